From an optimization exercise on the open Yosys and OpenROAD flow, aimed at small area and few clock cycles; shortcuts taken in it are not production practice.
Where RTL was checked, it was by simulation tests only, not by an equivalence proof against the original.
The runs stand in the order in which they began. Some may have run side by side, so a run need not build on the results above it, and the first need not be the original design.
The series may have gaps, and a smaller design here may also do less where the tests do not look.
No functional check of the RTL was part of run 3.
Power figures rest on the tool's default switching activity, not on a simulated workload.

[design/flow/run.sh]
#!/bin/bash
# synth_recipe.tcl (not shown) runs the flow's synth.tcl, then flattens the netlist and writes it again
# the make line also repeats each setting of config.mk as NAME=value (left out here)
make -C /OpenROAD-flow-scripts/flow DESIGN_CONFIG=/design/flow/config.mk WORK_HOME=/design/flow/orfs CLKGATE_MAP_FILE= SYNTH_SCRIPT=/design/flow/synth_recipe.tcl finish
[design/flow/config.mk]
export PLATFORM = sky130hd
export DESIGN_NAME = convolution_top_module
export DESIGN_NICKNAME = convolution_top_module
export VERILOG_FILES = /design/flow/design.v
export SDC_FILE = /design/flow/constraint.sdc
export NUM_CORES = 4
export LEC_CHECK = 0
export CAP_MARGIN = 20
export CORE_MARGIN = 2
export CORE_UTILIZATION = 40
export SLEW_MARGIN = 20
[design/flow/constraint.sdc]
create_clock -name core_clock -period 6.0 [get_ports {iCLK}]
set_input_delay 1.2000 -clock core_clock [delete_from_list [all_inputs] [get_ports {iCLK}]]
set_output_delay 1.2000 -clock core_clock [all_outputs]
set_load 0.01 [all_outputs]
[design/flow/design.v]
module adder
#(parameter I_X0=1, I_X1=1, O_Y0=1)
(
input signed [I_X0-1:0] i_x0,
input signed [I_X1-1:0] i_x1,
output reg signed [O_Y0-1:0] o_y0);
always @(*) begin
	o_y0=i_x0+i_x1;
	end
endmodule
module multiply
#(parameter I_X0=1, I_X1=1, O_Y0=1)
(
input signed [I_X0-1:0] i_x0,
input signed [I_X1-1:0] i_x1,
output reg signed [O_Y0-1:0] o_y0);
always @(*) begin
	o_y0= i_x0*i_x1;
	end
endmodule
module d_ff
#(parameter D=1)(
input i_clk,
input i_rst_n,
input [D-1:0] i_data,
output reg [D-1:0] o_data);
always @(posedge i_clk, negedge i_rst_n) begin
  	if(!i_rst_n)
    	o_data<=0;
    else
    	o_data<=i_data;
  	end
endmodule
module generate_d_ff
#(parameter D=16, N=27)(
input i_clk, i_rst_n,
input 		[D-1:0] i_data,
output 		[D-1:0] o_data);
wire [D-1:0] temp[0:N]; 
assign temp[0]=i_data;
genvar i;
	generate for(i=0; i<N; i=i+1)
	begin: gen_d_ff
		d_ff #(D) 
			d_ff_n(
				.i_clk(i_clk),
				.i_rst_n(i_rst_n),
				.i_data(temp[i]),
				.o_data(temp[i+1]));
		end
	endgenerate
assign o_data=temp[N];
endmodule
module processing_element
#(parameter I_X=8, I_W=8, I_PSUM=16, O_PSUM=19, O_MULTIPLY=16, O_ADDER=19, D=19)
(
input i_clk, i_rst_n,
input signed [I_X-1:0] i_x,
input signed [I_W-1:0] i_w,
input signed [I_PSUM-1:0] i_psum,
output signed [O_PSUM-1:0] o_psum);
wire signed [O_MULTIPLY-1:0] r_multiply;
wire signed [O_ADDER-1:0] r_adder;
multiply #(.I_X0(I_X), .I_X1(I_W), .O_Y0(O_MULTIPLY)) 
	mul0(
		.i_x0(i_x),
		.i_x1(i_w),
		.o_y0(r_multiply));
adder #(.I_X0(I_PSUM), .I_X1(O_MULTIPLY), .O_Y0(O_ADDER)) 
	add0 (
		.i_x0(i_psum),
		.i_x1(r_multiply),
		.o_y0(r_adder));
d_ff #(.D(O_PSUM)) 
	dff0 (
		.i_clk(i_clk),
		.i_rst_n(i_rst_n),
		.i_data(r_adder),
		.o_data(o_psum));
endmodule
module store_weight
(
	input i_clk, i_rst_n,
	input signed [7:0] i_w,
	input [4:0] i_addr,
	input i_wr_en,
	input i_valid,
	output reg signed[7:0] o_w0,
	output reg signed[7:0] o_w1,
	output reg signed[7:0] o_w2,
	output reg signed[7:0] o_w3,
	output reg signed[7:0] o_w4,
	output reg signed[7:0] o_w5,
	output reg signed[7:0] o_w6,
	output reg signed[7:0] o_w7,
	output reg signed[7:0] o_w8,
	output reg signed[7:0] o_w9,
	output reg signed[7:0] o_w10,
	output reg signed[7:0] o_w11,
	output reg signed[7:0] o_w12,
	output reg signed[7:0] o_w13,
	output reg signed[7:0] o_w14,
	output reg signed[7:0] o_w15,
	output reg signed[7:0] o_w16,
	output reg signed[7:0] o_w17,
	output reg signed[7:0] o_w18,
	output reg signed[7:0] o_w19,
	output reg signed[7:0] o_w20,
	output reg signed[7:0] o_w21,
	output reg signed[7:0] o_w22,
	output reg signed[7:0] o_w23,
	output reg signed[7:0] o_w24
);
always @(posedge i_clk, negedge i_rst_n) begin
	if(!i_rst_n) begin
		o_w0<=0;
		o_w1<=0;
		o_w2<=0;
		o_w3<=0;
		o_w4<=0;
		o_w5<=0;
		o_w6<=0;
		o_w7<=0;
		o_w8<=0;
		o_w9<=0;
		o_w10<=0;
		o_w11<=0;
		o_w12<=0;
		o_w13<=0;
		o_w14<=0;
		o_w15<=0;
		o_w16<=0;
		o_w17<=0;
		o_w18<=0;
		o_w19<=0;
		o_w20<=0;
		o_w21<=0;
		o_w22<=0;
		o_w23<=0;
		o_w24<=0;
		end
	else if(i_valid==1) begin
		if(i_wr_en==1 && i_addr==5'd0) o_w0<=i_w;
		else if(i_wr_en==1 && i_addr==5'd1) o_w1<=i_w;
		else if(i_wr_en==1 && i_addr==5'd2) o_w2<=i_w;
		else if(i_wr_en==1 && i_addr==5'd3) o_w3<=i_w;
		else if(i_wr_en==1 && i_addr==5'd4) o_w4<=i_w;
		else if(i_wr_en==1 && i_addr==5'd5) o_w5<=i_w;
		else if(i_wr_en==1 && i_addr==5'd6) o_w6<=i_w;
		else if(i_wr_en==1 && i_addr==5'd7) o_w7<=i_w;
		else if(i_wr_en==1 && i_addr==5'd8) o_w8<=i_w;
		else if(i_wr_en==1 && i_addr==5'd9) o_w9<=i_w;
		else if(i_wr_en==1 && i_addr==5'd10) o_w10<=i_w;
		else if(i_wr_en==1 && i_addr==5'd11) o_w11<=i_w;
		else if(i_wr_en==1 && i_addr==5'd12) o_w12<=i_w;
		else if(i_wr_en==1 && i_addr==5'd13) o_w13<=i_w;
		else if(i_wr_en==1 && i_addr==5'd14) o_w14<=i_w;
		else if(i_wr_en==1 && i_addr==5'd15) o_w15<=i_w;
		else if(i_wr_en==1 && i_addr==5'd16) o_w16<=i_w;
		else if(i_wr_en==1 && i_addr==5'd17) o_w17<=i_w;
		else if(i_wr_en==1 && i_addr==5'd18) o_w18<=i_w;
		else if(i_wr_en==1 && i_addr==5'd19) o_w19<=i_w;
		else if(i_wr_en==1 && i_addr==5'd20) o_w20<=i_w;
		else if(i_wr_en==1 && i_addr==5'd21) o_w21<=i_w;
		else if(i_wr_en==1 && i_addr==5'd22) o_w22<=i_w;
		else if(i_wr_en==1 && i_addr==5'd23) o_w23<=i_w;
		else if(i_wr_en==1 && i_addr==5'd24) o_w24<=i_w;
		end
	else begin
		o_w0<=0;
		o_w1<=0;
		o_w2<=0;
		o_w3<=0;
		o_w4<=0;
		o_w5<=0;
		o_w6<=0;
		o_w7<=0;
		o_w8<=0;
		o_w9<=0;
		o_w10<=0;
		o_w11<=0;
		o_w12<=0;
		o_w13<=0;
		o_w14<=0;
		o_w15<=0;
		o_w16<=0;
		o_w17<=0;
		o_w18<=0;
		o_w19<=0;
		o_w20<=0;
		o_w21<=0;
		o_w22<=0;
		o_w23<=0;
		o_w24<=0;
		end
	end
endmodule
module control
(
	input i_clk, i_rst_n,
	input i_valid,
	output reg o_valid
	);
reg [4:0] row;
reg [4:0] column;
always @(posedge i_clk, negedge i_rst_n) begin 
if(!i_rst_n) begin   
	row<=0;
	column<=0;
 	end
else begin
	if(i_valid==1) begin
		row<=row+1;
		if(row>=31) begin
			row<=0;
			column<=column+1;
			end
		end
  	end
end
always @(*) begin
	o_valid=0;
	if(i_valid==1) begin
		if(row<28) begin
			if(column<28) begin
				o_valid=1;
				end
			end
		end
	end
endmodule			
module saturation
#(parameter I=19, O=16)(
input signed [I-1:0] i_data,
output reg signed [O-1:0] o_data); 
localparam signed [O-1:0] max = {1'b0,{(O-1){1'b1}}}; 
localparam signed [O-1:0] min = {1'b1,{(O-1){1'b0}}};  
always @(*) begin  
	if(max<=i_data) begin
		o_data=max;
		end
	else if(i_data<=min) begin
		o_data=min;
		end
	else begin
		o_data={i_data[I-1],i_data[O-2:0]};
		end
	end
endmodule
module convolution_top_module
#(parameter I_X=8, I_W=8, I_PSUM=16, O_SAT=16) 
(
input iCLK, iRSTn,
input signed [7:0] iW, iX,
input [4:0] iADDR,
input iWren, iValid,
output signed [15:0] oY,
output oValid);
wire r_valid0;
wire r_valid1;
wire [7:0] r_x0;
wire [7:0] r_w0;
wire [7:0] r_w1;
wire [7:0] r_w2;
wire [7:0] r_w3;
wire [7:0] r_w4;
wire [7:0] r_w5;
wire [7:0] r_w6;
wire [7:0] r_w7;
wire [7:0] r_w8;
wire [7:0] r_w9;
wire [7:0] r_w10;
wire [7:0] r_w11;
wire [7:0] r_w12;
wire [7:0] r_w13;
wire [7:0] r_w14;
wire [7:0] r_w15;
wire [7:0] r_w16;
wire [7:0] r_w17;
wire [7:0] r_w18;
wire [7:0] r_w19;
wire [7:0] r_w20;
wire [7:0] r_w21;
wire [7:0] r_w22;
wire [7:0] r_w23;
wire [7:0] r_w24;
wire [15:0] r_psum1;
wire [16:0] r_psum2;
wire [16:0] r_psum3;
wire [17:0] r_psum4;
wire [18:0] r_psum5;
wire [15:0] r_psum6;
wire [16:0] r_psum7;
wire [16:0] r_psum8;
wire [17:0] r_psum9;
wire [18:0] r_psum10;
wire [15:0] r_psum11;
wire [16:0] r_psum12;
wire [16:0] r_psum13;
wire [17:0] r_psum14;
wire [18:0] r_psum15;
wire [15:0] r_psum16;
wire [16:0] r_psum17;
wire [16:0] r_psum18;
wire [17:0] r_psum19;
wire [18:0] r_psum20;
wire [15:0] r_psum21;
wire [16:0] r_psum22;
wire [16:0] r_psum23;
wire [17:0] r_psum24;
wire [18:0] r_psum25;
wire [15:0] r_sat0;
wire [15:0] r_sat1;
wire [15:0] r_sat2;
wire [15:0] r_sat3;
wire [15:0] r_gen0;
wire [15:0] r_gen1;
wire [15:0] r_gen2;
wire [15:0] r_gen3;
store_weight
	sw0(
		.i_clk(iCLK),
		.i_rst_n(iRSTn),
		.i_w(iW),
		.i_addr(iADDR),
		.i_wr_en(iWren),
		.i_valid(iValid),
		.o_w0(r_w0),
		.o_w1(r_w1),
		.o_w2(r_w2),
		.o_w3(r_w3),
		.o_w4(r_w4),
		.o_w5(r_w5),
		.o_w6(r_w6),
		.o_w7(r_w7),
		.o_w8(r_w8),
		.o_w9(r_w9),
		.o_w10(r_w10),
		.o_w11(r_w11),
		.o_w12(r_w12),
		.o_w13(r_w13),
		.o_w14(r_w14),
		.o_w15(r_w15),
		.o_w16(r_w16),
		.o_w17(r_w17),
		.o_w18(r_w18),
		.o_w19(r_w19),
		.o_w20(r_w20),
		.o_w21(r_w21),
		.o_w22(r_w22),
		.o_w23(r_w23),
		.o_w24(r_w24)
		);
generate_d_ff #(.D(16), .N(1))
	dff0(
		.i_clk(iCLK),
		.i_rst_n(iRSTn),
		.i_data(iX),
		.o_data(r_x0)
		);
generate_d_ff #(.D(16), .N(1))
	dff1(
		.i_clk(iCLK),
		.i_rst_n(iRSTn),
		.i_data(iValid),
		.o_data(r_valid0)
		);
control
		ct0(
			.i_clk(iCLK),
			.i_rst_n(iRSTn),
			.i_valid(r_valid0),
			.o_valid(r_valid1)
			);
generate_d_ff #(.D(16), .N(133))
	gdf_ct0(
		.i_clk(iCLK),
		.i_rst_n(iRSTn),
		.i_data(r_valid1),
		.o_data(oValid) );
processing_element 	#(	.I_X(8), .I_W(8), .I_PSUM(16), 
						.O_MULTIPLY(16), .O_ADDER(16), .O_PSUM(16), 
						.D(16)
						)
					pe0(
						.i_clk(iCLK),
						.i_rst_n(iRSTn),
						.i_x(r_x0),
						.i_w(r_w0),
						.i_psum(0),
						.o_psum(r_psum1)
						);
processing_element 	#(	.I_X(8), .I_W(8), .I_PSUM(16), 
						.O_MULTIPLY(16), .O_ADDER(17), .O_PSUM(17), 
						.D(17)
						)
					pe1(
						.i_clk(iCLK),
						.i_rst_n(iRSTn),
						.i_x(r_x0),
						.i_w(r_w1),
						.i_psum(r_psum1),
						.o_psum(r_psum2)
						);
processing_element 	#(	.I_X(8), .I_W(8), .I_PSUM(17), 
						.O_MULTIPLY(16), .O_ADDER(17), .O_PSUM(17), 
						.D(17)
						)
					pe2(
						.i_clk(iCLK),
						.i_rst_n(iRSTn),
						.i_x(r_x0),
						.i_w(r_w2),
						.i_psum(r_psum2),
						.o_psum(r_psum3)
						);
processing_element 	#(	.I_X(8), .I_W(8), .I_PSUM(17), 
						.O_MULTIPLY(16), .O_ADDER(18), .O_PSUM(18), 
						.D(18)
						)
					pe3(
						.i_clk(iCLK),
						.i_rst_n(iRSTn),
						.i_x(r_x0),
						.i_w(r_w3),
						.i_psum(r_psum3),
						.o_psum(r_psum4)
						);
processing_element 	#(	.I_X(8), .I_W(8), .I_PSUM(18), 
						.O_MULTIPLY(16), .O_ADDER(19), .O_PSUM(19), 
						.D(19)
						)
					pe4(
						.i_clk(iCLK),
						.i_rst_n(iRSTn),
						.i_x(r_x0),
						.i_w(r_w4),
						.i_psum(r_psum4),
						.o_psum(r_psum5)
						);
saturation #(.I(19), .O(16))
			sat0(
				.i_data(r_psum5),
				.o_data(r_sat0)
				);
generate_d_ff #(.D(16), .N(27))
	gdf0(
		.i_clk(iCLK),
		.i_rst_n(iRSTn),
		.i_data(r_sat0),
		.o_data(r_gen0) );  
processing_element 	#(	.I_X(8), .I_W(8), .I_PSUM(16), 
						.O_MULTIPLY(16), .O_ADDER(16), .O_PSUM(16), 
						.D(16)
						)
					pe5(
						.i_clk(iCLK),
						.i_rst_n(iRSTn),
						.i_x(r_x0),
						.i_w(r_w5),
						.i_psum(r_gen0),
						.o_psum(r_psum6)
						);
processing_element 	#(	.I_X(8), .I_W(8), .I_PSUM(16), 
						.O_MULTIPLY(16), .O_ADDER(17), .O_PSUM(17), 
						.D(17)
						)
					pe6(
						.i_clk(iCLK),
						.i_rst_n(iRSTn),
						.i_x(r_x0),
						.i_w(r_w6),
						.i_psum(r_psum6),
						.o_psum(r_psum7)
						);
processing_element 	#(	.I_X(8), .I_W(8), .I_PSUM(17), 
						.O_MULTIPLY(16), .O_ADDER(17), .O_PSUM(17), 
						.D(17)
						)
					pe7(
						.i_clk(iCLK),
						.i_rst_n(iRSTn),
						.i_x(r_x0),
						.i_w(r_w7),
						.i_psum(r_psum7),
						.o_psum(r_psum8)
						);
processing_element 	#(	.I_X(8), .I_W(8), .I_PSUM(17), 
						.O_MULTIPLY(16), .O_ADDER(18), .O_PSUM(18), 
						.D(18)
						)
					pe8(
						.i_clk(iCLK),
						.i_rst_n(iRSTn),
						.i_x(r_x0),
						.i_w(r_w8),
						.i_psum(r_psum8),
						.o_psum(r_psum9)
						);
processing_element 	#(	.I_X(8), .I_W(8), .I_PSUM(18), 
						.O_MULTIPLY(16), .O_ADDER(19), .O_PSUM(19), 
						.D(19)
						)
					pe9(
						.i_clk(iCLK),
						.i_rst_n(iRSTn),
						.i_x(r_x0),
						.i_w(r_w9),
						.i_psum(r_psum9),
						.o_psum(r_psum10)
						);
saturation #(.I(19), .O(16))
			sat1(
				.i_data(r_psum10),
				.o_data(r_sat1)
				);
generate_d_ff #(.D(16), .N(27))
	gdf1(
		.i_clk(iCLK),
		.i_rst_n(iRSTn),
		.i_data(r_sat1),
		.o_data(r_gen1) );  
processing_element 	#(	.I_X(8), .I_W(8), .I_PSUM(16), 
						.O_MULTIPLY(16), .O_ADDER(16), .O_PSUM(16), 
						.D(16)
						)
					pe10(
						.i_clk(iCLK),
						.i_rst_n(iRSTn),
						.i_x(r_x0),
						.i_w(r_w10),
						.i_psum(r_gen1),
						.o_psum(r_psum11)
						);
processing_element 	#(	.I_X(8), .I_W(8), .I_PSUM(16), 
						.O_MULTIPLY(16), .O_ADDER(17), .O_PSUM(17), 
						.D(17)
						)
					pe11(
						.i_clk(iCLK),
						.i_rst_n(iRSTn),
						.i_x(r_x0),
						.i_w(r_w11),
						.i_psum(r_psum11),
						.o_psum(r_psum12)
						);
processing_element 	#(	.I_X(8), .I_W(8), .I_PSUM(17), 
						.O_MULTIPLY(16), .O_ADDER(17), .O_PSUM(17), 
						.D(17)
						)
					pe12(
						.i_clk(iCLK),
						.i_rst_n(iRSTn),
						.i_x(r_x0),
						.i_w(r_w12),
						.i_psum(r_psum12),
						.o_psum(r_psum13)
						);
processing_element 	#(	.I_X(8), .I_W(8), .I_PSUM(17), 
						.O_MULTIPLY(16), .O_ADDER(18), .O_PSUM(18), 
						.D(18)
						)
					pe13(
						.i_clk(iCLK),
						.i_rst_n(iRSTn),
						.i_x(r_x0),
						.i_w(r_w13),
						.i_psum(r_psum13),
						.o_psum(r_psum14)
						);
processing_element 	#(	.I_X(8), .I_W(8), .I_PSUM(18), 
						.O_MULTIPLY(16), .O_ADDER(19), .O_PSUM(19), 
						.D(19)
						)
					pe14(
						.i_clk(iCLK),
						.i_rst_n(iRSTn),
						.i_x(r_x0),
						.i_w(r_w14),
						.i_psum(r_psum14),
						.o_psum(r_psum15)
						);
saturation #(.I(19), .O(16))
			sat2(
				.i_data(r_psum15),
				.o_data(r_sat2)
				);
generate_d_ff #(.D(16), .N(27))
	gdf2(
		.i_clk(iCLK),
		.i_rst_n(iRSTn),
		.i_data(r_sat2),
		.o_data(r_gen2) );  
processing_element 	#(	.I_X(8), .I_W(8), .I_PSUM(16), 
						.O_MULTIPLY(16), .O_ADDER(16), .O_PSUM(16), 
						.D(16)
						)
					pe15(
						.i_clk(iCLK),
						.i_rst_n(iRSTn),
						.i_x(r_x0),
						.i_w(r_w15),
						.i_psum(r_gen2),
						.o_psum(r_psum16)
						);
processing_element 	#(	.I_X(8), .I_W(8), .I_PSUM(16), 
						.O_MULTIPLY(16), .O_ADDER(17), .O_PSUM(17), 
						.D(17)
						)
					pe16(
						.i_clk(iCLK),
						.i_rst_n(iRSTn),
						.i_x(r_x0),
						.i_w(r_w16),
						.i_psum(r_psum16),
						.o_psum(r_psum17)
						);
processing_element 	#(	.I_X(8), .I_W(8), .I_PSUM(17), 
						.O_MULTIPLY(16), .O_ADDER(17), .O_PSUM(17), 
						.D(17)
						)
					pe17(
						.i_clk(iCLK),
						.i_rst_n(iRSTn),
						.i_x(r_x0),
						.i_w(r_w17),
						.i_psum(r_psum17),
						.o_psum(r_psum18)
						);
processing_element 	#(	.I_X(8), .I_W(8), .I_PSUM(17), 
						.O_MULTIPLY(16), .O_ADDER(18), .O_PSUM(18), 
						.D(18)
						)
					pe18(
						.i_clk(iCLK),
						.i_rst_n(iRSTn),
						.i_x(r_x0),
						.i_w(r_w18),
						.i_psum(r_psum18),
						.o_psum(r_psum19)
						);
processing_element 	#(	.I_X(8), .I_W(8), .I_PSUM(18), 
						.O_MULTIPLY(16), .O_ADDER(19), .O_PSUM(19), 
						.D(19)
						)
					pe19(
						.i_clk(iCLK),
						.i_rst_n(iRSTn),
						.i_x(r_x0),
						.i_w(r_w19),
						.i_psum(r_psum19),
						.o_psum(r_psum20)
						);
saturation #(.I(19), .O(16))
			sat3(
				.i_data(r_psum20),
				.o_data(r_sat3)
				);
generate_d_ff #(.D(16), .N(27))
	gdf3(
		.i_clk(iCLK),
		.i_rst_n(iRSTn),
		.i_data(r_sat3),
		.o_data(r_gen3) );  
processing_element 	#(	.I_X(8), .I_W(8), .I_PSUM(16), 
						.O_MULTIPLY(16), .O_ADDER(16), .O_PSUM(16), 
						.D(16)
						)
					pe20(
						.i_clk(iCLK),
						.i_rst_n(iRSTn),
						.i_x(r_x0),
						.i_w(r_w20),
						.i_psum(r_gen3),
						.o_psum(r_psum21)
						);
processing_element 	#(	.I_X(8), .I_W(8), .I_PSUM(16), 
						.O_MULTIPLY(16), .O_ADDER(17), .O_PSUM(17), 
						.D(17)
						)
					pe21(
						.i_clk(iCLK),
						.i_rst_n(iRSTn),
						.i_x(r_x0),
						.i_w(r_w21),
						.i_psum(r_psum21),
						.o_psum(r_psum22)
						);
processing_element 	#(	.I_X(8), .I_W(8), .I_PSUM(17), 
						.O_MULTIPLY(16), .O_ADDER(17), .O_PSUM(17), 
						.D(17)
						)
					pe22(
						.i_clk(iCLK),
						.i_rst_n(iRSTn),
						.i_x(r_x0),
						.i_w(r_w22),
						.i_psum(r_psum22),
						.o_psum(r_psum23)
						);
processing_element 	#(	.I_X(8), .I_W(8), .I_PSUM(17), 
						.O_MULTIPLY(16), .O_ADDER(18), .O_PSUM(18), 
						.D(18)
						)
					pe23(
						.i_clk(iCLK),
						.i_rst_n(iRSTn),
						.i_x(r_x0),
						.i_w(r_w23),
						.i_psum(r_psum23),
						.o_psum(r_psum24)
						);
processing_element 	#(	.I_X(8), .I_W(8), .I_PSUM(18), 
						.O_MULTIPLY(16), .O_ADDER(19), .O_PSUM(19), 
						.D(19)
						)
					pe24(
						.i_clk(iCLK),
						.i_rst_n(iRSTn),
						.i_x(r_x0),
						.i_w(r_w24),
						.i_psum(r_psum24),
						.o_psum(r_psum25)
						);
saturation #(.I(19), .O(16))
			sat4(
				.i_data(r_psum25),
				.o_data(oY)
				);  
endmodule
==> metrics.md, run 1 <==
| Metric | Value |
|---|---|
| Status | `finished clean` |
| Sink Count | `between 2000 and 3000` |
| Average cell area after synthesis | `12.6 µm²` |
| Synth warn | `23` |
| First-pass GRT wire length | `477000 µm` |
| Cell Area, Synth | `approximately 140000 µm²` |
| Post-synthesis compound-gate area fraction | `between 2 and 3%` |
| Cts bufs inserted | `roughly 270` |
| H-tree levels | `5` |
| Synth Area in Adders | `35.2%` |
| Tmin final | `5.67 ns` |
| Routed wire length | `286000 µm` |
| DP HPWL | `about 210000 µm` |
| Initial antenna violation count | `14` |
| CP required | `~6.8 ns` |
| Synth unique cells | `81` |
| Starting density of the core | `40.2%` |
| Via Count | `76800` |
| Area growth syn-to-layout | `11.5%` |
| GRT Util Overall | `16.5%` |
| Tcrit/Tclk final | `94.5%` |
| Post-Synth Simple-Gate Area | `8.06%` |
| Setup CP Type | `flop to flop` |
| Core Rows | `220` |
| Final ANT Viol Nets | `0` |
| Global route overflow | `0` |
| Vias per cell | `4.60` |
| Slew margin rel. | `a little over a quarter` |
| Clock buffer depth | `4` |
| Crit-path max FO | `38` |
| Filler cells | `32400` |
| Final number of max-transition violations | `0` |
| Die Area | `~370000 µm²` |
| Placer Congestion | `0.847` |
| Top-Level Pins | `between 40 and 50` |
| Core box area | `approximately 360000 µm²` |
| Crit path capture type | `flop` |
| Clock Tree Root | `clkbuf_16` |
| Largest family of logic cells by synthesized area | `adder cells` |
| Die width | `606 µm` |
| Post-place setup slack | `0.348 ns` |
| EDFF count, synth | `0` |
| Starting DRT DRC Count | `between 4000 and 5000` |
| Post-synth ARST share | `100%` |
| Crit path arrival time | `6.46 ns` |
| Seq/Total Area, Yosys | `~43%` |
| CTS tree | `yes` |
| Mapped Cells | `11500` |
| Port Buffers | `41` |
| Top FF cell, synth | `dfrtp_1` |
| Final setup viols | `0` |
| Worst Slack Setup Final | `roughly 0.33 ns` |
| Hold Violations, Final | `0` |
| Drt wl/cell | `17.1 µm` |
| Total negative slack | `0 ns` |
| Layout cells sized above 1 | `7.31%` |
| Max Clock Freq | `176 MHz` |
| Mux cell area share after synthesis | `1.35%` |
| Largest net degree at the start of global routing | `180` |
| RSZ-0062 raised after global routing | `no` |
| Register bit total from synthesis | `about 2500` |
| NumNets Final | `approximately 15000` |
| Worst skew pair latency | `0.92 ns` |
| CP Launch Type | `flop` |
| # DRC | `0` |
| Worst hold path type | `input port to asynchronous set/reset pin` |
| MaxCap Viol Count | `0` |
| Clock skew | `0.0740 ns` |
| 1st-pass router iterations | `6` |
| Clock transition at the registers of the reported paths | `0.06 ns` |
| DIE HEIGHT | `between 600 and 700 µm` |
| Actual slew at the worst max-slew pin | `1.10 ns` |
| Xor-xnor portion of the synthesized cell area | `2.63%` |
| Number of global-route vias before repair | `approximately 84000` |
## cells in the mapped netlist, drive strengths merged, types with 36 or more instances
| master | n | area share, % |
|---|---|---|
| o21a | 70 | 0.36 |
| nand2b | 69 | 0.30 |
| a21oi | 170 | 0.59 |
| nand3 | 45 | 0.16 |
| xnor2 | 365 | 2.2 |
| fa | 1919 | 27 |
| inv | 2152 | 5.6 |
| xor2 | 70 | 0.42 |
| nor2b | 64 | 0.28 |
| mux2 | 164 | 1.3 |
| o21ai | 146 | 0.55 |
| o21bai | 36 | 0.19 |
| ha | 1000 | 8.6 |
| nor2 | 446 | 1.2 |
| nor3 | 50 | 0.17 |
| and2 | 818 | 3.5 |
| dfrtp | 2515 | 43 |
| clkbuf | 256 | 0.67 |
| nand2 | 719 | 1.9 |
## final cells by class
type / instances / area (µm²) / area share, %
Multi-Input combinational cell: 6495 / 72600 / 45.0
Sequential cell: 2515 / 63000 / 39.0
Inverter: 2172 / 8150 / 5.05
Clock buffer: 369 / 7640 / 4.74
Tap cell: 4773 / 5970 / 3.70
Timing Repair Buffer: 232 / 2390 / 1.48
Clock inverter: 122 / 1570 / 0.973
Antenna cell: 12 / 30.0 / 0.0186
## through the flow
| stage | instances | instance area (µm²) | hold WS (ns) | util, % |
|---|---|---|---|---|
| 6_report | 16700 | 161000 | 0.264 | 44.8 |
| 5_1_grt | 16700 | 161000 | 0.264 | 44.8 |
| 4_1_cts | 16700 | 161000 | 0.227 | 44.8 |
| 3_5_place_dp | 16200 | 152000 | 0.335 | 42.3 |
| 3_3_place_gp | 16200 | 152000 | 0.331 | 42.3 |
| 2_1_floorplan | 11500 | 145000 | 0.331 | - |
## state kept, by name, indices dropped and copies added (netlist names), 19 cells and up
register and count:
gdf2.gen_d_ff.d_ff_n.o_data 432, gdf0.gen_d_ff.d_ff_n.o_data 432, pe9.dff0.o_data 19, gdf3.gen_d_ff.d_ff_n.o_data 432
pe19.dff0.o_data 19, pe24.dff0.o_data 19, gdf_ct0.gen_d_ff.d_ff_n.o_data 133, pe4.dff0.o_data 19
pe14.dff0.o_data 19, gdf1.gen_d_ff.d_ff_n.o_data 432
## routing by layer
metal	vias up	wire length [µm]	global-route usage (%)
li1	35200	-	-
met1	40000	132000	23.8
met2	1250	133000	25.9
met3	434	12500	2.67
met4	0	8780	4.83
met5	-	0	0
## logic make-up after synthesis
group | count (synthesis)
muxes | 175
adders and majority gates | 2919
buffers and inverters | 2462
xor gates and xnor gates | 435
and+or+nand+nor | 2343
AOI/OAI and AO/OA | 623
DFF | 2515
## worst max-delay path: stages (launching register included)
cell     delay [ns]
dfrtp_4        0.78
buf_12         0.29
buf_4          0.29
nand2_1        0.10
fa_1           0.51
inv_1          0.05
fa_1           0.48
fa_1           0.56
fa_1           0.43
fa_1           0.44
ha_1           0.33
o21a_1         0.21
o31a_1         0.11
nor2_1         0.21
o21ai_0        0.16
a41oi_1        0.27
nor2b_1        0.19
xnor2_1        0.13
## final timing paths
kind / startpoint / end / slack, ns / depth (start not counted)
setup / recovery: dff0.gen_d_ff[0].d_ff_n.o_data[6] / pe13.dff0.o_data[14] / 0.33 / 17
hold / removal: iRSTn / pe3.dff0.o_data[16] / 0.26 / 1
setup reg to reg: dff0.gen_d_ff[0].d_ff_n.o_data[6] / pe13.dff0.o_data[14] / 0.33 / 17
hold reg to reg: gdf1.gen_d_ff[10].d_ff_n.o_data[6] / gdf1.gen_d_ff[11].d_ff_n.o_data[6] / 0.31 / 0
max in group asynchronous: iRSTn / gdf2.gen_d_ff[12].d_ff_n.o_data[8] / 4.23 / 2
min in group core_clock: gdf1.gen_d_ff[10].d_ff_n.o_data[6] / gdf1.gen_d_ff[11].d_ff_n.o_data[6] / 0.31 / 0
## placed cells by master (no fill, tap or decap), types with 121 or more instances in the layout
master,instances
a21oi_1,170
and2_1,810
buf_4,149
clkbuf_16,274
dfrtp_1,2507
fa_1,1919
ha_1,1000
inv_1,2152
mux2_2,164
nand2_1,719
nor2_1,446
o21ai_0,121
xnor2_1,365
## timing repair
item,4_1_cts,5_1_grt
endpoints found under the setup margin,0,1
endpoints found under the hold margin,0,0
hold buffers,0,0
gates resized for setup,0,0
setup buffers,0,1
Testbench counts, summed over its fixed seeds: cycles 49,168.
Power of run 1 is not shown: the default activity estimate is doubtful for this run.
--- run 2: outline of the changes from run 1 ---
design/flow/design.v: 730 -> 3324 lines; modules unchanged: 0
  fa: new, 4 lines
  ha: new, 4 lines
  convolution_top_module: edited, 481 -> 3316 lines, shown in part
  removed: adder, multiply, d_ff, generate_d_ff, processing_element, store_weight, control, saturation
==> module fa as of run 2 <==
module fa (input a, input b, input c, output s, output co);
	assign s = a ^ b ^ c;
	assign co = (a & b) | (c & (a ^ b));
endmodule
==> module ha as of run 2 <==
module ha (input a, input b, output s, output co);
	assign s = a ^ b;
	assign co = a & b;
endmodule
==> module convolution_top_module as of run 2, first 50 of 3316 lines <==
module convolution_top_module
(
input iCLK, iRSTn,
input signed [7:0] iW, iX,
input [4:0] iADDR,
input iWren, iValid,
output signed [15:0] oY,
output oValid);
reg [7:0] w0, w1, w2, w3, w4, w5, w6, w7, w8, w9, w10, w11, w12,
          w13, w14, w15, w16, w17, w18, w19, w20, w21, w22, w23, w24;
always @(posedge iCLK)
	if (iValid && iWren)
		case (iADDR)
		5'd0: w0 <= iW;   5'd1: w1 <= iW;   5'd2: w2 <= iW;   5'd3: w3 <= iW;
		5'd4: w4 <= iW;   5'd5: w5 <= iW;   5'd6: w6 <= iW;   5'd7: w7 <= iW;
		5'd8: w8 <= iW;   5'd9: w9 <= iW;   5'd10: w10 <= iW; 5'd11: w11 <= iW;
		5'd12: w12 <= iW; 5'd13: w13 <= iW; 5'd14: w14 <= iW; 5'd15: w15 <= iW;
		5'd16: w16 <= iW; 5'd17: w17 <= iW; 5'd18: w18 <= iW; 5'd19: w19 <= iW;
		5'd20: w20 <= iW; 5'd21: w21 <= iW; 5'd22: w22 <= iW; 5'd23: w23 <= iW;
		5'd24: w24 <= iW;
		default: ;
		endcase
reg [1031:0] line;
always @(posedge iCLK) line <= {line[1023:0], iX};
function [15:0] sat18(input [17:0] v);
	if (!v[17] && v[16:15] != 2'b00) sat18 = 16'h7fff;
	else if (v[17] && v[16:15] != 2'b11) sat18 = 16'h8000;
	else sat18 = v[15:0];
endfunction
reg [15:0] T0, T1, T2, T3, T4;
reg [17:0] Q0, Q1, Q2, Q3, Q4;
wire [7:0] xq01 = line[1023:1016];
wire [7:0] xq02 = line[1015:1008];
wire [7:0] xq03 = line[1007:1000];
wire [7:0] xq04 = line[999:992];
wire q0_p1 = (w1[0] & xq01[0]);
wire q0_p2 = (w2[0] & xq02[0]);
wire q0_p3 = (w3[0] & xq03[0]);
wire q0_p4 = (w4[0] & xq04[0]);
wire q0_p5 = (w1[0] & xq01[1]);
wire q0_p6 = (w1[1] & xq01[0]);
wire q0_p7 = (w2[0] & xq02[1]);
wire q0_p8 = (w2[1] & xq02[0]);
wire q0_p9 = (w3[0] & xq03[1]);
wire q0_p10 = (w3[1] & xq03[0]);
wire q0_p11 = (w4[0] & xq04[1]);
wire q0_p12 = (w4[1] & xq04[0]);
wire q0_p13 = (w1[0] & xq01[2]);
wire q0_p14 = (w1[1] & xq01[1]);
wire q0_p15 = (w1[2] & xq01[0]);
--- a/design/flow/config.mk
+++ b/design/flow/config.mk
@@ -11 +11,2 @@
 export SLEW_MARGIN = 20
+export SYNTH_HIERARCHICAL = 1
==> metrics.md, run 2 <==
| Metric | Value |
|---|---|
| Tmin final | `5.91 ns (+0.238 ns)` |
| Synth Area in Adders | `39.6% (+4.4 points)` |
| Final ANT Viol Nets | `0 (unchanged)` |
| Tcrit/Tclk final | `98.4% (+4.0 points)` |
| Worst Slack Setup Final | `0.0949 ns (-0.238 ns)` |
| Register bit total from synthesis | `1414 (-44%)` |
| Finished Core Util | `46.7% (+1.8 points)` |
| Crit path capture type | `flop` |
| First-pass GRT wire length | `304000 µm (-36%)` |
| Average cell area after synthesis | `12.9 µm² (+2.1%)` |
| Post-place setup slack | `-0.0213 ns (-0.370 ns)` |
| Die Area | `203000 µm² (-45%)` |
| Global route overflow | `0 (unchanged)` |
| Synth unique cells | `71 (-12%)` |
| Number of flip-flops in the largest register | `1032` |
| Critical-path top delay cell | `fa_2` |
| Port Buffers | `41 (unchanged)` |
| CP required | `6.74 ns (-0.06 ns)` |
| Filler cells | `17800 (-45%)` |
| Reg with most FFs | `line` |
| Commonest non-fill, non-tap cell in the layout | `fa_1` |
| WP buf/inv | `0 (-3)` |
| Post-synth ARST share | `0.849% (-99 points)` |
| Synth warn | `7 (-70%)` |
| Mapped Cells | `6184 (-46%)` |
| Starting DRT DRC Count | `2888 (-31%)` |
| Hold Violations, Final | `0 (unchanged)` |
| MaxCap Viol Count | `0 (unchanged)` |
| Drt wl/cell | `20.7 µm (+21%)` |
| DIE HEIGHT | `450 µm (-26%)` |
| Clock Tree Root | `clkbuf_16` |
| # DRC | `0 (unchanged)` |
| Clock transition at the registers of the reported paths | `0.06 ns (about the same)` |
| Max rail drop VDD | `1.17 mV` |
| CTS tree | `yes` |
| Post-synthesis compound-gate area fraction | `5.13% (+2.2 points)` |
| RSZ-0062 raised after global routing | `yes` |
| DP HPWL | `156000 µm (-25%)` |
| Placed cells | `9131 (-44%)` |
| 1st-pass router iterations | `7 (+1)` |
| Routed wire length | `197000 µm (-31%)` |
| Post-Synth Simple-Gate Area | `13.9% (+5.8 points)` |
| Cell Area, Synth | `79700 µm² (-45%)` |
| Delay-heaviest family, CP | `adder cells` |
| Layout cells sized above 1 | `12.1% (+4.7 points)` |
| Top FF cell, synth | `dfxtp_1` |
| Status | `finished clean` |
| CP cell instances | `and2_4, fa_1, fa_2, fa_2, fa_1, fa_2, fa_1, fa_1, ha_4, a21o_1, a21o_1, o31ai_2, a31oi_2, a41o_1, a21oi_2, xnor2_1` |
| Synth area leader | `fa_1` |
| Vias per cell | `4.93 (+7.2%)` |
| Synth top cells by count | `fa_1 (1356), and2_1 (1230), dfxtp_1 (1202), nand2_1 (467), ha_1 (354)` |
| Largest net degree at the start of global routing | `26 (-86%)` |
| Largest family of logic cells by synthesized area | `adder cells` |
| Number of global-route vias before repair | `51200 (-39%)` |
| Xor-xnor portion of the synthesized cell area | `2.37% (-0.26 points)` |
| Max Clock Freq | `169 MHz (-4.0%)` |
| Worst skew pair latency | `0.82 ns (-0.10 ns)` |
| Starting density of the core | `40.3% (+0.093 points)` |
| LEAKAGE | `about 0.04 µW` |
| Crit-path max FO | `6 (-84%)` |
| Initial antenna violation count | `9 (-5)` |
| Crit path arrival time | `6.64 ns (+0.18 ns)` |
| Die width | `450 µm (-26%)` |
| Placer Congestion | `0.913 (+7.9%)` |
| Sink Count | `1414 (-44%)` |
| Final setup viols | `0 (unchanged)` |
| Slew margin rel. | `21.7% (-4.8 points)` |
| Core box area | `198000 µm² (-45%)` |
| Actual slew at the worst max-slew pin | `1.17 ns (+0.0681 ns)` |
| CP Launch Type | `flop` |
| Core Rows | `163 (-26%)` |
| Mux cell area share after synthesis | `0.0534% (-1.3 points)` |
| Final hold slack | `0.281 ns (+0.0174 ns)` |
| Setup CP Type | `flop to flop` |
| Clock buffer depth | `3 (-1)` |
| EDFF count, synth | `200 (+200)` |
| Cell with the most instances after synthesis | `fa_1` |
| Via Count | `46900 (-39%)` |
| Cts bufs inserted | `149 (-46%)` |
| Largest cells by area after synthesis | `fa_1 (34%), dfxtp_1 (30%), and2_1 (9.7%)` |
| NumNets Final | `8471 (-42%)` |
| Layout Cells excl Fill | `9506 (-43%)` |
| Top-Level Pins | `42 (unchanged)` |
| H-tree levels | `4 (-1)` |
| Pwr/cell area | `463 nW/µm²` |
| Worst hold path type | `flop to flop` |
| Seq/Total Area, Yosys | `38.1% (-5.4 points)` |
| Top-area cell type share of the netlist area | `34.1% (-9.4 points)` |
| Area growth syn-to-layout | `15.7%` |
| GRT Util Overall | `19.8% (+3.3 points)` |
| CP peak stage delay | `0.59 ns (-0.19 ns)` |
| Clock skew | `0.0605 ns (-0.0135 ns)` |
| Final number of max-transition violations | `0 (unchanged)` |
| Most frequent cells in the layout | `fa_1 (1329), and2_1 (1219), dfxtp_1 (1183)` |
| Hold buffer count at CTS | `0 (unchanged)` |
| Worst path most repeated cell | `fa_1` |
[run 2: cell count changes after synthesis, moves of 162 or more]
| cell | delta |
|---|---|
| mux2_2 | -162 |
| ha_1 | -646 |
| inv_1 | -2047 |
| dfxtp_1 | +1202 |
| and2_1 | +412 |
| fa_1 | -563 |
| clkbuf_1 | -186 |
| edfxtp_1 | +200 |
| nand2_1 | -252 |
| xnor2_1 | -211 |
| dfrtp_1 | -2503 |
| nor2_1 | -287 |
[run 2: cell type report]
class | count | area, µm² | share of cell area (%)
multi-input combinational | 4598 | 49200 | 53.3
sequential | 1414 | 30400 | 33.0
clock buffer | 199 | 4250 | 4.61
timing repair buffer | 468 | 3640 | 3.95
tap | 2640 | 3300 | 3.58
clock inverter | 77 | 1050 | 1.14
inverter | 105 | 394 | 0.427
antenna | 5 | 12.5 | 0.0136
[run 2: where the power goes]
| group | internal [µW] | total [µW] | leakage (µW) | switching [µW] |
|---|---|---|---|---|
| combinational | 10600 | 22400 | 0.0256 | 11800 |
| clock | 5540 | 9630 | 0.00257 | 4090 |
| sequential | 10400 | 10600 | 0.0118 | 246 |
| total | 26600 | 42700 | 0.0400 | 16100 |
[run 2: worst register-to-register path: stages, from the launching register on]
cell and delay [ns]:
edfxtp_1 0.48, and2_4 0.21, fa_1 0.56, fa_2 0.48, fa_2 0.59, fa_1 0.44
fa_2 0.56, fa_1 0.43, fa_1 0.54, ha_4 0.23, a21o_1 0.16, a21o_1 0.22
o31ai_2 0.26, a31oi_2 0.10, a41o_1 0.28, a21oi_2 0.14, xnor2_1 0.14
[run 2: repair_timing]
action                     4_1_cts  5_1_grt
resized for setup                3      115
pin swaps                        0       69
buffers inserted                24       70
setup endpoints to repair        9       30
[run 2: kinds of logic after synthesis]
kind of cell | count (synthesis)
buffers and inverters | 179
other | 1
flip-flops | 1414
AND/OR/NAND/NOR | 2021
XOR/XNOR | 215
adder cells (fa/ha/maj) | 1710
multiplexers | 4
AO/OA/AOI/OAI | 640
[run 2: worst paths after layout]
check | from | to | slack (ns) | cells past startpoint
min in group asynchronous | iRSTn | ov[1] | 0.79 | 1
worst min register to register | line[356] | line[364] | 0.28 | 0
max in group asynchronous | iRSTn | cnt[0] | 4.82 | 1
worst min-delay path | line[356] | line[364] | 0.28 | 0
worst max-delay path | w3[6] | Q0[16] | 0.09 | 16
worst max register to register | w3[6] | Q0[16] | 0.09 | 16
[run 2: metal layers]
metal	vias up	GRT usage (%)	share of wire (%)
met5	-	0	0.014
met4	4	6.59	3.2
met3	306	4.05	6.0
met2	1210	31.9	48
met1	24200	26.8	43
li1	21200	-	-
[run 2: per-stage QoR]
stage	total power (µW)	cell area (µm²)	setup TNS (ns)
after floorplan	25000	79700	0
after global routing	45900	92200	-0.375
final	42700	92200	0
after global placement	31700	85700	-0.0556
after detailed placement	31700	85700	-0.0409
after CTS	41900	91200	0
[run 2: modules after synthesis (local to each module, per instance)]
| module | flip-flops and latches | cell area (µm²) |
|---|---|---|
| fa | 0 | 20.0 |
| convolution_top_module | 1414 | 51600 |
| ha | 0 | 12.5 |
Testbench counts for the RTL of run 2, summed over its fixed seeds: cycles 49,168.
## Run 3: large edit since run 2, in outline
design/flow/design.v: 3324 -> 3749 lines; modules unchanged: 2
  pgc: new, 4 lines
  gc: new, 3 lines
  convolution_top_module: edited, 3316 -> 3734 lines, shown in part
==> module pgc as of run 3 <==
module pgc (input gh, input ph, input gl, input pl, output g, output p);
	assign g = gh | (ph & gl);
	assign p = ph & pl;
endmodule
==> module gc as of run 3 <==
module gc (input gh, input ph, input gl, output g);
	assign g = gh | (ph & gl);
endmodule
==> module convolution_top_module, changes in run 3, first 41 of 4474 lines <==
@@ -10,2 +10,3 @@
           w13, w14, w15, w16, w17, w18, w19, w20, w21, w22, w23, w24;
+wire [7:0] nW = ~iW;
 always @(posedge iCLK)
@@ -13,9 +14,9 @@
 		case (iADDR)
-		5'd0: w0 <= iW;   5'd1: w1 <= iW;   5'd2: w2 <= iW;   5'd3: w3 <= iW;
-		5'd4: w4 <= iW;   5'd5: w5 <= iW;   5'd6: w6 <= iW;   5'd7: w7 <= iW;
-		5'd8: w8 <= iW;   5'd9: w9 <= iW;   5'd10: w10 <= iW; 5'd11: w11 <= iW;
-		5'd12: w12 <= iW; 5'd13: w13 <= iW; 5'd14: w14 <= iW; 5'd15: w15 <= iW;
-		5'd16: w16 <= iW; 5'd17: w17 <= iW; 5'd18: w18 <= iW; 5'd19: w19 <= iW;
-		5'd20: w20 <= iW; 5'd21: w21 <= iW; 5'd22: w22 <= iW; 5'd23: w23 <= iW;
-		5'd24: w24 <= iW;
+		5'd0: w0 <= nW;   5'd1: w1 <= nW;   5'd2: w2 <= nW;   5'd3: w3 <= nW;
+		5'd4: w4 <= nW;   5'd5: w5 <= nW;   5'd6: w6 <= nW;   5'd7: w7 <= nW;
+		5'd8: w8 <= nW;   5'd9: w9 <= nW;   5'd10: w10 <= nW; 5'd11: w11 <= nW;
+		5'd12: w12 <= nW; 5'd13: w13 <= nW; 5'd14: w14 <= nW; 5'd15: w15 <= nW;
+		5'd16: w16 <= nW; 5'd17: w17 <= nW; 5'd18: w18 <= nW; 5'd19: w19 <= nW;
+		5'd20: w20 <= nW; 5'd21: w21 <= nW; 5'd22: w22 <= nW; 5'd23: w23 <= nW;
+		5'd24: w24 <= nW;
 		default: ;
@@ -23,3 +24,3 @@
 reg [1031:0] line;
-always @(posedge iCLK) line <= {line[1023:0], iX};
+always @(posedge iCLK) line <= {line[1023:0], ~iX};
 function [15:0] sat18(input [17:0] v);
@@ -35,258 +36,258 @@
 wire [7:0] xq04 = line[999:992];
-wire q0_p1 = (w1[0] & xq01[0]);
-wire q0_p2 = (w2[0] & xq02[0]);
-wire q0_p3 = (w3[0] & xq03[0]);
-wire q0_p4 = (w4[0] & xq04[0]);
-wire q0_p5 = (w1[0] & xq01[1]);
-wire q0_p6 = (w1[1] & xq01[0]);
-wire q0_p7 = (w2[0] & xq02[1]);
-wire q0_p8 = (w2[1] & xq02[0]);
-wire q0_p9 = (w3[0] & xq03[1]);
-wire q0_p10 = (w3[1] & xq03[0]);
-wire q0_p11 = (w4[0] & xq04[1]);
-wire q0_p12 = (w4[1] & xq04[0]);
-wire q0_p13 = (w1[0] & xq01[2]);
--- a/design/flow/config.mk
+++ b/design/flow/config.mk
@@ -9,3 +9,6 @@
 export CORE_MARGIN = 2
-export CORE_UTILIZATION = 40
+export CORE_UTILIZATION = 55
+export CTS_CLUSTER_DIAMETER = 150
+export CTS_CLUSTER_SIZE = 24
+export GPL_TIMING_DRIVEN = 0
 export SLEW_MARGIN = 20
==> metrics.md, run 3 <==
| Metric | Value |
|---|---|
| Global route overflow | `0 (unchanged)` |
| Register bit total from synthesis | `1414 (unchanged)` |
| EDFF count, synth | `200 (unchanged)` |
| 1st-pass router iterations | `7 (unchanged)` |
| Top-area cell type share of the netlist area | `34.7% (+0.69 points)` |
| Hold Violations, Final | `0 (unchanged)` |
| Max Clock Freq | `165 MHz (-2.7%)` |
| Synth warn | `7 (unchanged)` |
| Xor-xnor portion of the synthesized cell area | `2.58% (+0.21 points)` |
| Worst Slack Setup Final | `-0.0688 ns (-0.164 ns)` |
| Largest family of logic cells by synthesized area | `adder cells` |
| Setup CP Type | `flop to flop` |
| MaxCap Viol Count | `0 (unchanged)` |
| Area growth syn-to-layout | `9.23%` |
| Number of flip-flops in the largest register | `1032 (unchanged)` |
| DP HPWL | `142000 µm (-9.0%)` |
| Worst hold path type | `flop to flop` |
| Starting density of the core | `55.5% (+15 points)` |
| Final setup viols | `4 (+4)` |
| Clock transition at the registers of the reported paths | `0.11 ns (+0.05 ns)` |
| Mux cell area share after synthesis | `0.0129% (-0.040 points)` |
| Clock skew | `0.0368 ns (-0.0237 ns)` |
| Via Count | `45400 (-3.3%)` |
| # DRC | `0 (unchanged)` |
| CTS tree | `yes` |
| Top FF cell, synth | `dfxtp_1` |
| Clock buffer depth | `3 (unchanged)` |
| NumNets Final | `8106 (-4.3%)` |
| Post-synth ARST share | `0.849% (unchanged)` |
| Tmin final | `6.07 ns (+0.164 ns)` |
| Actual slew at the worst max-slew pin | `1.19 ns (+0.0166 ns)` |
| Tcrit/Tclk final | `101% (+2.7 points)` |
| Final number of max-transition violations | `0 (unchanged)` |
| Routed wire length | `187000 µm (-5.2%)` |
| Cts bufs inserted | `70 (-53%)` |
| Drt wl/cell | `22.5 µm (+8.7%)` |
| Most frequent cells in the layout | `fa_1 (1292), nor2_1 (1291), dfxtp_1 (1178)` |
| DIE HEIGHT | `380 µm (-16%)` |
| Synth Area in Adders | `40.6% (+0.99 points)` |
| Layout cells sized above 1 | `14.7% (+2.6 points)` |
| Core box area | `140000 µm² (-29%)` |
| Largest net degree at the start of global routing | `26 (unchanged)` |
| CP Launch Type | `flop` |
| Initial antenna violation count | `10 (+1)` |
| Crit-path max FO | `5 (-1)` |
| Worst skew pair latency | `0.72 ns (-0.10 ns)` |
| Commonest non-fill, non-tap cell in the layout | `fa_1` |
| Min-delay src | `line[464]` |
| Synth unique cells | `57 (-20%)` |
| Die width | `380 µm (-16%)` |
| Total negative slack | `-0.155 ns (-0.155 ns)` |
| Core Rows | `137 (-16%)` |
| RSZ-0062 raised after global routing | `yes` |
| Crit path arrival time | `6.69 ns (+0.05 ns)` |
| Synth top cells by count | `fa_1 (1347), nor2_1 (1306), dfxtp_1 (1202), or2_2 (370), ha_1 (363)` |
| Crit path capture type | `flop` |
| Sink Count | `1414 (unchanged)` |
| Synth area leader | `fa_1` |
| Post-synthesis compound-gate area fraction | `4.80% (-0.33 points)` |
| Final ANT Viol Nets | `0 (unchanged)` |
| Reg2reg start | `w13[7]` |
| Seq/Total Area, Yosys | `39.1% (+1.0 points)` |
| Final hold slack | `0.306 ns (+0.0249 ns)` |
| Largest cells by area after synthesis | `fa_1 (35%), dfxtp_1 (31%), edfxtp_1 (7.7%)` |
| GRT Util Overall | `26.8% (+7.0 points)` |
| Average cell area after synthesis | `12.5 µm² (-3.1%)` |
| Vias per cell | `5.47 (+11%)` |
| Port Buffers | `38 (-7.3%)` |
| Number of global-route vias before repair | `49600 (-3.2%)` |
| Cell with the most instances after synthesis | `fa_1` |
| CP required | `6.62 ns (-0.12 ns)` |
| CP Launch Point | `w13[7]` |
| Top-Level Pins | `42 (unchanged)` |
| Post-Synth Simple-Gate Area | `10.9% (-3.0 points)` |
| Die Area | `144000 µm² (-29%)` |
| Violated checks | `setup timing` |
| Placer Congestion | `0.938 (+2.7%)` |
| Cell Area, Synth | `77600 µm² (-2.6%)` |
| Slew margin rel. | `20.6% (-1.1 points)` |
| Hold buffer count at CTS | `0 (unchanged)` |
| H-tree levels | `3 (-1)` |
| Reg with most FFs | `line` |
| Starting DRT DRC Count | `3109 (+7.7%)` |
| Mapped Cells | `6212 (+0.45%)` |
| First-pass GRT wire length | `293000 µm (-3.8%)` |
| Clock Tree Root | `clkbuf_16` |
| Status | `complete, but fails checks` |
[run 3: changes by cell type after synthesis, moves of 155 or more]
cell,previous run,this run
and2_1,1230,89
clkbuf_1,68,328
a21o_1,106,261
nand2_1,467,41
nor2_1,159,1306
or2_2,9,370
[run 3: layer usage]
layer | part of all wire (%) | track usage (%) | vias to the layer above
met1 | 42 | 37.3 | 23400
met4 | 3.8 | 9.05 | 8
li1 | - | - | 20000
met2 | 47 | 42.6 | 1578
met5 | 0.034 | 0 | -
met3 | 6.8 | 5.13 | 384
[run 3: area by class of cell]
class                   instances  area, µm²
inverters                      80        300
clock buffers                  96       1880
fillers                     11300      54900
diodes                          7       17.5
multi-input cells            4397      46700
clock inverters                10        153
repair buffers                233       2040
well taps                    1876       2350
plain buffers                 175        886
flip-flops and latches       1414      30400
[run 3: worst paths after layout]
path,to,slack [ns],cells past startpoint
max,Q2[15],-0.07,15
max in group asynchronous,ov[0],4.82,1
min reg2reg,line[472],0.31,0
min in group asynchronous,cnt[4],0.84,1
max reg2reg,Q2[15],-0.07,15
min,line[472],0.31,0
[run 3: per-stage QoR]
| stage | utilization (%) | worst slack [ns] | area, µm² | std cells |
|---|---|---|---|---|
| finish | 60.7 | -0.0688 | 84800 | 8288 |
| global placement | 57.5 | -0.992 | 80400 | 8133 |
| CTS | 60.1 | -0.0277 | 83900 | 8247 |
| detailed placement | 57.7 | -0.952 | 80600 | 8143 |
| floorplan | - | 0.0201 | 77600 | 6219 |
| global route | 60.7 | -0.154 | 84700 | 8281 |
[run 3: per-module statistics from Yosys, one instance, submodules excluded]
module / area [µm²] / cells / copies in the design / flops+latches
convolution_top_module: 45400 / 4309 / 1 / 1414
fa: 20.0 / 1 / 1341 / 0
pgc: 13.8 / 2 / 87 / 0
ha: 12.5 / 1 / 252 / 0
gc: 7.51 / 1 / 136 / 0
[run 3: cells by family (layout without fill, tap and decap cells)]
logic type | count (synthesis) | after routing
AND/OR/NAND/NOR | 1893 | 1893
adder cells (fa/ha/maj) | 1710 | 1710
AO/OA/AOI/OAI | 556 | 556
other | 1 | 15
multiplexers | 1 | 1
buffers and inverters | 408 | 594
XOR/XNOR | 229 | 229
flip-flops | 1414 | 1414
[run 3: repair_timing]
item	4_1_cts	5_1_grt
setup endpoints to repair	39	32
buffers inserted	142	42
resized for setup	251	166
pin swaps	90	98
[run 3: worst max-delay path, cell delays in order (launching register included)]
cell and delay, ns:
edfxtp_1 0.46, buf_6 0.16, or2_2 0.28, fa_2 0.56, fa_1 0.46, fa_1 0.54, fa_1 0.45, fa_1 0.60
fa_1 0.44, fa_2 0.60, ha_4 0.24, a21oi_4 0.15, nor2_1 0.07, a2111o_1 0.39, or4b_1 0.47, o211ai_1 0.10
Power of run 3 is not shown: the default activity estimate is doubtful for this run.
## Run 4: large edit since run 3, in outline
design/flow/design.v: 3749 -> 3954 lines; modules unchanged: 4
  convolution_top_module: edited, 3734 -> 3939 lines, shown in part
==> module convolution_top_module, changes in run 4, first 26 of 2394 lines <==
@@ -31,3 +31,3 @@
 reg [15:0] T0, T1, T2, T3, T4;
-reg [17:0] Q0, Q1, Q2, Q3, Q4;
+reg [17:0] Q0a, Q1a, Q2a, Q3a, Q4a, Q0b, Q1b, Q2b, Q3b, Q4b;
 wire [7:0] xq01 = line[1023:1016];
@@ -530,3 +530,3 @@
 wire [17:0] q0_B728 = {1'b0, q0_c726, q0_c724, q0_c722, q0_c720, q0_c718, q0_c716, q0_c714, q0_c712, q0_c710, q0_c708, q0_c706, q0_c704, q0_c702, q0_c700, q0_c698, q0_c696, q0_s695};
-always @(posedge iCLK) Q0 <= q0_A727 + q0_B728;
+always @(posedge iCLK) begin Q0a <= q0_A727; Q0b <= q0_B728; end
 wire [7:0] xq11 = line[775:768];
@@ -1029,3 +1029,3 @@
 wire [17:0] q1_B1456 = {1'b0, q1_c1454, q1_c1452, q1_c1450, q1_c1448, q1_c1446, q1_c1444, q1_c1442, q1_c1440, q1_c1438, q1_c1436, q1_c1434, q1_c1432, q1_c1430, q1_c1428, q1_c1426, q1_c1424, q1_s1423};
-always @(posedge iCLK) Q1 <= q1_A1455 + q1_B1456;
+always @(posedge iCLK) begin Q1a <= q1_A1455; Q1b <= q1_B1456; end
 wire [7:0] xq21 = line[527:520];
@@ -1528,3 +1528,3 @@
 wire [17:0] q2_B2184 = {1'b0, q2_c2182, q2_c2180, q2_c2178, q2_c2176, q2_c2174, q2_c2172, q2_c2170, q2_c2168, q2_c2166, q2_c2164, q2_c2162, q2_c2160, q2_c2158, q2_c2156, q2_c2154, q2_c2152, q2_s2151};
-always @(posedge iCLK) Q2 <= q2_A2183 + q2_B2184;
+always @(posedge iCLK) begin Q2a <= q2_A2183; Q2b <= q2_B2184; end
 wire [7:0] xq31 = line[279:272];
@@ -2027,3 +2027,3 @@
 wire [17:0] q3_B2912 = {1'b0, q3_c2910, q3_c2908, q3_c2906, q3_c2904, q3_c2902, q3_c2900, q3_c2898, q3_c2896, q3_c2894, q3_c2892, q3_c2890, q3_c2888, q3_c2886, q3_c2884, q3_c2882, q3_c2880, q3_s2879};
-always @(posedge iCLK) Q3 <= q3_A2911 + q3_B2912;
+always @(posedge iCLK) begin Q3a <= q3_A2911; Q3b <= q3_B2912; end
 wire [7:0] xq41 = line[31:24];
@@ -2526,3 +2526,3 @@
==> metrics.md, run 4 <==
| Metric | Value |
|---|---|
| DIE HEIGHT | `379 µm (-0.25%)` |
| Placer Congestion | `0.920 (-2.0%)` |
| Reg2reg start | `T2[1]` |
| Post-synth ARST share | `0.803% (-0.045 points)` |
| DP HPWL | `139000 µm (-2.4%)` |
| Max Clock Freq | `172 MHz (+4.4%)` |
| Worst skew pair latency | `0.73 ns (about the same)` |
| Starting DRT DRC Count | `3061 (-1.5%)` |
| Status | `finished clean` |
| MaxCap Viol Count | `0 (unchanged)` |
| Critical-path top delay cell | `clkdlybuf4s50_1` |
| Die width | `379 µm (-0.25%)` |
| Global route overflow | `0 (unchanged)` |
| Initial antenna violation count | `10 (unchanged)` |
| Hold buffer count at CTS | `0 (unchanged)` |
| Largest net degree at the start of global routing | `26 (unchanged)` |
| First-pass GRT wire length | `274000 µm (-6.5%)` |
| # DRC | `0 (unchanged)` |
| Via Count | `42100 (-7.2%)` |
| Register bit total from synthesis | `1494 (+5.7%)` |
| Top FF cell, synth | `dfxtp_1` |
| Clock Tree Root | `clkbuf_16` |
| Synth top cells by count | `fa_1 (1412), dfxtp_1 (1282), nor2_1 (1258), or2_2 (370), clkbuf_1 (322)` |
| WP buf/inv | `3 (+2)` |
| Drt wl/cell | `21.9 µm (-2.7%)` |
| Clock transition at the registers of the reported paths | `0.09 ns (-0.02 ns)` |
| Cell Area, Synth | `77200 µm² (-0.51%)` |
| Largest cells by area after synthesis | `fa_1 (37%), dfxtp_1 (33%), edfxtp_1 (7.8%)` |
| CP cell instances | `ha_1, inv_1, ha_1, ha_1, and2_1, and2_1, and2_1, a21o_1, a21o_1, xnor2_2, o21ai_1, clkbuf_2, o21ai_1, clkdlybuf4s50_1` |
| RSZ-0062 raised after global routing | `no` |
| H-tree levels | `3 (unchanged)` |
| Mapped Cells | `5887 (-5.2%)` |
| Clock skew | `0.0413 ns (+0.00451 ns)` |
| Top-area cell type share of the netlist area | `36.6% (+1.9 points)` |
| CP peak stage delay | `0.58 ns (-0.02 ns)` |
| Port Buffers | `38 (unchanged)` |
| Die Area | `143000 µm² (-0.51%)` |
| Sink Count | `1494 (+5.7%)` |
| Tcrit/Tclk final | `96.9% (-4.3 points)` |
| Crit path arrival time | `4.61 ns (-2.08 ns)` |
| 1st-pass router iterations | `8 (+1)` |
| Average cell area after synthesis | `13.1 µm² (+5.0%)` |
| Number of global-route vias before repair | `46400 (-6.4%)` |
| Crit path capture type | `primary output` |
| Starting density of the core | `55.4% (-0.15 points)` |
| Reg with most FFs | `line` |
| Min-delay src | `line[726]` |
| Layout cells sized above 1 | `8.59% (-6.1 points)` |
| Core Rows | `137 (unchanged)` |
| Cts bufs inserted | `73 (+4.3%)` |
| Most frequent cells in the layout | `fa_1 (1412), dfxtp_1 (1281), nor2_1 (1254)` |
| Seq/Total Area, Yosys | `41.4% (+2.3 points)` |
| Hold Violations, Final | `0 (unchanged)` |
| Total negative slack | `0 ns (+0.155 ns)` |
| Synth area leader | `fa_1` |
| Clock buffer depth | `3 (unchanged)` |
| Delay-heaviest family, CP | `adder cells` |
| Core box area | `139000 µm² (-0.25%)` |
| CP Launch Type | `flop` |
| Crit-path max FO | `10 (+5)` |
| Commonest non-fill, non-tap cell in the layout | `fa_1` |
| NumNets Final | `7772 (-4.1%)` |
| Number of flip-flops in the largest register | `1032 (unchanged)` |
| Setup CP Type | `flop to primary output` |
| Slew margin rel. | `32.9% (+12 points)` |
| Final setup viols | `0 (-4)` |
| Worst hold path type | `flop to flop` |
| Cell with the most instances after synthesis | `fa_1` |
| GRT Util Overall | `25.7% (-1.1 points)` |
| CTS tree | `yes` |
| Top-Level Pins | `42 (unchanged)` |
| Vias per cell | `5.30 (-3.2%)` |
| CP required | `4.80 ns (-1.82 ns)` |
| Routed wire length | `174000 µm (-6.7%)` |
| CP Launch Point | `T4[15]` |
| Area growth syn-to-layout | `7.01%` |
| Actual slew at the worst max-slew pin | `1.00 ns (-0.183 ns)` |
| Final ANT Viol Nets | `0 (unchanged)` |
| Synth warn | `7 (unchanged)` |
| Final number of max-transition violations | `0 (unchanged)` |
| EDFF count, synth | `200 (unchanged)` |
| Synth unique cells | `37 (-35%)` |
| Tmin final | `5.81 ns (-0.256 ns)` |
## run 4: kinds of logic after synthesis
| logic type | count (synthesis) | share of synthesized area [%] |
|---|---|---|
| DFF | 1494 | 41.4 |
| other | 1 | 0.00486 |
| adders and majority gates | 1720 | 41.6 |
| AOI/OAI and AO/OA | 334 | 2.97 |
| buffers and inverters | 407 | 1.98 |
| xor gates and xnor gates | 165 | 1.87 |
| and+or+nand+nor | 1766 | 10.2 |
## run 4: per-layer routing
layer | global-route usage (%) | vias up | share of wire [%]
met2 | 39.3 | 1347 | 45
met5 | 0 | - | 0.013
li1 | - | 18500 | -
met3 | 4.97 | 237 | 7.2
met4 | 6.83 | 4 | 2.5
met1 | 37.8 | 22000 | 45
## run 4: worst paths after layout
check / slack (ns) / cells after the start / to
worst max-delay path: 0.19 / 14 / oY[13]
worst min-delay path: 0.31 / 0 / line[734]
worst max register to register: 0.27 / 21 / T3[15]
worst min register to register: 0.31 / 0 / line[734]
max in group asynchronous: 4.85 / 1 / cnt[6]
min in group asynchronous: 0.81 / 1 / ov[0]
## run 4: timing repair
action / CTS / global route
gates resized for setup: 18 / 39
endpoints found under the setup margin: 27 / 19
pin swaps: 0 / 5
setup buffers: 0 / 2
## run 4: final cells by class
cell class                      instances  area (µm²)
Timing Repair Buffer                   53         614
Clock buffer                          106        1990
Antenna cell                            3        7.51
Tap cell                             1876        2350
Sequential cell                      1494       32000
Fill cell                           11400       56700
Buffer                                323        1230
Inverter                               84         315
Multi-Input combinational cell       3998       43900
Clock inverter                         10         215
## run 4: modules after synthesis, one instance, submodules excluded
module	area (µm²)	copies in the design
convolution_top_module	43300	1
fa	20.0	1411
gc	7.51	136
ha	12.5	272
pgc	13.8	87
## run 4: through the flow
step | cell area [µm²] | utilization [%] | cells | hold WS (ns) | setup WS, ns
6_report | 82600 | 59.3 | 7947 | 0.307 | 0.187
5_1_grt | 82600 | 59.3 | 7946 | 0.313 | 0.00543
4_1_cts | 82500 | 59.2 | 7942 | 0.313 | -0.0113
3_5_place_dp | 80200 | 57.6 | 7826 | 0.312 | -0.531
3_3_place_gp | 80000 | 57.4 | 7813 | 0.309 | -0.460
2_1_floorplan | 77200 | - | 5899 | 0.310 | 0.871
Testbench counts for the RTL of run 4, summed over its fixed seeds: cycles 49,168.
Power of run 4 is not shown: the default activity estimate is doubtful for this run.
==> run 5: too many edits to list; what changed since run 4 <==
design/flow/design.v: 3954 -> 3986 lines; modules unchanged: 4
  convolution_top_module: edited, 3939 -> 3971 lines, shown in part
==> module convolution_top_module, changes in run 5, first 26 of 6799 lines <==
@@ -31,3 +31,5 @@
 reg [15:0] T0, T1, T2, T3, T4;
-reg [17:0] Q0a, Q1a, Q2a, Q3a, Q4a, Q0b, Q1b, Q2b, Q3b, Q4b;
+reg [8:0] Q0a, Q1a, Q2a, Q3a, Q4a, Q0b, Q1b, Q2b, Q3b, Q4b;
+reg [8:0] Q0l, Q1l, Q2l, Q3l, Q4l;
+reg       Q0c, Q1c, Q2c, Q3c, Q4c;
 wire [7:0] xq01 = line[1023:1016];
@@ -530,3 +532,12 @@
 wire [17:0] q0_B728 = {1'b0, q0_c726, q0_c724, q0_c722, q0_c720, q0_c718, q0_c716, q0_c714, q0_c712, q0_c710, q0_c708, q0_c706, q0_c704, q0_c702, q0_c700, q0_c698, q0_c696, q0_s695};
-always @(posedge iCLK) begin Q0a <= q0_A727; Q0b <= q0_B728; end
+wire rq0_s729, rq0_c730; ha urq0_s729 (q0_A727[0], q0_B728[0], rq0_s729, rq0_c730);
+wire rq0_s731, rq0_c732; fa urq0_s731 (q0_A727[1], q0_B728[1], rq0_c730, rq0_s731, rq0_c732);
+wire rq0_s733, rq0_c734; fa urq0_s733 (q0_A727[2], q0_B728[2], rq0_c732, rq0_s733, rq0_c734);
+wire rq0_s735, rq0_c736; fa urq0_s735 (q0_A727[3], q0_B728[3], rq0_c734, rq0_s735, rq0_c736);
+wire rq0_s737, rq0_c738; fa urq0_s737 (q0_A727[4], q0_B728[4], rq0_c736, rq0_s737, rq0_c738);
+wire rq0_s739, rq0_c740; fa urq0_s739 (q0_A727[5], q0_B728[5], rq0_c738, rq0_s739, rq0_c740);
+wire rq0_s741, rq0_c742; fa urq0_s741 (q0_A727[6], q0_B728[6], rq0_c740, rq0_s741, rq0_c742);
+wire rq0_s743, rq0_c744; fa urq0_s743 (q0_A727[7], q0_B728[7], rq0_c742, rq0_s743, rq0_c744);
+wire rq0_s745, rq0_c746; fa urq0_s745 (q0_A727[8], q0_B728[8], rq0_c744, rq0_s745, rq0_c746);
+always @(posedge iCLK) begin Q0l <= {rq0_s745, rq0_s743, rq0_s741, rq0_s739, rq0_s737, rq0_s735, rq0_s733, rq0_s731, rq0_s729}; Q0c <= rq0_c746; Q0a <= q0_A727[17:9]; Q0b <= q0_B728[17:9]; end
 wire [7:0] xq11 = line[775:768];
@@ -535,497 +546,506 @@
 wire [7:0] xq14 = line[751:744];
-wire q1_p729 = ~(w6[0] | xq11[0]);
-wire q1_p730 = ~(w7[0] | xq12[0]);
-wire q1_p731 = ~(w8[0] | xq13[0]);
==> metrics.md, run 5 <==
| Metric | Value |
|---|---|
| DP HPWL | `138000 µm (-0.55%)` |
| Initial antenna violation count | `12 (+2)` |
| Number of global-route vias before repair | `46900 (+1.0%)` |
| Crit path arrival time | `6.50 ns (+1.89 ns)` |
| Status | `finished clean` |
| Synth unique cells | `37 (unchanged)` |
| Vias per cell | `5.29 (about the same)` |
| Mapped Cells | `5877 (-0.17%)` |
| Setup CP Type | `flop to flop` |
| H-tree levels | `3 (unchanged)` |
| Final number of max-transition violations | `0 (unchanged)` |
| Reg2reg start | `line[1011]` |
| Reg with most FFs | `line` |
| CP Launch Type | `flop` |
| Critical-path top delay cell | `fa_1` |
| Finished Core Util | `58.9% (-0.38 points)` |
| Global route overflow | `0 (unchanged)` |
| EDFF count, synth | `200 (unchanged)` |
| MaxCap Viol Count | `0 (unchanged)` |
| 1st-pass router iterations | `6 (-2)` |
| GRT Util Overall | `25.9% (+0.22 points)` |
| Average cell area after synthesis | `13.1 µm² (-0.38%)` |
| Worst skew pair latency | `0.74 ns (about the same)` |
| Drt wl/cell | `22.1 µm (+0.57%)` |
| # DRC | `0 (unchanged)` |
| Area growth syn-to-layout | `6.65%` |
| Die width | `378 µm (-0.27%)` |
| Largest cells by area after synthesis | `fa_1 (37%), dfxtp_1 (32%), edfxtp_1 (7.8%)` |
| Largest net degree at the start of global routing | `26 (unchanged)` |
| Actual slew at the worst max-slew pin | `1.08 ns (+0.0736 ns)` |
| Post-synth ARST share | `0.825% (+0.022 points)` |
| CTS tree | `yes` |
| Starting DRT DRC Count | `2969 (-3.0%)` |
| CP cell instances | `clkbuf_1, nor2_1, fa_1, fa_1, fa_1, fa_1, fa_1, fa_1, fa_1, fa_1, fa_1, fa_1` |
| Synth top cells by count | `fa_1 (1412), nor2_1 (1258), dfxtp_1 (1242), or2_2 (370), ha_1 (338)` |
| Cts bufs inserted | `71 (-2.7%)` |
| Port Buffers | `38 (unchanged)` |
| CP Launch Point | `line[1011]` |
| Register bit total from synthesis | `1454 (-2.7%)` |
| Commonest non-fill, non-tap cell in the layout | `fa_1` |
| Slew margin rel. | `27.9% (-4.9 points)` |
| DIE HEIGHT | `378 µm (-0.27%)` |
| Delay-heaviest family, CP | `adder cells` |
| First-pass GRT wire length | `276000 µm (+0.62%)` |
| Routed wire length | `174000 µm (about the same)` |
| Clock skew | `0.0487 ns (+0.00742 ns)` |
| Hold Violations, Final | `0 (unchanged)` |
| Top-area cell type share of the netlist area | `36.8% (+0.20 points)` |
| Top FF cell, synth | `dfxtp_1` |
| Sink Count | `1454 (-2.7%)` |
| Post-CTS Setup Bufs | `0 (unchanged)` |
| Die Area | `143000 µm² (-0.55%)` |
| Max Clock Freq | `170 MHz (-1.4%)` |
| Cell with the most instances after synthesis | `fa_1` |
| Number of flip-flops in the largest register | `1032 (unchanged)` |
| WP buf/inv | `1 (-2)` |
| Clock transition at the registers of the reported paths | `0.10 ns (about the same)` |
| Starting density of the core | `55.2% (-0.17 points)` |
| Crit path capture type | `flop` |
| RSZ-0062 raised after global routing | `no` |
| Core Rows | `137 (unchanged)` |
| Clock buffer depth | `3 (unchanged)` |
| Tmin final | `5.90 ns (+0.0841 ns)` |
| CP peak stage delay | `0.60 ns (+0.02 ns)` |
| Clock Tree Root | `clkbuf_16` |
| Synth area leader | `fa_1` |
| Worst hold path type | `flop to flop` |
| CP required | `6.60 ns (+1.80 ns)` |
| Most frequent cells in the layout | `fa_1 (1412), nor2_1 (1256), dfxtp_1 (1242)` |
| Placer Congestion | `0.906 (-1.5%)` |
| Layout cells sized above 1 | `8.75% (+0.16 points)` |
| Final ANT Viol Nets | `0 (unchanged)` |
| Tcrit/Tclk final | `98.3% (+1.4 points)` |
| Crit-path max FO | `8 (-2)` |
| Core box area | `139000 µm² (-0.25%)` |
| Top-Level Pins | `42 (unchanged)` |
| Worst path most repeated cell | `fa_1` |
| Synth warn | `7 (unchanged)` |
| Min-delay src | `line[228]` |
| Cell Area, Synth | `76800 µm² (-0.55%)` |
| Via Count | `41800 (-0.62%)` |
| Final setup viols | `0 (unchanged)` |
| NumNets Final | `7762 (-0.13%)` |
| Seq/Total Area, Yosys | `40.6% (-0.81 points)` |
-- run 5: changes by cell type after synthesis, sizes merged --
cell,previous run,this run
dfxtp,1282,1242
ha,308,338
-- run 5: kinds of logic after synthesis --
| kind of cell | Yosys count | synth area share (%) |
|---|---|---|
| AND/OR/NAND/NOR | 1766 | 10.2 |
| XOR/XNOR | 165 | 1.88 |
| flip-flops | 1454 | 40.6 |
| other | 1 | 0.00488 |
| AO/OA/AOI/OAI | 334 | 2.98 |
| adder cells (fa/ha/maj) | 1750 | 42.3 |
| buffers and inverters | 407 | 1.99 |
-- run 5: worst paths after layout --
path                                  end  slack [ns]  cells after the start
max in group asynchronous          cnt[5]        4.79                      1
worst max-delay path               Q0l[8]        0.10                     12
worst min-delay path            line[236]        0.30                      0
worst min register to register  line[236]        0.30                      0
min in group asynchronous           ov[1]        0.83                      1
worst max register to register     Q0l[8]        0.10                     12
-- run 5: area by class of cell --
cell class,count,area [µm²]
fillers,11300,57100
flip-flops and latches,1454,31200
repair buffers,49,568
clock inverters,10,208
plain buffers,299,1160
inverters,84,325
well taps,1876,2350
diodes,2,5.00
clock buffers,102,1890
multi-input cells,4028,44200
-- run 5: routing by layer --
metal	track usage (%)	up-vias	routed length [µm]
li1	-	18500	-
met1	35.8	21900	74400
met2	42.5	1176	84500
met3	4.32	274	9960
met4	7.36	4	5470
met5	0	-	19
-- run 5: metrics by stage --
step	setup TNS (ns)	area (µm²)	cells	worst slack (ns)	hold slack [ns]
after CTS	0	81900	7926	0.000355	0.303
after global placement	-0.143	79500	7803	-0.143	0.310
after detailed placement	-0.243	79800	7814	-0.143	0.312
final	0	81900	7904	0.103	0.298
after floorplan	0	76800	5889	0.695	0.310
after global routing	0	81900	7902	0.00139	0.316
-- run 5: worst reg2reg max path, delay by kind of cell (launching register included) --
kind,cells,cell delay (ns)
fa+ha+maj,10,4.78
buf+inv,1,0.46
flops,1,0.42
simple gates,1,0.14
-- run 5: modules after synthesis (local to each module, per instance) --
| module | cells | cell area [µm²] | copies in the design | flops+latches |
|---|---|---|---|---|
| ha | 1 | 12.5 | 302 | 0 |
| fa | 1 | 20.0 | 1411 | 0 |
| gc | 1 | 7.51 | 136 | 0 |
| pgc | 2 | 13.8 | 87 | 0 |
| convolution_top_module | 3854 | 42500 | 1 | 1454 |
-- run 5: what timing repair did --
action                     4_1_cts  5_1_grt
hold buffers                     0        0
gates resized for setup         12       55
setup endpoints to repair        4       27
Testbench counts for the RTL of run 5, summed over its fixed seeds: cycles 49,168.
Power of run 5 is not shown: the default activity estimate is doubtful for this run.
## Run 6: large edit since run 5, in outline
design/flow/design.v: 3986 -> 5592 lines; modules unchanged: 4
  ppa: new, 3 lines
  ppn: new, 3 lines
  convolution_top_module: edited, 3971 -> 5571 lines, shown in part
==> module ppa as of run 6 <==
module ppa (input an, input bn, output y);
	assign y = ~(an | bn);
endmodule
==> module ppn as of run 6 <==
module ppn (input an, input bn, output y);
	assign y = an | bn;
endmodule
==> module convolution_top_module, changes in run 6, first 35 of 9419 lines <==
@@ -35,3924 +35,5524 @@
 wire [7:0] xq01 = line[1023:1016];
+wire q0_g1; ppa uq0_g1 (w1[0], xq01[0], q0_g1);
+wire q0_g2; ppa uq0_g2 (w1[0], xq01[1], q0_g2);
+wire q0_g3; ppa uq0_g3 (w1[0], xq01[2], q0_g3);
+wire q0_g4; ppa uq0_g4 (w1[0], xq01[3], q0_g4);
+wire q0_g5; ppa uq0_g5 (w1[0], xq01[4], q0_g5);
+wire q0_g6; ppa uq0_g6 (w1[0], xq01[5], q0_g6);
+wire q0_g7; ppa uq0_g7 (w1[0], xq01[6], q0_g7);
+wire q0_g8; ppa uq0_g8 (w1[1], xq01[0], q0_g8);
+wire q0_g9; ppa uq0_g9 (w1[1], xq01[1], q0_g9);
+wire q0_g10; ppa uq0_g10 (w1[1], xq01[2], q0_g10);
+wire q0_g11; ppa uq0_g11 (w1[1], xq01[3], q0_g11);
+wire q0_g12; ppa uq0_g12 (w1[1], xq01[4], q0_g12);
+wire q0_g13; ppa uq0_g13 (w1[1], xq01[5], q0_g13);
+wire q0_g14; ppa uq0_g14 (w1[1], xq01[6], q0_g14);
+wire q0_g15; ppa uq0_g15 (w1[2], xq01[0], q0_g15);
+wire q0_g16; ppa uq0_g16 (w1[2], xq01[1], q0_g16);
+wire q0_g17; ppa uq0_g17 (w1[2], xq01[2], q0_g17);
+wire q0_g18; ppa uq0_g18 (w1[2], xq01[3], q0_g18);
+wire q0_g19; ppa uq0_g19 (w1[2], xq01[4], q0_g19);
+wire q0_g20; ppa uq0_g20 (w1[2], xq01[5], q0_g20);
+wire q0_g21; ppa uq0_g21 (w1[2], xq01[6], q0_g21);
+wire q0_g22; ppa uq0_g22 (w1[3], xq01[0], q0_g22);
+wire q0_g23; ppa uq0_g23 (w1[3], xq01[1], q0_g23);
+wire q0_g24; ppa uq0_g24 (w1[3], xq01[2], q0_g24);
+wire q0_g25; ppa uq0_g25 (w1[3], xq01[3], q0_g25);
+wire q0_g26; ppa uq0_g26 (w1[3], xq01[4], q0_g26);
+wire q0_g27; ppa uq0_g27 (w1[3], xq01[5], q0_g27);
+wire q0_g28; ppa uq0_g28 (w1[3], xq01[6], q0_g28);
+wire q0_g29; ppa uq0_g29 (w1[4], xq01[0], q0_g29);
+wire q0_g30; ppa uq0_g30 (w1[4], xq01[1], q0_g30);
+wire q0_g31; ppa uq0_g31 (w1[4], xq01[2], q0_g31);
+wire q0_g32; ppa uq0_g32 (w1[4], xq01[3], q0_g32);
+wire q0_g33; ppa uq0_g33 (w1[4], xq01[4], q0_g33);
==> metrics.md, run 6 <==
| Metric | Value |
|---|---|
| Status | `finished clean` |
| Placed instance area | `78500 µm² (-1.6%)` |
| CTS tree | `yes` |
| Synth Area in Adders | `43.0% (+0.66 points)` |
| CP required | `6.57 ns (-0.03 ns)` |
| Seq/Total Area, Yosys | `41.2% (+0.63 points)` |
| Setup CP Type | `flop to flop` |
| Routed wire length | `177000 µm (+1.2%)` |
| Actual slew at the worst max-slew pin | `1.08 ns (+0.00747 ns)` |
| Post-synth ARST share | `0.825% (unchanged)` |
| Commonest non-fill, non-tap cell in the layout | `fa_1` |
| Top-Level Pins | `42 (unchanged)` |
| Sink Count | `1454 (unchanged)` |
| Global route overflow | `0 (unchanged)` |
| WP buf/inv | `0 (-1)` |
| Synth area leader | `fa_1` |
| Cell Area, Synth | `75600 µm² (-1.5%)` |
| Port Buffers | `38 (unchanged)` |
| Area growth syn-to-layout | `6.65% (about the same)` |
| Slew margin rel. | `27.4% (-0.50 points)` |
| Mapped Cells | `5576 (-5.1%)` |
| GRT Util Overall | `26.3% (+0.40 points)` |
| Synth warn | `7 (unchanged)` |
| Placer Congestion | `0.908 (+0.22%)` |
| Cts bufs inserted | `71 (unchanged)` |
| Die Area | `140000 µm² (-1.5%)` |
| Tcrit/Tclk final | `98.1% (-0.18 points)` |
| Most frequent cells in the layout | `fa_1 (1412), nor2_1 (1276), dfxtp_1 (1238)` |
| Average cell area after synthesis | `13.6 µm² (+3.8%)` |
| Final setup viols | `0 (unchanged)` |
| Worst path most repeated cell | `fa_1` |
| Largest family of logic cells by synthesized area | `adder cells` |
| Clock Tree Root | `clkbuf_16` |
| Worst hold path type | `flop to flop` |
| CP cell instances | `nor2_1, fa_1, fa_1, fa_1, fa_1, fa_1, fa_1, fa_1, fa_1, fa_1, fa_1` |
| Post-Synth Simple-Gate Area | `10.3% (+0.077 points)` |
| CP peak stage delay | `0.71 ns (+0.11 ns)` |
| Top-area cell type share of the netlist area | `37.4% (+0.57 points)` |
| Top FF cell, synth | `dfxtp_1` |
| Crit path arrival time | `6.45 ns (-0.05 ns)` |
| RSZ-0062 raised after global routing | `no` |
| Initial antenna violation count | `12 (unchanged)` |
| DIE HEIGHT | `375 µm (-0.76%)` |
| Synth top cells by count | `fa_1 (1412), nor2_1 (1276), dfxtp_1 (1242), or2_1 (350), ha_1 (338)` |
| Largest cells by area after synthesis | `fa_1 (37%), dfxtp_1 (33%), edfxtp_1 (7.9%)` |
| Clock skew | `0.0474 ns (-0.00128 ns)` |
| Delay-heaviest family, CP | `adder cells` |
| Worst skew pair latency | `0.72 ns (-0.02 ns)` |
| Number of flip-flops in the largest register | `1032 (unchanged)` |
| Tmin final | `5.89 ns (-0.0110 ns)` |
| Starting DRT DRC Count | `3045 (+2.6%)` |
| MaxCap Viol Count | `0 (unchanged)` |
| Crit path capture type | `flop` |
| Reg with most FFs | `line` |
| First-pass GRT wire length | `276000 µm (about the same)` |
| Final ANT Viol Nets | `0 (unchanged)` |
| Starting density of the core | `55.2% (about the same)` |
| Via Count | `41400 (-1.1%)` |
| Clock transition at the registers of the reported paths | `0.10 ns (about the same)` |
| Sequential Area | `31200 µm² (about the same)` |
| Crit-path max FO | `9 (+1)` |
| Post-synthesis compound-gate area fraction | `3.01% (+0.030 points)` |
| Largest net degree at the start of global routing | `26 (unchanged)` |
| Hold Violations, Final | `0 (unchanged)` |
| Core box area | `137000 µm² (-1.5%)` |
| EDFF count, synth | `200 (unchanged)` |
| Die width | `375 µm (-0.76%)` |
| Mux cell area share after synthesis | `0% (unchanged)` |
| Clock buffer depth | `3 (unchanged)` |
| Hold buffer count at CTS | `0 (unchanged)` |
| 1st-pass router iterations | `5 (-1)` |
| NumNets Final | `7484 (-3.6%)` |
| Register bit total from synthesis | `1454 (unchanged)` |
| Xor-xnor portion of the synthesized cell area | `1.92% (+0.041 points)` |
| Max Clock Freq | `170 MHz (+0.19%)` |
| Number of global-route vias before repair | `45800 (-2.2%)` |
| # DRC | `0 (unchanged)` |
| Final number of max-transition violations | `0 (unchanged)` |
| H-tree levels | `3 (unchanged)` |
| Filler cells | `11000 (-2.9%)` |
| Synth unique cells | `42 (+14%)` |
| Combined area of the multi-input logic cells | `44200 µm² (about the same)` |
| Critical-path top delay cell | `dfxtp_1` |
| Cell with the most instances after synthesis | `fa_1` |
| Layout cells sized above 1 | `2.39% (-6.4 points)` |
| Final Cell Area | `80600 µm² (-1.5%)` |
| DP HPWL | `136000 µm (-1.4%)` |
| Core Rows | `136 (-0.73%)` |
| Vias per cell | `5.49 (+3.6%)` |
| CP Launch Type | `flop` |
| Drt wl/cell | `23.4 µm (+6.1%)` |
## run 6: final cells by class
| cell class | instances | area share [%] |
|---|---|---|
| clock buffer | 96 | 2.35 |
| inverter | 99 | 0.464 |
| multi-input combinational | 4022 | 54.8 |
| tap | 1794 | 2.78 |
| antenna | 4 | 0.0124 |
| sequential | 1454 | 38.7 |
| timing repair buffer | 48 | 0.714 |
| buffer | 13 | 0.0698 |
| clock inverter | 10 | 0.166 |
## run 6: metal layers
layer	routed length [µm]	share of wire (%)	track usage, %
met4	5130	2.9	8.17
met2	82500	47	40.9
met3	12900	7.3	5.07
met5	0	0	0
met1	76000	43	37.7
## run 6: cell families (layout without fill, tap and decap cells)
group,after synthesis,count (layout)
compound gates,333,333
xor+xnor,166,166
fa+ha+maj,1750,1750
buf+inv,112,266
flops,1454,1454
other cells,1,17
simple gates,1760,1760
## run 6: timing repair
| action | in CTS | in global routing |
|---|---|---|
| gates cloned | 0 | 0 |
| buffers inserted | 0 | 1 |
| gates resized for setup | 11 | 33 |
| pin swaps | 0 | 0 |
| endpoints found under the setup margin | 15 | 23 |
## run 6: worst paths after layout
path                             from   endpoint  slack (ns)  depth (start not counted)
max in group asynchronous       iRSTn     cnt[1]        4.83                          1
max                        line[1011]     Q0l[8]        0.11                         11
max reg2reg                line[1011]     Q0l[8]        0.11                         11
min reg2reg                 line[967]  line[975]        0.30                          0
min                         line[967]  line[975]        0.30                          0
min in group asynchronous       iRSTn      ov[1]        0.83                          1
## run 6: stage by stage
step | hold slack, ns | utilization (%) | cells | worst slack (ns) | TNS [ns]
global route | 0.323 | 58.9 | 7536 | 0.000388 | 0
floorplan | 0.310 | - | 5588 | 0.763 | 0
CTS | 0.298 | 58.8 | 7535 | 0.00377 | 0
global placement | 0.310 | 57.1 | 7420 | -0.186 | -0.208
finish | 0.303 | 58.9 | 7540 | 0.114 | 0
detailed placement | 0.312 | 57.3 | 7429 | -0.251 | -0.369
## run 6: per-module statistics from Yosys, one instance, submodules excluded
module / flops+latches / cells / times used
ppn: 0 / 1 / 350
ha: 0 / 1 / 302
pgc: 0 / 2 / 87
gc: 0 / 1 / 136
ppa: 0 / 1 / 1250
fa: 0 / 1 / 1411
convolution_top_module: 1454 / 1953 / 1
Testbench counts for the RTL of run 6, summed over its fixed seeds: cycles 49,168.
Power of run 6 is not shown: the default activity estimate is doubtful for this run.
--- run 7: outline of the changes from run 6 ---
design/flow/design.v: 5592 -> 5596 lines; modules unchanged: 6
  convolution_top_module: edited, 5571 -> 5575 lines, shown in part
==> module convolution_top_module, changes in run 7, first 38 of 11023 lines <==
@@ -30,4184 +30,4166 @@
 endfunction
-reg [15:0] T0, T1, T2, T3, T4;
-reg [8:0] Q0a, Q1a, Q2a, Q3a, Q4a, Q0b, Q1b, Q2b, Q3b, Q4b;
-reg [8:0] Q0l, Q1l, Q2l, Q3l, Q4l;
+reg [15:0] T1, T2, T3, T4;
+reg [9:0] Q0a, Q1a, Q2a, Q3a, Q4a, Q0b, Q1b, Q2b, Q3b, Q4b;
+reg [7:0] Q0l, Q1l, Q2l, Q3l, Q4l;
 reg       Q0c, Q1c, Q2c, Q3c, Q4c;
+wire [7:0] xq00 = line[1031:1024];
+wire q0_g1; ppa uq0_g1 (w0[0], xq00[0], q0_g1);
+wire q0_g2; ppa uq0_g2 (w0[0], xq00[1], q0_g2);
+wire q0_g3; ppa uq0_g3 (w0[0], xq00[2], q0_g3);
+wire q0_g4; ppa uq0_g4 (w0[0], xq00[3], q0_g4);
+wire q0_g5; ppa uq0_g5 (w0[0], xq00[4], q0_g5);
+wire q0_g6; ppa uq0_g6 (w0[0], xq00[5], q0_g6);
+wire q0_g7; ppa uq0_g7 (w0[0], xq00[6], q0_g7);
+wire q0_g8; ppa uq0_g8 (w0[1], xq00[0], q0_g8);
+wire q0_g9; ppa uq0_g9 (w0[1], xq00[1], q0_g9);
+wire q0_g10; ppa uq0_g10 (w0[1], xq00[2], q0_g10);
+wire q0_g11; ppa uq0_g11 (w0[1], xq00[3], q0_g11);
+wire q0_g12; ppa uq0_g12 (w0[1], xq00[4], q0_g12);
+wire q0_g13; ppa uq0_g13 (w0[1], xq00[5], q0_g13);
+wire q0_g14; ppa uq0_g14 (w0[1], xq00[6], q0_g14);
+wire q0_g15; ppa uq0_g15 (w0[2], xq00[0], q0_g15);
+wire q0_g16; ppa uq0_g16 (w0[2], xq00[1], q0_g16);
+wire q0_g17; ppa uq0_g17 (w0[2], xq00[2], q0_g17);
+wire q0_g18; ppa uq0_g18 (w0[2], xq00[3], q0_g18);
+wire q0_g19; ppa uq0_g19 (w0[2], xq00[4], q0_g19);
+wire q0_g20; ppa uq0_g20 (w0[2], xq00[5], q0_g20);
+wire q0_g21; ppa uq0_g21 (w0[2], xq00[6], q0_g21);
+wire q0_g22; ppa uq0_g22 (w0[3], xq00[0], q0_g22);
+wire q0_g23; ppa uq0_g23 (w0[3], xq00[1], q0_g23);
+wire q0_g24; ppa uq0_g24 (w0[3], xq00[2], q0_g24);
+wire q0_g25; ppa uq0_g25 (w0[3], xq00[3], q0_g25);
+wire q0_g26; ppa uq0_g26 (w0[3], xq00[4], q0_g26);
+wire q0_g27; ppa uq0_g27 (w0[3], xq00[5], q0_g27);
+wire q0_g28; ppa uq0_g28 (w0[3], xq00[6], q0_g28);
==> metrics.md, run 7 <==
| Metric | Value |
|---|---|
| 1st-pass router iterations | `5 (unchanged)` |
| Placer Congestion | `0.918 (+1.1%)` |
| Delay-heaviest family, CP | `compound AO/OA/AOI/OAI gates` |
| Register bit total from synthesis | `1445 (-0.62%)` |
| GRT Util Overall | `26.1% (-0.18 points)` |
| Seq/Total Area, Yosys | `41.0% (-0.24 points)` |
| Crit path capture type | `primary output` |
| Port Buffers | `38 (unchanged)` |
| Post-synth ARST share | `0.830% (+0.0051 points)` |
| Core Rows | `136 (unchanged)` |
| Max Clock Freq | `171 MHz (+0.91%)` |
| Clock skew | `0.0406 ns (-0.00689 ns)` |
| Most frequent cells in the layout | `fa_1 (1431), nor2_1 (1272), dfxtp_1 (1233)` |
| Largest net degree at the start of global routing | `26 (unchanged)` |
| Post-CTS Setup Bufs | `0 (unchanged)` |
| Layout cells sized above 1 | `3.02% (+0.63 points)` |
| Hold buffer count at CTS | `0 (unchanged)` |
| Cell with the most instances after synthesis | `fa_1` |
| Top-Level Pins | `42 (unchanged)` |
| Area growth syn-to-layout | `6.67% (about the same)` |
| Hold Violations, Final | `0 (unchanged)` |
| Crit path arrival time | `4.63 ns (-1.82 ns)` |
| DIE HEIGHT | `375 µm (about the same)` |
| CTS tree | `yes` |
| Clock transition at the registers of the reported paths | `0.11 ns (about the same)` |
| Final setup viols | `0 (unchanged)` |
| Crit-path max FO | `10 (+1)` |
| Commonest non-fill, non-tap cell in the layout | `fa_1` |
| Placed cells | `7386 (-0.58%)` |
| Critical-path top delay cell | `clkdlybuf4s50_1` |
| Setup CP Type | `flop to primary output` |
| Top FF cell, synth | `dfxtp_1` |
| Actual slew at the worst max-slew pin | `0.935 ns (-0.150 ns)` |
| WP buf/inv | `2 (+2)` |
| CP peak stage delay | `0.49 ns (-0.22 ns)` |
| Combined area of the multi-input logic cells | `44300 µm² (+0.21%)` |
| Worst skew pair latency | `0.72 ns (about the same)` |
| Routed wire length | `175000 µm (-0.68%)` |
| Via Count | `40800 (-1.3%)` |
| Worst path most repeated cell | `a21o_1` |
| DP HPWL | `139000 µm (+1.9%)` |
| Clock buffer depth | `3 (unchanged)` |
| Slew margin rel. | `37.5% (+10 points)` |
| Average cell area after synthesis | `13.7 µm² (+0.96%)` |
| EDFF count, synth | `200 (unchanged)` |
| Sink Count | `1445 (-0.62%)` |
| # DRC | `0 (unchanged)` |
| Synth area leader | `fa_1` |
| CP required | `4.80 ns (-1.77 ns)` |
| Final hold slack | `0.309 ns (+0.00594 ns)` |
| NumNets Final | `7450 (-0.45%)` |
| RSZ-0062 raised after global routing | `yes` |
| Tcrit/Tclk final | `97.2% (-0.88 points)` |
| Clock Tree Root | `clkbuf_16` |
| Status | `finished clean` |
| Starting density of the core | `55.2% (about the same)` |
| CP cell instances | `ha_1, fa_1, ha_1, a21o_1, a21o_1, a21o_1, a21o_1, a21o_1, xor2_1, o21ai_2, buf_6, o21ai_0, clkdlybuf4s50_1` |
| Tmin final | `5.83 ns (-0.0528 ns)` |
| Synth warn | `7 (unchanged)` |
| Core box area | `137000 µm² (unchanged)` |
| Final number of max-transition violations | `0 (unchanged)` |
| First-pass GRT wire length | `274000 µm (-0.79%)` |
| Global route overflow | `0 (unchanged)` |
| Number of flip-flops in the largest register | `1032 (unchanged)` |
| CP Launch Type | `flop` |
| Die Area | `140000 µm² (about the same)` |
| Number of global-route vias before repair | `45600 (-0.43%)` |
| Reg with most FFs | `line` |
| Drt wl/cell | `23.4 µm (-0.15%)` |
| Filler cells | `11000 (-0.25%)` |
| Vias per cell | `5.44 (-0.74%)` |
| Layout Cells excl Fill | `7500 (-0.53%)` |
| Mapped Cells | `5524 (-0.93%)` |
| Worst hold path type | `flop to flop` |
| MaxCap Viol Count | `0 (unchanged)` |
| Synth unique cells | `36 (-14%)` |
| Die width | `375 µm (about the same)` |
| Final ANT Viol Nets | `0 (unchanged)` |
| Starting DRT DRC Count | `2859 (-6.1%)` |
| Synth top cells by count | `fa_1 (1431), nor2_1 (1272), dfxtp_1 (1233), or2_1 (350), ha_1 (329)` |
| Top-area cell type share of the netlist area | `37.9% (+0.50 points)` |
| Largest cells by area after synthesis | `fa_1 (38%), dfxtp_1 (33%), edfxtp_1 (7.9%)` |
| Cell Area, Synth | `75600 µm² (about the same)` |
| Sequential Area | `31000 µm² (-0.59%)` |
| Cts bufs inserted | `71 (unchanged)` |
| Initial antenna violation count | `5 (-7)` |
| H-tree levels | `3 (unchanged)` |
-- run 7: per-layer routing --
layer  share of wire, %  global-route usage, %
met1                 41                   34.6
met2                 51                   44.9
met3                4.9                   3.33
met4                3.5                   8.54
met5                  0                      0
-- run 7: worst paths after layout --
kind | end | slack [ns] | from | depth (start not counted)
worst max-delay path | oY[5] | 0.17 | T4[9] | 13
max in group asynchronous | cnt[0] | 4.77 | iRSTn | 1
worst min-delay path | line[430] | 0.31 | line[422] | 0
min in group asynchronous | cnt[8] | 0.85 | iRSTn | 1
worst min register to register | line[430] | 0.31 | line[422] | 0
worst max register to register | T4[15] | 0.37 | T3[9] | 20
-- run 7: final cells by class --
type	count	share of cell area, %
inverters	98	0.456
flip-flops and latches	1445	38.4
repair buffers	49	0.726
plain buffers	13	0.154
diodes	3	0.00931
well taps	1794	2.78
clock buffers	101	2.38
clock inverters	10	0.199
multi-input cells	3987	54.9
-- run 7: modules after synthesis, one instance, submodules excluded --
module,cell area (µm²),cells,flops+latches,times used
fa,20.0,1,0,1431
gc,7.51,1,0,136
convolution_top_module,34000,1876,1445,1
ppa,3.75,1,0,1250
pgc,13.8,2,0,87
ha,12.5,1,0,307
ppn,6.26,1,0,350
-- run 7: cells by family (layout without fill, tap and decap cells) --
| family | after synthesis | in the layout | share of synthesized area, % |
|---|---|---|---|
| buf+inv | 111 | 271 | 0.650 |
| flops | 1445 | 1445 | 41.0 |
| compound gates | 310 | 310 | 3.02 |
| simple gates | 1743 | 1743 | 10.2 |
| other cells | 1 | 23 | 0.00496 |
| fa+ha+maj | 1760 | 1760 | 43.3 |
| xor+xnor | 154 | 154 | 1.82 |
-- run 7: metrics by stage --
stage	util (%)	TNS (ns)	worst slack (ns)	instance area, µm²
6_report	58.9	0	0.167	80700
3_5_place_dp	57.3	0	0.357	78500
4_1_cts	58.9	0	0.0623	80600
2_1_floorplan	-	0	1.01	75700
5_1_grt	58.9	-0.0571	-0.0252	80700
3_3_place_gp	57.2	0	0.339	78300
-- run 7: timing repair --
action / 4_1_cts / 5_1_grt
pin swaps: 0 / 0
hold endpoints to repair: 0 / 0
gates resized for setup: 1 / 2
setup endpoints to repair: 15 / 11
Testbench counts for the RTL of run 7, summed over its fixed seeds: cycles 49,168.
Power of run 7 is not shown: the default activity estimate is doubtful for this run.
==> inputs of run 8 (changes only) <==
--- a/design/flow/config.mk
+++ b/design/flow/config.mk
@@ -9,3 +9,3 @@
 export CORE_MARGIN = 2
-export CORE_UTILIZATION = 55
+export CORE_UTILIZATION = 65
 export CTS_CLUSTER_DIAMETER = 150
==> metrics.md, run 8 <==
| Metric | Value |
|---|---|
| Cts bufs inserted | `70 (-1.4%)` |
| Vias per cell | `5.67 (+4.2%)` |
| Tcrit/Tclk final | `96.9% (-0.36 points)` |
| Seq/Total Area, Yosys | `41.0% (unchanged)` |
| Synth unique cells | `36 (unchanged)` |
| First-pass GRT wire length | `268000 µm (-2.1%)` |
| Top FF cell, synth | `dfxtp_1` |
| Setup CP Type | `flop to primary output` |
| NumNets Final | `7450 (unchanged)` |
| Number of flip-flops in the largest register | `1032 (unchanged)` |
| Placer Congestion | `0.955 (+4.0%)` |
| Worst Slack Setup Final | `0.188 ns (+0.0216 ns)` |
| CP cell instances | `ha_1, fa_1, ha_1, a21o_1, a21o_1, a21o_1, a21o_1, a21o_1, xor2_1, a21oi_4, buf_6, o21ai_1, clkdlybuf4s50_1` |
| DP HPWL | `132000 µm (-4.6%)` |
| Worst skew pair latency | `0.69 ns (-0.03 ns)` |
| Crit-path max FO | `10 (unchanged)` |
| Cell Area, Synth | `75600 µm² (unchanged)` |
| Reg with most FFs | `line` |
| Placed cells | `7117 (-3.6%)` |
| Layout Cells excl Fill | `7232 (-3.6%)` |
| Final setup viols | `0 (unchanged)` |
| Die Area | `119000 µm² (-15%)` |
| Die width | `345 µm (-7.9%)` |
| Synth area leader | `fa_1` |
| Starting DRT DRC Count | `3267 (+14%)` |
| Top-Level Pins | `42 (unchanged)` |
| Synth warn | `7 (unchanged)` |
| Largest cells by area after synthesis | `fa_1 (38%), dfxtp_1 (33%), edfxtp_1 (7.9%)` |
| Layout cells sized above 1 | `2.96% (-0.054 points)` |
| GRT Util Overall | `29.9% (+3.8 points)` |
| CTS tree | `yes` |
| Crit path arrival time | `4.61 ns (-0.02 ns)` |
| Global route overflow | `0 (unchanged)` |
| Commonest non-fill, non-tap cell in the layout | `fa_1` |
| Final number of max-transition violations | `0 (unchanged)` |
| Via Count | `41000 (+0.50%)` |
| Post-place setup slack | `0.386 ns (+0.0299 ns)` |
| Post-synth ARST share | `0.830% (unchanged)` |
| Max Clock Freq | `172 MHz (+0.37%)` |
| Number of global-route vias before repair | `46000 (+0.83%)` |
| Post-CTS Setup Bufs | `0 (unchanged)` |
| Crit path capture type | `primary output` |
| CP required | `4.80 ns (about the same)` |
| Starting density of the core | `65.3% (+10 points)` |
| Critical-path top delay cell | `clkdlybuf4s50_1` |
| Clock skew | `0.0306 ns (-0.00997 ns)` |
| Worst hold path type | `flop to flop` |
| DIE HEIGHT | `345 µm (-7.9%)` |
| Clock buffer depth | `3 (unchanged)` |
| EDFF count, synth | `200 (unchanged)` |
| Core box area | `116000 µm² (-16%)` |
| Slew margin rel. | `39.4% (+1.9 points)` |
| Clock transition at the registers of the reported paths | `0.10 ns (about the same)` |
| Synth top cells by count | `fa_1 (1431), nor2_1 (1272), dfxtp_1 (1233), or2_1 (350), ha_1 (329)` |
| Port Buffers | `38 (unchanged)` |
| CP Launch Type | `flop` |
| Routed wire length | `169000 µm (-3.8%)` |
| Area growth syn-to-layout | `6.19%` |
| Average cell area after synthesis | `13.7 µm² (unchanged)` |
| Top-area cell type share of the netlist area | `37.9% (unchanged)` |
| Cell with the most instances after synthesis | `fa_1` |
| MaxCap Viol Count | `0 (unchanged)` |
| R2R setup slack | `0.36 ns (about the same)` |
| H-tree levels | `3 (unchanged)` |
| Actual slew at the worst max-slew pin | `0.906 ns (-0.0287 ns)` |
| Core Rows | `125 (-8.1%)` |
| Sink Count | `1445 (unchanged)` |
| Drt wl/cell | `23.3 µm (-0.22%)` |
| Largest net degree at the start of global routing | `26 (unchanged)` |
| Worst path most repeated cell | `a21o_1` |
| 1st-pass router iterations | `5 (unchanged)` |
| Status | `finished clean` |
| Most frequent cells in the layout | `fa_1 (1431), nor2_1 (1272), dfxtp_1 (1233)` |
| Final ANT Viol Nets | `0 (unchanged)` |
| Tmin final | `5.81 ns (-0.0216 ns)` |
| Clock Tree Root | `clkbuf_16` |
| CP peak stage delay | `0.55 ns (+0.06 ns)` |
| Register bit total from synthesis | `1445 (unchanged)` |
| Initial antenna violation count | `4 (-1)` |
| Hold Violations, Final | `0 (unchanged)` |
| Mapped Cells | `5524 (unchanged)` |
| # DRC | `0 (unchanged)` |
-- run 8: cell counts after synthesis --
Identical to the previous run, type by type.
-- run 8: logic make-up (layout without fill, tap and decap cells) --
kind of cell               count (synthesis)  in the layout  synth area share (%)
AOI/OAI and AO/OA                        310            310                  3.02
xor gates and xnor gates                 154            154                  1.82
adders and majority gates               1760           1760                  43.3
buffers and inverters                    111            274                 0.650
DFF                                     1445           1445                  41.0
other                                      1             22               0.00496
and+or+nand+nor                         1743           1743                  10.2
-- run 8: Yosys stat by module (local to each module, per instance) --
module                  copies in the design  cells
ppn                                      350      1
pgc                                       87      2
convolution_top_module                     1   1876
ppa                                     1250      1
gc                                       136      1
fa                                      1431      1
ha                                       307      1
-- run 8: timing repair --
action / 4_1_cts / 5_1_grt
setup endpoints to repair: 0 / 11
gates resized for setup: 0 / 3
hold buffers: 0 / 0
-- run 8: final cells by class --
| cell class | count | area, µm² |
|---|---|---|
| fill | 8252 | 35400 |
| clock buffer | 104 | 1880 |
| multi-input combinational | 3987 | 44300 |
| antenna | 2 | 5.00 |
| sequential | 1445 | 31000 |
| clock inverter | 9 | 163 |
| inverter | 98 | 368 |
| timing repair buffer | 50 | 601 |
| buffer | 13 | 124 |
| tap | 1524 | 1910 |
-- run 8: per-layer routing --
layer	global-route usage [%]	vias to the layer above	part of all wire, %
li1	-	17700	-
met5	0	-	0
met2	49.1	1616	49
met3	4.95	348	7.3
met4	11.9	0	4.3
met1	40.5	21400	39
-- run 8: path summary, 6_finish.rpt --
| check | start | cells after the start | end |
|---|---|---|---|
| max | T4[9] | 13 | oY[13] |
| min | line[730] | 0 | line[738] |
| max reg2reg | T3[9] | 21 | T4[15] |
| min reg2reg | line[730] | 0 | line[738] |
| max in group asynchronous | iRSTn | 1 | cnt[0] |
| min in group asynchronous | iRSTn | 1 | cnt[1] |
-- run 8: critical path, delay by kind of cell, from the launching register on --
kind,cells,cell delay (ns)
AOI/OAI and AO/OA,7,1.26
adders and majority gates,3,1.11
buffers and inverters,2,0.76
DFF,1,0.44
xor gates and xnor gates,1,0.37
-- run 8: metrics by stage --
| step | util (%) | hold WS [ns] | cell area [µm²] | setup TNS, ns |
|---|---|---|---|---|
| 5_1_grt | 69.4 | 0.319 | 80300 | -0.0273 |
| 3_3_place_gp | 67.4 | 0.310 | 78000 | 0 |
| 3_5_place_dp | 67.6 | 0.312 | 78200 | 0 |
| 4_1_cts | 69.3 | 0.315 | 80300 | 0 |
| 2_1_floorplan | - | 0.310 | 75700 | 0 |
| 6_report | 69.4 | 0.318 | 80300 | 0 |
Power of run 8 is not shown: the default activity estimate is doubtful for this run.
==> inputs of run 9 (changes only) <==
--- a/design/flow/config.mk
+++ b/design/flow/config.mk
@@ -9,5 +9,6 @@
 export CORE_MARGIN = 2
-export CORE_UTILIZATION = 65
-export CTS_CLUSTER_DIAMETER = 150
-export CTS_CLUSTER_SIZE = 24
+export CORE_UTILIZATION = 55
+export CTS_BUF_LIST = sky130_fd_sc_hd__clkbuf_8
+export CTS_CLUSTER_DIAMETER = 100
+export CTS_CLUSTER_SIZE = 14
 export GPL_TIMING_DRIVEN = 0
==> metrics.md, run 9 <==
| Metric | Value |
|---|---|
| Die Area | `140000 µm² (+18%)` |
| Die width | `375 µm (+8.6%)` |
| Clock Tree Root | `clkbuf_8` |
| Average cell area after synthesis | `13.7 µm² (unchanged)` |
| DIE HEIGHT | `375 µm (+8.6%)` |
| Actual slew at the worst max-slew pin | `0.978 ns (+0.0719 ns)` |
| Starting DRT DRC Count | `2501 (-23%)` |
| EDFF count, synth | `200 (unchanged)` |
| Post-synth ARST share | `0.830% (unchanged)` |
| Mapped Cells | `5524 (unchanged)` |
| Port Buffers | `38 (unchanged)` |
| Crit path arrival time | `4.67 ns (+0.06 ns)` |
| Cts bufs inserted | `116 (+66%)` |
| H-tree levels | `3 (unchanged)` |
| Placer Congestion | `0.918 (-3.9%)` |
| Setup CP Type | `flop to primary output` |
| Largest net degree at the start of global routing | `18 (-31%)` |
| Tmin final | `5.87 ns (+0.0579 ns)` |
| Synth area leader | `fa_1` |
| Status | `finished clean` |
| Crit path capture type | `primary output` |
| DP HPWL | `139000 µm (+4.8%)` |
| Placed cells | `7386 (+3.8%)` |
| Register bit total from synthesis | `1445 (unchanged)` |
| Starting density of the core | `55.2% (-10 points)` |
| Final hold slack | `0.302 ns (-0.0163 ns)` |
| Number of flip-flops in the largest register | `1032 (unchanged)` |
| Synth top cells by count | `fa_1 (1431), nor2_1 (1272), dfxtp_1 (1233), or2_1 (350), ha_1 (329)` |
| Clock skew | `0.0408 ns (+0.0102 ns)` |
| Worst hold path type | `flop to flop` |
| Routed wire length | `177000 µm (+4.7%)` |
| Sink Count | `1445 (unchanged)` |
| Filler cells | `11000 (+33%)` |
| Max Clock Freq | `170 MHz (-0.99%)` |
| Synth unique cells | `36 (unchanged)` |
| Via Count | `41200 (+0.31%)` |
| CP required | `4.80 ns (about the same)` |
| Core Rows | `136 (+8.8%)` |
| Worst skew pair latency | `0.87 ns (+0.18 ns)` |
| Clock transition at the registers of the reported paths | `0.11 ns (about the same)` |
| Most frequent cells in the layout | `fa_1 (1430), nor2_1 (1272), dfxtp_1 (1230)` |
| Area growth syn-to-layout | `6.56%` |
| Number of global-route vias before repair | `46100 (+0.30%)` |
| Core box area | `137000 µm² (+18%)` |
| Vias per cell | `5.44 (-4.1%)` |
| Reg with most FFs | `line` |
| Seq/Total Area, Yosys | `41.0% (unchanged)` |
| Drt wl/cell | `23.3 µm (about the same)` |
| Largest cells by area after synthesis | `fa_1 (38%), dfxtp_1 (33%), edfxtp_1 (7.9%)` |
| MaxCap Viol Count | `0 (unchanged)` |
| Top-area cell type share of the netlist area | `37.9% (unchanged)` |
| Top FF cell, synth | `dfxtp_1` |
| Clock buffer depth | `3 (unchanged)` |
| Tcrit/Tclk final | `97.8% (+0.97 points)` |
| Layout Cells excl Fill | `7567 (+4.6%)` |
| Slew margin rel. | `34.6% (-4.8 points)` |
| Commonest non-fill, non-tap cell in the layout | `fa_1` |
| Synth warn | `7 (unchanged)` |
| Final setup viols | `0 (unchanged)` |
| Crit-path max FO | `10 (unchanged)` |
| Global route overflow | `0 (unchanged)` |
| NumNets Final | `7495 (+0.60%)` |
| Cell Area, Synth | `75600 µm² (unchanged)` |
| First-pass GRT wire length | `275000 µm (+2.8%)` |
| CTS tree | `yes` |
| Cell with the most instances after synthesis | `fa_1` |
| CP Launch Type | `flop` |
| Layout cells sized above 1 | `3.93% (+0.97 points)` |
| Top-Level Pins | `42 (unchanged)` |
| Hold Violations, Final | `0 (unchanged)` |
| Final ANT Viol Nets | `0 (unchanged)` |
| 1st-pass router iterations | `7 (+2)` |
| GRT Util Overall | `26.3% (-3.7 points)` |
| Initial antenna violation count | `6 (+2)` |
| Final number of max-transition violations | `0 (unchanged)` |
| RSZ-0062 raised after global routing | `yes` |
| # DRC | `0 (unchanged)` |
-- run 9: cell counts after synthesis --
No cell type changed its count.
-- run 9: path summary, 6_finish.rpt --
path,startpoint,end,slack (ns),cells after the start
setup reg to reg,T3[9],T4[15],0.40,20
setup / recovery,T4[9],oY[10],0.13,13
hold / removal,line[625],line[633],0.30,0
hold reg to reg,line[625],line[633],0.30,0
min in group asynchronous,iRSTn,cnt[3],0.70,1
max in group asynchronous,iRSTn,cnt[7],4.91,1
-- run 9: worst max-delay path: stages, from the launching register on --
cell	delay, ns
dfxtp_2	0.36
ha_1	0.31
fa_1	0.46
ha_1	0.34
a21o_1	0.20
a21o_1	0.22
a21o_1	0.18
a21o_1	0.22
a21o_1	0.23
xnor2_4	0.28
a21oi_4	0.12
buf_6	0.20
o21ai_2	0.13
clkdlybuf4s50_1	0.55
-- run 9: kinds of logic (layout without fill, tap and decap cells) --
logic type,after synthesis,count (layout),share of synthesized area [%]
adders and majority gates,1760,1760,43.3
and+or+nand+nor,1743,1743,10.2
DFF,1445,1445,41.0
AOI/OAI and AO/OA,310,310,3.02
xor gates and xnor gates,154,154,1.82
buffers and inverters,111,337,0.650
other,1,24,0.00496
-- run 9: cell type report --
type | instances | area, µm² | share of cell area (%)
inverters | 98 | 368 | 0.457
well taps | 1794 | 2240 | 2.79
clock inverters | 60 | 349 | 0.433
repair buffers | 49 | 584 | 0.725
clock buffers | 117 | 1610 | 2.00
flip-flops and latches | 1445 | 31000 | 38.5
plain buffers | 13 | 124 | 0.154
multi-input cells | 3987 | 44300 | 55.0
diodes | 4 | 10.0 | 0.0124
-- run 9: routing by layer --
metal  track usage, %  vias up  share of wire (%)
met2             44.9     1307                 50
met3             3.64      312                5.2
met1             34.7    21800                 41
met4             8.93        0                3.5
met5                0        -                  0
li1                 -    17800                  -
-- run 9: stage by stage --
step	cell area [µm²]	worst slack [ns]	setup TNS, ns	utilization [%]
after floorplan	75700	1.01	0	-
after global placement	78300	0.339	0	57.2
after detailed placement	78500	0.357	0	57.3
after CTS	80600	0.000509	0	58.8
after global routing	80600	-0.0993	-0.622	58.8
final	80600	0.130	0	58.8
-- run 9: per-module statistics from Yosys (local to each module, per instance) --
| module | copies in the design | area (µm²) |
|---|---|---|
| convolution_top_module | 1 | 34000 |
| fa | 1431 | 20.0 |
| pgc | 87 | 13.8 |
| ha | 307 | 12.5 |
| gc | 136 | 7.51 |
| ppn | 350 | 6.26 |
| ppa | 1250 | 3.75 |
-- run 9: what timing repair did --
item | in CTS | in global routing
hold buffers | 0 | 0
resized for setup | 13 | 1
endpoints found under the setup margin | 15 | 9
setup buffers | 0 | 0
pin swaps | 1 | 0
Power of run 9 is not shown: the default activity estimate is doubtful for this run.
==> inputs of run 10 (changes only) <==
--- a/design/flow/config.mk
+++ b/design/flow/config.mk
@@ -10,5 +10,5 @@
 export CORE_UTILIZATION = 55
-export CTS_BUF_LIST = sky130_fd_sc_hd__clkbuf_8
-export CTS_CLUSTER_DIAMETER = 100
-export CTS_CLUSTER_SIZE = 14
+export CTS_BUF_LIST = sky130_fd_sc_hd__clkbuf_4 sky130_fd_sc_hd__clkbuf_8
+export CTS_CLUSTER_DIAMETER = 80
+export CTS_CLUSTER_SIZE = 10
 export GPL_TIMING_DRIVEN = 0
==> metrics.md, run 10 <==
| Metric | Value |
|---|---|
| RSZ-0062 raised after global routing | `yes` |
| CP Launch Type | `flop` |
| Crit path arrival time | `4.58 ns (-0.09 ns)` |
| CP peak stage delay | `0.56 ns (about the same)` |
| Number of global-route vias before repair | `46700 (+1.3%)` |
| Starting DRT DRC Count | `2556 (+2.2%)` |
| Clock skew | `0.0483 ns (+0.00748 ns)` |
| WP buf/inv | `1 (-1)` |
| Register bit total from synthesis | `1445 (unchanged)` |
| Layout cells sized above 1 | `5.84% (+1.9 points)` |
| Worst hold path type | `flop to flop` |
| Worst Slack Setup Final | `0.221 ns (+0.0906 ns)` |
| Hold buffer count at CTS | `0 (unchanged)` |
| Cell with the most instances after synthesis | `fa_1` |
| Die Area | `140000 µm² (unchanged)` |
| Max Clock Freq | `173 MHz (+1.6%)` |
| Crit path capture type | `primary output` |
| Filler cells | `11000 (-0.34%)` |
| Mux cell area share after synthesis | `0% (unchanged)` |
| GRT Util Overall | `26.5% (+0.26 points)` |
| Finished Core Util | `59.6% (+0.79 points)` |
| Port Buffers | `38 (unchanged)` |
| Commonest non-fill, non-tap cell in the layout | `fa_1` |
| Via Count | `41400 (+0.59%)` |
| Worst path most repeated cell | `a21o_1` |
| Largest family of logic cells by synthesized area | `adder cells` |
| Top-Level Pins | `42 (unchanged)` |
| Routed wire length | `177000 µm (+0.50%)` |
| Synth area leader | `fa_1` |
| Final setup viols | `0 (unchanged)` |
| MaxCap Viol Count | `0 (unchanged)` |
| Post-synthesis compound-gate area fraction | `3.02% (unchanged)` |
| Cell Area, Synth | `75600 µm² (unchanged)` |
| H-tree levels | `4 (+1)` |
| Clock buffer depth | `3 (unchanged)` |
| Seq/Total Area, Yosys | `41.0% (unchanged)` |
| Synth unique cells | `36 (unchanged)` |
| Vias per cell | `5.42 (-0.37%)` |
| # DRC | `0 (unchanged)` |
| Global route overflow | `0 (unchanged)` |
| Core Rows | `136 (unchanged)` |
| Synth Area in Adders | `43.3% (unchanged)` |
| Critical-path top delay cell | `clkdlybuf4s50_1` |
| Actual slew at the worst max-slew pin | `0.972 ns (-0.00628 ns)` |
| Worst skew pair latency | `0.91 ns (+0.04 ns)` |
| Cts bufs inserted | `168 (+45%)` |
| Drt wl/cell | `23.2 µm (-0.46%)` |
| Number of flip-flops in the largest register | `1032 (unchanged)` |
| First-pass GRT wire length | `278000 µm (+0.85%)` |
| Final number of max-transition violations | `0 (unchanged)` |
| Clock Tree Root | `clkbuf_8` |
| Most frequent cells in the layout | `fa_1 (1431), nor2_1 (1272), dfxtp_1 (1231)` |
| CTS tree | `yes` |
| Synth top cells by count | `fa_1 (1431), nor2_1 (1272), dfxtp_1 (1233), or2_1 (350), ha_1 (329)` |
| Delay-heaviest family, CP | `compound AO/OA/AOI/OAI gates` |
| Sink Count | `1445 (unchanged)` |
| Slew margin rel. | `35.0% (+0.42 points)` |
| Final ANT Viol Nets | `0 (unchanged)` |
| Die width | `375 µm (unchanged)` |
| Placer Congestion | `0.918 (unchanged)` |
| Tcrit/Tclk final | `96.3% (-1.5 points)` |
| Hold Violations, Final | `0 (unchanged)` |
| DP HPWL | `139000 µm (unchanged)` |
| CP cell instances | `ha_1, fa_1, ha_1, a21o_1, a21o_1, a21o_1, a21o_1, a21o_1, xnor2_4, a21oi_4, o21ai_0, clkdlybuf4s50_1` |
| CP required | `4.80 ns (about the same)` |
| Crit-path max FO | `6 (-4)` |
| Starting density of the core | `55.2% (unchanged)` |
| Final Cell Area | `81700 µm² (+1.3%)` |
| Tmin final | `5.78 ns (-0.0906 ns)` |
| Initial antenna violation count | `6 (unchanged)` |
| EDFF count, synth | `200 (unchanged)` |
| Clock transition at the registers of the reported paths | `0.08 ns (-0.03 ns)` |
| Largest net degree at the start of global routing | `17 (-1)` |
| Post-Synth Simple-Gate Area | `10.2% (unchanged)` |
| Average cell area after synthesis | `13.7 µm² (unchanged)` |
| Placed instance area | `78500 µm² (unchanged)` |
| Top FF cell, synth | `dfxtp_1` |
| Reg with most FFs | `line` |
| Status | `finished clean` |
| Top-area cell type share of the netlist area | `37.9% (unchanged)` |
| Setup CP Type | `flop to primary output` |
| Xor-xnor portion of the synthesized cell area | `1.82% (unchanged)` |
| Post-synth ARST share | `0.830% (unchanged)` |
| DIE HEIGHT | `375 µm (unchanged)` |
| 1st-pass router iterations | `7 (unchanged)` |
| Area growth syn-to-layout | `8.00%` |
| Mapped Cells | `5524 (unchanged)` |
| Core box area | `137000 µm² (unchanged)` |
| Largest cells by area after synthesis | `fa_1 (38%), dfxtp_1 (33%), edfxtp_1 (7.9%)` |
| NumNets Final | `7548 (+0.71%)` |
| Post-place setup slack | `0.357 ns (unchanged)` |
| Synth warn | `7 (unchanged)` |
## run 10: cell count changes in the layout (fill, tap and decap cells not counted), moves of 2 or more
cell / before / now
clkbuf_8: 117 / 174
clkbuf_4: 0 / 50
inv_1: 135 / 90
dlygate4sd2_1: 3 / 13
clkdlybuf4s50_1: 34 / 25
clkinvlp_4: 0 / 6
diode_2: 4 / 6
inv_6: 5 / 3
inv_8: 2 / 4
## run 10: per-module statistics from Yosys (local to each module, per instance)
module                  times used  area (µm²)
ppa                           1250        3.75
pgc                             87        13.8
gc                             136        7.51
ha                             307        12.5
ppn                            350        6.26
fa                            1431        20.0
convolution_top_module           1       34000
## run 10: timing repair
action,CTS,global route
resized for setup,21,0
setup endpoints to repair,15,2
pin swaps,1,0
buffers inserted,1,0
## run 10: area by class of cell
class,instances,area [µm²],area share (%)
Multi-Input combinational cell,3987,44300,54.2
Sequential cell,1445,31000,38.0
Clock buffer,224,2770,3.39
Tap cell,1794,2240,2.75
Timing Repair Buffer,50,577,0.706
Inverter,98,368,0.450
Clock inverter,23,282,0.345
Buffer,13,124,0.152
Antenna cell,6,15.0,0.0184
## run 10: worst paths after layout
check	slack [ns]	end	cells past startpoint	startpoint
min in group asynchronous	0.67	cnt[2]	1	iRSTn
max in group asynchronous	4.95	cnt[3]	1	iRSTn
max	0.22	oY[4]	12	T4[9]
max reg2reg	0.41	T4[15]	20	T3[9]
min reg2reg	0.28	line[487]	0	line[479]
min	0.28	line[487]	0	line[479]
## run 10: kinds of logic (layout without fill, tap and decap cells)
group,count (synthesis),after routing
AOI/OAI and AO/OA,310,310
xor gates and xnor gates,154,154
adders and majority gates,1760,1760
buffers and inverters,111,408
DFF,1445,1445
other,1,26
and+or+nand+nor,1743,1743
## run 10: worst reg2reg max path: cells and delay by family, from the launching register on
family	cells	cell delay, ns
AO/OA/AOI/OAI	12	2.59
adder cells (fa/ha/maj)	5	1.95
XOR/XNOR	2	0.46
flip-flops	1	0.31
AND/OR/NAND/NOR	1	0.17
## run 10: layer usage
metal / GRT usage [%] / up-vias / routed length (µm)
met1: 34.6 / 21900 / 71600
met4: 9.29 / 0 / 6160
met5: 0 / - / 0
li1: - / 17900 / -
met2: 45.1 / 1301 / 89500
met3: 4.51 / 335 / 10200
## run 10: through the flow
step / hold slack [ns] / cells / setup TNS, ns
floorplan: 0.310 / 5543 / 0
global placement: 0.310 / 7375 / 0
detailed placement: 0.312 / 7386 / 0
CTS: 0.288 / 7634 / 0
global route: 0.288 / 7638 / -0.0641
finish: 0.279 / 7640 / 0
Power of run 10 is not shown: the default activity estimate is doubtful for this run.
==> run 11: too many edits to list; what changed since run 10 <==
design/flow/design.v: 5596 -> 5480 lines; modules unchanged: 6
  convolution_top_module: edited, 5575 -> 5459 lines, shown in part
==> module convolution_top_module, changes in run 11, first 37 of 2230 lines <==
@@ -4385,1178 +4385,1062 @@
 always @(posedge iCLK) T1 <= ct1_sum5755;
-wire s1_p5756 = T1[0];
-wire s1_p5757 = T1[1];
-wire s1_p5758 = T1[2];
-wire s1_p5759 = T1[3];
-wire s1_p5760 = T1[4];
-wire s1_p5761 = T1[5];
-wire s1_p5762 = T1[6];
-wire s1_p5763 = T1[7];
-wire s1_p5764 = T1[8];
-wire s1_p5765 = T1[9];
-wire s1_p5766 = T1[10];
-wire s1_p5767 = T1[11];
-wire s1_p5768 = T1[12];
-wire s1_p5769 = T1[13];
-wire s1_p5770 = T1[14];
-wire s1_p5771 = ~T1[15];
-wire s1_s5772, s1_c5773; ha us1_s5772 (s1_p5764, Q1c, s1_s5772, s1_c5773);
-wire s1_s5774, s1_c5775; ha us1_s5774 (s1_p5765, Q1a[1], s1_s5774, s1_c5775);
-wire s1_s5776, s1_c5777; ha us1_s5776 (s1_p5766, Q1a[2], s1_s5776, s1_c5777);
-wire s1_s5778, s1_c5779; ha us1_s5778 (s1_p5767, Q1a[3], s1_s5778, s1_c5779);
-wire s1_s5780, s1_c5781; ha us1_s5780 (s1_p5768, Q1a[4], s1_s5780, s1_c5781);
-wire s1_s5782, s1_c5783; ha us1_s5782 (s1_p5769, Q1a[5], s1_s5782, s1_c5783);
-wire s1_s5784, s1_c5785; ha us1_s5784 (s1_p5770, Q1a[6], s1_s5784, s1_c5785);
-wire s1_s5786 = ~(s1_p5771 ^ Q1a[7]);
-wire s1_c5787 = s1_p5771 | Q1a[7];
-wire s1_s5788 = ~(Q1a[8] ^ Q1b[8]);
-wire s1_c5789 = Q1a[8] | Q1b[8];
-wire s1_s5790 = ~(Q1a[9] ^ Q1b[9]);
-wire s1_c5791 = Q1a[9] | Q1b[9];
-wire s1_s5792, s1_c5793; ha us1_s5792 (Q1a[0], Q1b[0], s1_s5792, s1_c5793);
-wire s1_s5794, s1_c5795; fa us1_s5794 (Q1b[1], s1_s5774, s1_c5773, s1_s5794, s1_c5795);
-wire s1_s5796, s1_c5797; fa us1_s5796 (Q1b[2], s1_s5776, s1_c5775, s1_s5796, s1_c5797);
-wire s1_s5798, s1_c5799; fa us1_s5798 (Q1b[3], s1_s5778, s1_c5777, s1_s5798, s1_c5799);
-wire s1_s5800, s1_c5801; fa us1_s5800 (Q1b[4], s1_s5780, s1_c5779, s1_s5800, s1_c5801);
-wire s1_s5802, s1_c5803; fa us1_s5802 (Q1b[5], s1_s5782, s1_c5781, s1_s5802, s1_c5803);
--- a/design/flow/config.mk
+++ b/design/flow/config.mk
@@ -10,5 +10,5 @@
 export CORE_UTILIZATION = 55
-export CTS_BUF_LIST = sky130_fd_sc_hd__clkbuf_4 sky130_fd_sc_hd__clkbuf_8
-export CTS_CLUSTER_DIAMETER = 80
-export CTS_CLUSTER_SIZE = 10
+export CTS_BUF_LIST = sky130_fd_sc_hd__clkbuf_8
+export CTS_CLUSTER_DIAMETER = 100
+export CTS_CLUSTER_SIZE = 14
 export GPL_TIMING_DRIVEN = 0
==> metrics.md, run 11 <==
| Metric | Value |
|---|---|
| Status | `finished clean` |
| Mapped Cells | `5461 (-1.1%)` |
| Register bit total from synthesis | `1445 (unchanged)` |
| Worst skew pair latency | `0.89 ns (-0.02 ns)` |
| Clock transition at the registers of the reported paths | `0.10 ns (+0.02 ns)` |
| Synth warn | `7 (unchanged)` |
| Hold Violations, Final | `0 (unchanged)` |
| Most frequent cells in the layout | `fa_1 (1443), nor2_1 (1272), dfxtp_1 (1232)` |
| Number of global-route vias before repair | `45700 (-2.2%)` |
| # DRC | `0 (unchanged)` |
| Clock Tree Root | `clkbuf_8` |
| Synth unique cells | `36 (unchanged)` |
| Setup CP Type | `flop to primary output` |
| Hold Crit Depth | `0 (unchanged)` |
| Via Count | `40700 (-1.8%)` |
| Area growth syn-to-layout | `6.66%` |
| Synth top cells by count | `fa_1 (1443), nor2_1 (1272), dfxtp_1 (1233), or2_1 (350), ha_1 (281)` |
| CTS tree | `yes` |
| CP Launch Type | `flop` |
| Core Rows | `135 (-0.74%)` |
| Critical-path top delay cell | `clkdlybuf4s50_1` |
| Final setup viols | `0 (unchanged)` |
| Top FF cell, synth | `dfxtp_1` |
| R2r worst-path depth | `10 (-50%)` |
| First-pass GRT wire length | `272000 µm (-2.0%)` |
| Post-CTS Setup Bufs | `0 (-1)` |
| CP Launch Point | `T4[9]` |
| Clock skew | `0.0479 ns (-0.000338 ns)` |
| Final number of max-transition violations | `0 (unchanged)` |
| Slew margin rel. | `29.3% (-5.7 points)` |
| Placer Congestion | `0.935 (+2.0%)` |
| RSZ-0062 raised after global routing | `no` |
| Sink Count | `1445 (unchanged)` |
| Worst hold path type | `flop to flop` |
| Vias per cell | `5.42 (about the same)` |
| Tmin final | `5.77 ns (-0.0107 ns)` |
| Filler cells | `11000 (+0.24%)` |
| Drt wl/cell | `23.1 µm (-0.73%)` |
| Placed cells | `7313 (-0.99%)` |
| Actual slew at the worst max-slew pin | `1.06 ns (+0.0848 ns)` |
| Crit-path max FO | `10 (+4)` |
| Layout Cells excl Fill | `7499 (-1.8%)` |
| Largest net degree at the start of global routing | `20 (+3)` |
| Post-synth ARST share | `0.830% (unchanged)` |
| Reg with most FFs | `line` |
| Starting density of the core | `55.5% (+0.28 points)` |
| Average cell area after synthesis | `13.8 µm² (+0.54%)` |
| CP required | `4.80 ns (about the same)` |
| Top-area cell type share of the netlist area | `38.4% (+0.55 points)` |
| CP peak stage delay | `0.58 ns (+0.02 ns)` |
| Finished Core Util | `59.2% (-0.44 points)` |
| Tcrit/Tclk final | `96.1% (-0.18 points)` |
| Worst path most repeated cell | `a21o_1` |
| 1st-pass router iterations | `5 (-2)` |
| Crit path capture type | `primary output` |
| Global route overflow | `0 (unchanged)` |
| Port Buffers | `38 (unchanged)` |
| Cts bufs inserted | `115 (-32%)` |
| Sequential Area | `31000 µm² (about the same)` |
| Final ANT Viol Nets | `0 (unchanged)` |
| Combined area of the multi-input logic cells | `43900 µm² (-0.81%)` |
| Die width | `374 µm (-0.30%)` |
| NumNets Final | `7398 (-2.0%)` |
| DP HPWL | `136000 µm (-2.2%)` |
| Cell Area, Synth | `75200 µm² (-0.61%)` |
| DIE HEIGHT | `374 µm (-0.30%)` |
| Starting DRT DRC Count | `2998 (+17%)` |
| Max Clock Freq | `173 MHz (+0.18%)` |
| Reg2reg start | `line[525]` |
| EDFF count, synth | `200 (unchanged)` |
| Layout cells sized above 1 | `3.85% (-2.0 points)` |
| Total negative slack | `0 ns (unchanged)` |
| Top-Level Pins | `42 (unchanged)` |
| Seq/Total Area, Yosys | `41.2% (+0.25 points)` |
| Synth area leader | `fa_1` |
| Cell with the most instances after synthesis | `fa_1` |
| Hold buffer count at CTS | `0 (unchanged)` |
| Routed wire length | `173000 µm (-2.6%)` |
| Die Area | `140000 µm² (-0.61%)` |
| GRT Util Overall | `26.0% (-0.52 points)` |
| CP cell instances | `fa_1, ha_1, a21o_1, a21o_1, a21o_1, a21o_1, a21o_1, xnor2_4, a21oi_4, buf_6, o21ai_1, clkdlybuf4s50_1` |
| Clock buffer depth | `3 (unchanged)` |
| Number of flip-flops in the largest register | `1032 (unchanged)` |
| Initial antenna violation count | `6 (unchanged)` |
| Crit path arrival time | `4.57 ns (about the same)` |
| MaxCap Viol Count | `0 (unchanged)` |
| Core box area | `135000 µm² (-1.1%)` |
| Largest cells by area after synthesis | `fa_1 (38%), dfxtp_1 (33%), edfxtp_1 (8.0%)` |
| H-tree levels | `3 (-1)` |
| Commonest non-fill, non-tap cell in the layout | `fa_1` |
| Min-delay src | `line[867]` |
==> run 11: cell count changes after synthesis <==
| cell | before | now |
|---|---|---|
| inv_1 | 98 | 70 |
| ha_1 | 329 | 281 |
| conb_1 | 1 | 2 |
| fa_1 | 1431 | 1443 |
==> run 11: cell type report <==
type / count / share of cell area, %
tap: 1781 / 2.78
clock buffer: 118 / 2.03
sequential: 1445 / 38.7
buffer: 13 / 0.155
multi-input combinational: 3955 / 54.8
inverter: 70 / 0.328
antenna: 9 / 0.0281
timing repair buffer: 49 / 0.740
clock inverter: 59 / 0.476
==> run 11: cells by family after synthesis <==
group	synth area share, %
xor+xnor	1.83
fa+ha+maj	43.1
buf+inv	0.514
compound gates	3.04
other cells	0.00999
flops	41.2
simple gates	10.3
==> run 11: modules after synthesis (local to each module, per instance) <==
| module | cell area, µm² | cells inside | copies in the design | flops+latches |
|---|---|---|---|---|
| pgc | 13.8 | 2 | 87 | 0 |
| fa | 20.0 | 1 | 1443 | 0 |
| ppn | 6.26 | 1 | 350 | 0 |
| ha | 12.5 | 1 | 267 | 0 |
| ppa | 3.75 | 1 | 1250 | 0 |
| gc | 7.51 | 1 | 136 | 0 |
| convolution_top_module | 33800 | 1841 | 1 | 1445 |
==> run 11: worst paths after layout <==
path,to,slack [ns]
setup / recovery,oY[12],0.23
min in group asynchronous,cnt[8],0.68
hold / removal,line[875],0.30
setup reg to reg,Q2c,0.59
hold reg to reg,line[875],0.30
max in group asynchronous,cnt[5],4.94
==> run 11: stage by stage <==
step	hold slack, ns	cell area, µm²	setup WS [ns]
5_1_grt	0.301	80200	0.0157
2_1_floorplan	0.310	75200	1.01
3_3_place_gp	0.309	77800	0.580
3_5_place_dp	0.312	78100	0.570
4_1_cts	0.297	80100	0.00731
6_report	0.303	80200	0.232
==> run 11: what timing repair did <==
| action | CTS | global route |
|---|---|---|
| setup endpoints to repair | 11 | 4 |
| resized for setup | 2 | 4 |
| hold endpoints to repair | 0 | 0 |
| pin swaps | 0 | 1 |
==> run 11: layer usage <==
metal  global-route usage, %  part of all wire (%)
met5                       0                     0
met4                    9.46                   4.0
met3                    3.82                   6.0
met2                    43.4                    50
met1                    34.9                    40
==> run 11: critical path: cells and delay by family, from the launching register on <==
family                   cells  cell delay [ns]
buffers and inverters        2             0.78
XOR/XNOR                     1             0.30
AO/OA/AOI/OAI                7             1.38
adder cells (fa/ha/maj)      2             0.77
flip-flops                   1             0.46
Testbench counts for the RTL of run 11, summed over its fixed seeds: cycles 49,168.
Power of run 11 is not shown: the default activity estimate is doubtful for this run.
## Run 12: large edit since run 11, in outline
design/flow/design.v: 5480 -> 5449 lines; modules unchanged: 6
  convolution_top_module: edited, 5459 -> 5428 lines, shown in part
==> module convolution_top_module, changes in run 12, first 18 of 2750 lines <==
@@ -4052,1395 +4052,1364 @@
 always @(posedge iCLK) begin Q4l <= {rq4_s5269, rq4_s5267, rq4_s5265, rq4_s5263, rq4_s5261, rq4_s5259, rq4_s5257, rq4_s5255}; Q4c <= rq4_c5270; Q4a <= q4_A5253[17:8]; Q4b <= q4_B5254[17:8]; end
-wire s0_s5271, s0_c5272; ha us0_s5271 (Q0c, Q0a[0], s0_s5271, s0_c5272);
-wire s0_s5273, s0_c5274; ha us0_s5273 (Q0a[1], Q0b[1], s0_s5273, s0_c5274);
-wire s0_s5275, s0_c5276; ha us0_s5275 (Q0a[2], Q0b[2], s0_s5275, s0_c5276);
-wire s0_s5277, s0_c5278; ha us0_s5277 (Q0a[3], Q0b[3], s0_s5277, s0_c5278);
-wire s0_s5279, s0_c5280; ha us0_s5279 (Q0a[4], Q0b[4], s0_s5279, s0_c5280);
-wire s0_s5281, s0_c5282; ha us0_s5281 (Q0a[5], Q0b[5], s0_s5281, s0_c5282);
-wire s0_s5283, s0_c5284; ha us0_s5283 (Q0a[6], Q0b[6], s0_s5283, s0_c5284);
-wire s0_s5285, s0_c5286; ha us0_s5285 (Q0a[7], Q0b[7], s0_s5285, s0_c5286);
-wire s0_s5287, s0_c5288; ha us0_s5287 (Q0a[8], Q0b[8], s0_s5287, s0_c5288);
-wire s0_s5289, s0_c5290; ha us0_s5289 (Q0a[9], Q0b[9], s0_s5289, s0_c5290);
-wire [17:0] s0_A5291 = {s0_s5289, s0_s5287, s0_s5285, s0_s5283, s0_s5281, s0_s5279, s0_s5277, s0_s5275, s0_s5273, Q0b[0], Q0l[7], Q0l[6], Q0l[5], Q0l[4], Q0l[3], Q0l[2], Q0l[1], Q0l[0]};
-wire [17:0] s0_B5292 = {s0_c5288, s0_c5286, s0_c5284, s0_c5282, s0_c5280, s0_c5278, s0_c5276, s0_c5274, s0_c5272, s0_s5271, 1'b0, 1'b0, 1'b0, 1'b0, 1'b0, 1'b0, 1'b0, 1'b0};
-wire cs0_g5293, cs0_p5294; ha ucs0_g5293 (s0_A5291[0], s0_B5292[0], cs0_p5294, cs0_g5293);
-wire cs0_g5295, cs0_p5296; ha ucs0_g5295 (s0_A5291[1], s0_B5292[1], cs0_p5296, cs0_g5295);
-wire cs0_g5297, cs0_p5298; ha ucs0_g5297 (s0_A5291[2], s0_B5292[2], cs0_p5298, cs0_g5297);
-wire cs0_g5299, cs0_p5300; ha ucs0_g5299 (s0_A5291[3], s0_B5292[3], cs0_p5300, cs0_g5299);
--- a/design/flow/config.mk
+++ b/design/flow/config.mk
@@ -10,5 +10,4 @@
 export CORE_UTILIZATION = 55
-export CTS_BUF_LIST = sky130_fd_sc_hd__clkbuf_8
-export CTS_CLUSTER_DIAMETER = 100
-export CTS_CLUSTER_SIZE = 14
+export CTS_CLUSTER_DIAMETER = 120
+export CTS_CLUSTER_SIZE = 20
 export GPL_TIMING_DRIVEN = 0
==> metrics.md, run 12 <==
| Metric | Value |
|---|---|
| Status | `finished clean` |
| Final ANT Viol Nets | `0 (unchanged)` |
| EDFF count, synth | `200 (unchanged)` |
| Max Clock Freq | `173 MHz (-0.27%)` |
| Hold Violations, Final | `0 (unchanged)` |
| # DRC | `0 (unchanged)` |
| Crit path capture type | `primary output` |
| Drt wl/cell | `23.6 µm (+2.6%)` |
| Commonest non-fill, non-tap cell in the layout | `fa_1` |
| Die width | `372 µm (-0.34%)` |
| Cell with the most instances after synthesis | `fa_1` |
| Actual slew at the worst max-slew pin | `1.07 ns (+0.0144 ns)` |
| Global route overflow | `0 (unchanged)` |
| RSZ-0062 raised after global routing | `no` |
| Synth unique cells | `37 (+2.8%)` |
| Filler cells | `10800 (-1.4%)` |
| Synth area leader | `fa_1` |
| Layout cells sized above 1 | `2.81% (-1.0 points)` |
| Sink Count | `1445 (unchanged)` |
| Core Rows | `135 (unchanged)` |
| CP Launch Type | `flop` |
| Die Area | `139000 µm² (-0.68%)` |
| R2r worst-path depth | `20 (+10)` |
| Synth Area in Adders | `43.1% (about the same)` |
| Crit-path max FO | `10 (unchanged)` |
| Vias per cell | `5.47 (+0.75%)` |
| Number of flip-flops in the largest register | `1032 (unchanged)` |
| Mux cell area share after synthesis | `0% (unchanged)` |
| Crit path arrival time | `4.58 ns (about the same)` |
| Final number of max-transition violations | `0 (unchanged)` |
| Finished Core Util | `59.2% (+0.069 points)` |
| Post-Synth Simple-Gate Area | `10.3% (+0.049 points)` |
| Total negative slack | `0 ns (unchanged)` |
| Final Cell Area | `80100 µm² (-0.13%)` |
| Most frequent cells in the layout | `fa_1 (1443), nor2_1 (1269), dfxtp_1 (1233)` |
| CP required | `4.80 ns (about the same)` |
| Clock transition at the registers of the reported paths | `0.09 ns (about the same)` |
| Cts bufs inserted | `85 (-26%)` |
| Final setup viols | `0 (unchanged)` |
| Hold Crit Depth | `0 (unchanged)` |
| 1st-pass router iterations | `5 (unchanged)` |
| Tcrit/Tclk final | `96.4% (+0.26 points)` |
| Top-Level Pins | `42 (unchanged)` |
| Largest net degree at the start of global routing | `22 (+10%)` |
| DP HPWL | `137000 µm (+0.70%)` |
| Placer Congestion | `0.925 (-1.1%)` |
| Synth top cells by count | `fa_1 (1443), nor2_1 (1271), dfxtp_1 (1233), or2_1 (351), ha_1 (264)` |
| Clock Tree Root | `clkbuf_16` |
| Largest family of logic cells by synthesized area | `adder cells` |
| Post-synthesis compound-gate area fraction | `2.75% (-0.29 points)` |
| H-tree levels | `3 (unchanged)` |
| CTS tree | `yes` |
| Via Count | `40500 (-0.41%)` |
| Seq/Total Area, Yosys | `41.5% (+0.29 points)` |
| Mapped Cells | `5426 (-0.64%)` |
| Clock skew | `0.0210 ns (-0.0269 ns)` |
| Worst skew pair latency | `0.71 ns (-0.18 ns)` |
| Slew margin rel. | `28.3% (-0.96 points)` |
| First-pass GRT wire length | `274000 µm (+0.87%)` |
| GRT Util Overall | `26.9% (+0.89 points)` |
| NumNets Final | `7311 (-1.2%)` |
| Number of global-route vias before repair | `45300 (-0.97%)` |
| Tmin final | `5.78 ns (+0.0158 ns)` |
| Clock buffer depth | `3 (unchanged)` |
| Initial antenna violation count | `8 (+2)` |
| Top-area cell type share of the netlist area | `38.7% (+0.27 points)` |
| Routed wire length | `175000 µm (+1.4%)` |
| Reg with most FFs | `line` |
| DIE HEIGHT | `372 µm (-0.34%)` |
| Xor-xnor portion of the synthesized cell area | `1.77% (-0.069 points)` |
| Average cell area after synthesis | `13.8 µm² (about the same)` |
| Port Buffers | `39 (+2.6%)` |
| Largest cells by area after synthesis | `fa_1 (39%), dfxtp_1 (33%), edfxtp_1 (8.0%)` |
| Cell Area, Synth | `74600 µm² (-0.69%)` |
| Register bit total from synthesis | `1445 (unchanged)` |
| Hold buffer count at CTS | `0 (unchanged)` |
| MaxCap Viol Count | `0 (unchanged)` |
| Starting DRT DRC Count | `2748 (-8.3%)` |
| Setup CP Type | `flop to primary output` |
| Area growth syn-to-layout | `7.26%` |
| Post-synth ARST share | `0.830% (unchanged)` |
| Worst hold path type | `flop to flop` |
| Placed instance area | `77500 µm² (-0.70%)` |
| Starting density of the core | `55.2% (-0.24 points)` |
| Synth warn | `7 (unchanged)` |
| Core box area | `135000 µm² (-0.25%)` |
| Top FF cell, synth | `dfxtp_1` |
==> run 12: per-module statistics from Yosys, one instance, submodules excluded, excerpt <==
module,cells inside,copies in the design,flops+latches,cell area [µm²]
pgc,2,81,0,13.8
ha,1,250,0,12.5
convolution_top_module,1842,1,1445,33700
fa,1,1443,0,20.0
ppa,1,1250,0,3.75
ppn,1,350,0,6.26
==> run 12: kinds of logic after synthesis <==
| kind of cell | after synthesis |
|---|---|
| buffers and inverters | 91 |
| flip-flops | 1445 |
| AND/OR/NAND/NOR | 1737 |
| adder cells (fa/ha/maj) | 1707 |
| XOR/XNOR | 147 |
| AO/OA/AOI/OAI | 297 |
| other | 2 |
==> run 12: what timing repair did <==
item | in CTS | in global routing
hold endpoints to repair | 0 | 0
endpoints found under the setup margin | 6 | 6
buffers inserted | 0 | 0
resized for setup | 1 | 6
==> run 12: layout make-up <==
type | instances | area, µm² | area share, %
clock buffer | 124 | 2290 | 2.87
multi-input combinational | 3904 | 43400 | 54.2
buffer | 13 | 96.3 | 0.120
sequential | 1445 | 31000 | 38.7
timing repair buffer | 52 | 593 | 0.741
tap | 1781 | 2230 | 2.78
antenna | 4 | 10.0 | 0.0125
inverter | 78 | 293 | 0.366
clock inverter | 12 | 196 | 0.245
==> run 12: path summary, 6_finish.rpt <==
| kind | startpoint | slack (ns) | to |
|---|---|---|---|
| setup / recovery | T4[15] | 0.22 | oY[5] |
| hold / removal | line[721] | 0.31 | line[729] |
| setup reg to reg | T2[15] | 0.45 | T3[15] |
| hold reg to reg | line[721] | 0.31 | line[729] |
| max in group asynchronous | iRSTn | 4.82 | cnt[0] |
| min in group asynchronous | iRSTn | 0.83 | ov[0] |
==> run 12: routing by layer <==
layer	vias to the layer above	part of all wire [%]	global-route usage, %
met5	-	0.0046	0
met4	2	4.7	11.0
met3	347	6.0	4.00
met2	1388	49	43.9
met1	21400	41	36.5
li1	17400	-	-
==> run 12: per-stage QoR <==
stage / instances / hold WS [ns] / setup WS (ns)
6_report: 7413 / 0.313 / 0.216
3_3_place_gp: 7260 / 0.309 / 0.447
3_5_place_dp: 7273 / 0.312 / 0.428
2_1_floorplan: 5440 / 0.310 / 1.01
4_1_cts: 7409 / 0.317 / -0.205
5_1_grt: 7411 / 0.316 / 0.0136
==> run 12: worst max-delay path: stages (launching register included) <==
cell,delay (ns)
dfxtp_1,0.46
fa_1,0.44
ha_1,0.35
and2_1,0.18
and2_1,0.16
and2_1,0.15
a21o_1,0.20
a21o_1,0.17
xnor2_1,0.31
o21ai_2,0.20
buf_2,0.23
o21ai_1,0.36
clkdlybuf4s50_1,0.66
Testbench counts for the RTL of run 12, summed over its fixed seeds: cycles 49,168.
Power of run 12 is not shown: the default activity estimate is doubtful for this run.
==> inputs of run 13 (changes only) <==
--- a/design/flow/config.mk
+++ b/design/flow/config.mk
@@ -10,4 +10,5 @@
 export CORE_UTILIZATION = 55
-export CTS_CLUSTER_DIAMETER = 120
-export CTS_CLUSTER_SIZE = 20
+export CTS_BUF_LIST = sky130_fd_sc_hd__clkbuf_8
+export CTS_CLUSTER_DIAMETER = 90
+export CTS_CLUSTER_SIZE = 12
 export GPL_TIMING_DRIVEN = 0
==> metrics.md, run 13 <==
| Metric | Value |
|---|---|
| Synth unique cells | `37 (unchanged)` |
| Global route overflow | `0 (unchanged)` |
| Worst hold path type | `flop to flop` |
| Synth top cells by count | `fa_1 (1443), nor2_1 (1271), dfxtp_1 (1233), or2_1 (351), ha_1 (264)` |
| Max Clock Freq | `171 MHz (-1.2%)` |
| Top FF cell, synth | `dfxtp_1` |
| R2r worst-path depth | `20 (unchanged)` |
| Largest net degree at the start of global routing | `18 (-18%)` |
| Clock skew | `0.0470 ns (+0.0260 ns)` |
| Crit-path max FO | `10 (unchanged)` |
| EDFF count, synth | `200 (unchanged)` |
| Largest cells by area after synthesis | `fa_1 (39%), dfxtp_1 (33%), edfxtp_1 (8.0%)` |
| Starting DRT DRC Count | `2946 (+7.2%)` |
| CP cell instances | `fa_1, ha_1, a21o_1, a21o_1, a21o_1, a21o_1, a21o_1, xor2_1, a21oi_2, buf_6, o21ai_2, clkdlybuf4s50_1` |
| DP HPWL | `137000 µm (unchanged)` |
| Worst skew pair latency | `0.89 ns (+0.18 ns)` |
| CP peak stage delay | `0.62 ns (-0.04 ns)` |
| R2R setup slack | `0.47 ns (+0.02 ns)` |
| Core Rows | `135 (unchanged)` |
| Slew margin rel. | `28.6% (+0.30 points)` |
| Register bit total from synthesis | `1445 (unchanged)` |
| Starting density of the core | `55.2% (unchanged)` |
| Average cell area after synthesis | `13.8 µm² (unchanged)` |
| RSZ-0062 raised after global routing | `no` |
| Min-delay src | `line[462]` |
| Tcrit/Tclk final | `97.6% (+1.2 points)` |
| NumNets Final | `7367 (+0.77%)` |
| Placed instance area | `77500 µm² (unchanged)` |
| Final ANT Viol Nets | `0 (unchanged)` |
| Area growth syn-to-layout | `7.27% (about the same)` |
| Placer Congestion | `0.925 (unchanged)` |
| Delay-heaviest family, CP | `compound AO/OA/AOI/OAI gates` |
| # DRC | `0 (unchanged)` |
| Synth area leader | `fa_1` |
| 1st-pass router iterations | `6 (+1)` |
| Reg2reg start | `T2[15]` |
| Commonest non-fill, non-tap cell in the layout | `fa_1` |
| Core box area | `135000 µm² (unchanged)` |
| Setup CP Type | `flop to primary output` |
| Final number of max-transition violations | `0 (unchanged)` |
| Port Buffers | `39 (unchanged)` |
| Number of global-route vias before repair | `45800 (+1.2%)` |
| Reg with most FFs | `line` |
| CTS tree | `yes` |
| H-tree levels | `4 (+1)` |
| Clock transition at the registers of the reported paths | `0.08 ns (about the same)` |
| Number of flip-flops in the largest register | `1032 (unchanged)` |
| Sink Count | `1445 (unchanged)` |
| Hold worst-path end | `line[470]` |
| Met3 usage | `4.72% (+0.72 points)` |
| Routed wire length | `177000 µm (+0.80%)` |
| Top-Level Pins | `42 (unchanged)` |
| Seq/Total Area, Yosys | `41.5% (unchanged)` |
| Layout cells sized above 1 | `4.03% (+1.2 points)` |
| Via Count | `40900 (+0.85%)` |
| Cts bufs inserted | `141 (+66%)` |
| CP required | `4.80 ns (about the same)` |
| Crit path capture type | `primary output` |
| Vias per cell | `5.45 (-0.29%)` |
| CP Launch Type | `flop` |
| Gr busiest metal | `met2` |
| Final setup viols | `0 (unchanged)` |
| First-pass GRT wire length | `276000 µm (+0.69%)` |
| Die width | `372 µm (unchanged)` |
| Met1 Usage GRT | `36.4% (-0.038 points)` |
| WP buf/inv | `2 (unchanged)` |
| Hold Violations, Final | `0 (unchanged)` |
| DIE HEIGHT | `372 µm (unchanged)` |
| Layout Cells excl Fill | `7498 (+1.1%)` |
| MaxCap Viol Count | `0 (unchanged)` |
| Actual slew at the worst max-slew pin | `1.07 ns (-0.00448 ns)` |
| Hold Crit Depth | `0 (unchanged)` |
| Drt wl/cell | `23.6 µm (-0.34%)` |
| Post-synth ARST share | `0.830% (unchanged)` |
| Worst path most repeated cell | `a21o_1` |
| Final Cell Area | `80100 µm² (about the same)` |
| Synth warn | `7 (unchanged)` |
| GRT Util Overall | `27.2% (+0.25 points)` |
| Clock Tree Root | `clkbuf_8` |
| Cell with the most instances after synthesis | `fa_1` |
| Critical-path top delay cell | `clkdlybuf4s50_1` |
| Die Area | `139000 µm² (unchanged)` |
| Placed cells | `7273 (unchanged)` |
| Tmin final | `5.85 ns (+0.0705 ns)` |
| Cell Area, Synth | `74600 µm² (unchanged)` |
| Mapped Cells | `5426 (unchanged)` |
| Initial antenna violation count | `9 (+1)` |
| FF-to-FF End | `T3[15]` |
| Crit path arrival time | `4.65 ns (+0.07 ns)` |
| Status | `finished clean` |
| Met2 usage | `44.0% (about the same)` |
| Clock buffer depth | `3 (unchanged)` |
| Top-area cell type share of the netlist area | `38.7% (unchanged)` |
| Most frequent cells in the layout | `fa_1 (1443), nor2_1 (1269), dfxtp_1 (1233)` |
## run 13: final cells by class
cell class	count	area, µm²
plain buffers	13	96.3
diodes	8	20.0
fillers	10900	55100
repair buffers	52	593
clock inverters	73	465
multi-input cells	3904	43400
well taps	1781	2230
clock buffers	144	1980
inverters	78	293
flip-flops and latches	1445	31000
## run 13: worst max-delay path by stage
| stage | from | endpoint | slack (ns) | cells past startpoint |
|---|---|---|---|---|
| after floorplan | w1[3] | Q0l[7] | 1.01 | 10 |
| after global placement | T2[15] | T3[15] | 0.45 | 20 |
| after detailed placement | T2[15] | T3[15] | 0.43 | 20 |
| after CTS | T4[15] | oY[1] | -0.0006 | 11 |
| after global routing | T4[15] | oY[6] | 0.004 | 12 |
| final | T4[9] | oY[0] | 0.15 | 12 |
## run 13: routing by layer
layer  wire length (µm)  up-vias
li1                   -    17500
met4               8650        0
met5                  0        -
met3              11300      377
met1              71500    21500
met2              85300     1466
## run 13: cell families (layout without fill, tap and decap cells)
| family | Yosys count | after routing | synth area share, % |
|---|---|---|---|
| AND/OR/NAND/NOR | 1737 | 1737 | 10.3 |
| XOR/XNOR | 147 | 147 | 1.77 |
| flip-flops | 1445 | 1445 | 41.5 |
| other | 2 | 24 | 0.0101 |
| adder cells (fa/ha/maj) | 1707 | 1707 | 43.1 |
| buffers and inverters | 91 | 360 | 0.521 |
| AO/OA/AOI/OAI | 297 | 297 | 2.75 |
## run 13: repair_timing
| action | CTS | global route |
|---|---|---|
| endpoints found under the setup margin | 6 | 8 |
| resized for setup | 11 | 8 |
| hold buffers | 0 | 0 |
| buffers inserted | 0 | 0 |
## run 13: stage by stage
step | setup WS (ns) | util, % | hold WS (ns) | TNS, ns
floorplan | 1.01 | - | 0.310 | 0
global placement | 0.447 | 57.2 | 0.309 | 0
finish | 0.145 | 59.2 | 0.294 | 0
detailed placement | 0.428 | 57.4 | 0.312 | 0
global route | 0.00352 | 59.2 | 0.307 | 0
CTS | -0.000650 | 59.2 | 0.303 | -0.000650
## run 13: Yosys stat by module (local to each module, per instance)
module / cells / copies in the design
ppa: 1 / 1250
convolution_top_module: 1842 / 1
fa: 1 / 1443
ha: 1 / 250
pgc: 2 / 81
gc: 1 / 129
ppn: 1 / 350
Power of run 13 is not shown: the default activity estimate is doubtful for this run.

static timing again, ports no longer ideal:
The results above use ideal ports. As a check the final layouts listed here were re-extracted and re-timed, cells and wires unchanged. Step 1 sets driving cells, clkbuf_16 on the clock port and buf_2 on the other inputs (assumed; they add their load-dependent delay and slew). Step 2 adds t to the input delays and takes it off the output delays; t is the mean of the earliest and latest rising clock arrival at the registers after step 1. Input paths then give back, and output paths get back, about the clock's delay inside the block. a / b / c = ideal / step 1 / step 2; a / b = the first two.
run	t (ns)	setup slack, ns	worst setup path after step 2	latest minus earliest clock arrival (ns)
run 1	0.970	0.333 / 0.333 / 0.333	register to register	0.078 / 0.079
run 2	0.885	0.095 / 0.095 / 0.095	register to register	0.067 / 0.067
run 3	0.782	-0.069 / -0.069 / -0.069	register to register	0.048 / 0.048
run 4	0.793	0.187 / 0.108 / 0.274	register to register	0.048 / 0.048
run 5	0.789	0.103 / 0.103 / 0.103	register to register	0.063 / 0.064
run 6	0.786	0.114 / 0.099 / 0.114	register to register	0.050 / 0.050
run 7	0.775	0.167 / 0.085 / 0.374	register to register	0.045 / 0.044
run 8	0.748	0.188 / 0.118 / 0.363	register to register	0.033 / 0.033
run 9	0.919	0.130 / 0.061 / 0.395	register to register	0.052 / 0.052
run 10	0.959	0.221 / 0.151 / 0.411	register to register	0.051 / 0.051
run 11	0.935	0.232 / 0.159 / 0.590	register to register	0.053 / 0.053
run 12	0.778	0.216 / 0.136 / 0.452	register to register	0.030 / 0.030
run 13	0.948	0.145 / 0.068 / 0.474	register to register	0.066 / 0.066
